Background: an optimization exercise with open tools, aiming at small area. Do not read the settings as production practice. RTL that was checked went through simulation tests only; none was proved equivalent to the original. The runs stand in the order in which they began. Some may have run side by side, so a run need not build on the results above it, and the first need not be the original design. Some runs may be left out. An edit can pass the tests and still lose a function that they never use. The RTL of runs 2 to 5, 20, 22 and 25 was laid out without a check of its function. The flow treats the clock pin as an ideal source, which a real chip does not have. No activity file was given, so power comes from the tool's default toggle rates.

[config.mk]
export PLATFORM = sky130hd
export DESIGN_NAME = VectorAccumulate
export DESIGN_NICKNAME = VectorAccumulate
export VERILOG_FILES = /design/flow/design.v
export SDC_FILE = /design/flow/constraint.sdc
export NUM_CORES = 4
export LEC_CHECK = 0
export CAP_MARGIN = 20
export CORE_MARGIN = 2
export CORE_UTILIZATION = 40
export SLEW_MARGIN = 20
[constraint.sdc]
create_clock -name core_clock -period 4.0 [get_ports {clk}]
set_input_delay 0.8000 -clock core_clock [delete_from_list [all_inputs] [get_ports {clk}]]
set_output_delay 0.8000 -clock core_clock [all_outputs]
set_load 0.01 [all_outputs]
[design.v]
module VectorAccumulate #(
    parameter vector_length = 7,
    parameter data_width = 16
) (
    input wire clk,
    input wire [vector_length*data_width-1: 0] vector_in,
    output wire [data_width+$clog2(vector_length)-1: 0] vector_sum
);
localparam expanded_vector_length = 2 ** ($clog2(vector_length));
localparam length_diff = expanded_vector_length - vector_length;
localparam left_pad_zeros = length_diff * data_width;
wire [expanded_vector_length*data_width-1:0] expanded_vector_in;
assign expanded_vector_in = {{length_diff{1'b0}}, vector_in}; 
localparam num_stages = $clog2(vector_length);
generate
    begin: adder_gen
        genvar stage; 
        for (stage=0; stage<4; stage=stage+1) begin: stage_gen
            genvar i;
                for (i=2**(stage+1)-1; i<expanded_vector_length; i=i+(2**(stage+1))) begin: stage_io
                    reg [data_width+stage: 0] sum;
                    wire [data_width+stage-1: 0] A, B;
                    if (stage == 0) begin
                        assign A = expanded_vector_in[i*data_width-1: (i-1)*data_width];
                        assign B = expanded_vector_in[(i+1)*data_width-1: i*data_width];
                    end else begin
                        assign A = stage_gen[stage-1].stage_io[i].sum;
                        assign B = stage_gen[stage-1].stage_io[i-2**stage].sum; 
                    end
                    always@(posedge clk) begin
                        sum <= A + B; 
                    end
                end
        end
    end
endgenerate
assign vector_sum = adder_gen.stage_gen[num_stages-1].stage_io[expanded_vector_length-1].sum;
endmodule
[run.sh]
#!/bin/bash
# synth_recipe.tcl (not shown) runs the flow's synth.tcl, then flattens the netlist and writes it again
# the make line also repeats each setting of config.mk as NAME=value (left out here)
make -C /OpenROAD-flow-scripts/flow DESIGN_CONFIG=/design/flow/config.mk WORK_HOME=/design/flow/orfs CLKGATE_MAP_FILE= SYNTH_SCRIPT=/design/flow/synth_recipe.tcl finish
==> results of run 1 <==
## how the worst min path moves through the flow
stage | from | end | slack [ps] | cells after the start
after floorplan | adder_gen.stage_gen[0].stage_io[3].sum[0] | adder_gen.stage_gen[1].stage_io[3].sum[0] | 420 | 1
after detailed placement | adder_gen.stage_gen[0].stage_io[3].sum[0] | adder_gen.stage_gen[1].stage_io[3].sum[0] | 440 | 1
after global routing | adder_gen.stage_gen[1].stage_io[7].sum[0] | adder_gen.stage_gen[2].stage_io[7].sum[0] | 460 | 1
after global placement | adder_gen.stage_gen[0].stage_io[3].sum[0] | adder_gen.stage_gen[1].stage_io[3].sum[0] | 440 | 1
final | adder_gen.stage_gen[1].stage_io[7].sum[0] | adder_gen.stage_gen[2].stage_io[7].sum[0] | 460 | 1
after CTS | adder_gen.stage_gen[1].stage_io[7].sum[0] | adder_gen.stage_gen[2].stage_io[7].sum[0] | 460 | 1
## cell type report
type / instances / area [sq um]
Clock buffer: 21 / 460
Inverter: 21 / 78.8
Sequential cell: 122 / 2440
Tap cell: 225 / 282
Clock inverter: 11 / 96.3
Multi-Input combinational cell: 614 / 4530
Fill cell: 1587 / 8100
Timing Repair Buffer: 131 / 1310
## cell usage in the layout (no fill, tap or decap), drive strengths merged, types with 6 or more instances in the layout
cell type      instances
xnor2                 52
a21oi                 80
a21o                  36
ha                    99
inv                   22
clkbuf                21
o21bai                 7
nor2b                 11
clkdlybuf4s50        131
fa                     6
dfxtp                122
a211oi                15
o21ai                 49
nand2b                 8
nor2                  55
nand3                 19
nor3                   7
nand2                 44
a21boi                 6
a211o                  6
nand4                 12
o21a                  17
xor2                  24
a31oi                  7
## worst max-delay path: stages
cell and delay, ps:
clkdlybuf4s50_1 400, ha_1 260, fa_1 440, a211o_1 330
a21oi_1 270, a21oi_1 140, a31oi_1 260, o21ai_1 160
a311o_1 340
## stage by stage
step | setup slack, ps | instances | hold WS (ps) | utilization, % | total power, mW
floorplan | 1180 | 764 | 420 | - | 3.84
global placement | 530 | 1113 | 438 | 49.9 | 4.64
detailed placement | 485 | 1113 | 443 | 49.9 | 4.68
CTS | 921 | 1145 | 459 | 53.2 | 6.13
global route | 759 | 1145 | 462 | 53.2 | 6.56
finish | 906 | 1145 | 456 | 53.2 | 6.07
## routing by layer
layer	wire length (um)	GRT usage [%]
met1	7830	23.7
met2	7350	29.2
met3	651	3.85
met4	239	6.30
met5	0	0
## power by group through the flow
stage	Sequential, mW	Combinational, mW	Clock [mW]
after floorplan	1.81	2.03	0
after global placement	1.82	2.82	0
after detailed placement	1.83	2.85	0
after CTS	1.81	2.87	1.45
after global routing	1.83	3.23	1.51
final	1.79	2.86	1.42
## logic make-up (layout without fill, tap and decap cells)
| logic type | count (synthesis) | count (layout) | share of synthesized area, % |
|---|---|---|---|
| xor gates and xnor gates | 76 | 76 | 9.41 |
| DFF | 122 | 122 | 34.5 |
| AOI/OAI and AO/OA | 258 | 258 | 23.7 |
| muxes | 1 | 1 | 0.142 |
| adders and majority gates | 105 | 105 | 19.2 |
| and+or+nand+nor | 174 | 174 | 11.6 |
| buffers and inverters | 28 | 184 | 1.49 |
==> notes.md, run 1 <==
slew at the pin closest to its max-slew limit=564 ps; worst r2r dst=adder_gen.stage_gen[2].stage_io[7].sum[16]; Setup Skew=10.8 ps; initial detailed-routing violation count=244; core area=17300 sq um; H-tree Lvls=4; Cell Area, Placed=8640 sq um; global-route wire length before repair=26700 um; clock share of power=23.3%; switching share of power=35.9%; post-synthesis async set-or-reset flop share=0%; DP HPWL=13000 um; antenna-violating nets left=0; cell internal pwr=3.89 mW; vias per cell=5.17; Design Area, Final=9200 sq um; post-synth cell types=54; Post-Syn Area=7070 sq um; switching power=2.18 mW; Tmin final=3090 ps; max-cap viol count=0; vias=5915; total gr overflow=0; CP startpoint kind=primary input; crit path to=adder_gen.stage_gen[0].stage_io[3].sum[16]; initial antenna violation count=0; clock sinks=122; Largest regs=adder_gen.stage_gen.stage_io.sum (122); Synth area leader=dfxtp_1; Final Hold Fails=0; Setup crit end kind=register; share of the synthesized area in the top cell type=34.5%; Wirelength per Cell=14.0 um; Critical Path AT=3400 ps; cts hold-fix bufs=0; largest net degree at the start of global routing=17; DRC=0; Tcrit/Tclk final=77.3%; area grow syn2layout=30.0%; final WL=16100 um; worst reg2reg path startpoint=adder_gen.stage_gen[1].stage_io[3].sum[0]; Nets=1125; reg2reg path depth=9; die area=18800 sq um; largest register by flop count=adder_gen.stage_gen.stage_io.sum; VDD IR max=0.370 mV; Root Driver=clkbuf_16; Highest Clock Rate=323 MHz; status=no timing/DRC/antenna violations; Synth Register Bits=122; Leak=3.95 nW; final setup fails=0; Setup Buffers After CTS=0; die height=137 um; count of input and output buffers=131; CP Class=primary input to register; layout cells sized above 1=4.35%; most frequent cell after synthesis=dfxtp_1; Fin Setup TNS=0 ps; Worst Hold Class=register to register; CTS tree=done; number of flops mapped to enable cells by yosys=0; max FFs per register=122; die width=137 um; post-synthesis cell count=764; Synth area leaders=dfxtp_1, ha_1, xnor2_1; Final Max Slew Viols=0; peak fanout along the critical path=3; CTS Buf Count=17; most frequent cells after synthesis=dfxtp_1, ha_1, a21oi_1, nor2_1, xnor2_1; IO Pins=132; sequential power share=29.5%; Synth Flop Type=dfxtp_1; power share of the combinational group=47.2%; Initial Util=40.9%; gr usage total=18.0%; sequential area share after synthesis=34.5%; n_diodes=0; post-cts resize count=0; Initial DRT Pass Iterations=6; Avg Inst Size Synth=9.26 sq um; normalized max-slew margin=62.3%; pwr/cell area=660 nW/um^2; RSZ-0062 raised after global routing=no; Worst R2R Setup Slack=1680 ps; gpl congestion=0.877; Critical Path Start=vector_in[32]; FP Rows=48; vias in the first global route=5789; worst skew pair latency=420 ps; Post-Syn Nets=982; CP required=4310 ps; Reg clk slew, reported paths=50 ps; CTS Buffer Depth=2; synth warn=1
==> run 2, diff against run 1 <==
==> design.v (replaced) <==
module VectorAccumulate #(
    parameter vector_length = 7,
    parameter data_width = 16
) (
    input wire clk,
    input wire [vector_length*data_width-1: 0] vector_in,
    output wire [data_width+$clog2(vector_length)-1: 0] vector_sum
);
reg [18:0] s1, s2, s3;
always @(posedge clk) begin
    s1 <= vector_in[15:0] + vector_in[31:16] + vector_in[47:32] + vector_in[63:48]
        + vector_in[79:64] + vector_in[95:80] + vector_in[111:96];
    s2 <= s1;
    s3 <= s2;
end
assign vector_sum = s3;
endmodule
==> notes.md, run 2 <==
final WL=8400 um; Final Max Slew Viols=0; most frequent cells in the layout=inv_1, fa_1, dfxtp_1; Reg clk slew, reported paths=60 ps; max-cap viol count=0; RSZ-0062 raised after global routing=yes; post-synthesis async set-or-reset flop share=0%; worst skew pair latency=310 ps; post-synthesis cell count=429; Synth area leader=fa_1; synth warn=1; status=failed layout checks; Synth Register Bits=57; Synth area leaders=fa_1, dfxtp_1, inv_1; crit path max-delay cell type=fa_1; Design Power=7.34 mW; die width=107 um; Highest Clock Rate=247 MHz; Root Driver=clkbuf_8; final setup margin=-53.9 ps; post-synth cell types=37; hold slack=324 ps; vias per cell=4.24; CTS tree=done; CP Class=primary input to register; global-route wire length before repair=14900 um; multi-input combinational cell area=3020 sq um; Leak=3.34 nW; clock sinks=57; Tmin final=4050 ps; CP max stage delay=530 ps; CP startpoint kind=primary input; final setup fails=5; layout cells sized above 1=38.9%; Setup Skew=5.58 ps; VDD IR max=0.501 mV; gpl congestion=0.794; most common cell after layout, fill and taps aside=inv_1; CP dominant cell by count=fa_1; vias in the first global route=3597; Critical Path AT=4250 ps; CTS Buf Count=9; Fin Setup TNS=-163 ps; most frequent cells after synthesis=inv_1, fa_1, dfxtp_1, ha_1, nand2_1; Design Area, Final=6790 sq um; IO Pins=132; Nets=837; share of the synthesized area in the top cell type=36.6%; n_diodes=0; Largest regs=s1 (19), s2 (19), s3 (19); die height=107 um; pre-CTS setup slack=-919 ps; antenna-violating nets left=0; initial antenna violation count=0; number of flops mapped to enable cells by yosys=0; count of input and output buffers=131; DRC=0; Wirelength per Cell=11.0 um; largest net degree at the start of global routing=11; fillers=850; initial detailed-routing violation count=39; Final Hold Fails=0; CP required=4190 ps; Initial Util=41.3%; DP HPWL=7180 um; normalized max-slew margin=80.1%; peak fanout along the critical path=4; Setup crit end kind=register; slew at the pin closest to its max-slew limit=298 ps; sequential area share after synthesis=26.8%; area grow syn2layout=59.2%; FP Rows=37; register area=1140 sq um; Crit path max-delay family=adder cells; Synth Flop Type=dfxtp_1; die area=11500 sq um; vias=3248; Avg Inst Size Synth=9.93 sq um; total gr overflow=0; sequence of cells on the critical path=dlygate4sd2_1 > inv_1 > fa_1 > inv_1 > fa_1 > fa_1 > inv_2 > fa_1 > inv_2 > ha_4 > nand4_1 > buf_4 > a211oi_4 > nor3b_2 > xnor2_1; most frequent cell after synthesis=inv_1; Tcrit/Tclk final=101%; CTS Buffer Depth=2; Post-Syn Nets=641; Cell Area, Placed=6100 sq um; Failed Checks=negative setup slack; gr usage total=15.9%; pwr/cell area=1080 nW/um^2; Post-Syn Area=4260 sq um; H-tree Lvls=3; core area=10300 sq um; Initial DRT Pass Iterations=4; Worst Hold Class=register to register; worst path bufs/invs=6
run 2: changes by cell type in the layout (fill, tap and decap cells not counted), moves of 32 or more:
cell             change
clkdlybuf4s50_1     -92
fa_1                +64
o21ai_0             -46
dfxtp_1             -65
inv_1               +86
ha_1                -93
a21oi_1             -74
xnor2_1             -46
inv_2               +56
nand2_1             -34
buf_4               +46
nor2_1              -48
dlygate4sd2_1       +32
run 2: logic make-up (layout without fill, tap and decap cells):
logic type                 Yosys count  after routing  share of synthesized area [%]
buffers and inverters              170            371                           15.1
adders and majority gates           99             99                           42.8
DFF                                 57             57                           26.8
AOI/OAI and AO/OA                   47             47                           8.02
and+or+nand+nor                     44             44                           4.84
xor gates and xnor gates            11             11                           2.26
muxes                                1              1                          0.235
run 2: what timing repair did:
item                       CTS  global route
resized for setup          278            72
hold buffers                 0             0
setup endpoints to repair   15            13
buffers inserted            22             4
pin swaps                  132            77
run 2: through the flow:
| step | std cells | utilization (%) |
|---|---|---|
| 2_1_floorplan | 429 | - |
| 3_3_place_gp | 724 | 59.0 |
| 3_5_place_dp | 724 | 59.0 |
| 4_1_cts | 762 | 65.0 |
| 5_1_grt | 766 | 65.7 |
| 6_report | 766 | 65.7 |
run 2: layer usage:
metal | vias up | track usage (%) | part of all wire [%] | wire length (um)
met3 | 8 | 2.49 | 4.3 | 361
met1 | 1538 | 20.0 | 43 | 3630
li1 | 1624 | - | - | -
met4 | 0 | 4.73 | 1.0 | 88
met5 | - | 0 | 0 | 0
met2 | 78 | 28.1 | 51 | 4320
run 2: layout make-up:
| class | count | area share (%) |
|---|---|---|
| clock buffers | 11 | 2.23 |
| flip-flops and latches | 57 | 16.8 |
| clock inverters | 5 | 1.14 |
| inverters | 166 | 9.48 |
| repair buffers | 189 | 23.3 |
| well taps | 136 | 2.51 |
| multi-input cells | 202 | 44.5 |
run 2: path summary, 6_finish.rpt:
| check | start | to | slack [ps] | cells past startpoint |
|---|---|---|---|---|
| max | vector_in[5] | s1[14] | -50 | 15 |
| min | s1[15] | s2[15] | 320 | 0 |
| max reg2reg | s1[12] | s2[12] | 3570 | 0 |
| min reg2reg | s1[15] | s2[15] | 320 | 0 |
run 2: power breakdown:
group	switching [mW]	internal, mW
registers	0.0657	0.912
logic	2.70	3.08
clock network	0.197	0.382
total	2.96	4.37
==> run 3, diff against run 2 <==
==> design.v (replaced) <==
module VectorAccumulate #(
    parameter vector_length = 7,
    parameter data_width = 16
) (
    input wire clk,
    input wire [vector_length*data_width-1: 0] vector_in,
    output wire [data_width+$clog2(vector_length)-1: 0] vector_sum
);
wire s1 = vector_in[0] ^ vector_in[16] ^ vector_in[32];
wire c2 = (vector_in[0] & vector_in[16]) | (vector_in[0] & vector_in[32]) | (vector_in[16] & vector_in[32]);
wire s3 = vector_in[48] ^ vector_in[64] ^ vector_in[80];
wire c4 = (vector_in[48] & vector_in[64]) | (vector_in[48] & vector_in[80]) | (vector_in[64] & vector_in[80]);
wire s5 = vector_in[96] ^ s1 ^ s3;
wire c6 = (vector_in[96] & s1) | (vector_in[96] & s3) | (s1 & s3);
wire s7 = vector_in[1] ^ vector_in[17] ^ vector_in[33];
wire c8 = (vector_in[1] & vector_in[17]) | (vector_in[1] & vector_in[33]) | (vector_in[17] & vector_in[33]);
wire s9 = vector_in[49] ^ vector_in[65] ^ vector_in[81];
wire c10 = (vector_in[49] & vector_in[65]) | (vector_in[49] & vector_in[81]) | (vector_in[65] & vector_in[81]);
wire s11 = vector_in[97] ^ c2 ^ c4;
wire c12 = (vector_in[97] & c2) | (vector_in[97] & c4) | (c2 & c4);
wire s13 = s7 ^ s9 ^ s11;
wire c14 = (s7 & s9) | (s7 & s11) | (s9 & s11);
wire s15 = c6 ^ s13;
wire c16 = c6 & s13;
wire s17 = vector_in[2] ^ vector_in[18] ^ vector_in[34];
wire c18 = (vector_in[2] & vector_in[18]) | (vector_in[2] & vector_in[34]) | (vector_in[18] & vector_in[34]);
wire s19 = vector_in[50] ^ vector_in[66] ^ vector_in[82];
wire c20 = (vector_in[50] & vector_in[66]) | (vector_in[50] & vector_in[82]) | (vector_in[66] & vector_in[82]);
wire s21 = vector_in[98] ^ c8 ^ c10;
wire c22 = (vector_in[98] & c8) | (vector_in[98] & c10) | (c8 & c10);
wire s23 = s17 ^ s19 ^ c12;
wire c24 = (s17 & s19) | (s17 & c12) | (s19 & c12);
wire s25 = s21 ^ c14 ^ s23;
wire c26 = (s21 & c14) | (s21 & s23) | (c14 & s23);
wire s27 = c16 ^ s25;
wire c28 = c16 & s25;
wire s29 = vector_in[3] ^ vector_in[19] ^ vector_in[35];
wire c30 = (vector_in[3] & vector_in[19]) | (vector_in[3] & vector_in[35]) | (vector_in[19] & vector_in[35]);
wire s31 = vector_in[51] ^ vector_in[67] ^ vector_in[83];
wire c32 = (vector_in[51] & vector_in[67]) | (vector_in[51] & vector_in[83]) | (vector_in[67] & vector_in[83]);
wire s33 = vector_in[99] ^ c18 ^ c20;
wire c34 = (vector_in[99] & c18) | (vector_in[99] & c20) | (c18 & c20);
wire s35 = s29 ^ s31 ^ c22;
wire c36 = (s29 & s31) | (s29 & c22) | (s31 & c22);
wire s37 = s33 ^ c24 ^ s35;
wire c38 = (s33 & c24) | (s33 & s35) | (c24 & s35);
wire s39 = c26 ^ s37 ^ c28;
wire c40 = (c26 & s37) | (c26 & c28) | (s37 & c28);
wire s41 = vector_in[4] ^ vector_in[20] ^ vector_in[36];
wire c42 = (vector_in[4] & vector_in[20]) | (vector_in[4] & vector_in[36]) | (vector_in[20] & vector_in[36]);
wire s43 = vector_in[52] ^ vector_in[68] ^ vector_in[84];
wire c44 = (vector_in[52] & vector_in[68]) | (vector_in[52] & vector_in[84]) | (vector_in[68] & vector_in[84]);
wire s45 = vector_in[100] ^ c30 ^ c32;
wire c46 = (vector_in[100] & c30) | (vector_in[100] & c32) | (c30 & c32);
wire s47 = s41 ^ s43 ^ c34;
wire c48 = (s41 & s43) | (s41 & c34) | (s43 & c34);
wire s49 = s45 ^ c36 ^ s47;
wire c50 = (s45 & c36) | (s45 & s47) | (c36 & s47);
wire s53 = vector_in[5] ^ vector_in[21] ^ vector_in[37];
wire c54 = (vector_in[5] & vector_in[21]) | (vector_in[5] & vector_in[37]) | (vector_in[21] & vector_in[37]);
wire s55 = vector_in[53] ^ vector_in[69] ^ vector_in[85];
wire c56 = (vector_in[53] & vector_in[69]) | (vector_in[53] & vector_in[85]) | (vector_in[69] & vector_in[85]);
wire s57 = vector_in[101] ^ c42 ^ c44;
wire c58 = (vector_in[101] & c42) | (vector_in[101] & c44) | (c42 & c44);
wire s59 = s53 ^ s55 ^ c46;
wire c60 = (s53 & s55) | (s53 & c46) | (s55 & c46);
wire s61 = s57 ^ c48 ^ s59;
wire c62 = (s57 & c48) | (s57 & s59) | (c48 & s59);
wire s63 = c50 ^ s61;
wire c64 = c50 & s61;
wire s65 = vector_in[6] ^ vector_in[22] ^ vector_in[38];
wire c66 = (vector_in[6] & vector_in[22]) | (vector_in[6] & vector_in[38]) | (vector_in[22] & vector_in[38]);
wire s67 = vector_in[54] ^ vector_in[70] ^ vector_in[86];
wire c68 = (vector_in[54] & vector_in[70]) | (vector_in[54] & vector_in[86]) | (vector_in[70] & vector_in[86]);
wire s69 = vector_in[102] ^ c54 ^ c56;
wire c70 = (vector_in[102] & c54) | (vector_in[102] & c56) | (c54 & c56);
wire s71 = s65 ^ s67 ^ c58;
wire c72 = (s65 & s67) | (s65 & c58) | (s67 & c58);
wire s73 = s69 ^ c60 ^ s71;
wire c74 = (s69 & c60) | (s69 & s71) | (c60 & s71);
wire s75 = c62 ^ s73 ^ c64;
wire c76 = (c62 & s73) | (c62 & c64) | (s73 & c64);
wire s77 = vector_in[7] ^ vector_in[23] ^ vector_in[39];
wire c78 = (vector_in[7] & vector_in[23]) | (vector_in[7] & vector_in[39]) | (vector_in[23] & vector_in[39]);
wire s79 = vector_in[55] ^ vector_in[71] ^ vector_in[87];
wire c80 = (vector_in[55] & vector_in[71]) | (vector_in[55] & vector_in[87]) | (vector_in[71] & vector_in[87]);
wire s81 = vector_in[103] ^ c66 ^ c68;
wire c82 = (vector_in[103] & c66) | (vector_in[103] & c68) | (c66 & c68);
wire s83 = s77 ^ s79 ^ c70;
wire c84 = (s77 & s79) | (s77 & c70) | (s79 & c70);
wire s85 = s81 ^ c72 ^ s83;
wire c86 = (s81 & c72) | (s81 & s83) | (c72 & s83);
wire s89 = vector_in[8] ^ vector_in[24] ^ vector_in[40];
wire c90 = (vector_in[8] & vector_in[24]) | (vector_in[8] & vector_in[40]) | (vector_in[24] & vector_in[40]);
wire s91 = vector_in[56] ^ vector_in[72] ^ vector_in[88];
wire c92 = (vector_in[56] & vector_in[72]) | (vector_in[56] & vector_in[88]) | (vector_in[72] & vector_in[88]);
wire s93 = vector_in[104] ^ c78 ^ c80;
wire c94 = (vector_in[104] & c78) | (vector_in[104] & c80) | (c78 & c80);
wire s95 = s89 ^ s91 ^ c82;
wire c96 = (s89 & s91) | (s89 & c82) | (s91 & c82);
wire s97 = s93 ^ c84 ^ s95;
wire c98 = (s93 & c84) | (s93 & s95) | (c84 & s95);
wire s99 = c86 ^ s97;
wire c100 = c86 & s97;
wire s101 = vector_in[9] ^ vector_in[25] ^ vector_in[41];
wire c102 = (vector_in[9] & vector_in[25]) | (vector_in[9] & vector_in[41]) | (vector_in[25] & vector_in[41]);
wire s103 = vector_in[57] ^ vector_in[73] ^ vector_in[89];
wire c104 = (vector_in[57] & vector_in[73]) | (vector_in[57] & vector_in[89]) | (vector_in[73] & vector_in[89]);
wire s105 = vector_in[105] ^ c90 ^ c92;
wire c106 = (vector_in[105] & c90) | (vector_in[105] & c92) | (c90 & c92);
wire s107 = s101 ^ s103 ^ c94;
wire c108 = (s101 & s103) | (s101 & c94) | (s103 & c94);
wire s109 = s105 ^ c96 ^ s107;
wire c110 = (s105 & c96) | (s105 & s107) | (c96 & s107);
wire s111 = c98 ^ s109 ^ c100;
wire c112 = (c98 & s109) | (c98 & c100) | (s109 & c100);
wire s113 = vector_in[10] ^ vector_in[26] ^ vector_in[42];
wire c114 = (vector_in[10] & vector_in[26]) | (vector_in[10] & vector_in[42]) | (vector_in[26] & vector_in[42]);
wire s115 = vector_in[58] ^ vector_in[74] ^ vector_in[90];
wire c116 = (vector_in[58] & vector_in[74]) | (vector_in[58] & vector_in[90]) | (vector_in[74] & vector_in[90]);
wire s117 = vector_in[106] ^ c102 ^ c104;
wire c118 = (vector_in[106] & c102) | (vector_in[106] & c104) | (c102 & c104);
wire s119 = s113 ^ s115 ^ c106;
wire c120 = (s113 & s115) | (s113 & c106) | (s115 & c106);
wire s121 = s117 ^ c108 ^ s119;
wire c122 = (s117 & c108) | (s117 & s119) | (c108 & s119);
wire s125 = vector_in[11] ^ vector_in[27] ^ vector_in[43];
wire c126 = (vector_in[11] & vector_in[27]) | (vector_in[11] & vector_in[43]) | (vector_in[27] & vector_in[43]);
wire s127 = vector_in[59] ^ vector_in[75] ^ vector_in[91];
wire c128 = (vector_in[59] & vector_in[75]) | (vector_in[59] & vector_in[91]) | (vector_in[75] & vector_in[91]);
wire s129 = vector_in[107] ^ c114 ^ c116;
wire c130 = (vector_in[107] & c114) | (vector_in[107] & c116) | (c114 & c116);
wire s131 = s125 ^ s127 ^ c118;
wire c132 = (s125 & s127) | (s125 & c118) | (s127 & c118);
wire s133 = s129 ^ c120 ^ s131;
wire c134 = (s129 & c120) | (s129 & s131) | (c120 & s131);
wire s135 = c122 ^ s133;
wire c136 = c122 & s133;
wire s137 = vector_in[12] ^ vector_in[28] ^ vector_in[44];
wire c138 = (vector_in[12] & vector_in[28]) | (vector_in[12] & vector_in[44]) | (vector_in[28] & vector_in[44]);
wire s139 = vector_in[60] ^ vector_in[76] ^ vector_in[92];
wire c140 = (vector_in[60] & vector_in[76]) | (vector_in[60] & vector_in[92]) | (vector_in[76] & vector_in[92]);
wire s141 = vector_in[108] ^ c126 ^ c128;
wire c142 = (vector_in[108] & c126) | (vector_in[108] & c128) | (c126 & c128);
wire s143 = s137 ^ s139 ^ c130;
wire c144 = (s137 & s139) | (s137 & c130) | (s139 & c130);
wire s145 = s141 ^ c132 ^ s143;
wire c146 = (s141 & c132) | (s141 & s143) | (c132 & s143);
wire s147 = c134 ^ s145 ^ c136;
wire c148 = (c134 & s145) | (c134 & c136) | (s145 & c136);
wire s149 = vector_in[13] ^ vector_in[29] ^ vector_in[45];
wire c150 = (vector_in[13] & vector_in[29]) | (vector_in[13] & vector_in[45]) | (vector_in[29] & vector_in[45]);
wire s151 = vector_in[61] ^ vector_in[77] ^ vector_in[93];
wire c152 = (vector_in[61] & vector_in[77]) | (vector_in[61] & vector_in[93]) | (vector_in[77] & vector_in[93]);
wire s153 = vector_in[109] ^ c138 ^ c140;
wire c154 = (vector_in[109] & c138) | (vector_in[109] & c140) | (c138 & c140);
wire s155 = s149 ^ s151 ^ c142;
wire c156 = (s149 & s151) | (s149 & c142) | (s151 & c142);
wire s157 = s153 ^ c144 ^ s155;
wire c158 = (s153 & c144) | (s153 & s155) | (c144 & s155);
wire s161 = vector_in[14] ^ vector_in[30] ^ vector_in[46];
wire c162 = (vector_in[14] & vector_in[30]) | (vector_in[14] & vector_in[46]) | (vector_in[30] & vector_in[46]);
wire s163 = vector_in[62] ^ vector_in[78] ^ vector_in[94];
wire c164 = (vector_in[62] & vector_in[78]) | (vector_in[62] & vector_in[94]) | (vector_in[78] & vector_in[94]);
wire s165 = vector_in[110] ^ c150 ^ c152;
wire c166 = (vector_in[110] & c150) | (vector_in[110] & c152) | (c150 & c152);
wire s167 = s161 ^ s163 ^ c154;
wire c168 = (s161 & s163) | (s161 & c154) | (s163 & c154);
wire s169 = s165 ^ c156 ^ s167;
wire c170 = (s165 & c156) | (s165 & s167) | (c156 & s167);
wire s171 = c158 ^ s169;
wire c172 = c158 & s169;
wire s173 = vector_in[15] ^ vector_in[31] ^ vector_in[47];
wire c174 = (vector_in[15] & vector_in[31]) | (vector_in[15] & vector_in[47]) | (vector_in[31] & vector_in[47]);
wire s175 = vector_in[63] ^ vector_in[79] ^ vector_in[95];
wire c176 = (vector_in[63] & vector_in[79]) | (vector_in[63] & vector_in[95]) | (vector_in[79] & vector_in[95]);
wire s177 = vector_in[111] ^ c162 ^ c164;
wire c178 = (vector_in[111] & c162) | (vector_in[111] & c164) | (c162 & c164);
wire s179 = s173 ^ s175 ^ c166;
wire c180 = (s173 & s175) | (s173 & c166) | (s175 & c166);
wire s181 = s177 ^ c168 ^ s179;
wire c182 = (s177 & c168) | (s177 & s179) | (c168 & s179);
wire s183 = c170 ^ s181 ^ c172;
wire c184 = (c170 & s181) | (c170 & c172) | (s181 & c172);
wire s185 = c174 ^ c176 ^ c178;
wire c186 = (c174 & c176) | (c174 & c178) | (c176 & c178);
wire s187 = c180 ^ s185 ^ c182;
wire c188 = (c180 & s185) | (c180 & c182) | (s185 & c182);
reg [27:0] r1;
always @(posedge clk) begin
    r1[0] <= s5;
    r1[1] <= s15;
    r1[2] <= s27;
    r1[3] <= s39;
    r1[4] <= c38;
    r1[5] <= s49;
    r1[6] <= c40;
    r1[7] <= s63;
    r1[8] <= s75;
    r1[9] <= c74;
    r1[10] <= s85;
    r1[11] <= c76;
    r1[12] <= s99;
    r1[13] <= s111;
    r1[14] <= c110;
    r1[15] <= s121;
    r1[16] <= c112;
    r1[17] <= s135;
    r1[18] <= s147;
    r1[19] <= c146;
    r1[20] <= s157;
    r1[21] <= c148;
    r1[22] <= s171;
    r1[23] <= s183;
    r1[24] <= s187;
    r1[25] <= c184;
    r1[26] <= c186;
    r1[27] <= c188;
end
wire s191 = r1[4] ^ r1[5] ^ r1[6];
wire c192 = (r1[4] & r1[5]) | (r1[4] & r1[6]) | (r1[5] & r1[6]);
wire s193 = r1[7] ^ c192;
wire c194 = r1[7] & c192;
wire s195 = r1[8] ^ c194;
wire c196 = r1[8] & c194;
wire s197 = r1[9] ^ r1[10] ^ r1[11];
wire c198 = (r1[9] & r1[10]) | (r1[9] & r1[11]) | (r1[10] & r1[11]);
wire s199 = s197 ^ c196;
wire c200 = s197 & c196;
wire s201 = r1[12] ^ c198 ^ c200;
wire c202 = (r1[12] & c198) | (r1[12] & c200) | (c198 & c200);
wire s203 = r1[13] ^ c202;
wire c204 = r1[13] & c202;
wire s205 = r1[14] ^ r1[15] ^ r1[16];
wire c206 = (r1[14] & r1[15]) | (r1[14] & r1[16]) | (r1[15] & r1[16]);
wire s207 = s205 ^ c204;
wire c208 = s205 & c204;
wire s209 = r1[17] ^ c206 ^ c208;
wire c210 = (r1[17] & c206) | (r1[17] & c208) | (c206 & c208);
wire s211 = r1[18] ^ c210;
wire c212 = r1[18] & c210;
wire s213 = r1[19] ^ r1[20] ^ r1[21];
wire c214 = (r1[19] & r1[20]) | (r1[19] & r1[21]) | (r1[20] & r1[21]);
reg [21:0] r2;
always @(posedge clk) begin
    r2[0] <= r1[0];
    r2[1] <= r1[1];
    r2[2] <= r1[2];
    r2[3] <= r1[3];
    r2[4] <= s191;
    r2[5] <= s193;
    r2[6] <= s195;
    r2[7] <= s199;
    r2[8] <= s201;
    r2[9] <= s203;
    r2[10] <= s207;
    r2[11] <= s209;
    r2[12] <= s211;
    r2[13] <= s213;
    r2[14] <= c212;
    r2[15] <= r1[22];
    r2[16] <= c214;
    r2[17] <= r1[23];
    r2[18] <= r1[24];
    r2[19] <= r1[25];
    r2[20] <= r1[26];
    r2[21] <= r1[27];
end
wire s217 = r2[13] ^ r2[14];
wire c218 = r2[13] & r2[14];
wire s219 = r2[15] ^ r2[16] ^ c218;
wire c220 = (r2[15] & r2[16]) | (r2[15] & c218) | (r2[16] & c218);
wire s221 = r2[17] ^ c220;
wire c222 = r2[17] & c220;
wire s223 = r2[18] ^ r2[19] ^ c222;
wire c224 = (r2[18] & r2[19]) | (r2[18] & c222) | (r2[19] & c222);
wire s225 = r2[20] ^ r2[21] ^ c224;
wire c226 = (r2[20] & r2[21]) | (r2[20] & c224) | (r2[21] & c224);
reg [18:0] r3;
always @(posedge clk) begin
    r3[0] <= r2[0];
    r3[1] <= r2[1];
    r3[2] <= r2[2];
    r3[3] <= r2[3];
    r3[4] <= r2[4];
    r3[5] <= r2[5];
    r3[6] <= r2[6];
    r3[7] <= r2[7];
    r3[8] <= r2[8];
    r3[9] <= r2[9];
    r3[10] <= r2[10];
    r3[11] <= r2[11];
    r3[12] <= r2[12];
    r3[13] <= s217;
    r3[14] <= s219;
    r3[15] <= s221;
    r3[16] <= s223;
    r3[17] <= s225;
    r3[18] <= c226;
end
assign vector_sum = {r3[18], r3[17], r3[16], r3[15], r3[14], r3[13], r3[12], r3[11], r3[10], r3[9], r3[8], r3[7], r3[6], r3[5], r3[4], r3[3], r3[2], r3[1], r3[0]};
endmodule
==> flow/run.sh (new file) <==
#!/bin/bash
# The standard layout (standard.sh), with two changes to how it is made:
#  - Yosys's synth runs without its early "abc -fast" pass (-noabc), so that extract_fa
#    finds the design's full and half adders in their plain form and maps them to
#    fa/ha cells without inverters on their pins;
#  - every input and output port still gets a buffer, but a buf_1 rather than the
#    delay-buffer cell buffer_ports picks by default.
set -euo pipefail
export SYNTH_ARGS="-noabc"
export BUFFER_PORTS_ARGS="-buffer_cell sky130_fd_sc_hd__buf_1"
bash standard.sh > standard.log 2>&1
==> standard.sh (new file) <==
#!/bin/bash
# synth_recipe.tcl (not shown) runs the flow's synth.tcl, then flattens the netlist and writes it again
# the make line also repeats each setting of config.mk as NAME=value (left out here)
make -C /OpenROAD-flow-scripts/flow DESIGN_CONFIG=/design/flow/config.mk WORK_HOME=/design/flow/orfs CLKGATE_MAP_FILE= SYNTH_SCRIPT=/design/flow/synth_recipe.tcl "${@:-finish}"
removed: run.sh
==> notes.md, run 3 <==
max FFs per register=28; Hold EP=r3[1]; share of the synthesized area in the top cell type=54.5%; vias in the first global route=2016; VDD IR max=0.208 mV; worst skew pair latency=330 ps; die width=96.4 um; Highest Clock Rate=311 MHz; final non-filler cell total=427; sequence of cells on the critical path=buf_1 > fa_1 > fa_1 > fa_1 > fa_1 > ha_1 > fa_1; RSZ-0062 raised after global routing=no; Synth Register Bits=69; most frequent cells in the layout=buf_1, fa_1, dfxtp_1; DP HPWL=4590 um; initial antenna violation count=0; IO Pins=132; Setup Skew=8.69 ps; DRC=0; gr usage total=12.5%; synth warn=1; Layout Utilization=52.1%; Synth area leader=fa_1; Critical Path AT=3420 ps; Root Driver=clkbuf_8; Wirelength per Cell=11.8 um; Placed Cells=412; gpl congestion=0.776; largest register by flop count=r1; Setup crit end kind=register; status=no timing/DRC/antenna violations; FP Rows=33; sequential area share after synthesis=40.4%; Post-Syn Nets=396; CP Class=primary input to register; initial detailed-routing violation count=12; max-cap viol count=0; final setup margin=784 ps; die height=96.4 um; most frequent cells after synthesis=fa_1, dfxtp_1, ha_1; Reg clk slew, reported paths=70 ps; vias per cell=4.25; final WL=5020 um; Worst R2R Setup Slack=1120 ps; Leak=1.67 nW; Largest regs=r1 (28), r2 (22), r3 (19); most common cell after layout, fill and taps aside=buf_1; CTS tree=done; Initial Util=41.4%; area grow syn2layout=25.8%; n_diodes=0; global-route wire length before repair=8490 um; Post-Syn Area=3420 sq um; CP max stage delay=490 ps; post-cts resize count=0; Final Hold Fails=0; Avg Inst Size Synth=19.4 sq um; Tcrit/Tclk final=80.4%; normalized max-slew margin=86.4%; CTS Buffer Depth=2; Synth area leaders=fa_1, dfxtp_1, ha_1; post-synthesis async set-or-reset flop share=0%; peak fanout along the critical path=1; H-tree Lvls=3; Hold Path Cell Cnt=0; largest net degree at the start of global routing=13; antenna-violating nets left=0; total gr overflow=0; HP Start=r2[1]; Fin Setup TNS=0 ps; Nets=538; Synth Flop Type=dfxtp_1; vias=1815; cts hold-fix bufs=0; count of input and output buffers=131; reg2reg path depth=9; Tmin final=3220 ps; hold slack=326 ps; post-synth cell types=3; core area=8260 sq um; CTS Buf Count=9; pre-CTS setup slack=406 ps; Design Area, Final=4300 sq um; worst r2r dst=r2[12]; Final Max Slew Viols=0; Design Power=2.76 mW; CP dominant cell by count=fa_1; clock sinks=69; CP startpoint kind=primary input; Setup Buffers After CTS=0; layout cells sized above 1=4.66%; CP required=4210 ps; worst path bufs/invs=1; Worst Hold Class=register to register; worst reg2reg path startpoint=r1[4]; final setup fails=0; pwr/cell area=643 nW/um^2; die area=9300 sq um; post-synthesis cell count=176; crit path max-delay cell type=fa_1; Crit path max-delay family=adder cells; number of flops mapped to enable cells by yosys=0; slew at the pin closest to its max-slew limit=205 ps; Cell Area, Placed=4040 sq um; Initial DRT Pass Iterations=3; most frequent cell after synthesis=fa_1
## run 3: where the power goes
part | internal [mW] | switching [mW] | total, mW
sequential | 1.07 | 0.109 | 1.18
combinational | 0.413 | 0.459 | 0.872
clock | 0.475 | 0.243 | 0.718
## run 3: cells by family after synthesis
logic type	share of synthesized area, %
adders and majority gates	59.6
DFF	40.4
## run 3: worst max-delay path by stage
stage	startpoint	to	slack, ps	cells after the start
2_1_floorplan	vector_in[0]	r1[3]	620	6
3_3_place_gp	vector_in[0]	r1[3]	460	7
3_5_place_dp	vector_in[11]	r1[23]	410	7
4_1_cts	vector_in[11]	r1[23]	790	7
5_1_grt	vector_in[3]	r1[8]	690	7
6_report	vector_in[11]	r1[23]	780	7
## run 3: per-layer routing
layer  routed length, um  global-route usage (%)
met5                   0                       0
met4                  93                    6.34
met3                 508                    3.03
met2                2580                    22.5
met1                1840                    13.8
## run 3: final cells by class
| cell class | instances | area (sq um) |
|---|---|---|
| fillers | 722 | 3960 |
| multi-input cells | 107 | 2040 |
| flip-flops and latches | 69 | 1380 |
| repair buffers | 131 | 492 |
| clock inverters | 6 | 136 |
| well taps | 105 | 131 |
| clock buffers | 9 | 124 |
==> run 4, diff against run 3 <==
--- a/flow/run.sh
+++ b/flow/run.sh
@@ -9,3 +9,4 @@
 export SYNTH_ARGS="-noabc"
 export BUFFER_PORTS_ARGS="-buffer_cell sky130_fd_sc_hd__buf_1"
+export CTS_ARGS="-sink_clustering_enable -repair_clock_nets -dont_use_dummy_load -buf_list sky130_fd_sc_hd__clkbuf_4 -root_buf sky130_fd_sc_hd__clkbuf_4"
 bash standard.sh > standard.log 2>&1
==> notes.md, run 4 <==
global-route wire length before repair=8320 um; most frequent cells in the layout=buf_1, fa_1, dfxtp_1; CP required=4240 ps; cts hold-fix bufs=0; CP max stage delay=560 ps; max-cap viol count=0; clock sinks=69; DRC=0; Initial Util=41.4%; sequence of cells on the critical path=buf_1 > fa_1 > fa_1 > fa_1 > fa_1 > ha_1 > fa_1; VDD IR max=0.179 mV; Cell Area, Placed=4040 sq um; die width=96.4 um; Reg clk slew, reported paths=90 ps; Leak=1.58 nW; post-synthesis async set-or-reset flop share=0%; Synth area leaders=fa_1, dfxtp_1, ha_1; Final Hold Fails=0; antenna-violating nets left=0; Critical Path AT=3410 ps; layout cells sized above 1=2.85%; CP startpoint kind=primary input; slew at the pin closest to its max-slew limit=205 ps; max FFs per register=28; post-cts resize count=0; Setup crit end kind=register; final setup fails=0; status=no timing/DRC/antenna violations; largest net degree at the start of global routing=13; cell internal pwr=1.58 mW; CTS Buffer Depth=2; switching power=0.759 mW; die height=96.4 um; number of flops mapped to enable cells by yosys=0; Final Max Slew Viols=0; Avg Inst Size Synth=19.4 sq um; gr usage total=12.2%; Setup Skew=31.5 ps; gpl congestion=0.776; Tmin final=3170 ps; Design Power=2.34 mW; Setup Buffers After CTS=0; largest register by flop count=r1; switching share of power=32.4%; vias=1801; Post-Syn Nets=396; Worst Hold Class=register to register; initial detailed-routing violation count=9; IO Pins=132; Tcrit/Tclk final=79.3%; pwr/cell area=570 nW/um^2; post-synth cell types=3; share of the synthesized area in the top cell type=54.5%; vias in the first global route=1998; sequential power share=50.0%; n_diodes=0; Hold Path Cell Cnt=0; count of input and output buffers=131; power share of the combinational group=37.2%; Root Driver=clkbuf_4; area grow syn2layout=20.2%; most frequent cell after synthesis=fa_1; pre-CTS setup slack=406 ps; RSZ-0062 raised after global routing=no; Design Area, Final=4110 sq um; worst reg2reg path startpoint=r1[4]; HP Start=r2[3]; Synth Flop Type=dfxtp_1; Critical Path Start=vector_in[0]; CP dominant cell by count=fa_1; reg2reg path depth=9; CTS Buf Count=9; Wirelength per Cell=11.8 um; sequential area share after synthesis=40.4%; post-synthesis cell count=176; Crit path max-delay family=adder cells; most frequent cells after synthesis=fa_1, dfxtp_1, ha_1; Post-Syn Area=3420 sq um; DP HPWL=4590 um; Highest Clock Rate=315 MHz; Synth area leader=fa_1; normalized max-slew margin=86.4%; vias per cell=4.28; worst path bufs/invs=1; final WL=4960 um; H-tree Lvls=3; core area=8260 sq um; Initial DRT Pass Iterations=2; synth warn=1; CP Class=primary input to register; Largest regs=r1 (28), r2 (22), r3 (19); total gr overflow=0; Synth Register Bits=69; FP Rows=33; peak fanout along the critical path=1; Worst path depth=7; initial antenna violation count=0; worst skew pair latency=390 ps; most common cell after layout, fill and taps aside=buf_1; Fin Setup TNS=0 ps; clock share of power=12.8%; die area=9300 sq um; crit path max-delay cell type=fa_1; Worst R2R Setup Slack=1110 ps; final setup margin=828 ps; CTS tree=done; Nets=538
[run 4: per-stage QoR]
stage,utilization [%],instances,hold slack (ps)
global route,49.8,421,337
floorplan,-,176,310
CTS,49.8,421,333
global placement,48.9,412,311
finish,49.8,421,325
detailed placement,48.9,412,312
[run 4: path summary, 6_finish.rpt]
| path | to |
|---|---|
| worst max-delay path | r1[3] |
| worst min-delay path | r3[3] |
| worst max register to register | r2[12] |
| worst min register to register | r3[3] |
[run 4: power by group through the flow]
stage,sequential (mW),combinational (mW),clock [mW]
after floorplan,1.23,0.523,0
after global placement,1.19,0.881,0
after detailed placement,1.20,0.907,0
after CTS,1.18,0.921,0.319
after global routing,1.21,1.10,0.344
final,1.17,0.870,0.300
[run 4: worst reg2reg max path, delay by kind of cell, from the launching register on]
family,cells,cell delay (ps)
adders and majority gates,9,2470
DFF,1,330
[run 4: layout make-up]
type | instances | area, sq um
multi-input cells | 107 | 2040
clock buffers | 9 | 67.6
flip-flops and latches | 69 | 1380
repair buffers | 131 | 492
well taps | 105 | 131
fillers | 743 | 4150
[run 4: logic make-up after synthesis]
family | synth area share [%]
adders and majority gates | 59.6
DFF | 40.4
[run 4: metal layers]
layer | global-route usage (%) | vias to the layer above | part of all wire [%]
met5 | 0 | - | 0
met4 | 6.34 | 0 | 2.0
met3 | 2.79 | 9 | 10
met2 | 21.8 | 100 | 51
met1 | 13.6 | 868 | 37
li1 | - | 824 | -
==> run 5, diff against run 4 <==
--- a/flow/run.sh
+++ b/flow/run.sh
@@ -9,4 +9,4 @@
 export SYNTH_ARGS="-noabc"
 export BUFFER_PORTS_ARGS="-buffer_cell sky130_fd_sc_hd__buf_1"
-export CTS_ARGS="-sink_clustering_enable -repair_clock_nets -dont_use_dummy_load -buf_list sky130_fd_sc_hd__clkbuf_4 -root_buf sky130_fd_sc_hd__clkbuf_4"
+export CTS_ARGS="-sink_clustering_enable -repair_clock_nets -dont_use_dummy_load -buf_list sky130_fd_sc_hd__clkbuf_2 -root_buf sky130_fd_sc_hd__clkbuf_4 -sink_clustering_size 20"
 bash standard.sh > standard.log 2>&1
==> notes.md, run 5 <==
Critical Path AT=3410 ps; peak fanout along the critical path=1; max FFs per register=28; largest register by flop count=r1; count of input and output buffers=131; die width=96.4 um; pwr/cell area=570 nW/um^2; Worst Hold Class=register to register; H-tree Lvls=3; Wirelength per Cell=11.8 um; largest net degree at the start of global routing=13; Synth area leaders=fa_1, dfxtp_1, ha_1; CP required=4240 ps; RSZ-0062 raised after global routing=no; antenna-violating nets left=0; CTS Buffer Depth=2; slew at the pin closest to its max-slew limit=205 ps; Leak=1.58 nW; Nets=538; initial detailed-routing violation count=9; Final Hold Fails=0; clock sinks=69; multi-input combinational cell area=2040 sq um; most frequent cell after synthesis=fa_1; simple logic cell fraction of the synthesized area=0%; Setup Skew=31.5 ps; post-synthesis cell count=176; register area=1380 sq um; number of flops mapped to enable cells by yosys=0; Synth Area in Adders=59.6%; most frequent cells after synthesis=fa_1, dfxtp_1, ha_1; initial antenna violation count=0; Design Power=2.34 mW; Largest regs=r1 (28), r2 (22), r3 (19); Tcrit/Tclk final=79.3%; layout cells sized above 1=2.85%; max-cap viol count=0; Root Driver=clkbuf_4; vias=1801; mux cell area share after synthesis=0%; post-synthesis async set-or-reset flop share=0%; post-cts resize count=0; Cell Area, Placed=4040 sq um; Fin Setup TNS=0 ps; Synth area leader=fa_1; final setup margin=828 ps; Initial Util=41.4%; share of the synthesized area in the top cell type=54.5%; Reg clk slew, reported paths=90 ps; Critical Path Start=vector_in[0]; worst skew pair latency=390 ps; n_diodes=0; pre-CTS setup slack=406 ps; DRC=0; Post-Syn Nets=396; DP HPWL=4590 um; Setup Buffers After CTS=0; Highest Clock Rate=315 MHz; sequential area share after synthesis=40.4%; Synth Flop Type=dfxtp_1; Design Area, Final=4110 sq um; post-synthesis compound-gate area fraction=0%; Synth Register Bits=69; CTS Buf Count=9; Tmin final=3170 ps; Setup crit end kind=register; vias in the first global route=1998; IO Pins=132; vias per cell=4.28; die height=96.4 um; final setup fails=0; post-synth cell types=3; core area=8260 sq um; Avg Inst Size Synth=19.4 sq um; status=no timing/DRC/antenna violations; worst reg2reg path startpoint=r1[4]; normalized max-slew margin=86.4%; Post-Syn Area=3420 sq um; cts hold-fix bufs=0; fillers=743; CP Class=primary input to register; FP Rows=33; VDD IR max=0.179 mV; gr usage total=12.2%; global-route wire length before repair=8320 um; CP startpoint kind=primary input; total gr overflow=0; Initial DRT Pass Iterations=2; synth warn=1; most common cell after layout, fill and taps aside=buf_1; gpl congestion=0.776; CTS tree=done; area grow syn2layout=20.2%; XOR/XNOR Fraction of Synth Area=0%; HP Start=r2[3]; die area=9300 sq um; most frequent cells in the layout=buf_1, fa_1, dfxtp_1; largest family of logic cells by synthesized area=adder cells; Final Max Slew Viols=0; final WL=4960 um
-- run 5: worst max-delay path, stage by stage --
cell and delay (ps):
buf_1 90, fa_1 440, fa_1 430, fa_1 560
fa_1 420, ha_1 210, fa_1 450
-- run 5: cells by family (layout without fill, tap and decap cells) --
logic type / after synthesis / in the layout
buffers and inverters: 0 / 140
flip-flops: 69 / 69
adder cells (fa/ha/maj): 107 / 107
-- run 5: power breakdown --
part | internal [mW] | switching, mW
sequential | 1.06 | 0.106
combinational | 0.412 | 0.458
clock | 0.105 | 0.195
-- run 5: metrics by stage --
stage	std cells	utilization (%)	hold WS [ps]
2_1_floorplan	176	-	310
3_3_place_gp	412	48.9	311
3_5_place_dp	412	48.9	312
4_1_cts	421	49.8	333
5_1_grt	421	49.8	337
6_report	421	49.8	325
-- run 5: worst paths after layout --
| kind | slack (ps) | end | cells after the start |
|---|---|---|---|
| setup / recovery | 830 | r1[3] | 7 |
| hold / removal | 320 | r3[3] | 0 |
| setup reg to reg | 1110 | r2[12] | 9 |
| hold reg to reg | 320 | r3[3] | 0 |
-- run 5: final cells by class --
cell class                      count  share of cell area (%)
Multi-Input combinational cell    107                    49.6
Sequential cell                    69                    33.6
Timing Repair Buffer              131                    12.0
Tap cell                          105                    3.20
Clock buffer                        9                    1.64
-- run 5: routing by layer --
metal / wire, um / global-route usage [%]
met3: 510 / 2.79
met4: 98 / 6.34
met1: 1850 / 13.6
met5: 0 / 0
met2: 2510 / 21.8
==> run 6, diff against run 5 <==
==> design.v (replaced) <==
module VectorAccumulate #(
    parameter vector_length = 7,
    parameter data_width = 16
) (
    input wire clk,
    input wire [vector_length*data_width-1: 0] vector_in,
    output wire [data_width+$clog2(vector_length)-1: 0] vector_sum
);
reg [28:0] r1;
reg [20:0] r2;
reg [18:0] r3;
wire n1 = vector_in[0] ^ vector_in[16] ^ vector_in[32];
wire n2 = (vector_in[0] & vector_in[16]) | (vector_in[0] & vector_in[32]) | (vector_in[16] & vector_in[32]);
wire n3 = vector_in[48] ^ vector_in[64] ^ vector_in[80];
wire n4 = (vector_in[48] & vector_in[64]) | (vector_in[48] & vector_in[80]) | (vector_in[64] & vector_in[80]);
wire n5 = vector_in[96] ^ n1 ^ n3;
wire n6 = (vector_in[96] & n1) | (vector_in[96] & n3) | (n1 & n3);
wire n7 = vector_in[1] ^ vector_in[17] ^ vector_in[33];
wire n8 = (vector_in[1] & vector_in[17]) | (vector_in[1] & vector_in[33]) | (vector_in[17] & vector_in[33]);
wire n9 = vector_in[49] ^ vector_in[65] ^ vector_in[81];
wire n10 = (vector_in[49] & vector_in[65]) | (vector_in[49] & vector_in[81]) | (vector_in[65] & vector_in[81]);
wire n11 = vector_in[97] ^ n2 ^ n4;
wire n12 = (vector_in[97] & n2) | (vector_in[97] & n4) | (n2 & n4);
wire n13 = n7 ^ n9 ^ n6;
wire n14 = (n7 & n9) | (n7 & n6) | (n9 & n6);
wire n15 = n11 ^ n13;
wire n16 = n11 & n13;
wire n17 = vector_in[2] ^ vector_in[18] ^ vector_in[34];
wire n18 = (vector_in[2] & vector_in[18]) | (vector_in[2] & vector_in[34]) | (vector_in[18] & vector_in[34]);
wire n19 = vector_in[50] ^ vector_in[66] ^ vector_in[82];
wire n20 = (vector_in[50] & vector_in[66]) | (vector_in[50] & vector_in[82]) | (vector_in[66] & vector_in[82]);
wire n21 = vector_in[98] ^ n8 ^ n10;
wire n22 = (vector_in[98] & n8) | (vector_in[98] & n10) | (n8 & n10);
wire n23 = n17 ^ n19 ^ n12;
wire n24 = (n17 & n19) | (n17 & n12) | (n19 & n12);
wire n25 = n21 ^ n23 ^ n14;
wire n26 = (n21 & n23) | (n21 & n14) | (n23 & n14);
wire n27 = n16 ^ n25;
wire n28 = n16 & n25;
wire n29 = vector_in[3] ^ vector_in[19] ^ vector_in[35];
wire n30 = (vector_in[3] & vector_in[19]) | (vector_in[3] & vector_in[35]) | (vector_in[19] & vector_in[35]);
wire n31 = vector_in[51] ^ vector_in[67] ^ vector_in[83];
wire n32 = (vector_in[51] & vector_in[67]) | (vector_in[51] & vector_in[83]) | (vector_in[67] & vector_in[83]);
wire n33 = vector_in[99] ^ n18 ^ n20;
wire n34 = (vector_in[99] & n18) | (vector_in[99] & n20) | (n18 & n20);
wire n35 = n29 ^ n31 ^ n22;
wire n36 = (n29 & n31) | (n29 & n22) | (n31 & n22);
wire n37 = n33 ^ n24 ^ n35;
wire n38 = (n33 & n24) | (n33 & n35) | (n24 & n35);
wire n39 = n26 ^ n37 ^ n28;
wire n40 = (n26 & n37) | (n26 & n28) | (n37 & n28);
wire n41 = vector_in[4] ^ vector_in[20] ^ vector_in[36];
wire n42 = (vector_in[4] & vector_in[20]) | (vector_in[4] & vector_in[36]) | (vector_in[20] & vector_in[36]);
wire n43 = vector_in[52] ^ vector_in[68] ^ vector_in[84];
wire n44 = (vector_in[52] & vector_in[68]) | (vector_in[52] & vector_in[84]) | (vector_in[68] & vector_in[84]);
wire n45 = vector_in[100] ^ n30 ^ n32;
wire n46 = (vector_in[100] & n30) | (vector_in[100] & n32) | (n30 & n32);
wire n47 = n41 ^ n43 ^ n34;
wire n48 = (n41 & n43) | (n41 & n34) | (n43 & n34);
wire n49 = n45 ^ n36 ^ n47;
wire n50 = (n45 & n36) | (n45 & n47) | (n36 & n47);
wire n51 = n38 ^ n49 ^ n40;
wire n52 = (n38 & n49) | (n38 & n40) | (n49 & n40);
wire n53 = vector_in[5] ^ vector_in[21] ^ vector_in[37];
wire n54 = (vector_in[5] & vector_in[21]) | (vector_in[5] & vector_in[37]) | (vector_in[21] & vector_in[37]);
wire n55 = vector_in[53] ^ vector_in[69] ^ vector_in[85];
wire n56 = (vector_in[53] & vector_in[69]) | (vector_in[53] & vector_in[85]) | (vector_in[69] & vector_in[85]);
wire n57 = vector_in[101] ^ n42 ^ n44;
wire n58 = (vector_in[101] & n42) | (vector_in[101] & n44) | (n42 & n44);
wire n59 = n53 ^ n55 ^ n46;
wire n60 = (n53 & n55) | (n53 & n46) | (n55 & n46);
wire n61 = n57 ^ n48 ^ n59;
wire n62 = (n57 & n48) | (n57 & n59) | (n48 & n59);
wire n63 = vector_in[6] ^ vector_in[22] ^ vector_in[38];
wire n64 = (vector_in[6] & vector_in[22]) | (vector_in[6] & vector_in[38]) | (vector_in[22] & vector_in[38]);
wire n65 = vector_in[54] ^ vector_in[70] ^ vector_in[86];
wire n66 = (vector_in[54] & vector_in[70]) | (vector_in[54] & vector_in[86]) | (vector_in[70] & vector_in[86]);
wire n67 = vector_in[102] ^ n54 ^ n56;
wire n68 = (vector_in[102] & n54) | (vector_in[102] & n56) | (n54 & n56);
wire n69 = n63 ^ n65 ^ n58;
wire n70 = (n63 & n65) | (n63 & n58) | (n65 & n58);
wire n71 = n67 ^ n60 ^ n69;
wire n72 = (n67 & n60) | (n67 & n69) | (n60 & n69);
wire n73 = vector_in[7] ^ vector_in[23] ^ vector_in[39];
wire n74 = (vector_in[7] & vector_in[23]) | (vector_in[7] & vector_in[39]) | (vector_in[23] & vector_in[39]);
wire n75 = vector_in[55] ^ vector_in[71] ^ vector_in[87];
wire n76 = (vector_in[55] & vector_in[71]) | (vector_in[55] & vector_in[87]) | (vector_in[71] & vector_in[87]);
wire n77 = vector_in[103] ^ n64 ^ n66;
wire n78 = (vector_in[103] & n64) | (vector_in[103] & n66) | (n64 & n66);
wire n79 = n73 ^ n75 ^ n68;
wire n80 = (n73 & n75) | (n73 & n68) | (n75 & n68);
wire n81 = n77 ^ n70 ^ n79;
wire n82 = (n77 & n70) | (n77 & n79) | (n70 & n79);
wire n83 = vector_in[8] ^ vector_in[24] ^ vector_in[40];
wire n84 = (vector_in[8] & vector_in[24]) | (vector_in[8] & vector_in[40]) | (vector_in[24] & vector_in[40]);
wire n85 = vector_in[56] ^ vector_in[72] ^ vector_in[88];
wire n86 = (vector_in[56] & vector_in[72]) | (vector_in[56] & vector_in[88]) | (vector_in[72] & vector_in[88]);
wire n87 = vector_in[104] ^ n74 ^ n76;
wire n88 = (vector_in[104] & n74) | (vector_in[104] & n76) | (n74 & n76);
wire n89 = n83 ^ n85 ^ n78;
wire n90 = (n83 & n85) | (n83 & n78) | (n85 & n78);
wire n91 = n87 ^ n80 ^ n89;
wire n92 = (n87 & n80) | (n87 & n89) | (n80 & n89);
wire n93 = vector_in[9] ^ vector_in[25] ^ vector_in[41];
wire n94 = (vector_in[9] & vector_in[25]) | (vector_in[9] & vector_in[41]) | (vector_in[25] & vector_in[41]);
wire n95 = vector_in[57] ^ vector_in[73] ^ vector_in[89];
wire n96 = (vector_in[57] & vector_in[73]) | (vector_in[57] & vector_in[89]) | (vector_in[73] & vector_in[89]);
wire n97 = vector_in[105] ^ n84 ^ n86;
wire n98 = (vector_in[105] & n84) | (vector_in[105] & n86) | (n84 & n86);
wire n99 = n93 ^ n95 ^ n88;
wire n100 = (n93 & n95) | (n93 & n88) | (n95 & n88);
wire n101 = n97 ^ n90 ^ n99;
wire n102 = (n97 & n90) | (n97 & n99) | (n90 & n99);
wire n103 = vector_in[10] ^ vector_in[26] ^ vector_in[42];
wire n104 = (vector_in[10] & vector_in[26]) | (vector_in[10] & vector_in[42]) | (vector_in[26] & vector_in[42]);
wire n105 = vector_in[58] ^ vector_in[74] ^ vector_in[90];
wire n106 = (vector_in[58] & vector_in[74]) | (vector_in[58] & vector_in[90]) | (vector_in[74] & vector_in[90]);
wire n107 = vector_in[106] ^ n94 ^ n96;
wire n108 = (vector_in[106] & n94) | (vector_in[106] & n96) | (n94 & n96);
wire n109 = n103 ^ n105 ^ n98;
wire n110 = (n103 & n105) | (n103 & n98) | (n105 & n98);
wire n111 = n107 ^ n100 ^ n109;
wire n112 = (n107 & n100) | (n107 & n109) | (n100 & n109);
wire n113 = vector_in[11] ^ vector_in[27] ^ vector_in[43];
wire n114 = (vector_in[11] & vector_in[27]) | (vector_in[11] & vector_in[43]) | (vector_in[27] & vector_in[43]);
wire n115 = vector_in[59] ^ vector_in[75] ^ vector_in[91];
wire n116 = (vector_in[59] & vector_in[75]) | (vector_in[59] & vector_in[91]) | (vector_in[75] & vector_in[91]);
wire n117 = vector_in[107] ^ n104 ^ n106;
wire n118 = (vector_in[107] & n104) | (vector_in[107] & n106) | (n104 & n106);
wire n119 = n113 ^ n115 ^ n108;
wire n120 = (n113 & n115) | (n113 & n108) | (n115 & n108);
wire n121 = n117 ^ n110 ^ n119;
wire n122 = (n117 & n110) | (n117 & n119) | (n110 & n119);
wire n123 = vector_in[12] ^ vector_in[28] ^ vector_in[44];
wire n124 = (vector_in[12] & vector_in[28]) | (vector_in[12] & vector_in[44]) | (vector_in[28] & vector_in[44]);
wire n125 = vector_in[60] ^ vector_in[76] ^ vector_in[92];
wire n126 = (vector_in[60] & vector_in[76]) | (vector_in[60] & vector_in[92]) | (vector_in[76] & vector_in[92]);
wire n127 = vector_in[108] ^ n114 ^ n116;
wire n128 = (vector_in[108] & n114) | (vector_in[108] & n116) | (n114 & n116);
wire n129 = n123 ^ n125 ^ n118;
wire n130 = (n123 & n125) | (n123 & n118) | (n125 & n118);
wire n131 = n127 ^ n120 ^ n129;
wire n132 = (n127 & n120) | (n127 & n129) | (n120 & n129);
wire n133 = n122 ^ n131;
wire n134 = n122 & n131;
wire n135 = vector_in[13] ^ vector_in[29] ^ vector_in[45];
wire n136 = (vector_in[13] & vector_in[29]) | (vector_in[13] & vector_in[45]) | (vector_in[29] & vector_in[45]);
wire n137 = vector_in[61] ^ vector_in[77] ^ vector_in[93];
wire n138 = (vector_in[61] & vector_in[77]) | (vector_in[61] & vector_in[93]) | (vector_in[77] & vector_in[93]);
wire n139 = vector_in[109] ^ n124 ^ n126;
wire n140 = (vector_in[109] & n124) | (vector_in[109] & n126) | (n124 & n126);
wire n141 = n135 ^ n137 ^ n128;
wire n142 = (n135 & n137) | (n135 & n128) | (n137 & n128);
wire n143 = n139 ^ n130 ^ n141;
wire n144 = (n139 & n130) | (n139 & n141) | (n130 & n141);
wire n145 = n132 ^ n143 ^ n134;
wire n146 = (n132 & n143) | (n132 & n134) | (n143 & n134);
wire n147 = vector_in[14] ^ vector_in[30] ^ vector_in[46];
wire n148 = (vector_in[14] & vector_in[30]) | (vector_in[14] & vector_in[46]) | (vector_in[30] & vector_in[46]);
wire n149 = vector_in[62] ^ vector_in[78] ^ vector_in[94];
wire n150 = (vector_in[62] & vector_in[78]) | (vector_in[62] & vector_in[94]) | (vector_in[78] & vector_in[94]);
wire n151 = vector_in[110] ^ n136 ^ n138;
wire n152 = (vector_in[110] & n136) | (vector_in[110] & n138) | (n136 & n138);
wire n153 = n147 ^ n149 ^ n140;
wire n154 = (n147 & n149) | (n147 & n140) | (n149 & n140);
wire n155 = n151 ^ n142 ^ n153;
wire n156 = (n151 & n142) | (n151 & n153) | (n142 & n153);
wire n157 = n144 ^ n155 ^ n146;
wire n158 = (n144 & n155) | (n144 & n146) | (n155 & n146);
wire n159 = vector_in[15] ^ vector_in[31] ^ vector_in[47];
wire n160 = (vector_in[15] & vector_in[31]) | (vector_in[15] & vector_in[47]) | (vector_in[31] & vector_in[47]);
wire n161 = vector_in[63] ^ vector_in[79] ^ vector_in[95];
wire n162 = (vector_in[63] & vector_in[79]) | (vector_in[63] & vector_in[95]) | (vector_in[79] & vector_in[95]);
wire n163 = vector_in[111] ^ n148 ^ n150;
wire n164 = (vector_in[111] & n148) | (vector_in[111] & n150) | (n148 & n150);
wire n165 = n159 ^ n161 ^ n152;
wire n166 = (n159 & n161) | (n159 & n152) | (n161 & n152);
wire n167 = n163 ^ n154 ^ n165;
wire n168 = (n163 & n154) | (n163 & n165) | (n154 & n165);
wire n169 = n160 ^ n162 ^ n164;
wire n170 = (n160 & n162) | (n160 & n164) | (n162 & n164);
wire n171 = n166 ^ n169 ^ n168;
wire n172 = (n166 & n169) | (n166 & n168) | (n169 & n168);
always @(posedge clk) begin
    r1[0] <= n5;
    r1[1] <= n15;
    r1[2] <= n27;
    r1[3] <= n39;
    r1[4] <= n51;
    r1[5] <= n50;
    r1[6] <= n61;
    r1[7] <= n52;
    r1[8] <= n62;
    r1[9] <= n71;
    r1[10] <= n72;
    r1[11] <= n81;
    r1[12] <= n82;
    r1[13] <= n91;
    r1[14] <= n92;
    r1[15] <= n101;
    r1[16] <= n102;
    r1[17] <= n111;
    r1[18] <= n112;
    r1[19] <= n121;
    r1[20] <= n133;
    r1[21] <= n145;
    r1[22] <= n157;
    r1[23] <= n156;
    r1[24] <= n167;
    r1[25] <= n158;
    r1[26] <= n171;
    r1[27] <= n170;
    r1[28] <= n172;
end
wire n173 = r1[5] ^ r1[6] ^ r1[7];
wire n174 = (r1[5] & r1[6]) | (r1[5] & r1[7]) | (r1[6] & r1[7]);
wire n175 = r1[8] ^ r1[9] ^ n174;
wire n176 = (r1[8] & r1[9]) | (r1[8] & n174) | (r1[9] & n174);
wire n177 = r1[10] ^ r1[11] ^ n176;
wire n178 = (r1[10] & r1[11]) | (r1[10] & n176) | (r1[11] & n176);
wire n179 = r1[12] ^ r1[13] ^ n178;
wire n180 = (r1[12] & r1[13]) | (r1[12] & n178) | (r1[13] & n178);
wire n181 = r1[14] ^ r1[15] ^ n180;
wire n182 = (r1[14] & r1[15]) | (r1[14] & n180) | (r1[15] & n180);
wire n183 = r1[16] ^ r1[17] ^ n182;
wire n184 = (r1[16] & r1[17]) | (r1[16] & n182) | (r1[17] & n182);
wire n185 = r1[18] ^ r1[19] ^ n184;
wire n186 = (r1[18] & r1[19]) | (r1[18] & n184) | (r1[19] & n184);
wire n187 = r1[23] ^ r1[24] ^ r1[25];
wire n188 = (r1[23] & r1[24]) | (r1[23] & r1[25]) | (r1[24] & r1[25]);
always @(posedge clk) begin
    r2[0] <= r1[0];
    r2[1] <= r1[1];
    r2[2] <= r1[2];
    r2[3] <= r1[3];
    r2[4] <= r1[4];
    r2[5] <= n173;
    r2[6] <= n175;
    r2[7] <= n177;
    r2[8] <= n179;
    r2[9] <= n181;
    r2[10] <= n183;
    r2[11] <= n185;
    r2[12] <= r1[20];
    r2[13] <= n186;
    r2[14] <= r1[21];
    r2[15] <= r1[22];
    r2[16] <= n187;
    r2[17] <= r1[26];
    r2[18] <= n188;
    r2[19] <= r1[27];
    r2[20] <= r1[28];
end
wire n189 = r2[12] ^ r2[13];
wire n190 = r2[12] & r2[13];
wire n191 = r2[14] ^ n190;
wire n192 = r2[14] & n190;
wire n193 = r2[15] ^ n192;
wire n194 = r2[15] & n192;
wire n195 = r2[16] ^ n194;
wire n196 = r2[16] & n194;
wire n197 = r2[17] ^ r2[18] ^ n196;
wire n198 = (r2[17] & r2[18]) | (r2[17] & n196) | (r2[18] & n196);
wire n199 = r2[19] ^ r2[20] ^ n198;
wire n200 = (r2[19] & r2[20]) | (r2[19] & n198) | (r2[20] & n198);
always @(posedge clk) begin
    r3[0] <= r2[0];
    r3[1] <= r2[1];
    r3[2] <= r2[2];
    r3[3] <= r2[3];
    r3[4] <= r2[4];
    r3[5] <= r2[5];
    r3[6] <= r2[6];
    r3[7] <= r2[7];
    r3[8] <= r2[8];
    r3[9] <= r2[9];
    r3[10] <= r2[10];
    r3[11] <= r2[11];
    r3[12] <= n189;
    r3[13] <= n191;
    r3[14] <= n193;
    r3[15] <= n195;
    r3[16] <= n197;
    r3[17] <= n199;
    r3[18] <= n200;
end
assign vector_sum = {r3[18], r3[17], r3[16], r3[15], r3[14], r3[13], r3[12], r3[11], r3[10], r3[9], r3[8], r3[7], r3[6], r3[5], r3[4], r3[3], r3[2], r3[1], r3[0]};
endmodule
==> flow/run.sh (replaced) <==
#!/bin/bash
# The standard layout (standard.sh) with these changes to how it is made:
#  - Yosys's synth runs without its early "abc -fast" pass (-noabc), so that extract_fa
#    finds the design's full and half adders in their plain form and maps them to
#    fa/ha cells without inverters on their pins;
#  - every input and output port still gets a buffer, but a buf_1 rather than the
#    delay-buffer cell buffer_ports picks by default;
#  - clock tree synthesis uses clkbuf_4 buffers and no dummy loads.
# standard.sh's make output goes to standard.log; ORFS writes each step's log under orfs/logs.
set -euo pipefail
export SYNTH_ARGS="-noabc"
export BUFFER_PORTS_ARGS="-buffer_cell sky130_fd_sc_hd__buf_1"
export CTS_ARGS="-sink_clustering_enable -repair_clock_nets -dont_use_dummy_load -buf_list sky130_fd_sc_hd__clkbuf_4 -root_buf sky130_fd_sc_hd__clkbuf_4"
bash standard.sh > standard.log 2>&1
==> notes.md, run 6 <==
status=no timing/DRC/antenna violations; Initial DRT Pass Iterations=2; vias in the first global route=2027; number of flops mapped to enable cells by yosys=0; total gr overflow=0; Synth Flop Type=dfxtp_1; most frequent cells in the layout=buf_1, fa_1, dfxtp_1; post-synthesis cell count=169; post-synth cell types=3; Synth area leader=fa_1; DP HPWL=4400 um; Initial Util=40.9%; n_diodes=0; largest net degree at the start of global routing=13; CTS Buf Count=9; H-tree Lvls=3; die width=95.3 um; largest register by flop count=r1; pre-CTS setup slack=-43.2 ps; Synth area leaders=fa_1, dfxtp_1, ha_1; post-synthesis compound-gate area fraction=0%; Hold EP=r2[2]; Post-Syn Nets=382; VDD IR max=0.180 mV; Synth Register Bits=69; vias per cell=4.15; Setup Skew=31.4 ps; worst reg2reg path startpoint=r1[5]; die height=95.3 um; Final Max Slew Viols=0; peak fanout along the critical path=1; post-cts resize count=0; CTS Buffer Depth=2; Nets=524; Synth Area in Adders=58.5%; Wirelength per Cell=11.2 um; Setup Buffers After CTS=0; slew at the pin closest to its max-slew limit=166 ps; Setup crit end kind=register; final non-filler cell total=414; sequential area share after synthesis=41.5%; Critical Path AT=3860 ps; most frequent cell after synthesis=fa_1; worst skew pair latency=380 ps; initial antenna violation count=0; Reg clk slew, reported paths=100 ps; normalized max-slew margin=89.0%; post-synthesis async set-or-reset flop share=0%; cts hold-fix bufs=0; layout cells sized above 1=2.91%; final setup fails=0; DRC=0; Leak=1.52 nW; Design Power=2.28 mW; most frequent cells after synthesis=fa_1, dfxtp_1, ha_1; gpl congestion=0.701; global-route wire length before repair=8310 um; initial detailed-routing violation count=15; antenna-violating nets left=0; CTS tree=done; reg2reg path depth=7; most common cell after layout, fill and taps aside=buf_1; gr usage total=12.2%; Avg Inst Size Synth=19.7 sq um; pwr/cell area=568 nW/um^2; count of input and output buffers=131; IO Pins=132; die area=9070 sq um; FP Rows=33; worst r2r dst=r2[11]; Largest regs=r1 (29), r2 (21), r3 (19); CP startpoint kind=primary input; Post-Syn Area=3330 sq um; core area=8130 sq um; Hold Path Cell Cnt=0; Fin Setup TNS=0 ps; Final Hold Fails=0; Worst Hold Class=register to register; max-cap viol count=0; CP required=4260 ps; Tmin final=3600 ps; fillers=732; Tcrit/Tclk final=89.9%; share of the synthesized area in the top cell type=55.9%; largest family of logic cells by synthesized area=adder cells; clock sinks=69; mux cell area share after synthesis=0%; max FFs per register=29; Highest Clock Rate=278 MHz; XOR/XNOR Fraction of Synth Area=0%; HP Start=r1[2]; area grow syn2layout=20.7%; RSZ-0062 raised after global routing=no; final WL=4650 um; CP Class=primary input to register; simple logic cell fraction of the synthesized area=0%; Placed Cells=405; final setup margin=402 ps; synth warn=1; vias=1719; Root Driver=clkbuf_4; Worst R2R Setup Slack=700 ps
==> run 6: routing by layer <==
metal	GRT usage [%]	share of wire (%)	up-vias
met5	0	0	-
met4	4.35	1.0	0
met3	3.95	7.4	4
met2	20.5	52	75
met1	14.8	40	842
li1	-	-	798
==> run 6: cell families after synthesis <==
logic type | count (synthesis)
adder cells (fa/ha/maj) | 100
flip-flops | 69
==> run 6: critical path, cell delays in order <==
cell   delay, ps
buf_1         90
fa_1         500
fa_1         440
fa_1         460
fa_1         490
ha_1         220
fa_1         420
fa_1         450
==> run 6: power by group <==
part	leakage, nW	internal (mW)	switching [mW]
registers	0.582	1.06	0.118
clock network	0.0414	0.105	0.181
logic	0.897	0.390	0.427
==> run 6: area by class of cell <==
| class | count | area (sq um) | share of cell area, % |
|---|---|---|---|
| multi-input combinational | 100 | 1950 | 48.5 |
| clock buffer | 9 | 67.6 | 1.68 |
| timing repair buffer | 131 | 492 | 12.2 |
| tap | 105 | 131 | 3.27 |
| sequential | 69 | 1380 | 34.3 |
==> run 6: worst max-delay path by stage <==
stage / from / end / slack (ps) / cells after the start
floorplan: vector_in[0] / r1[4] / 170 / 7
global placement: vector_in[0] / r1[4] / 20 / 8
detailed placement: vector_in[0] / r1[4] / -40 / 8
CTS: vector_in[9] / r1[22] / 410 / 8
global route: vector_in[0] / r1[4] / 290 / 8
finish: vector_in[0] / r1[4] / 400 / 8
==> run 6: per-stage QoR <==
stage	utilization, %	hold WS (ps)	instance area (sq um)
2_1_floorplan	-	310	3330
3_3_place_gp	48.6	310	3950
3_5_place_dp	48.6	312	3950
4_1_cts	49.4	315	4020
5_1_grt	49.4	324	4020
6_report	49.4	314	4020
==> run 7, diff against run 6 <==
--- a/config.mk
+++ b/config.mk
@@ -8,4 +8,4 @@
 export CAP_MARGIN = 20
 export CORE_MARGIN = 2
-export CORE_UTILIZATION = 40
+export CORE_UTILIZATION = 60
 export SLEW_MARGIN = 20
==> notes.md, run 7 <==
count of input and output buffers=131; initial detailed-routing violation count=49; Synth area leader=fa_1; Highest Clock Rate=275 MHz; clock sinks=69; IO Pins=132; post-synth cell types=3; vias in the first global route=1930; die area=6160 sq um; Nets=524; Root Driver=clkbuf_4; final WL=4670 um; most frequent cells after synthesis=fa_1, dfxtp_1, ha_1; worst skew pair latency=380 ps; Initial Util=61.2%; most common cell after layout, fill and taps aside=buf_1; Synth Register Bits=69; Setup Skew=24.0 ps; Layout Utilization=73.2%; mux cell area share after synthesis=0%; Hold Path Cell Cnt=0; final setup fails=0; Post-Syn Area=3330 sq um; number of flops mapped to enable cells by yosys=0; post-synthesis cell count=169; synth warn=1; CP required=4240 ps; Post-Syn Nets=382; peak fanout along the critical path=1; antenna-violating nets left=0; CTS Buf Count=9; die height=78.5 um; most frequent cells in the layout=buf_1, fa_1, dfxtp_1; RSZ-0062 raised after global routing=no; global-route wire length before repair=8160 um; largest register by flop count=r1; post-cts resize count=0; Initial DRT Pass Iterations=4; cts hold-fix bufs=0; area grow syn2layout=19.5%; Avg Inst Size Synth=19.7 sq um; post-synthesis async set-or-reset flop share=0%; largest family of logic cells by synthesized area=adder cells; share of the synthesized area in the top cell type=55.9%; core area=5440 sq um; slew at the pin closest to its max-slew limit=186 ps; vias per cell=4.59; die width=78.5 um; CP Class=primary input to register; normalized max-slew margin=87.7%; Wirelength per Cell=12.3 um; Worst Hold Class=register to register; total gr overflow=0; Synth Flop Type=dfxtp_1; XOR/XNOR Fraction of Synth Area=0%; gr usage total=18.3%; Reg clk slew, reported paths=90 ps; Tmin final=3640 ps; gpl congestion=0.691; largest net degree at the start of global routing=13; max-cap viol count=0; Setup Buffers After CTS=0; CTS tree=done; fillers=366; simple logic cell fraction of the synthesized area=0%; Setup crit end kind=register; VDD IR max=0.294 mV; Leak=1.52 nW; Fin Setup TNS=0 ps; Final Hold Fails=0; Largest regs=r1 (29), r2 (21), r3 (19); n_diodes=0; layout cells sized above 1=2.91%; worst reg2reg path startpoint=r1[5]; DP HPWL=4300 um; vias=1747; CTS Buffer Depth=2; status=no timing/DRC/antenna violations; Synth area leaders=fa_1, dfxtp_1, ha_1; Worst R2R Setup Slack=720 ps; post-synthesis compound-gate area fraction=0%; max FFs per register=29; Tcrit/Tclk final=90.9%; H-tree Lvls=3; HP Start=r1[28]; CP startpoint kind=primary input; Cell Area, Placed=3910 sq um; most frequent cell after synthesis=fa_1; pwr/cell area=573 nW/um^2; Hold EP=r2[20]; sequential area share after synthesis=41.5%; initial antenna violation count=0; Final Max Slew Viols=0; Critical Path AT=3880 ps; worst r2r dst=r2[11]; Design Area, Final=3980 sq um; DRC=0; FP Rows=27; Design Power=2.28 mW; Synth Area in Adders=58.5%; reg2reg path depth=7
run 7: critical path, cell delays in order:
cell,delay (ps)
buf_1,90
fa_1,500
fa_1,430
fa_1,460
fa_1,500
ha_1,220
fa_1,420
fa_1,460
run 7: kinds of logic after synthesis:
logic type,after synthesis
adders and majority gates,100
DFF,69
run 7: worst max path at each step:
stage / slack [ps] / to / depth (start not counted) / startpoint
finish: 360 / r1[4] / 8 / vector_in[0]
global route: 330 / r1[22] / 8 / vector_in[9]
detailed placement: -50 / r1[4] / 8 / vector_in[0]
CTS: 370 / r1[4] / 8 / vector_in[0]
floorplan: 170 / r1[4] / 7 / vector_in[0]
global placement: 20 / r1[4] / 8 / vector_in[0]
run 7: stage by stage:
stage	hold WS [ps]	worst slack, ps	cells
CTS	312	372	381
finish	311	363	381
floorplan	310	171	169
detailed placement	312	-53.8	372
global placement	310	17.9	372
global route	310	330	381
run 7: routing by layer:
metal / GRT usage, % / share of wire [%] / vias up
met5: 0 / 0 / -
met4: 6.84 / 0.51 / 0
met3: 5.98 / 6.7 / 2
met2: 30.2 / 55 / 69
met1: 22.7 / 37 / 879
li1: - / - / 797
run 7: where the power goes:
part | internal (mW) | switching [mW]
Clock | 0.105 | 0.178
Combinational | 0.389 | 0.433
Sequential | 1.06 | 0.113
Total | 1.56 | 0.724
run 7: layout make-up:
cell class                 count  area [sq um]  area share, %
clock buffer                   9          67.6           1.70
multi-input combinational    100          1950           49.0
sequential                    69          1380           34.7
tap                           72          90.1           2.26
timing repair buffer         131           492           12.4
==> run 8, diff against run 7 <==
--- a/flow/run.sh
+++ b/flow/run.sh
@@ -11,4 +11,4 @@
 export SYNTH_ARGS="-noabc"
 export BUFFER_PORTS_ARGS="-buffer_cell sky130_fd_sc_hd__buf_1"
-export CTS_ARGS="-sink_clustering_enable -repair_clock_nets -dont_use_dummy_load -buf_list sky130_fd_sc_hd__clkbuf_4 -root_buf sky130_fd_sc_hd__clkbuf_4"
+export CTS_ARGS="-sink_clustering_enable -repair_clock_nets -dont_use_dummy_load -buf_list sky130_fd_sc_hd__clkbuf_8 -root_buf sky130_fd_sc_hd__clkbuf_8 -sink_clustering_size 35 -sink_clustering_max_diameter 200"
 bash standard.sh > standard.log 2>&1
--- a/config.mk
+++ b/config.mk
@@ -8,4 +8,4 @@
 export CAP_MARGIN = 20
 export CORE_MARGIN = 2
-export CORE_UTILIZATION = 60
+export CORE_UTILIZATION = 40
 export SLEW_MARGIN = 20
==> notes.md, run 8 <==
status=no timing/DRC/antenna violations; VDD IR max=0.212 mV; FP Rows=33; most frequent cells in the layout=buf_1, fa_1, dfxtp_1; Root Driver=clkbuf_8; Post-Syn Nets=382; normalized max-slew margin=88.5%; most common cell after layout, fill and taps aside=buf_1; number of flops mapped to enable cells by yosys=0; post-synth cell types=3; DP HPWL=4400 um; clock share of power=16.4%; Wirelength per Cell=11.3 um; Tmin final=3660 ps; Final Max Slew Viols=0; DRC=0; switching power=0.740 mW; Synth Register Bits=69; CP dominant cell by count=fa_1; clock sinks=69; H-tree Lvls=3; Highest Clock Rate=273 MHz; layout cells sized above 1=2.91%; post-cts resize count=0; IO Pins=132; final setup fails=0; Largest regs=r1 (29), r2 (21), r3 (19); crit path max-delay cell type=fa_1; vias in the first global route=2030; die height=95.3 um; register area=1380 sq um; Final Hold Fails=0; post-synthesis cell count=169; Synth area leader=fa_1; Worst Hold Class=register to register; Nets=524; core area=8130 sq um; largest register by flop count=r1; fillers=730; RSZ-0062 raised after global routing=no; sequence of cells on the critical path=buf_1 > fa_1 > fa_1 > fa_1 > fa_1 > ha_1 > fa_1 > fa_1; Leak=1.54 nW; post-synthesis async set-or-reset flop share=0%; Placed Cells=405; Avg Inst Size Synth=19.7 sq um; final WL=4660 um; Tcrit/Tclk final=91.6%; final setup margin=336 ps; cts hold-fix bufs=0; switching share of power=30.9%; Setup Skew=21.4 ps; sequential area share after synthesis=41.5%; vias=1716; Setup Buffers After CTS=0; most frequent cells after synthesis=fa_1, dfxtp_1, ha_1; gpl congestion=0.701; most frequent cell after synthesis=fa_1; n_diodes=0; CTS Buffer Depth=2; antenna-violating nets left=0; CTS tree=done; initial antenna violation count=0; synth warn=1; Initial DRT Pass Iterations=3; pwr/cell area=587 nW/um^2; Worst R2R Setup Slack=710 ps; Setup crit end kind=register; share of the synthesized area in the top cell type=55.9%; CP Class=primary input to register; CP max stage delay=500 ps; power share of the combinational group=34.1%; global-route wire length before repair=8280 um; sequential power share=49.5%; Reg clk slew, reported paths=70 ps; peak fanout along the critical path=1; Synth area leaders=fa_1, dfxtp_1, ha_1; Critical Path AT=3860 ps; count of input and output buffers=131; worst skew pair latency=330 ps; CP required=4200 ps; CP startpoint kind=primary input; die area=9070 sq um; area grow syn2layout=22.4%; Post-Syn Area=3330 sq um; multi-input combinational cell area=1950 sq um; max FFs per register=29; initial detailed-routing violation count=14; slew at the pin closest to its max-slew limit=173 ps; gr usage total=12.2%; largest net degree at the start of global routing=13; final non-filler cell total=414; CTS Buf Count=9; cell internal pwr=1.65 mW; Initial Util=40.9%; die width=95.3 um; max-cap viol count=0; Synth Flop Type=dfxtp_1; total gr overflow=0; vias per cell=4.14; pre-CTS setup slack=-43.2 ps
-- run 8: cell type report --
| cell class | count | area share, % |
|---|---|---|
| clock buffers | 9 | 3.04 |
| multi-input cells | 100 | 47.8 |
| flip-flops and latches | 69 | 33.9 |
| well taps | 105 | 3.22 |
| repair buffers | 131 | 12.1 |
-- run 8: kinds of logic after synthesis --
family | synth area share [%]
DFF | 41.5
adders and majority gates | 58.5
-- run 8: per-stage QoR --
step	utilization (%)	instance area, sq um	power, mW	hold slack (ps)	setup TNS (ps)
2_1_floorplan	-	3330	1.70	310	0
3_3_place_gp	48.6	3950	2.03	310	0
3_5_place_dp	48.6	3950	2.07	312	-61.3
4_1_cts	50.1	4080	2.47	316	0
5_1_grt	50.1	4080	2.68	321	0
6_report	50.1	4080	2.39	314	0
-- run 8: power groups by stage --
| stage | Combinational (mW) | Sequential (mW) | Clock [mW] |
|---|---|---|---|
| floorplan | 0.474 | 1.23 | 0 |
| global placement | 0.831 | 1.20 | 0 |
| detailed placement | 0.860 | 1.21 | 0 |
| CTS | 0.863 | 1.19 | 0.415 |
| global route | 1.01 | 1.22 | 0.442 |
| finish | 0.817 | 1.18 | 0.393 |
-- run 8: metal layers --
| layer | track usage, % | share of wire, % | up-vias |
|---|---|---|---|
| met5 | 0 | 0 | - |
| met4 | 4.71 | 1.6 | 0 |
| met3 | 3.72 | 7.4 | 6 |
| met2 | 20.8 | 52 | 75 |
| met1 | 14.6 | 39 | 839 |
| li1 | - | - | 796 |
-- run 8: worst max-delay path: cells and delay by family --
family / cells / cell delay (ps)
adders and majority gates: 7 / 2980
buffers and inverters: 1 / 90
-- run 8: worst paths after layout --
kind | start | end | depth (start not counted)
setup / recovery | vector_in[0] | r1[4] | 8
setup reg to reg | r1[5] | r2[11] | 7
hold / removal | r1[2] | r2[2] | 0
hold reg to reg | r1[2] | r2[2] | 0
==> run 9, diff against run 8 <==
--- a/flow/run.sh
+++ b/flow/run.sh
@@ -11,4 +11,4 @@
 export SYNTH_ARGS="-noabc"
 export BUFFER_PORTS_ARGS="-buffer_cell sky130_fd_sc_hd__buf_1"
-export CTS_ARGS="-sink_clustering_enable -repair_clock_nets -dont_use_dummy_load -buf_list sky130_fd_sc_hd__clkbuf_8 -root_buf sky130_fd_sc_hd__clkbuf_8 -sink_clustering_size 35 -sink_clustering_max_diameter 200"
+export CTS_ARGS="-sink_clustering_enable -repair_clock_nets -dont_use_dummy_load -buf_list sky130_fd_sc_hd__clkbuf_16 -root_buf sky130_fd_sc_hd__clkbuf_16 -sink_clustering_size 70 -sink_clustering_max_diameter 500"
 bash standard.sh > standard.log 2>&1
==> notes.md, run 9 <==
clock sinks=69; Highest Clock Rate=273 MHz; final setup fails=0; Wirelength per Cell=11.2 um; Tcrit/Tclk final=91.7%; clock share of power=23.3%; post-synth cell types=3; gpl congestion=0.701; die area=9070 sq um; Worst R2R Setup Slack=710 ps; Tmin final=3670 ps; Setup Buffers After CTS=0; CP required=4190 ps; Synth area leader=fa_1; most common cell after layout, fill and taps aside=buf_1; cts hold-fix bufs=0; most frequent cells in the layout=buf_1, fa_1, dfxtp_1; Final Max Slew Viols=0; Final Hold Fails=0; Root Driver=clkbuf_16; most frequent cell after synthesis=fa_1; CP Class=primary input to register; Fin Setup TNS=0 ps; Critical Path AT=3850 ps; sequential power share=45.4%; count of input and output buffers=131; IO Pins=132; total gr overflow=0; Synth Register Bits=69; area grow syn2layout=25.5%; Initial Util=40.9%; vias in the first global route=2052; Hold Path Cell Cnt=0; peak fanout along the critical path=1; Avg Inst Size Synth=19.7 sq um; Synth area leaders=fa_1, dfxtp_1, ha_1; Post-Syn Nets=382; Design Power=2.61 mW; Critical Path Start=vector_in[0]; cell internal pwr=1.85 mW; status=no timing/DRC/antenna violations; reg2reg path depth=7; post-cts resize count=0; normalized max-slew margin=88.5%; max FFs per register=29; die height=95.3 um; n_diodes=0; initial antenna violation count=0; post-synthesis cell count=169; antenna-violating nets left=0; CTS tree=done; power share of the combinational group=31.3%; max-cap viol count=0; slew at the pin closest to its max-slew limit=174 ps; initial detailed-routing violation count=10; Post-Syn Area=3330 sq um; switching power=0.762 mW; CP startpoint kind=primary input; pwr/cell area=624 nW/um^2; largest register by flop count=r1; gr usage total=12.3%; Synth Flop Type=dfxtp_1; Largest regs=r1 (29), r2 (21), r3 (19); core area=8130 sq um; Leak=1.59 nW; RSZ-0062 raised after global routing=no; FP Rows=33; number of flops mapped to enable cells by yosys=0; worst r2r dst=r2[11]; post-synthesis async set-or-reset flop share=0%; largest net degree at the start of global routing=13; final WL=4630 um; Initial DRT Pass Iterations=3; Setup crit end kind=register; die width=95.3 um; DP HPWL=4400 um; VDD IR max=0.212 mV; Worst Hold Class=register to register; worst skew pair latency=310 ps; vias=1727; hold slack=314 ps; Reg clk slew, reported paths=50 ps; switching share of power=29.2%; Setup Skew=16.4 ps; global-route wire length before repair=8330 um; synth warn=1; vias per cell=4.17; layout cells sized above 1=2.91%; sequential area share after synthesis=41.5%; CTS Buffer Depth=2; fillers=720; crit path to=r1[4]; most frequent cells after synthesis=fa_1, dfxtp_1, ha_1; CTS Buf Count=9; H-tree Lvls=3; DRC=0; Nets=524; share of the synthesized area in the top cell type=55.9%; worst reg2reg path startpoint=r1[5]
## run 9: cell counts after synthesis
Identical to the previous run, type by type.
## run 9: power groups by stage
| stage | combinational [mW] | clock (mW) | sequential (mW) |
|---|---|---|---|
| after floorplan | 0.474 | 0 | 1.23 |
| after global placement | 0.831 | 0 | 1.20 |
| after detailed placement | 0.860 | 0 | 1.21 |
| after CTS | 0.860 | 0.632 | 1.20 |
| after global routing | 1.01 | 0.660 | 1.23 |
| final | 0.815 | 0.608 | 1.19 |
## run 9: critical path, stage by stage
cell,delay [ps]
buf_1,90
fa_1,500
fa_1,440
fa_1,460
fa_1,490
ha_1,220
fa_1,420
fa_1,450
## run 9: cells by family (layout without fill, tap and decap cells)
logic type | after synthesis | count (layout) | share of synthesized area [%]
DFF | 69 | 69 | 41.5
buffers and inverters | 0 | 140 | 0
adders and majority gates | 100 | 100 | 58.5
## run 9: per-layer routing
metal / global-route usage [%] / part of all wire (%) / vias to the layer above / wire (um)
li1: - / - / 798 / -
met3: 3.72 / 6.9 / 6 / 319
met2: 21.0 / 52 / 73 / 2390
met5: 0 / 0 / - / 0
met1: 14.6 / 40 / 850 / 1850
met4: 4.71 / 1.6 / 0 / 74
## run 9: layout make-up
type / count / area, sq um / area share, %
Clock buffer: 9 / 225 / 5.39
Timing Repair Buffer: 131 / 492 / 11.8
Tap cell: 105 / 131 / 3.14
Sequential cell: 69 / 1380 / 33.1
Multi-Input combinational cell: 100 / 1950 / 46.6
## run 9: worst min-delay path by stage
stage            from     end
6_report        r1[2]   r2[2]
2_1_floorplan   r1[0]   r2[0]
5_1_grt        r1[27]  r2[19]
4_1_cts         r1[2]   r2[2]
3_3_place_gp   r1[27]  r2[19]
3_5_place_dp   r1[20]  r2[12]
## run 9: metrics by stage
step	instances	setup WS [ps]	utilization [%]	cell area [sq um]
after floorplan	169	171	-	3330
after global placement	405	16.0	48.6	3950
after detailed placement	405	-43.2	48.6	3950
after CTS	414	315	51.4	4180
after global routing	414	188	51.4	4180
final	414	333	51.4	4180
==> run 10, diff against run 9 <==
--- a/flow/run.sh
+++ b/flow/run.sh
@@ -11,4 +11,4 @@
 export SYNTH_ARGS="-noabc"
 export BUFFER_PORTS_ARGS="-buffer_cell sky130_fd_sc_hd__buf_1"
-export CTS_ARGS="-sink_clustering_enable -repair_clock_nets -dont_use_dummy_load -buf_list sky130_fd_sc_hd__clkbuf_16 -root_buf sky130_fd_sc_hd__clkbuf_16 -sink_clustering_size 70 -sink_clustering_max_diameter 500"
+export CTS_ARGS="-repair_clock_nets -dont_use_dummy_load -buf_list sky130_fd_sc_hd__clkbuf_8 -root_buf sky130_fd_sc_hd__clkbuf_8"
 bash standard.sh > standard.log 2>&1
==> notes.md, run 10 <==
status=no timing/DRC/antenna violations; clock sinks=69; Fin Setup TNS=0 ps; area grow syn2layout=22.4%; crit path to=r1[4]; DP HPWL=4400 um; largest net degree at the start of global routing=13; most frequent cells after synthesis=fa_1, dfxtp_1, ha_1; sequential area share after synthesis=41.5%; most frequent cell after synthesis=fa_1; Synth area leader=fa_1; IO Pins=132; Nets=524; Post-Syn Area=3330 sq um; vias=1716; largest register by flop count=r1; Critical Path Start=vector_in[0]; most common cell after layout, fill and taps aside=buf_1; switching share of power=30.9%; core area=8130 sq um; CTS Buf Count=9; Initial DRT Pass Iterations=3; Synth area leaders=fa_1, dfxtp_1, ha_1; DRC=0; Worst Hold Class=register to register; n_diodes=0; die width=95.3 um; antenna-violating nets left=0; Avg Inst Size Synth=19.7 sq um; Highest Clock Rate=273 MHz; Final Hold Fails=0; gpl congestion=0.701; Design Power=2.39 mW; Largest regs=r1 (29), r2 (21), r3 (19); pwr/cell area=587 nW/um^2; die area=9070 sq um; CTS Buffer Depth=2; Tcrit/Tclk final=91.6%; Synth Register Bits=69; synth warn=1; Initial Util=40.9%; sequential power share=49.5%; Post-Syn Nets=382; worst reg2reg path startpoint=r1[5]; H-tree Lvls=3; global-route wire length before repair=8280 um; max-cap viol count=0; number of flops mapped to enable cells by yosys=0; vias per cell=4.14; Setup crit end kind=register; slew at the pin closest to its max-slew limit=173 ps; Setup Skew=21.4 ps; final non-filler cell total=414; total gr overflow=0; CP Class=primary input to register; Placed Cells=405; initial detailed-routing violation count=14; clock share of power=16.4%; VDD IR max=0.212 mV; most frequent cells in the layout=buf_1, fa_1, dfxtp_1; power share of the combinational group=34.1%; Final Max Slew Viols=0; post-synthesis async set-or-reset flop share=0%; vias in the first global route=2030; Worst R2R Setup Slack=710 ps; switching power=0.740 mW; Setup Buffers After CTS=0; CTS tree=done; CP required=4200 ps; post-synth cell types=3; worst r2r dst=r2[11]; worst skew pair latency=330 ps; post-cts resize count=0; final WL=4660 um; normalized max-slew margin=88.5%; count of input and output buffers=131; Root Driver=clkbuf_8; Synth Flop Type=dfxtp_1; cell internal pwr=1.65 mW; RSZ-0062 raised after global routing=no; final setup fails=0; post-synthesis cell count=169; Wirelength per Cell=11.3 um; CP startpoint kind=primary input; gr usage total=12.2%; share of the synthesized area in the top cell type=55.9%; Tmin final=3660 ps; reg2reg path depth=7; peak fanout along the critical path=1; layout cells sized above 1=2.91%; FP Rows=33; die height=95.3 um; initial antenna violation count=0; max FFs per register=29; Reg clk slew, reported paths=70 ps; Critical Path AT=3860 ps; Leak=1.54 nW; cts hold-fix bufs=0
[run 10: cell counts after synthesis]
No cell type changed its count.
[run 10: how the worst min path moves through the flow]
stage | depth (start not counted) | slack, ps | startpoint | endpoint
after detailed placement | 0 | 310 | r1[20] | r2[12]
after global placement | 0 | 310 | r1[27] | r2[19]
after global routing | 0 | 320 | r1[27] | r2[19]
after floorplan | 0 | 310 | r1[0] | r2[0]
after CTS | 0 | 320 | r1[2] | r2[2]
final | 0 | 310 | r1[2] | r2[2]
[run 10: worst max-delay path, cell delays in order]
cell,delay (ps)
buf_1,90
fa_1,500
fa_1,440
fa_1,460
fa_1,490
ha_1,220
fa_1,420
fa_1,450
[run 10: per-layer routing]
metal | track usage (%) | up-vias | routed length [um]
li1 | - | 796 | -
met4 | 4.71 | 0 | 74
met3 | 3.72 | 6 | 344
met2 | 20.8 | 75 | 2410
met1 | 14.6 | 839 | 1830
met5 | 0 | - | 0
[run 10: layout make-up]
class | instances | area, sq um
Clock buffer | 9 | 124
Fill cell | 730 | 4060
Multi-Input combinational cell | 100 | 1950
Sequential cell | 69 | 1380
Tap cell | 105 | 131
Timing Repair Buffer | 131 | 492
[run 10: kinds of logic (layout without fill, tap and decap cells)]
family / Yosys count / after routing / share of synthesized area (%)
adders and majority gates: 100 / 100 / 58.5
buffers and inverters: 0 / 140 / 0
DFF: 69 / 69 / 41.5
[run 10: metrics by stage]
step	cell area [sq um]	utilization, %	hold slack, ps	setup WS, ps
2_1_floorplan	3330	-	310	171
3_3_place_gp	3950	48.6	310	16.0
3_5_place_dp	3950	48.6	312	-43.2
4_1_cts	4080	50.1	316	319
5_1_grt	4080	50.1	321	191
6_report	4080	50.1	314	336
[run 10: power groups by stage]
stage	Sequential [mW]	Combinational, mW	Clock [mW]
finish	1.18	0.817	0.393
global route	1.22	1.01	0.442
CTS	1.19	0.863	0.415
detailed placement	1.21	0.860	0
global placement	1.20	0.831	0
floorplan	1.23	0.474	0
==> run 11, diff against run 10 <==
--- a/flow/run.sh
+++ b/flow/run.sh
@@ -11,4 +11,4 @@
 export SYNTH_ARGS="-noabc"
 export BUFFER_PORTS_ARGS="-buffer_cell sky130_fd_sc_hd__buf_1"
-export CTS_ARGS="-repair_clock_nets -dont_use_dummy_load -buf_list sky130_fd_sc_hd__clkbuf_8 -root_buf sky130_fd_sc_hd__clkbuf_8"
+export CTS_ARGS="-sink_clustering_enable -repair_clock_nets -dont_use_dummy_load -buf_list sky130_fd_sc_hd__clkbuf_2 -root_buf sky130_fd_sc_hd__clkbuf_4"
 bash standard.sh > standard.log 2>&1
==> notes.md, run 11 <==
layout cells sized above 1=2.91%; gr usage total=12.2%; Synth Flop Type=dfxtp_1; Root Driver=clkbuf_4; max FFs per register=29; clock sinks=69; post-synthesis cell count=169; IO Pins=132; Post-Syn Area=3330 sq um; most common cell after layout, fill and taps aside=buf_1; Placed Cells=405; normalized max-slew margin=89.0%; final WL=4650 um; most frequent cells after synthesis=fa_1, dfxtp_1, ha_1; slew at the pin closest to its max-slew limit=166 ps; H-tree Lvls=3; Post-Syn Nets=382; initial antenna violation count=0; number of flops mapped to enable cells by yosys=0; Synth Register Bits=69; final setup fails=0; worst skew pair latency=380 ps; Reg clk slew, reported paths=100 ps; synth warn=1; vias=1719; final setup margin=402 ps; final non-filler cell total=414; Initial Util=40.9%; Leak=1.52 nW; Final Hold Fails=0; Highest Clock Rate=278 MHz; die area=9070 sq um; FP Rows=33; Initial DRT Pass Iterations=2; core area=8130 sq um; Fin Setup TNS=0 ps; CTS tree=done; vias per cell=4.15; fillers=732; cts hold-fix bufs=0; CP startpoint kind=primary input; pwr/cell area=568 nW/um^2; sequential area share after synthesis=41.5%; peak fanout along the critical path=1; Synth area leader=fa_1; Tmin final=3600 ps; status=no timing/DRC/antenna violations; antenna-violating nets left=0; area grow syn2layout=20.7%; Tcrit/Tclk final=89.9%; max-cap viol count=0; share of the synthesized area in the top cell type=55.9%; count of input and output buffers=131; die width=95.3 um; Avg Inst Size Synth=19.7 sq um; largest net degree at the start of global routing=13; Setup Skew=31.4 ps; RSZ-0062 raised after global routing=no; DP HPWL=4400 um; CP required=4260 ps; die height=95.3 um; CTS Buf Count=9; Setup crit end kind=register; Setup Buffers After CTS=0; Design Power=2.28 mW; Synth area leaders=fa_1, dfxtp_1, ha_1; post-cts resize count=0; largest register by flop count=r1; post-synthesis async set-or-reset flop share=0%; Nets=524; post-synth cell types=3; DRC=0; Wirelength per Cell=11.2 um; most frequent cells in the layout=buf_1, fa_1, dfxtp_1; global-route wire length before repair=8310 um; CTS Buffer Depth=2; initial detailed-routing violation count=15; gpl congestion=0.701; multi-input combinational cell area=1950 sq um; VDD IR max=0.180 mV; pre-CTS setup slack=-43.2 ps; vias in the first global route=2027; register area=1380 sq um; Worst Hold Class=register to register; most frequent cell after synthesis=fa_1; n_diodes=0; CP Class=primary input to register; Critical Path AT=3860 ps; Final Max Slew Viols=0; total gr overflow=0; Largest regs=r1 (29), r2 (21), r3 (19)
## run 11: cell types whose count changed in the layout (fill, tap and decap cells not counted)
cell	previous run	this run
clkbuf_4	0	9
clkbuf_8	9	0
## run 11: per-layer routing
metal	vias up	GRT usage [%]	wire, um
met2	75	20.5	2410
met1	842	14.8	1840
met3	4	3.95	346
met4	0	4.35	47
li1	798	-	-
met5	-	0	0
## run 11: final timing paths
kind                                   start  slack (ps)     end  cells past startpoint
worst max-delay path            vector_in[0]         400   r1[4]                      8
worst min-delay path                   r1[2]         310   r2[2]                      0
worst max register to register         r1[5]         700  r2[11]                      7
worst min register to register         r1[2]         310   r2[2]                      0
## run 11: logic make-up after synthesis
family     Yosys count  synth area share, %
flops               69                 41.5
fa+ha+maj          100                 58.5
## run 11: power by group
part           internal [mW]  switching, mW  total (mW)
combinational          0.390          0.427       0.818
sequential              1.06          0.118        1.18
clock                  0.105          0.181       0.286
total                   1.56          0.726        2.28
## run 11: area by class of cell
cell class,instances,share of cell area [%]
clock buffers,9,1.68
multi-input cells,100,48.5
flip-flops and latches,69,34.3
well taps,105,3.27
repair buffers,131,12.2
## run 11: worst max-delay path: stages
cell	delay [ps]
buf_1	90
fa_1	500
fa_1	440
fa_1	460
fa_1	490
ha_1	220
fa_1	420
fa_1	450
## run 11: through the flow
step	utilization (%)	hold WS, ps	area [sq um]
3_5_place_dp	48.6	312	3950
2_1_floorplan	-	310	3330
3_3_place_gp	48.6	310	3950
5_1_grt	49.4	324	4020
6_report	49.4	314	4020
4_1_cts	49.4	315	4020
==> run 12, diff against run 11 <==
--- a/flow/run.sh
+++ b/flow/run.sh
@@ -11,4 +11,4 @@
 export SYNTH_ARGS="-noabc"
 export BUFFER_PORTS_ARGS="-buffer_cell sky130_fd_sc_hd__buf_1"
-export CTS_ARGS="-sink_clustering_enable -repair_clock_nets -dont_use_dummy_load -buf_list sky130_fd_sc_hd__clkbuf_2 -root_buf sky130_fd_sc_hd__clkbuf_4"
+export CTS_ARGS="-sink_clustering_enable -repair_clock_nets -dont_use_dummy_load -buf_list sky130_fd_sc_hd__clkbuf_4 -root_buf sky130_fd_sc_hd__clkbuf_4 -sink_clustering_size 25 -sink_clustering_max_diameter 100"
 bash standard.sh > standard.log 2>&1
==> notes.md, run 12 <==
Synth area leaders=fa_1, dfxtp_1, ha_1; initial detailed-routing violation count=15; H-tree Lvls=3; CP startpoint kind=primary input; Synth Flop Type=dfxtp_1; total gr overflow=0; largest family of logic cells by synthesized area=adder cells; Tmin final=3600 ps; IO Pins=132; vias per cell=4.15; most frequent cells in the layout=buf_1, fa_1, dfxtp_1; Largest regs=r1 (29), r2 (21), r3 (19); mux cell area share after synthesis=0%; cts hold-fix bufs=0; count of input and output buffers=131; Root Driver=clkbuf_4; Post-Syn Area=3330 sq um; Post-Syn Nets=382; fillers=732; Final Max Slew Viols=0; share of the synthesized area in the top cell type=55.9%; vias=1719; final non-filler cell total=414; Initial Util=40.9%; final setup fails=0; Leak=1.52 nW; pwr/cell area=568 nW/um^2; post-synth cell types=3; Worst Hold Class=register to register; most frequent cells after synthesis=fa_1, dfxtp_1, ha_1; clock sinks=69; Layout Utilization=49.4%; Design Power=2.28 mW; CP Class=primary input to register; most common cell after layout, fill and taps aside=buf_1; Setup Buffers After CTS=0; final WL=4650 um; Highest Clock Rate=278 MHz; die area=9070 sq um; max FFs per register=29; slew at the pin closest to its max-slew limit=166 ps; peak fanout along the critical path=1; VDD IR max=0.180 mV; die height=95.3 um; Reg clk slew, reported paths=100 ps; Fin Setup TNS=0 ps; CTS Buf Count=9; die width=95.3 um; normalized max-slew margin=89.0%; vias in the first global route=2027; FP Rows=33; post-synthesis compound-gate area fraction=0%; Setup crit end kind=register; RSZ-0062 raised after global routing=no; Setup Skew=31.4 ps; gr usage total=12.2%; n_diodes=0; post-cts resize count=0; Nets=524; sequential area share after synthesis=41.5%; Wirelength per Cell=11.2 um; CTS Buffer Depth=2; post-synthesis cell count=169; most frequent cell after synthesis=fa_1; XOR/XNOR Fraction of Synth Area=0%; gpl congestion=0.701; layout cells sized above 1=2.91%; Tcrit/Tclk final=89.9%; final setup margin=402 ps; largest net degree at the start of global routing=13; largest register by flop count=r1; DRC=0; Avg Inst Size Synth=19.7 sq um; global-route wire length before repair=8310 um; number of flops mapped to enable cells by yosys=0; area grow syn2layout=20.7%; core area=8130 sq um; DP HPWL=4400 um; initial antenna violation count=0; simple logic cell fraction of the synthesized area=0%; post-synthesis async set-or-reset flop share=0%; Initial DRT Pass Iterations=2; worst skew pair latency=380 ps; CTS tree=done; synth warn=1; antenna-violating nets left=0; Synth Register Bits=69; Placed Cells=405; Critical Path AT=3860 ps; status=no timing/DRC/antenna violations; Final Hold Fails=0; max-cap viol count=0; pre-CTS setup slack=-43.2 ps; CP required=4260 ps; Synth area leader=fa_1; Synth Area in Adders=58.5%
[run 12: cell counts after synthesis]
No cell type changed its count.
[run 12: worst paths after layout]
path / from / endpoint / slack [ps] / cells after the start
max: vector_in[0] / r1[4] / 400 / 8
min: r1[2] / r2[2] / 310 / 0
max reg2reg: r1[5] / r2[11] / 700 / 7
min reg2reg: r1[2] / r2[2] / 310 / 0
[run 12: final cells by class]
class | count | area (sq um) | area share, %
Sequential cell | 69 | 1380 | 34.3
Tap cell | 105 | 131 | 3.27
Multi-Input combinational cell | 100 | 1950 | 48.5
Timing Repair Buffer | 131 | 492 | 12.2
Clock buffer | 9 | 67.6 | 1.68
[run 12: routing by layer]
layer  global-route usage, %  wire [um]  share of wire, %
met1                    14.8       1840                40
met2                    20.5       2410                52
met3                    3.95        346               7.4
met4                    4.35         47               1.0
met5                       0          0                 0
[run 12: worst max-delay path, stage by stage]
cell and delay [ps]:
buf_1 90, fa_1 500, fa_1 440, fa_1 460, fa_1 490, ha_1 220
fa_1 420, fa_1 450
[run 12: logic make-up after synthesis]
| family | after synthesis |
|---|---|
| adders and majority gates | 100 |
| DFF | 69 |
[run 12: through the flow]
step	area (sq um)	hold WS, ps
CTS	4020	315
floorplan	3330	310
global route	4020	324
finish	4020	314
global placement	3950	310
detailed placement	3950	312
[run 12: report_power, final]
part / switching, mW / total, mW / internal (mW)
combinational: 0.427 / 0.818 / 0.390
clock: 0.181 / 0.286 / 0.105
sequential: 0.118 / 1.18 / 1.06
==> run 13, diff against run 12 <==
--- a/flow/run.sh
+++ b/flow/run.sh
@@ -11,4 +11,4 @@
 export SYNTH_ARGS="-noabc"
 export BUFFER_PORTS_ARGS="-buffer_cell sky130_fd_sc_hd__buf_1"
-export CTS_ARGS="-sink_clustering_enable -repair_clock_nets -dont_use_dummy_load -buf_list sky130_fd_sc_hd__clkbuf_4 -root_buf sky130_fd_sc_hd__clkbuf_4 -sink_clustering_size 25 -sink_clustering_max_diameter 100"
+export CTS_ARGS="-sink_clustering_enable -repair_clock_nets -dont_use_dummy_load -buf_list sky130_fd_sc_hd__clkbuf_4 -root_buf sky130_fd_sc_hd__clkbuf_4 -sink_clustering_size 40 -sink_clustering_max_diameter 300"
 bash standard.sh > standard.log 2>&1
==> notes.md, run 13 <==
synth warn=1; Synth area leader=fa_1; Setup Buffers After CTS=0; pwr/cell area=568 nW/um^2; Avg Inst Size Synth=19.7 sq um; Reg clk slew, reported paths=100 ps; max-cap viol count=0; Tmin final=3600 ps; largest register by flop count=r1; CTS Buf Count=9; clock sinks=69; initial detailed-routing violation count=15; H-tree Lvls=3; Setup crit end kind=register; status=no timing/DRC/antenna violations; Post-Syn Nets=382; Fin Setup TNS=0 ps; final WL=4650 um; Wirelength per Cell=11.2 um; antenna-violating nets left=0; layout cells sized above 1=2.91%; Design Power=2.28 mW; DP HPWL=4400 um; post-cts resize count=0; Synth area leaders=fa_1, dfxtp_1, ha_1; most frequent cells in the layout=buf_1, fa_1, dfxtp_1; CP required=4260 ps; VDD IR max=0.180 mV; post-synthesis async set-or-reset flop share=0%; normalized max-slew margin=89.0%; hold slack=314 ps; die width=95.3 um; final setup fails=0; post-synth cell types=3; final setup margin=402 ps; CP Class=primary input to register; Layout Utilization=49.4%; Design Area, Final=4020 sq um; initial antenna violation count=0; Critical Path AT=3860 ps; number of flops mapped to enable cells by yosys=0; count of input and output buffers=131; pre-CTS setup slack=-43.2 ps; Synth Register Bits=69; RSZ-0062 raised after global routing=no; largest net degree at the start of global routing=13; die area=9070 sq um; Leak=1.52 nW; Final Max Slew Viols=0; Initial DRT Pass Iterations=2; vias=1719; IO Pins=132; FP Rows=33; area grow syn2layout=20.7%; Tcrit/Tclk final=89.9%; Highest Clock Rate=278 MHz; CTS Buffer Depth=2; Largest regs=r1 (29), r2 (21), r3 (19); Root Driver=clkbuf_4; gr usage total=12.2%; global-route wire length before repair=8310 um; core area=8130 sq um; sequential area share after synthesis=41.5%; Post-Syn Area=3330 sq um; vias in the first global route=2027; total gr overflow=0; die height=95.3 um; Worst Hold Class=register to register; fillers=732; most frequent cells after synthesis=fa_1, dfxtp_1, ha_1; max FFs per register=29; slew at the pin closest to its max-slew limit=166 ps; Final Hold Fails=0; vias per cell=4.15; most frequent cell after synthesis=fa_1; post-synthesis cell count=169; most common cell after layout, fill and taps aside=buf_1; DRC=0; n_diodes=0; cts hold-fix bufs=0; Placed Cells=405; CTS tree=done; Synth Flop Type=dfxtp_1; worst skew pair latency=380 ps; final non-filler cell total=414; CP startpoint kind=primary input; peak fanout along the critical path=1; share of the synthesized area in the top cell type=55.9%; Initial Util=40.9%; Cell Area, Placed=3950 sq um; Setup Skew=31.4 ps; Nets=524; gpl congestion=0.701
## run 13: cell counts after synthesis
No cell type changed its count.
## run 13: cells by family (layout without fill, tap and decap cells)
| group | after synthesis | count (layout) | synth area share [%] |
|---|---|---|---|
| buf+inv | 0 | 140 | 0 |
| flops | 69 | 69 | 41.5 |
| fa+ha+maj | 100 | 100 | 58.5 |
## run 13: worst max-delay path, cell delays in order
cell	delay, ps
buf_1	90
fa_1	500
fa_1	440
fa_1	460
fa_1	490
ha_1	220
fa_1	420
fa_1	450
## run 13: power breakdown
| part | internal, mW | total, mW | switching (mW) |
|---|---|---|---|
| clock | 0.105 | 0.286 | 0.181 |
| combinational | 0.390 | 0.818 | 0.427 |
| sequential | 1.06 | 1.18 | 0.118 |
## run 13: path summary, 6_finish.rpt
| kind | from | endpoint | slack [ps] | cells after the start |
|---|---|---|---|---|
| max reg2reg | r1[5] | r2[11] | 700 | 7 |
| min | r1[2] | r2[2] | 310 | 0 |
| max | vector_in[0] | r1[4] | 400 | 8 |
| min reg2reg | r1[2] | r2[2] | 310 | 0 |
## run 13: area by class of cell
| cell class | count | area, sq um | area share (%) |
|---|---|---|---|
| sequential | 69 | 1380 | 34.3 |
| timing repair buffer | 131 | 492 | 12.2 |
| multi-input combinational | 100 | 1950 | 48.5 |
| clock buffer | 9 | 67.6 | 1.68 |
| tap | 105 | 131 | 3.27 |
## run 13: layer usage
layer | track usage [%] | wire [um] | vias up
met1 | 14.8 | 1840 | 842
met5 | 0 | 0 | -
met2 | 20.5 | 2410 | 75
met3 | 3.95 | 346 | 4
li1 | - | - | 798
met4 | 4.35 | 47 | 0
==> run 14, diff against run 13 <==
--- a/flow/run.sh
+++ b/flow/run.sh
@@ -11,4 +11,4 @@
 export SYNTH_ARGS="-noabc"
 export BUFFER_PORTS_ARGS="-buffer_cell sky130_fd_sc_hd__buf_1"
-export CTS_ARGS="-sink_clustering_enable -repair_clock_nets -dont_use_dummy_load -buf_list sky130_fd_sc_hd__clkbuf_4 -root_buf sky130_fd_sc_hd__clkbuf_4 -sink_clustering_size 40 -sink_clustering_max_diameter 300"
+export CTS_ARGS="-sink_clustering_enable -repair_clock_nets -dont_use_dummy_load -buf_list sky130_fd_sc_hd__clkbuf_4 -root_buf sky130_fd_sc_hd__clkbuf_4 -sink_clustering_levels 1 -sink_clustering_size 35 -sink_clustering_max_diameter 150"
 bash standard.sh > standard.log 2>&1
==> notes.md, run 14 <==
status=no timing/DRC/antenna violations; gr usage total=12.2%; share of the synthesized area in the top cell type=55.9%; worst path bufs/invs=1; crit path max-delay cell type=fa_1; Nets=524; Worst Hold Class=register to register; DP HPWL=4400 um; pwr/cell area=568 nW/um^2; most frequent cells after synthesis=fa_1, dfxtp_1, ha_1; fillers=732; max-cap viol count=0; busiest metal layer after global routing=met2; layout cells sized above 1=2.91%; post-synthesis async set-or-reset flop share=0%; normalized max-slew margin=89.0%; met2 usage=20.5%; post-synth cell types=3; vias per cell=4.15; initial detailed-routing violation count=15; post-cts resize count=0; CTS Buf Count=9; gpl congestion=0.701; cts hold-fix bufs=0; Hold Path Cell Cnt=0; die height=95.3 um; vias in the first global route=2027; largest register by flop count=r1; Tmin final=3600 ps; Worst R2R Setup Slack=700 ps; most frequent cells in the layout=buf_1, fa_1, dfxtp_1; CTS Buffer Depth=2; Reg clk slew, reported paths=100 ps; multi-input combinational cell area=1950 sq um; sequence of cells on the critical path=buf_1 > fa_1 > fa_1 > fa_1 > fa_1 > ha_1 > fa_1 > fa_1; post-synthesis cell count=169; Synth area leader=fa_1; vias=1719; Crit path max-delay family=adder cells; Synth Register Bits=69; initial antenna violation count=0; RSZ-0062 raised after global routing=no; global-route wire length before repair=8310 um; Tcrit/Tclk final=89.9%; count of input and output buffers=131; Worst path depth=8; peak fanout along the critical path=1; worst skew pair latency=380 ps; clock sinks=69; IO Pins=132; Synth area leaders=fa_1, dfxtp_1, ha_1; final WL=4650 um; Final Hold Fails=0; number of flops mapped to enable cells by yosys=0; slew at the pin closest to its max-slew limit=166 ps; Final Max Slew Viols=0; most common cell after layout, fill and taps aside=buf_1; CP max stage delay=500 ps; core area=8130 sq um; Layout Utilization=49.4%; DRC=0; H-tree Lvls=3; register area=1380 sq um; Leak=1.52 nW; synth warn=1; Largest regs=r1 (29), r2 (21), r3 (19); final setup fails=0; CP dominant cell by count=fa_1; Initial Util=40.9%; die area=9070 sq um; largest net degree at the start of global routing=13; die width=95.3 um; Setup Buffers After CTS=0; Setup crit end kind=register; pre-CTS setup slack=-43.2 ps; Post-Syn Nets=382; met1 Track Usage GR=14.8%; VDD IR max=0.180 mV; max FFs per register=29; antenna-violating nets left=0; Setup Skew=31.4 ps; area grow syn2layout=20.7%; CTS tree=done; CP startpoint kind=primary input; n_diodes=0; Highest Clock Rate=278 MHz; FP Rows=33; Critical Path AT=3860 ps; reg2reg path depth=7; CP Class=primary input to register; Avg Inst Size Synth=19.7 sq um; sequential area share after synthesis=41.5%; CP required=4260 ps; Synth Flop Type=dfxtp_1; Post-Syn Area=3330 sq um; Root Driver=clkbuf_4; hold slack=314 ps; total gr overflow=0; Wirelength per Cell=11.2 um; final setup margin=402 ps; most frequent cell after synthesis=fa_1; Initial DRT Pass Iterations=2; grt met3 use=3.95%
-- run 14: cell counts after synthesis --
No cell type changed its count.
-- run 14: final timing paths --
path,endpoint,from
worst max register to register,r2[11],r1[5]
worst min-delay path,r2[2],r1[2]
worst min register to register,r2[2],r1[2]
worst max-delay path,r1[4],vector_in[0]
-- run 14: final cells by class --
class	instances	area share, %
well taps	105	3.27
flip-flops and latches	69	34.3
clock buffers	9	1.68
multi-input cells	100	48.5
repair buffers	131	12.2
-- run 14: worst register-to-register path, cell delays in order, from the launching register on --
cell     delay (ps)
dfxtp_1         320
fa_1            430
fa_1            380
fa_1            380
fa_1            390
fa_1            390
fa_1            400
fa_1            480
-- run 14: metrics by stage --
step                      instance area [sq um]  power [mW]  TNS (ps)  cells
final                                      4020        2.28         0    414
after global placement                     3950        2.03         0    405
after global routing                       4020        2.57         0    414
after floorplan                            3330        1.70         0    169
after detailed placement                   3950        2.07     -61.3    405
after CTS                                  4020        2.36         0    414
-- run 14: report_power, final --
group / internal [mW] / switching [mW]
clock network: 0.105 / 0.181
logic: 0.390 / 0.427
registers: 1.06 / 0.118
-- run 14: kinds of logic (layout without fill, tap and decap cells) --
kind of cell	count (synthesis)	in the layout	share of synthesized area (%)
flops	69	69	41.5
fa+ha+maj	100	100	58.5
buf+inv	0	140	0
-- run 14: per-layer routing --
layer,vias up,routed length [um]
met5,-,0
met1,842,1840
met2,75,2410
li1,798,-
met3,4,346
met4,0,47
==> run 15, diff against run 14 <==
--- a/flow/run.sh
+++ b/flow/run.sh
@@ -11,4 +11,4 @@
 export SYNTH_ARGS="-noabc"
 export BUFFER_PORTS_ARGS="-buffer_cell sky130_fd_sc_hd__buf_1"
-export CTS_ARGS="-sink_clustering_enable -repair_clock_nets -dont_use_dummy_load -buf_list sky130_fd_sc_hd__clkbuf_4 -root_buf sky130_fd_sc_hd__clkbuf_4 -sink_clustering_levels 1 -sink_clustering_size 35 -sink_clustering_max_diameter 150"
+export CTS_ARGS="-repair_clock_nets -dont_use_dummy_load -buf_list sky130_fd_sc_hd__clkbuf_4 -root_buf sky130_fd_sc_hd__clkbuf_4 -sink_clustering_size 35 -sink_clustering_max_diameter 150"
 bash standard.sh > standard.log 2>&1
==> notes.md, run 15 <==
CP startpoint kind=primary input; CTS Buffer Depth=2; Hold Path Cell Cnt=0; Largest regs=r1 (29), r2 (21), r3 (19); worst skew pair latency=380 ps; H-tree Lvls=3; met2 WL=2410 um; Critical Path AT=3860 ps; Setup Skew=31.4 ps; clock sinks=69; normalized max-slew margin=89.0%; max FFs per register=29; met3 wire length=346 um; Highest Clock Rate=278 MHz; n_diodes=0; gpl congestion=0.701; top sig layer=met4; Nets=524; DP HPWL=4400 um; Post-Syn Area=3330 sq um; Initial Util=40.9%; initial antenna violation count=0; largest net degree at the start of global routing=13; Synth Register Bits=69; Synth Flop Type=dfxtp_1; die width=95.3 um; vias in the first global route=2027; CP Class=primary input to register; post-cts resize count=0; core area=8130 sq um; CTS tree=done; final WL=4650 um; Design Area, Final=4020 sq um; share of the synthesized area in the top cell type=55.9%; Setup crit end kind=register; worst reg2reg path startpoint=r1[5]; area grow syn2layout=20.7%; number of flops mapped to enable cells by yosys=0; most frequent cell after synthesis=fa_1; VDD IR max=0.180 mV; largest register by flop count=r1; vias=1719; power share of the combinational group=35.8%; status=no timing/DRC/antenna violations; count of input and output buffers=131; reg2reg path depth=7; most common cell after layout, fill and taps aside=buf_1; Root Driver=clkbuf_4; Leak=1.52 nW; Worst Hold Class=register to register; Wirelength per Cell=11.2 um; peak fanout along the critical path=1; final setup fails=0; post-synth cell types=3; CP required=4260 ps; Critical Path Start=vector_in[0]; pwr/cell area=568 nW/um^2; initial detailed-routing violation count=15; Tmin final=3600 ps; Layout Utilization=49.4%; gr usage total=12.2%; sequential power share=51.7%; global-route wire length before repair=8310 um; Design Power=2.28 mW; cell internal pwr=1.56 mW; slew at the pin closest to its max-slew limit=166 ps; max-cap viol count=0; post-synthesis async set-or-reset flop share=0%; total gr overflow=0; layout cells sized above 1=2.91%; HP Start=r1[2]; CTS Buf Count=9; Post-Syn Nets=382; die area=9070 sq um; Reg clk slew, reported paths=100 ps; Final Hold Fails=0; Avg Inst Size Synth=19.7 sq um; DRC=0; die height=95.3 um; synth warn=1; vias per cell=4.15; M1 wire length=1840 um; Synth area leaders=fa_1, dfxtp_1, ha_1; antenna-violating nets left=0; IO Pins=132; Final Max Slew Viols=0; most frequent cells in the layout=buf_1, fa_1, dfxtp_1; Synth area leader=fa_1; most frequent cells after synthesis=fa_1, dfxtp_1, ha_1; sequential area share after synthesis=41.5%; switching share of power=31.8%; FP Rows=33; Initial DRT Pass Iterations=2; Cell Area, Placed=3950 sq um; RSZ-0062 raised after global routing=no; clock share of power=12.5%; post-synthesis cell count=169; Setup Buffers After CTS=0; cts hold-fix bufs=0; Tcrit/Tclk final=89.9%; switching power=0.726 mW
[run 15: cell counts after synthesis]
Identical to the previous run, type by type.
[run 15: metrics by stage]
| step | hold WS, ps | cells | worst slack (ps) | setup TNS (ps) |
|---|---|---|---|---|
| after floorplan | 310 | 169 | 171 | 0 |
| after global placement | 310 | 405 | 16.0 | 0 |
| after detailed placement | 312 | 405 | -43.2 | -61.3 |
| after CTS | 315 | 414 | 410 | 0 |
| after global routing | 324 | 414 | 293 | 0 |
| final | 314 | 414 | 402 | 0 |
[run 15: area by class of cell]
class | count | area [sq um]
Fill cell | 732 | 4110
Tap cell | 105 | 131
Sequential cell | 69 | 1380
Multi-Input combinational cell | 100 | 1950
Clock buffer | 9 | 67.6
Timing Repair Buffer | 131 | 492
[run 15: metal layers]
layer	vias up	track usage [%]
met5	-	0
met4	0	4.35
met3	4	3.95
met2	75	20.5
met1	842	14.8
li1	798	-
[run 15: power by group through the flow]
stage               clock network, mW  logic, mW  registers, mW
global placement                    0      0.831           1.20
global route                    0.336       1.01           1.22
finish                          0.286      0.818           1.18
CTS                             0.308      0.862           1.19
detailed placement                  0      0.860           1.21
floorplan                           0      0.474           1.23
[run 15: final timing paths]
kind	end	slack (ps)
setup / recovery	r1[4]	400
hold / removal	r2[2]	310
setup reg to reg	r2[11]	700
hold reg to reg	r2[2]	310
[run 15: kinds of logic after synthesis]
logic type	after synthesis	synth area share, %
fa+ha+maj	100	58.5
flops	69	41.5
[run 15: critical path, stage by stage]
cell   delay, ps
buf_1         90
fa_1         500
fa_1         440
fa_1         460
fa_1         490
ha_1         220
fa_1         420
fa_1         450
==> run 16, diff against run 15 <==
--- a/flow/run.sh
+++ b/flow/run.sh
@@ -11,4 +11,4 @@
 export SYNTH_ARGS="-noabc"
 export BUFFER_PORTS_ARGS="-buffer_cell sky130_fd_sc_hd__buf_1"
-export CTS_ARGS="-repair_clock_nets -dont_use_dummy_load -buf_list sky130_fd_sc_hd__clkbuf_4 -root_buf sky130_fd_sc_hd__clkbuf_4 -sink_clustering_size 35 -sink_clustering_max_diameter 150"
+export CTS_ARGS="-sink_clustering_enable -repair_clock_nets -dont_use_dummy_load -buf_list sky130_fd_sc_hd__clkbuf_4 -root_buf sky130_fd_sc_hd__clkbuf_4 -sink_buffer_max_cap_derate 1.0"
 bash standard.sh > standard.log 2>&1
==> notes.md, run 16 <==
HP Start=r1[2]; sequential area share after synthesis=41.5%; VDD IR max=0.180 mV; hold slack=314 ps; CP max stage delay=500 ps; CTS tree=done; normalized max-slew margin=89.0%; die height=95.3 um; Final Max Slew Viols=0; global-route wire length before repair=8310 um; Highest Clock Rate=278 MHz; final non-filler cell total=414; worst r2r dst=r2[11]; initial antenna violation count=0; Setup Buffers After CTS=0; post-cts resize count=0; peak fanout along the critical path=1; status=no timing/DRC/antenna violations; total gr overflow=0; final setup fails=0; worst reg2reg path startpoint=r1[5]; number of flops mapped to enable cells by yosys=0; DRC=0; CP Class=primary input to register; Initial DRT Pass Iterations=2; H-tree Lvls=3; slew at the pin closest to its max-slew limit=166 ps; most common cell after layout, fill and taps aside=buf_1; CTS Buffer Depth=2; RSZ-0062 raised after global routing=no; post-synthesis cell count=169; Post-Syn Area=3330 sq um; met3 wire length=346 um; core area=8130 sq um; M1 wire length=1840 um; antenna-violating nets left=0; final setup margin=402 ps; Tcrit/Tclk final=89.9%; most frequent cells in the layout=buf_1, fa_1, dfxtp_1; pre-CTS setup slack=-43.2 ps; die area=9070 sq um; area grow syn2layout=20.7%; Synth Register Bits=69; worst skew pair latency=380 ps; Leak=1.52 nW; crit path max-delay cell type=fa_1; Post-Syn Nets=382; max FFs per register=29; largest register by flop count=r1; Crit path max-delay family=adder cells; DP HPWL=4400 um; gpl congestion=0.701; vias in the first global route=2027; Largest regs=r1 (29), r2 (21), r3 (19); Synth Flop Type=dfxtp_1; clock sinks=69; most frequent cells after synthesis=fa_1, dfxtp_1, ha_1; IO Pins=132; Synth area leader=fa_1; Worst Hold Class=register to register; CP required=4260 ps; CTS Buf Count=9; synth warn=1; reg2reg path depth=7; Initial Util=40.9%; Wirelength per Cell=11.2 um; CP dominant cell by count=fa_1; Avg Inst Size Synth=19.7 sq um; max-cap viol count=0; Placed Cells=405; Setup Skew=31.4 ps; CP startpoint kind=primary input; count of input and output buffers=131; Reg clk slew, reported paths=100 ps; cts hold-fix bufs=0; Critical Path Start=vector_in[0]; largest net degree at the start of global routing=13; Final Hold Fails=0; post-synth cell types=3; FP Rows=33; top sig layer=met4; Worst R2R Setup Slack=700 ps; met2 WL=2410 um; Setup crit end kind=register; layout cells sized above 1=2.91%; post-synthesis async set-or-reset flop share=0%; vias=1719; Tmin final=3600 ps; worst path bufs/invs=1; Worst path depth=8; die width=95.3 um; gr usage total=12.2%; Synth area leaders=fa_1, dfxtp_1, ha_1; initial detailed-routing violation count=15; Fin Setup TNS=0 ps; pwr/cell area=568 nW/um^2; most frequent cell after synthesis=fa_1; sequence of cells on the critical path=buf_1 > fa_1 > fa_1 > fa_1 > fa_1 > ha_1 > fa_1 > fa_1; share of the synthesized area in the top cell type=55.9%; Critical Path AT=3860 ps; vias per cell=4.15; final WL=4650 um; n_diodes=0; crit path to=r1[4]; Root Driver=clkbuf_4; Nets=524
==> run 16: cell type report <==
cell class	count	area, sq um
Fill cell	732	4110
Timing Repair Buffer	131	492
Sequential cell	69	1380
Tap cell	105	131
Multi-Input combinational cell	100	1950
Clock buffer	9	67.6
==> run 16: how the worst min path moves through the flow <==
stage          cells past startpoint  slack [ps]     end
6_report                           0         310   r2[2]
5_1_grt                            0         320   r2[4]
4_1_cts                            0         320   r2[2]
3_5_place_dp                       0         310  r2[12]
3_3_place_gp                       0         310  r2[19]
2_1_floorplan                      0         310   r2[0]
==> run 16: stage by stage <==
step | total power, mW | util, % | cell area [sq um]
after floorplan | 1.70 | - | 3330
after global placement | 2.03 | 48.6 | 3950
after detailed placement | 2.07 | 48.6 | 3950
after CTS | 2.36 | 49.4 | 4020
after global routing | 2.57 | 49.4 | 4020
final | 2.28 | 49.4 | 4020
==> run 16: worst register-to-register path: stages (launching register included) <==
cell     delay, ps
dfxtp_1        320
fa_1           430
fa_1           380
fa_1           380
fa_1           390
fa_1           390
fa_1           400
fa_1           480
==> run 16: routing by layer <==
metal,vias up,global-route usage (%)
li1,798,-
met1,842,14.8
met2,75,20.5
met3,4,3.95
met4,0,4.35
met5,-,0
==> run 16: cell families (layout without fill, tap and decap cells) <==
family | after synthesis | count (layout) | synth area share (%)
DFF | 69 | 69 | 41.5
adders and majority gates | 100 | 100 | 58.5
buffers and inverters | 0 | 140 | 0
==> run 16: where the power goes <==
part           total [mW]  internal, mW  switching (mW)  leakage [nW]
Clock               0.286         0.105           0.181        0.0414
Combinational       0.818         0.390           0.427         0.897
Sequential           1.18          1.06           0.118         0.582
==> run 17, diff against run 16 <==
--- a/flow/run.sh
+++ b/flow/run.sh
@@ -11,4 +11,4 @@
 export SYNTH_ARGS="-noabc"
 export BUFFER_PORTS_ARGS="-buffer_cell sky130_fd_sc_hd__buf_1"
-export CTS_ARGS="-sink_clustering_enable -repair_clock_nets -dont_use_dummy_load -buf_list sky130_fd_sc_hd__clkbuf_4 -root_buf sky130_fd_sc_hd__clkbuf_4 -sink_buffer_max_cap_derate 1.0"
+export CTS_ARGS="-sink_clustering_enable -repair_clock_nets -dont_use_dummy_load -buf_list sky130_fd_sc_hd__clkbuf_8 -root_buf sky130_fd_sc_hd__clkbuf_8 -sink_buffer_max_cap_derate 1.0 -sink_clustering_size 69 -sink_clustering_max_diameter 500"
 bash standard.sh > standard.log 2>&1
==> notes.md, run 17 <==
post-synthesis async set-or-reset flop share=0%; Setup crit end kind=register; Final Max Slew Viols=0; antenna-violating nets left=0; Cell Area, Placed=3950 sq um; peak fanout along the critical path=1; pre-CTS setup slack=-43.2 ps; total gr overflow=0; global-route wire length before repair=8280 um; Final Hold Fails=0; Worst Hold Class=register to register; status=no timing/DRC/antenna violations; Tmin final=3660 ps; worst skew pair latency=330 ps; CP startpoint kind=primary input; synth warn=1; DP HPWL=4400 um; n_diodes=0; Synth Register Bits=69; Hold EP=r2[2]; DRC=0; Hold Path Cell Cnt=0; gpl congestion=0.701; cts hold-fix bufs=0; CP required=4200 ps; final setup fails=0; area grow syn2layout=22.4%; crit path max-delay cell type=fa_1; Synth area leader=fa_1; H-tree Lvls=3; max-cap viol count=0; gr usage total=12.2%; pwr/cell area=587 nW/um^2; post-synthesis cell count=169; worst path bufs/invs=1; CP dominant cell by count=fa_1; most common cell after layout, fill and taps aside=buf_1; Tcrit/Tclk final=91.6%; HP Start=r1[2]; Root Driver=clkbuf_8; Critical Path AT=3860 ps; slew at the pin closest to its max-slew limit=173 ps; Avg Inst Size Synth=19.7 sq um; final WL=4660 um; RSZ-0062 raised after global routing=no; core area=8130 sq um; Initial Util=40.9%; final setup margin=336 ps; vias per cell=4.14; FP Rows=33; Initial DRT Pass Iterations=3; die area=9070 sq um; sequence of cells on the critical path=buf_1 > fa_1 > fa_1 > fa_1 > fa_1 > ha_1 > fa_1 > fa_1; most frequent cells in the layout=buf_1, fa_1, dfxtp_1; CTS Buf Count=9; IO Pins=132; VDD IR max=0.212 mV; Post-Syn Nets=382; post-cts resize count=0; largest net degree at the start of global routing=13; sequential area share after synthesis=41.5%; clock sinks=69; Synth Flop Type=dfxtp_1; normalized max-slew margin=88.5%; CTS Buffer Depth=2; Setup Skew=21.4 ps; CP max stage delay=500 ps; initial detailed-routing violation count=14; Reg clk slew, reported paths=70 ps; initial antenna violation count=0; CTS tree=done; worst r2r dst=r2[11]; worst reg2reg path startpoint=r1[5]; Highest Clock Rate=273 MHz; die height=95.3 um; Worst R2R Setup Slack=710 ps; Post-Syn Area=3330 sq um; layout cells sized above 1=2.91%; reg2reg path depth=7; Synth area leaders=fa_1, dfxtp_1, ha_1; die width=95.3 um; number of flops mapped to enable cells by yosys=0; count of input and output buffers=131; CP Class=primary input to register; Crit path max-delay family=adder cells; Setup Buffers After CTS=0; vias=1716; largest register by flop count=r1; most frequent cells after synthesis=fa_1, dfxtp_1, ha_1; share of the synthesized area in the top cell type=55.9%; Design Area, Final=4080 sq um; Wirelength per Cell=11.3 um; Nets=524; max FFs per register=29; post-synth cell types=3; Layout Utilization=50.1%; most frequent cell after synthesis=fa_1; Leak=1.54 nW; Largest regs=r1 (29), r2 (21), r3 (19); vias in the first global route=2030
-- run 17: cell counts after synthesis --
No cell type changed its count.
-- run 17: how the worst max path moves through the flow --
stage	start	end	slack, ps	depth (start not counted)
floorplan	vector_in[0]	r1[4]	170	7
global placement	vector_in[0]	r1[4]	20	8
detailed placement	vector_in[0]	r1[4]	-40	8
CTS	vector_in[0]	r1[4]	320	8
global route	vector_in[0]	r1[4]	190	8
finish	vector_in[0]	r1[4]	340	8
-- run 17: cells by family after synthesis --
kind of cell	share of synthesized area (%)
adders and majority gates	58.5
DFF	41.5
-- run 17: power breakdown --
| group | total [mW] | switching, mW | internal (mW) | leakage (nW) |
|---|---|---|---|---|
| Sequential | 1.18 | 0.119 | 1.07 | 0.582 |
| Clock | 0.393 | 0.194 | 0.199 | 0.0647 |
| Combinational | 0.817 | 0.427 | 0.389 | 0.897 |
| Total | 2.39 | 0.740 | 1.65 | 1.54 |
-- run 17: layer usage --
metal | up-vias | part of all wire [%] | global-route usage, %
met5 | - | 0 | 0
met4 | 0 | 1.6 | 4.71
met3 | 6 | 7.4 | 3.72
met2 | 75 | 52 | 20.8
met1 | 839 | 39 | 14.6
li1 | 796 | - | -
-- run 17: worst reg2reg max path, stage by stage, from the launching register on --
cell,delay (ps)
dfxtp_1,310
fa_1,430
fa_1,380
fa_1,380
fa_1,390
fa_1,390
fa_1,400
fa_1,470
-- run 17: layout make-up --
class	instances	area (sq um)
clock buffers	9	124
multi-input cells	100	1950
well taps	105	131
flip-flops and latches	69	1380
fillers	730	4060
repair buffers	131	492
-- run 17: through the flow --
| stage | hold WS [ps] | setup TNS (ps) | power (mW) | std cells |
|---|---|---|---|---|
| floorplan | 310 | 0 | 1.70 | 169 |
| global placement | 310 | 0 | 2.03 | 405 |
| detailed placement | 312 | -61.3 | 2.07 | 405 |
| CTS | 316 | 0 | 2.47 | 414 |
| global route | 321 | 0 | 2.68 | 414 |
| finish | 314 | 0 | 2.39 | 414 |
==> run 18, diff against run 17 <==
--- a/design.v
+++ b/design.v
@@ -142,44 +142,44 @@
 wire n131 = n127 ^ n120 ^ n129;
 wire n132 = (n127 & n120) | (n127 & n129) | (n120 & n129);
-wire n133 = n122 ^ n131;
-wire n134 = n122 & n131;
-wire n135 = vector_in[13] ^ vector_in[29] ^ vector_in[45];
-wire n136 = (vector_in[13] & vector_in[29]) | (vector_in[13] & vector_in[45]) | (vector_in[29] & vector_in[45]);
-wire n137 = vector_in[61] ^ vector_in[77] ^ vector_in[93];
-wire n138 = (vector_in[61] & vector_in[77]) | (vector_in[61] & vector_in[93]) | (vector_in[77] & vector_in[93]);
-wire n139 = vector_in[109] ^ n124 ^ n126;
-wire n140 = (vector_in[109] & n124) | (vector_in[109] & n126) | (n124 & n126);
-wire n141 = n135 ^ n137 ^ n128;
-wire n142 = (n135 & n137) | (n135 & n128) | (n137 & n128);
-wire n143 = n139 ^ n130 ^ n141;
-wire n144 = (n139 & n130) | (n139 & n141) | (n130 & n141);
-wire n145 = n132 ^ n143 ^ n134;
-wire n146 = (n132 & n143) | (n132 & n134) | (n143 & n134);
-wire n147 = vector_in[14] ^ vector_in[30] ^ vector_in[46];
-wire n148 = (vector_in[14] & vector_in[30]) | (vector_in[14] & vector_in[46]) | (vector_in[30] & vector_in[46]);
-wire n149 = vector_in[62] ^ vector_in[78] ^ vector_in[94];
-wire n150 = (vector_in[62] & vector_in[78]) | (vector_in[62] & vector_in[94]) | (vector_in[78] & vector_in[94]);
-wire n151 = vector_in[110] ^ n136 ^ n138;
-wire n152 = (vector_in[110] & n136) | (vector_in[110] & n138) | (n136 & n138);
-wire n153 = n147 ^ n149 ^ n140;
-wire n154 = (n147 & n149) | (n147 & n140) | (n149 & n140);
-wire n155 = n151 ^ n142 ^ n153;
-wire n156 = (n151 & n142) | (n151 & n153) | (n142 & n153);
-wire n157 = n144 ^ n155 ^ n146;
-wire n158 = (n144 & n155) | (n144 & n146) | (n155 & n146);
-wire n159 = vector_in[15] ^ vector_in[31] ^ vector_in[47];
-wire n160 = (vector_in[15] & vector_in[31]) | (vector_in[15] & vector_in[47]) | (vector_in[31] & vector_in[47]);
-wire n161 = vector_in[63] ^ vector_in[79] ^ vector_in[95];
-wire n162 = (vector_in[63] & vector_in[79]) | (vector_in[63] & vector_in[95]) | (vector_in[79] & vector_in[95]);
-wire n163 = vector_in[111] ^ n148 ^ n150;
-wire n164 = (vector_in[111] & n148) | (vector_in[111] & n150) | (n148 & n150);
-wire n165 = n159 ^ n161 ^ n152;
-wire n166 = (n159 & n161) | (n159 & n152) | (n161 & n152);
-wire n167 = n163 ^ n154 ^ n165;
-wire n168 = (n163 & n154) | (n163 & n165) | (n154 & n165);
-wire n169 = n160 ^ n162 ^ n164;
-wire n170 = (n160 & n162) | (n160 & n164) | (n162 & n164);
-wire n171 = n166 ^ n169 ^ n168;
-wire n172 = (n166 & n169) | (n166 & n168) | (n169 & n168);
+wire n133 = vector_in[13] ^ vector_in[29] ^ vector_in[45];
+wire n134 = (vector_in[13] & vector_in[29]) | (vector_in[13] & vector_in[45]) | (vector_in[29] & vector_in[45]);
+wire n135 = vector_in[61] ^ vector_in[77] ^ vector_in[93];
+wire n136 = (vector_in[61] & vector_in[77]) | (vector_in[61] & vector_in[93]) | (vector_in[77] & vector_in[93]);
+wire n137 = vector_in[109] ^ n124 ^ n126;
+wire n138 = (vector_in[109] & n124) | (vector_in[109] & n126) | (n124 & n126);
+wire n139 = n133 ^ n135 ^ n128;
+wire n140 = (n133 & n135) | (n133 & n128) | (n135 & n128);
+wire n141 = n137 ^ n130 ^ n139;
+wire n142 = (n137 & n130) | (n137 & n139) | (n130 & n139);
+wire n143 = n132 ^ n141;
+wire n144 = n132 & n141;
+wire n145 = vector_in[14] ^ vector_in[30] ^ vector_in[46];
+wire n146 = (vector_in[14] & vector_in[30]) | (vector_in[14] & vector_in[46]) | (vector_in[30] & vector_in[46]);
+wire n147 = vector_in[62] ^ vector_in[78] ^ vector_in[94];
+wire n148 = (vector_in[62] & vector_in[78]) | (vector_in[62] & vector_in[94]) | (vector_in[78] & vector_in[94]);
+wire n149 = vector_in[110] ^ n134 ^ n136;
+wire n150 = (vector_in[110] & n134) | (vector_in[110] & n136) | (n134 & n136);
+wire n151 = n145 ^ n147 ^ n138;
+wire n152 = (n145 & n147) | (n145 & n138) | (n147 & n138);
+wire n153 = n149 ^ n140 ^ n151;
+wire n154 = (n149 & n140) | (n149 & n151) | (n140 & n151);
+wire n155 = n142 ^ n153 ^ n144;
+wire n156 = (n142 & n153) | (n142 & n144) | (n153 & n144);
+wire n157 = vector_in[15] ^ vector_in[31] ^ vector_in[47];
+wire n158 = (vector_in[15] & vector_in[31]) | (vector_in[15] & vector_in[47]) | (vector_in[31] & vector_in[47]);
+wire n159 = vector_in[63] ^ vector_in[79] ^ vector_in[95];
+wire n160 = (vector_in[63] & vector_in[79]) | (vector_in[63] & vector_in[95]) | (vector_in[79] & vector_in[95]);
+wire n161 = vector_in[111] ^ n146 ^ n148;
+wire n162 = (vector_in[111] & n146) | (vector_in[111] & n148) | (n146 & n148);
+wire n163 = n157 ^ n159 ^ n150;
+wire n164 = (n157 & n159) | (n157 & n150) | (n159 & n150);
+wire n165 = n161 ^ n152 ^ n163;
+wire n166 = (n161 & n152) | (n161 & n163) | (n152 & n163);
+wire n167 = n154 ^ n165 ^ n156;
+wire n168 = (n154 & n165) | (n154 & n156) | (n165 & n156);
+wire n169 = n158 ^ n160 ^ n162;
+wire n170 = (n158 & n160) | (n158 & n162) | (n160 & n162);
+wire n171 = n164 ^ n169 ^ n166;
+wire n172 = (n164 & n169) | (n164 & n166) | (n169 & n166);
 always @(posedge clk) begin
     r1[0] <= n5;
@@ -203,11 +203,11 @@
     r1[18] <= n112;
     r1[19] <= n121;
-    r1[20] <= n133;
-    r1[21] <= n145;
-    r1[22] <= n157;
-    r1[23] <= n156;
+    r1[20] <= n122;
+    r1[21] <= n131;
+    r1[22] <= n143;
+    r1[23] <= n155;
     r1[24] <= n167;
-    r1[25] <= n158;
-    r1[26] <= n171;
+    r1[25] <= n171;
+    r1[26] <= n168;
     r1[27] <= n170;
     r1[28] <= n172;
@@ -227,6 +227,6 @@
 wire n185 = r1[18] ^ r1[19] ^ n184;
 wire n186 = (r1[18] & r1[19]) | (r1[18] & n184) | (r1[19] & n184);
-wire n187 = r1[23] ^ r1[24] ^ r1[25];
-wire n188 = (r1[23] & r1[24]) | (r1[23] & r1[25]) | (r1[24] & r1[25]);
+wire n187 = r1[20] ^ r1[21] ^ n186;
+wire n188 = (r1[20] & r1[21]) | (r1[20] & n186) | (r1[21] & n186);
 always @(posedge clk) begin
     r2[0] <= r1[0];
@@ -242,26 +242,24 @@
     r2[10] <= n183;
     r2[11] <= n185;
-    r2[12] <= r1[20];
-    r2[13] <= n186;
-    r2[14] <= r1[21];
-    r2[15] <= r1[22];
-    r2[16] <= n187;
-    r2[17] <= r1[26];
-    r2[18] <= n188;
+    r2[12] <= n187;
+    r2[13] <= r1[22];
+    r2[14] <= n188;
+    r2[15] <= r1[23];
+    r2[16] <= r1[24];
+    r2[17] <= r1[25];
+    r2[18] <= r1[26];
     r2[19] <= r1[27];
     r2[20] <= r1[28];
 end
-wire n189 = r2[12] ^ r2[13];
-wire n190 = r2[12] & r2[13];
-wire n191 = r2[14] ^ n190;
-wire n192 = r2[14] & n190;
-wire n193 = r2[15] ^ n192;
-wire n194 = r2[15] & n192;
-wire n195 = r2[16] ^ n194;
-wire n196 = r2[16] & n194;
-wire n197 = r2[17] ^ r2[18] ^ n196;
-wire n198 = (r2[17] & r2[18]) | (r2[17] & n196) | (r2[18] & n196);
-wire n199 = r2[19] ^ r2[20] ^ n198;
-wire n200 = (r2[19] & r2[20]) | (r2[19] & n198) | (r2[20] & n198);
+wire n189 = r2[13] ^ r2[14];
+wire n190 = r2[13] & r2[14];
+wire n191 = r2[15] ^ n190;
+wire n192 = r2[15] & n190;
+wire n193 = r2[16] ^ n192;
+wire n194 = r2[16] & n192;
+wire n195 = r2[17] ^ r2[18] ^ n194;
+wire n196 = (r2[17] & r2[18]) | (r2[17] & n194) | (r2[18] & n194);
+wire n197 = r2[19] ^ r2[20] ^ n196;
+wire n198 = (r2[19] & r2[20]) | (r2[19] & n196) | (r2[20] & n196);
 always @(posedge clk) begin
     r3[0] <= r2[0];
@@ -277,11 +275,11 @@
     r3[10] <= r2[10];
     r3[11] <= r2[11];
-    r3[12] <= n189;
-    r3[13] <= n191;
-    r3[14] <= n193;
-    r3[15] <= n195;
-    r3[16] <= n197;
-    r3[17] <= n199;
-    r3[18] <= n200;
+    r3[12] <= r2[12];
+    r3[13] <= n189;
+    r3[14] <= n191;
+    r3[15] <= n193;
+    r3[16] <= n195;
+    r3[17] <= n197;
+    r3[18] <= n198;
 end
 assign vector_sum = {r3[18], r3[17], r3[16], r3[15], r3[14], r3[13], r3[12], r3[11], r3[10], r3[9], r3[8], r3[7], r3[6], r3[5], r3[4], r3[3], r3[2], r3[1], r3[0]};
--- a/flow/run.sh
+++ b/flow/run.sh
@@ -11,4 +11,4 @@
 export SYNTH_ARGS="-noabc"
 export BUFFER_PORTS_ARGS="-buffer_cell sky130_fd_sc_hd__buf_1"
-export CTS_ARGS="-sink_clustering_enable -repair_clock_nets -dont_use_dummy_load -buf_list sky130_fd_sc_hd__clkbuf_8 -root_buf sky130_fd_sc_hd__clkbuf_8 -sink_buffer_max_cap_derate 1.0 -sink_clustering_size 69 -sink_clustering_max_diameter 500"
+export CTS_ARGS="-sink_clustering_enable -repair_clock_nets -dont_use_dummy_load -buf_list sky130_fd_sc_hd__clkbuf_4 -root_buf sky130_fd_sc_hd__clkbuf_4"
 bash standard.sh > standard.log 2>&1
==> notes.md, run 18 <==
status=no timing/DRC/antenna violations; total gr overflow=0; Tmin final=3620 ps; die area=9040 sq um; Critical Path AT=3910 ps; most common cell after layout, fill and taps aside=buf_1; share of the synthesized area in the top cell type=56.1%; largest register by flop count=r1; Worst R2R Setup Slack=380 ps; H-tree Lvls=3; Worst Hold Class=register to register; synth warn=1; Root Driver=clkbuf_4; Setup Buffers After CTS=0; Post-Syn Nets=380; vias per cell=4.16; Post-Syn Area=3320 sq um; global-route wire length before repair=8220 um; top sig layer=met4; Tcrit/Tclk final=90.6%; final setup fails=0; normalized max-slew margin=87.1%; HP Start=r1[23]; antenna-violating nets left=0; Highest Clock Rate=276 MHz; n_diodes=0; vias=1718; cts hold-fix bufs=0; sequential area share after synthesis=41.6%; Synth area leaders=fa_1, dfxtp_1, ha_1; die width=95.1 um; core area=8130 sq um; max FFs per register=29; Initial Util=40.8%; clock sinks=69; CP startpoint kind=register; pwr/cell area=568 nW/um^2; gr usage total=12.1%; met2 WL=2410 um; max-cap viol count=0; count of input and output buffers=131; largest net degree at the start of global routing=13; Initial DRT Pass Iterations=4; Largest regs=r1 (29), r2 (21), r3 (19); sequence of cells on the critical path=fa_1 > fa_1 > fa_1 > fa_1 > fa_1 > fa_1 > fa_1 > fa_1; CP dominant cell by count=fa_1; area grow syn2layout=20.8%; post-synth cell types=3; reg2reg path depth=8; Synth area leader=fa_1; CP required=4280 ps; Hold EP=r2[15]; M1 wire length=1770 um; die height=95.1 um; most frequent cells after synthesis=fa_1, dfxtp_1, ha_1; initial antenna violation count=0; CP Class=register to register; Wirelength per Cell=11.2 um; Hold Path Cell Cnt=0; slew at the pin closest to its max-slew limit=194 ps; met3 wire length=383 um; Reg clk slew, reported paths=110 ps; FP Rows=33; Synth Register Bits=69; CTS Buffer Depth=2; RSZ-0062 raised after global routing=no; Crit path max-delay family=adder cells; Design Area, Final=4010 sq um; worst reg2reg path startpoint=r1[5]; Leak=1.51 nW; post-synthesis cell count=168; final WL=4630 um; gpl congestion=0.677; most frequent cells in the layout=buf_1, fa_1, dfxtp_1; vias in the first global route=1961; Cell Area, Placed=3940 sq um; DP HPWL=4330 um; Setup crit end kind=register; Nets=522; initial detailed-routing violation count=27; CTS tree=done; worst skew pair latency=390 ps; peak fanout along the critical path=1; crit path max-delay cell type=fa_1; CP max stage delay=440 ps; worst r2r dst=r2[12]; CTS Buf Count=9; Final Hold Fails=0; most frequent cell after synthesis=fa_1; Avg Inst Size Synth=19.8 sq um; Final Max Slew Viols=0; VDD IR max=0.209 mV; DRC=0; Fin Setup TNS=0 ps; post-cts resize count=0; layout cells sized above 1=2.92%; post-synthesis async set-or-reset flop share=0%; Setup Skew=37.8 ps; worst path bufs/invs=0; IO Pins=132; number of flops mapped to enable cells by yosys=0; Synth Flop Type=dfxtp_1
==> run 18: how the worst max path moves through the flow <==
stage | start | endpoint | slack, ps | cells after the start
global route | r1[5] | r2[12] | 250 | 8
global placement | vector_in[0] | r1[4] | 20 | 8
floorplan | vector_in[0] | r1[4] | 170 | 7
CTS | r1[5] | r2[12] | 360 | 8
detailed placement | vector_in[11] | r1[24] | -30 | 8
finish | r1[5] | r2[12] | 380 | 8
==> run 18: power by group <==
| part | leakage, nW | switching (mW) | total, mW | internal, mW |
|---|---|---|---|---|
| clock | 0.0414 | 0.185 | 0.289 | 0.105 |
| sequential | 0.582 | 0.112 | 1.18 | 1.06 |
| combinational | 0.888 | 0.427 | 0.813 | 0.385 |
| total | 1.51 | 0.724 | 2.28 | 1.55 |
==> run 18: cells by family after synthesis <==
logic type / count (synthesis) / synth area share (%)
flops: 69 / 41.6
fa+ha+maj: 99 / 58.4
==> run 18: metrics by stage <==
| stage | util (%) | cells | total power, mW | setup slack [ps] | hold slack, ps |
|---|---|---|---|---|---|
| CTS | 49.3 | 413 | 2.35 | 357 | 310 |
| detailed placement | 48.5 | 404 | 2.05 | -33.1 | 312 |
| floorplan | - | 168 | 1.70 | 171 | 310 |
| global route | 49.3 | 413 | 2.57 | 246 | 321 |
| finish | 49.3 | 413 | 2.28 | 377 | 309 |
| global placement | 48.5 | 404 | 2.02 | 16.8 | 311 |
==> run 18: layout make-up <==
type                    count  area [sq um]
fillers                   727          4130
multi-input cells          99          1940
flip-flops and latches     69          1380
repair buffers            131           492
well taps                 105           131
clock buffers               9          67.6
==> run 18: per-layer routing <==
metal  up-vias  GRT usage (%)
met3         6           4.27
li1        793              -
met5         -              0
met1       841           14.0
met4         0           3.62
met2        78           21.2
==> run 18: worst reg2reg max path: cells and delay by family, from the launching register on <==
family                     cells  cell delay [ps]
DFF                            1              320
adders and majority gates      8             3200
==> run 19, diff against run 18 <==
==> design.v (replaced) <==
module VectorAccumulate #(
    parameter vector_length = 7,
    parameter data_width = 16
) (
    input wire clk,
    input wire [vector_length*data_width-1: 0] vector_in,
    output wire [data_width+$clog2(vector_length)-1: 0] vector_sum
);
reg [23:0] r1;
reg [18:0] r2;
reg [18:0] r3;
wire n1 = vector_in[0] ^ vector_in[16] ^ vector_in[32];
wire n2 = (vector_in[0] & vector_in[16]) | (vector_in[0] & vector_in[32]) | (vector_in[16] & vector_in[32]);
wire n3 = vector_in[48] ^ vector_in[64] ^ vector_in[80];
wire n4 = (vector_in[48] & vector_in[64]) | (vector_in[48] & vector_in[80]) | (vector_in[64] & vector_in[80]);
wire n5 = vector_in[96] ^ n1 ^ n3;
wire n6 = (vector_in[96] & n1) | (vector_in[96] & n3) | (n1 & n3);
wire n7 = vector_in[1] ^ vector_in[17] ^ vector_in[33];
wire n8 = (vector_in[1] & vector_in[17]) | (vector_in[1] & vector_in[33]) | (vector_in[17] & vector_in[33]);
wire n9 = vector_in[49] ^ vector_in[65] ^ vector_in[81];
wire n10 = (vector_in[49] & vector_in[65]) | (vector_in[49] & vector_in[81]) | (vector_in[65] & vector_in[81]);
wire n11 = vector_in[97] ^ n2 ^ n4;
wire n12 = (vector_in[97] & n2) | (vector_in[97] & n4) | (n2 & n4);
wire n13 = n7 ^ n9 ^ n6;
wire n14 = (n7 & n9) | (n7 & n6) | (n9 & n6);
wire n15 = n11 ^ n13;
wire n16 = n11 & n13;
wire n17 = vector_in[2] ^ vector_in[18] ^ vector_in[34];
wire n18 = (vector_in[2] & vector_in[18]) | (vector_in[2] & vector_in[34]) | (vector_in[18] & vector_in[34]);
wire n19 = vector_in[50] ^ vector_in[66] ^ vector_in[82];
wire n20 = (vector_in[50] & vector_in[66]) | (vector_in[50] & vector_in[82]) | (vector_in[66] & vector_in[82]);
wire n21 = vector_in[98] ^ n8 ^ n10;
wire n22 = (vector_in[98] & n8) | (vector_in[98] & n10) | (n8 & n10);
wire n23 = n17 ^ n19 ^ n12;
wire n24 = (n17 & n19) | (n17 & n12) | (n19 & n12);
wire n25 = n21 ^ n23 ^ n14;
wire n26 = (n21 & n23) | (n21 & n14) | (n23 & n14);
wire n27 = n16 ^ n25;
wire n28 = n16 & n25;
wire n29 = vector_in[3] ^ vector_in[19] ^ vector_in[35];
wire n30 = (vector_in[3] & vector_in[19]) | (vector_in[3] & vector_in[35]) | (vector_in[19] & vector_in[35]);
wire n31 = vector_in[51] ^ vector_in[67] ^ vector_in[83];
wire n32 = (vector_in[51] & vector_in[67]) | (vector_in[51] & vector_in[83]) | (vector_in[67] & vector_in[83]);
wire n33 = vector_in[99] ^ n18 ^ n20;
wire n34 = (vector_in[99] & n18) | (vector_in[99] & n20) | (n18 & n20);
wire n35 = n29 ^ n31 ^ n22;
wire n36 = (n29 & n31) | (n29 & n22) | (n31 & n22);
wire n37 = n33 ^ n24 ^ n35;
wire n38 = (n33 & n24) | (n33 & n35) | (n24 & n35);
wire n39 = n26 ^ n37 ^ n28;
wire n40 = (n26 & n37) | (n26 & n28) | (n37 & n28);
wire n41 = vector_in[4] ^ vector_in[20] ^ vector_in[36];
wire n42 = (vector_in[4] & vector_in[20]) | (vector_in[4] & vector_in[36]) | (vector_in[20] & vector_in[36]);
wire n43 = vector_in[52] ^ vector_in[68] ^ vector_in[84];
wire n44 = (vector_in[52] & vector_in[68]) | (vector_in[52] & vector_in[84]) | (vector_in[68] & vector_in[84]);
wire n45 = vector_in[100] ^ n30 ^ n32;
wire n46 = (vector_in[100] & n30) | (vector_in[100] & n32) | (n30 & n32);
wire n47 = n41 ^ n43 ^ n34;
wire n48 = (n41 & n43) | (n41 & n34) | (n43 & n34);
wire n49 = n45 ^ n36 ^ n47;
wire n50 = (n45 & n36) | (n45 & n47) | (n36 & n47);
wire n51 = n38 ^ n49 ^ n40;
wire n52 = (n38 & n49) | (n38 & n40) | (n49 & n40);
wire n53 = vector_in[5] ^ vector_in[21] ^ vector_in[37];
wire n54 = (vector_in[5] & vector_in[21]) | (vector_in[5] & vector_in[37]) | (vector_in[21] & vector_in[37]);
wire n55 = vector_in[53] ^ vector_in[69] ^ vector_in[85];
wire n56 = (vector_in[53] & vector_in[69]) | (vector_in[53] & vector_in[85]) | (vector_in[69] & vector_in[85]);
wire n57 = vector_in[101] ^ n42 ^ n44;
wire n58 = (vector_in[101] & n42) | (vector_in[101] & n44) | (n42 & n44);
wire n59 = n53 ^ n55 ^ n46;
wire n60 = (n53 & n55) | (n53 & n46) | (n55 & n46);
wire n61 = n57 ^ n48 ^ n59;
wire n62 = (n57 & n48) | (n57 & n59) | (n48 & n59);
wire n63 = n50 ^ n61 ^ n52;
wire n64 = (n50 & n61) | (n50 & n52) | (n61 & n52);
wire n65 = vector_in[6] ^ vector_in[22] ^ vector_in[38];
wire n66 = (vector_in[6] & vector_in[22]) | (vector_in[6] & vector_in[38]) | (vector_in[22] & vector_in[38]);
wire n67 = vector_in[54] ^ vector_in[70] ^ vector_in[86];
wire n68 = (vector_in[54] & vector_in[70]) | (vector_in[54] & vector_in[86]) | (vector_in[70] & vector_in[86]);
wire n69 = vector_in[102] ^ n54 ^ n56;
wire n70 = (vector_in[102] & n54) | (vector_in[102] & n56) | (n54 & n56);
wire n71 = n65 ^ n67 ^ n58;
wire n72 = (n65 & n67) | (n65 & n58) | (n67 & n58);
wire n73 = n69 ^ n60 ^ n71;
wire n74 = (n69 & n60) | (n69 & n71) | (n60 & n71);
wire n75 = vector_in[7] ^ vector_in[23] ^ vector_in[39];
wire n76 = (vector_in[7] & vector_in[23]) | (vector_in[7] & vector_in[39]) | (vector_in[23] & vector_in[39]);
wire n77 = vector_in[55] ^ vector_in[71] ^ vector_in[87];
wire n78 = (vector_in[55] & vector_in[71]) | (vector_in[55] & vector_in[87]) | (vector_in[71] & vector_in[87]);
wire n79 = vector_in[103] ^ n66 ^ n68;
wire n80 = (vector_in[103] & n66) | (vector_in[103] & n68) | (n66 & n68);
wire n81 = n75 ^ n77 ^ n70;
wire n82 = (n75 & n77) | (n75 & n70) | (n77 & n70);
wire n83 = n79 ^ n72 ^ n81;
wire n84 = (n79 & n72) | (n79 & n81) | (n72 & n81);
wire n85 = n74 ^ n83;
wire n86 = n74 & n83;
wire n87 = vector_in[8] ^ vector_in[24] ^ vector_in[40];
wire n88 = (vector_in[8] & vector_in[24]) | (vector_in[8] & vector_in[40]) | (vector_in[24] & vector_in[40]);
wire n89 = vector_in[56] ^ vector_in[72] ^ vector_in[88];
wire n90 = (vector_in[56] & vector_in[72]) | (vector_in[56] & vector_in[88]) | (vector_in[72] & vector_in[88]);
wire n91 = vector_in[104] ^ n76 ^ n78;
wire n92 = (vector_in[104] & n76) | (vector_in[104] & n78) | (n76 & n78);
wire n93 = n87 ^ n89 ^ n80;
wire n94 = (n87 & n89) | (n87 & n80) | (n89 & n80);
wire n95 = n91 ^ n82 ^ n93;
wire n96 = (n91 & n82) | (n91 & n93) | (n82 & n93);
wire n97 = n84 ^ n95 ^ n86;
wire n98 = (n84 & n95) | (n84 & n86) | (n95 & n86);
wire n99 = vector_in[9] ^ vector_in[25] ^ vector_in[41];
wire n100 = (vector_in[9] & vector_in[25]) | (vector_in[9] & vector_in[41]) | (vector_in[25] & vector_in[41]);
wire n101 = vector_in[57] ^ vector_in[73] ^ vector_in[89];
wire n102 = (vector_in[57] & vector_in[73]) | (vector_in[57] & vector_in[89]) | (vector_in[73] & vector_in[89]);
wire n103 = vector_in[105] ^ n88 ^ n90;
wire n104 = (vector_in[105] & n88) | (vector_in[105] & n90) | (n88 & n90);
wire n105 = n99 ^ n101 ^ n92;
wire n106 = (n99 & n101) | (n99 & n92) | (n101 & n92);
wire n107 = n103 ^ n94 ^ n105;
wire n108 = (n103 & n94) | (n103 & n105) | (n94 & n105);
wire n109 = n96 ^ n107 ^ n98;
wire n110 = (n96 & n107) | (n96 & n98) | (n107 & n98);
wire n111 = vector_in[10] ^ vector_in[26] ^ vector_in[42];
wire n112 = (vector_in[10] & vector_in[26]) | (vector_in[10] & vector_in[42]) | (vector_in[26] & vector_in[42]);
wire n113 = vector_in[58] ^ vector_in[74] ^ vector_in[90];
wire n114 = (vector_in[58] & vector_in[74]) | (vector_in[58] & vector_in[90]) | (vector_in[74] & vector_in[90]);
wire n115 = vector_in[106] ^ n100 ^ n102;
wire n116 = (vector_in[106] & n100) | (vector_in[106] & n102) | (n100 & n102);
wire n117 = n111 ^ n113 ^ n104;
wire n118 = (n111 & n113) | (n111 & n104) | (n113 & n104);
wire n119 = n115 ^ n106 ^ n117;
wire n120 = (n115 & n106) | (n115 & n117) | (n106 & n117);
wire n121 = n108 ^ n119 ^ n110;
wire n122 = (n108 & n119) | (n108 & n110) | (n119 & n110);
wire n123 = vector_in[11] ^ vector_in[27] ^ vector_in[43];
wire n124 = (vector_in[11] & vector_in[27]) | (vector_in[11] & vector_in[43]) | (vector_in[27] & vector_in[43]);
wire n125 = vector_in[59] ^ vector_in[75] ^ vector_in[91];
wire n126 = (vector_in[59] & vector_in[75]) | (vector_in[59] & vector_in[91]) | (vector_in[75] & vector_in[91]);
wire n127 = vector_in[107] ^ n112 ^ n114;
wire n128 = (vector_in[107] & n112) | (vector_in[107] & n114) | (n112 & n114);
wire n129 = n123 ^ n125 ^ n116;
wire n130 = (n123 & n125) | (n123 & n116) | (n125 & n116);
wire n131 = n127 ^ n118 ^ n129;
wire n132 = (n127 & n118) | (n127 & n129) | (n118 & n129);
wire n133 = vector_in[12] ^ vector_in[28] ^ vector_in[44];
wire n134 = (vector_in[12] & vector_in[28]) | (vector_in[12] & vector_in[44]) | (vector_in[28] & vector_in[44]);
wire n135 = vector_in[60] ^ vector_in[76] ^ vector_in[92];
wire n136 = (vector_in[60] & vector_in[76]) | (vector_in[60] & vector_in[92]) | (vector_in[76] & vector_in[92]);
wire n137 = vector_in[108] ^ n124 ^ n126;
wire n138 = (vector_in[108] & n124) | (vector_in[108] & n126) | (n124 & n126);
wire n139 = n133 ^ n135 ^ n128;
wire n140 = (n133 & n135) | (n133 & n128) | (n135 & n128);
wire n141 = n137 ^ n130 ^ n139;
wire n142 = (n137 & n130) | (n137 & n139) | (n130 & n139);
wire n143 = n132 ^ n141;
wire n144 = n132 & n141;
wire n145 = vector_in[13] ^ vector_in[29] ^ vector_in[45];
wire n146 = (vector_in[13] & vector_in[29]) | (vector_in[13] & vector_in[45]) | (vector_in[29] & vector_in[45]);
wire n147 = vector_in[61] ^ vector_in[77] ^ vector_in[93];
wire n148 = (vector_in[61] & vector_in[77]) | (vector_in[61] & vector_in[93]) | (vector_in[77] & vector_in[93]);
wire n149 = vector_in[109] ^ n134 ^ n136;
wire n150 = (vector_in[109] & n134) | (vector_in[109] & n136) | (n134 & n136);
wire n151 = n145 ^ n147 ^ n138;
wire n152 = (n145 & n147) | (n145 & n138) | (n147 & n138);
wire n153 = n149 ^ n140 ^ n151;
wire n154 = (n149 & n140) | (n149 & n151) | (n140 & n151);
wire n155 = n142 ^ n153 ^ n144;
wire n156 = (n142 & n153) | (n142 & n144) | (n153 & n144);
wire n157 = vector_in[14] ^ vector_in[30] ^ vector_in[46];
wire n158 = (vector_in[14] & vector_in[30]) | (vector_in[14] & vector_in[46]) | (vector_in[30] & vector_in[46]);
wire n159 = vector_in[62] ^ vector_in[78] ^ vector_in[94];
wire n160 = (vector_in[62] & vector_in[78]) | (vector_in[62] & vector_in[94]) | (vector_in[78] & vector_in[94]);
wire n161 = vector_in[110] ^ n146 ^ n148;
wire n162 = (vector_in[110] & n146) | (vector_in[110] & n148) | (n146 & n148);
wire n163 = n157 ^ n159 ^ n150;
wire n164 = (n157 & n159) | (n157 & n150) | (n159 & n150);
wire n165 = n161 ^ n152 ^ n163;
wire n166 = (n161 & n152) | (n161 & n163) | (n152 & n163);
wire n167 = n154 ^ n165 ^ n156;
wire n168 = (n154 & n165) | (n154 & n156) | (n165 & n156);
wire n169 = vector_in[15] ^ vector_in[31] ^ vector_in[47];
wire n170 = (vector_in[15] & vector_in[31]) | (vector_in[15] & vector_in[47]) | (vector_in[31] & vector_in[47]);
wire n171 = vector_in[63] ^ vector_in[79] ^ vector_in[95];
wire n172 = (vector_in[63] & vector_in[79]) | (vector_in[63] & vector_in[95]) | (vector_in[79] & vector_in[95]);
wire n173 = vector_in[111] ^ n158 ^ n160;
wire n174 = (vector_in[111] & n158) | (vector_in[111] & n160) | (n158 & n160);
wire n175 = n169 ^ n171 ^ n162;
wire n176 = (n169 & n171) | (n169 & n162) | (n171 & n162);
wire n177 = n173 ^ n164 ^ n175;
wire n178 = (n173 & n164) | (n173 & n175) | (n164 & n175);
wire n179 = n166 ^ n177 ^ n168;
wire n180 = (n166 & n177) | (n166 & n168) | (n177 & n168);
wire n181 = n170 ^ n172 ^ n174;
wire n182 = (n170 & n172) | (n170 & n174) | (n172 & n174);
wire n183 = n176 ^ n181 ^ n178;
wire n184 = (n176 & n181) | (n176 & n178) | (n181 & n178);
always @(posedge clk) begin
    r1[0] <= n5;
    r1[1] <= n15;
    r1[2] <= n27;
    r1[3] <= n39;
    r1[4] <= n51;
    r1[5] <= n63;
    r1[6] <= n62;
    r1[7] <= n73;
    r1[8] <= n64;
    r1[9] <= n85;
    r1[10] <= n97;
    r1[11] <= n109;
    r1[12] <= n121;
    r1[13] <= n120;
    r1[14] <= n131;
    r1[15] <= n122;
    r1[16] <= n143;
    r1[17] <= n155;
    r1[18] <= n167;
    r1[19] <= n179;
    r1[20] <= n183;
    r1[21] <= n180;
    r1[22] <= n182;
    r1[23] <= n184;
end
wire n185 = r1[6] ^ r1[7] ^ r1[8];
wire n186 = (r1[6] & r1[7]) | (r1[6] & r1[8]) | (r1[7] & r1[8]);
wire n187 = r1[9] ^ n186;
wire n188 = r1[9] & n186;
wire n189 = r1[10] ^ n188;
wire n190 = r1[10] & n188;
wire n191 = r1[11] ^ n190;
wire n192 = r1[11] & n190;
wire n193 = r1[12] ^ n192;
wire n194 = r1[12] & n192;
wire n195 = r1[13] ^ r1[14] ^ r1[15];
wire n196 = (r1[13] & r1[14]) | (r1[13] & r1[15]) | (r1[14] & r1[15]);
wire n197 = n195 ^ n194;
wire n198 = n195 & n194;
wire n199 = r1[16] ^ n196 ^ n198;
wire n200 = (r1[16] & n196) | (r1[16] & n198) | (n196 & n198);
wire n201 = r1[17] ^ n200;
wire n202 = r1[17] & n200;
wire n203 = r1[18] ^ n202;
wire n204 = r1[18] & n202;
wire n205 = r1[19] ^ n204;
wire n206 = r1[19] & n204;
wire n207 = r1[20] ^ r1[21] ^ n206;
wire n208 = (r1[20] & r1[21]) | (r1[20] & n206) | (r1[21] & n206);
wire n209 = r1[22] ^ r1[23] ^ n208;
wire n210 = (r1[22] & r1[23]) | (r1[22] & n208) | (r1[23] & n208);
always @(posedge clk) begin
    r2[0] <= r1[0];
    r2[1] <= r1[1];
    r2[2] <= r1[2];
    r2[3] <= r1[3];
    r2[4] <= r1[4];
    r2[5] <= r1[5];
    r2[6] <= n185;
    r2[7] <= n187;
    r2[8] <= n189;
    r2[9] <= n191;
    r2[10] <= n193;
    r2[11] <= n197;
    r2[12] <= n199;
    r2[13] <= n201;
    r2[14] <= n203;
    r2[15] <= n205;
    r2[16] <= n207;
    r2[17] <= n209;
    r2[18] <= n210;
end
always @(posedge clk) begin
    r3[0] <= r2[0];
    r3[1] <= r2[1];
    r3[2] <= r2[2];
    r3[3] <= r2[3];
    r3[4] <= r2[4];
    r3[5] <= r2[5];
    r3[6] <= r2[6];
    r3[7] <= r2[7];
    r3[8] <= r2[8];
    r3[9] <= r2[9];
    r3[10] <= r2[10];
    r3[11] <= r2[11];
    r3[12] <= r2[12];
    r3[13] <= r2[13];
    r3[14] <= r2[14];
    r3[15] <= r2[15];
    r3[16] <= r2[16];
    r3[17] <= r2[17];
    r3[18] <= r2[18];
end
assign vector_sum = {r3[18], r3[17], r3[16], r3[15], r3[14], r3[13], r3[12], r3[11], r3[10], r3[9], r3[8], r3[7], r3[6], r3[5], r3[4], r3[3], r3[2], r3[1], r3[0]};
endmodule
==> notes.md, run 19 <==
area grow syn2layout=22.9%; VDD IR max=0.185 mV; count of input and output buffers=131; Nets=527; synth warn=1; Tcrit/Tclk final=94.3%; Highest Clock Rate=265 MHz; Crit path max-delay family=adder cells; Tmin final=3770 ps; Synth area leaders=fa_1, dfxtp_1, ha_1; clock sinks=62; core area=7810 sq um; CP required=4270 ps; H-tree Lvls=3; Setup Buffers After CTS=0; largest net degree at the start of global routing=11; Critical Path Start=vector_in[16]; gpl congestion=0.698; worst path bufs/invs=1; max FFs per register=24; largest register by flop count=r1; vias in the first global route=2042; Synth area leader=fa_1; hold slack=294 ps; DP HPWL=4330 um; Initial Util=41.7%; Largest regs=r1 (24), r2 (19), r3 (19); crit path max-delay cell type=fa_1; Setup crit end kind=register; Final Hold Fails=0; Leak=1.48 nW; Worst path depth=9; most frequent cell after synthesis=fa_1; share of the synthesized area in the top cell type=57.2%; Worst R2R Setup Slack=460 ps; die area=8870 sq um; worst reg2reg path startpoint=r1[6]; vias per cell=4.28; register area=1240 sq um; total gr overflow=0; Post-Syn Nets=385; multi-input combinational cell area=2070 sq um; CTS tree=done; initial antenna violation count=0; vias=1750; pwr/cell area=564 nW/um^2; status=no timing/DRC/antenna violations; max-cap viol count=0; initial detailed-routing violation count=16; post-synthesis async set-or-reset flop share=0%; CP max stage delay=480 ps; CTS Buf Count=9; Final Max Slew Viols=0; Wirelength per Cell=11.4 um; FP Rows=32; Synth Flop Type=dfxtp_1; die width=94.2 um; n_diodes=0; die height=94.2 um; Setup Skew=30.3 ps; most frequent cells in the layout=buf_1, fa_1, dfxtp_1; post-cts resize count=0; Reg clk slew, reported paths=90 ps; sequential area share after synthesis=38.2%; fillers=674; worst skew pair latency=380 ps; antenna-violating nets left=0; IO Pins=132; final setup fails=0; Worst Hold Class=register to register; sequence of cells on the critical path=buf_1 > fa_2 > fa_2 > fa_2 > fa_1 > ha_2 > fa_2 > fa_2 > fa_1; normalized max-slew margin=87.4%; CP dominant cell by count=fa_2; gr usage total=12.4%; layout cells sized above 1=10.4%; Root Driver=clkbuf_4; worst r2r dst=r2[17]; number of flops mapped to enable cells by yosys=0; crit path to=r1[5]; Initial DRT Pass Iterations=4; final WL=4650 um; slew at the pin closest to its max-slew limit=190 ps; most common cell after layout, fill and taps aside=buf_1; Synth Register Bits=62; reg2reg path depth=12; Post-Syn Area=3250 sq um; post-synthesis cell count=167; Critical Path AT=4040 ps; Hold Path Cell Cnt=0; RSZ-0062 raised after global routing=no; DRC=0; Design Power=2.25 mW; CP startpoint kind=primary input; CTS Buffer Depth=2; global-route wire length before repair=8230 um; post-synth cell types=3; cts hold-fix bufs=0; most frequent cells after synthesis=fa_1, dfxtp_1, ha_1; Avg Inst Size Synth=19.5 sq um; CP Class=primary input to register; peak fanout along the critical path=1
==> run 19: cell count changes in the layout (fill, tap and decap cells not counted) <==
cell / before / now
ha_2: 0 / 3
fa_2: 0 / 20
ha_1: 6 / 9
fa_1: 93 / 73
dfxtp_1: 69 / 62
==> run 19: final cells by class <==
class / instances / area share [%]
Multi-Input combinational cell: 105 / 51.8
Tap cell: 102 / 3.19
Sequential cell: 62 / 31.0
Timing Repair Buffer: 131 / 12.3
Clock buffer: 9 / 1.69
==> run 19: how the worst min path moves through the flow <==
stage,startpoint,to,slack [ps]
3_3_place_gp,r2[9],r3[9],310
3_5_place_dp,r2[10],r3[10],310
4_1_cts,r2[10],r3[10],300
2_1_floorplan,r1[0],r2[0],310
6_report,r2[10],r3[10],290
5_1_grt,r2[10],r3[10],290
==> run 19: worst register-to-register path: cells and delay by family, from the launching register on <==
family / cells / cell delay (ps)
fa+ha+maj: 12 / 3110
flops: 1 / 330
==> run 19: through the flow <==
stage	setup WS, ps	area [sq um]	instances	utilization [%]	TNS, ps
after global routing	154	4000	409	51.2	0
after global placement	-163	3930	400	50.3	-774
after CTS	249	4000	409	51.2	0
final	228	4000	409	51.2	0
after floorplan	-12.9	3310	167	-	-12.9
after detailed placement	-199	3930	400	50.3	-879
==> run 19: power breakdown <==
part | leakage, nW | internal (mW) | total [mW] | switching (mW)
Sequential | 0.523 | 0.969 | 1.06 | 0.0869
Combinational | 0.920 | 0.444 | 0.919 | 0.475
Clock | 0.0414 | 0.104 | 0.278 | 0.173
Total | 1.48 | 1.52 | 2.25 | 0.736
==> run 19: cells by family after synthesis <==
| kind of cell | count (synthesis) | share of synthesized area (%) |
|---|---|---|
| adders and majority gates | 105 | 61.8 |
| DFF | 62 | 38.2 |
==> run 19: per-layer routing <==
metal  wire length, um  global-route usage (%)  vias to the layer above
li1                  -                       -                      797
met1              1780                    14.2                      851
met2              2300                    21.0                       95
met3               479                    3.93                        7
met4                85                    6.16                        0
met5                 0                       0                        -
==> run 20, diff against run 19 <==
==> design.v (replaced) <==
module VectorAccumulate #(
    parameter vector_length = 7,
    parameter data_width = 16
) (
    input wire clk,
    input wire [vector_length*data_width-1: 0] vector_in,
    output wire [data_width+$clog2(vector_length)-1: 0] vector_sum
);
reg [24:0] r1;
reg [18:0] r2;
reg [18:0] r3;
wire n1 = vector_in[0] ^ vector_in[16] ^ vector_in[32];
wire n2 = (vector_in[0] & vector_in[16]) | (vector_in[0] & vector_in[32]) | (vector_in[16] & vector_in[32]);
wire n3 = vector_in[48] ^ vector_in[64] ^ vector_in[80];
wire n4 = (vector_in[48] & vector_in[64]) | (vector_in[48] & vector_in[80]) | (vector_in[64] & vector_in[80]);
wire n5 = vector_in[96] ^ n1 ^ n3;
wire n6 = (vector_in[96] & n1) | (vector_in[96] & n3) | (n1 & n3);
wire n7 = vector_in[1] ^ vector_in[17] ^ vector_in[33];
wire n8 = (vector_in[1] & vector_in[17]) | (vector_in[1] & vector_in[33]) | (vector_in[17] & vector_in[33]);
wire n9 = vector_in[49] ^ vector_in[65] ^ vector_in[81];
wire n10 = (vector_in[49] & vector_in[65]) | (vector_in[49] & vector_in[81]) | (vector_in[65] & vector_in[81]);
wire n11 = vector_in[97] ^ n2 ^ n4;
wire n12 = (vector_in[97] & n2) | (vector_in[97] & n4) | (n2 & n4);
wire n13 = n7 ^ n9 ^ n6;
wire n14 = (n7 & n9) | (n7 & n6) | (n9 & n6);
wire n15 = n11 ^ n13;
wire n16 = n11 & n13;
wire n17 = vector_in[2] ^ vector_in[18] ^ vector_in[34];
wire n18 = (vector_in[2] & vector_in[18]) | (vector_in[2] & vector_in[34]) | (vector_in[18] & vector_in[34]);
wire n19 = vector_in[50] ^ vector_in[66] ^ vector_in[82];
wire n20 = (vector_in[50] & vector_in[66]) | (vector_in[50] & vector_in[82]) | (vector_in[66] & vector_in[82]);
wire n21 = vector_in[98] ^ n8 ^ n10;
wire n22 = (vector_in[98] & n8) | (vector_in[98] & n10) | (n8 & n10);
wire n23 = n17 ^ n19 ^ n12;
wire n24 = (n17 & n19) | (n17 & n12) | (n19 & n12);
wire n25 = n21 ^ n23 ^ n14;
wire n26 = (n21 & n23) | (n21 & n14) | (n23 & n14);
wire n27 = n16 ^ n25;
wire n28 = n16 & n25;
wire n29 = vector_in[3] ^ vector_in[19] ^ vector_in[35];
wire n30 = (vector_in[3] & vector_in[19]) | (vector_in[3] & vector_in[35]) | (vector_in[19] & vector_in[35]);
wire n31 = vector_in[51] ^ vector_in[67] ^ vector_in[83];
wire n32 = (vector_in[51] & vector_in[67]) | (vector_in[51] & vector_in[83]) | (vector_in[67] & vector_in[83]);
wire n33 = vector_in[99] ^ n18 ^ n20;
wire n34 = (vector_in[99] & n18) | (vector_in[99] & n20) | (n18 & n20);
wire n35 = n29 ^ n31 ^ n22;
wire n36 = (n29 & n31) | (n29 & n22) | (n31 & n22);
wire n37 = n33 ^ n24 ^ n35;
wire n38 = (n33 & n24) | (n33 & n35) | (n24 & n35);
wire n39 = n26 ^ n37 ^ n28;
wire n40 = (n26 & n37) | (n26 & n28) | (n37 & n28);
wire n41 = vector_in[4] ^ vector_in[20] ^ vector_in[36];
wire n42 = (vector_in[4] & vector_in[20]) | (vector_in[4] & vector_in[36]) | (vector_in[20] & vector_in[36]);
wire n43 = vector_in[52] ^ vector_in[68] ^ vector_in[84];
wire n44 = (vector_in[52] & vector_in[68]) | (vector_in[52] & vector_in[84]) | (vector_in[68] & vector_in[84]);
wire n45 = vector_in[100] ^ n30 ^ n32;
wire n46 = (vector_in[100] & n30) | (vector_in[100] & n32) | (n30 & n32);
wire n47 = n41 ^ n43 ^ n34;
wire n48 = (n41 & n43) | (n41 & n34) | (n43 & n34);
wire n49 = n45 ^ n36 ^ n47;
wire n50 = (n45 & n36) | (n45 & n47) | (n36 & n47);
wire n51 = n38 ^ n49 ^ n40;
wire n52 = (n38 & n49) | (n38 & n40) | (n49 & n40);
wire n53 = vector_in[5] ^ vector_in[21] ^ vector_in[37];
wire n54 = (vector_in[5] & vector_in[21]) | (vector_in[5] & vector_in[37]) | (vector_in[21] & vector_in[37]);
wire n55 = vector_in[53] ^ vector_in[69] ^ vector_in[85];
wire n56 = (vector_in[53] & vector_in[69]) | (vector_in[53] & vector_in[85]) | (vector_in[69] & vector_in[85]);
wire n57 = vector_in[101] ^ n42 ^ n44;
wire n58 = (vector_in[101] & n42) | (vector_in[101] & n44) | (n42 & n44);
wire n59 = n53 ^ n55 ^ n46;
wire n60 = (n53 & n55) | (n53 & n46) | (n55 & n46);
wire n61 = n57 ^ n48 ^ n59;
wire n62 = (n57 & n48) | (n57 & n59) | (n48 & n59);
wire n63 = n50 ^ n61 ^ n52;
wire n64 = (n50 & n61) | (n50 & n52) | (n61 & n52);
wire n65 = vector_in[6] ^ vector_in[22] ^ vector_in[38];
wire n66 = (vector_in[6] & vector_in[22]) | (vector_in[6] & vector_in[38]) | (vector_in[22] & vector_in[38]);
wire n67 = vector_in[54] ^ vector_in[70] ^ vector_in[86];
wire n68 = (vector_in[54] & vector_in[70]) | (vector_in[54] & vector_in[86]) | (vector_in[70] & vector_in[86]);
wire n69 = vector_in[102] ^ n54 ^ n56;
wire n70 = (vector_in[102] & n54) | (vector_in[102] & n56) | (n54 & n56);
wire n71 = n65 ^ n67 ^ n58;
wire n72 = (n65 & n67) | (n65 & n58) | (n67 & n58);
wire n73 = n69 ^ n60 ^ n71;
wire n74 = (n69 & n60) | (n69 & n71) | (n60 & n71);
wire n75 = n62 ^ n73 ^ n64;
wire n76 = (n62 & n73) | (n62 & n64) | (n73 & n64);
wire n77 = vector_in[7] ^ vector_in[23] ^ vector_in[39];
wire n78 = (vector_in[7] & vector_in[23]) | (vector_in[7] & vector_in[39]) | (vector_in[23] & vector_in[39]);
wire n79 = vector_in[55] ^ vector_in[71] ^ vector_in[87];
wire n80 = (vector_in[55] & vector_in[71]) | (vector_in[55] & vector_in[87]) | (vector_in[71] & vector_in[87]);
wire n81 = vector_in[103] ^ n66 ^ n68;
wire n82 = (vector_in[103] & n66) | (vector_in[103] & n68) | (n66 & n68);
wire n83 = n77 ^ n79 ^ n70;
wire n84 = (n77 & n79) | (n77 & n70) | (n79 & n70);
wire n85 = n81 ^ n72 ^ n83;
wire n86 = (n81 & n72) | (n81 & n83) | (n72 & n83);
wire n87 = vector_in[8] ^ vector_in[24] ^ vector_in[40];
wire n88 = (vector_in[8] & vector_in[24]) | (vector_in[8] & vector_in[40]) | (vector_in[24] & vector_in[40]);
wire n89 = vector_in[56] ^ vector_in[72] ^ vector_in[88];
wire n90 = (vector_in[56] & vector_in[72]) | (vector_in[56] & vector_in[88]) | (vector_in[72] & vector_in[88]);
wire n91 = vector_in[104] ^ n78 ^ n80;
wire n92 = (vector_in[104] & n78) | (vector_in[104] & n80) | (n78 & n80);
wire n93 = n87 ^ n89 ^ n82;
wire n94 = (n87 & n89) | (n87 & n82) | (n89 & n82);
wire n95 = n91 ^ n84 ^ n93;
wire n96 = (n91 & n84) | (n91 & n93) | (n84 & n93);
wire n97 = vector_in[9] ^ vector_in[25] ^ vector_in[41];
wire n98 = (vector_in[9] & vector_in[25]) | (vector_in[9] & vector_in[41]) | (vector_in[25] & vector_in[41]);
wire n99 = vector_in[57] ^ vector_in[73] ^ vector_in[89];
wire n100 = (vector_in[57] & vector_in[73]) | (vector_in[57] & vector_in[89]) | (vector_in[73] & vector_in[89]);
wire n101 = vector_in[105] ^ n88 ^ n90;
wire n102 = (vector_in[105] & n88) | (vector_in[105] & n90) | (n88 & n90);
wire n103 = n97 ^ n99 ^ n92;
wire n104 = (n97 & n99) | (n97 & n92) | (n99 & n92);
wire n105 = n101 ^ n94 ^ n103;
wire n106 = (n101 & n94) | (n101 & n103) | (n94 & n103);
wire n107 = vector_in[10] ^ vector_in[26] ^ vector_in[42];
wire n108 = (vector_in[10] & vector_in[26]) | (vector_in[10] & vector_in[42]) | (vector_in[26] & vector_in[42]);
wire n109 = vector_in[58] ^ vector_in[74] ^ vector_in[90];
wire n110 = (vector_in[58] & vector_in[74]) | (vector_in[58] & vector_in[90]) | (vector_in[74] & vector_in[90]);
wire n111 = vector_in[106] ^ n98 ^ n100;
wire n112 = (vector_in[106] & n98) | (vector_in[106] & n100) | (n98 & n100);
wire n113 = n107 ^ n109 ^ n102;
wire n114 = (n107 & n109) | (n107 & n102) | (n109 & n102);
wire n115 = n111 ^ n104 ^ n113;
wire n116 = (n111 & n104) | (n111 & n113) | (n104 & n113);
wire n117 = vector_in[11] ^ vector_in[27] ^ vector_in[43];
wire n118 = (vector_in[11] & vector_in[27]) | (vector_in[11] & vector_in[43]) | (vector_in[27] & vector_in[43]);
wire n119 = vector_in[59] ^ vector_in[75] ^ vector_in[91];
wire n120 = (vector_in[59] & vector_in[75]) | (vector_in[59] & vector_in[91]) | (vector_in[75] & vector_in[91]);
wire n121 = vector_in[107] ^ n108 ^ n110;
wire n122 = (vector_in[107] & n108) | (vector_in[107] & n110) | (n108 & n110);
wire n123 = n117 ^ n119 ^ n112;
wire n124 = (n117 & n119) | (n117 & n112) | (n119 & n112);
wire n125 = n121 ^ n114 ^ n123;
wire n126 = (n121 & n114) | (n121 & n123) | (n114 & n123);
wire n127 = n116 ^ n125;
wire n128 = n116 & n125;
wire n129 = vector_in[12] ^ vector_in[28] ^ vector_in[44];
wire n130 = (vector_in[12] & vector_in[28]) | (vector_in[12] & vector_in[44]) | (vector_in[28] & vector_in[44]);
wire n131 = vector_in[60] ^ vector_in[76] ^ vector_in[92];
wire n132 = (vector_in[60] & vector_in[76]) | (vector_in[60] & vector_in[92]) | (vector_in[76] & vector_in[92]);
wire n133 = vector_in[108] ^ n118 ^ n120;
wire n134 = (vector_in[108] & n118) | (vector_in[108] & n120) | (n118 & n120);
wire n135 = n129 ^ n131 ^ n122;
wire n136 = (n129 & n131) | (n129 & n122) | (n131 & n122);
wire n137 = n133 ^ n124 ^ n135;
wire n138 = (n133 & n124) | (n133 & n135) | (n124 & n135);
wire n139 = n126 ^ n137 ^ n128;
wire n140 = (n126 & n137) | (n126 & n128) | (n137 & n128);
wire n141 = vector_in[13] ^ vector_in[29] ^ vector_in[45];
wire n142 = (vector_in[13] & vector_in[29]) | (vector_in[13] & vector_in[45]) | (vector_in[29] & vector_in[45]);
wire n143 = vector_in[61] ^ vector_in[77] ^ vector_in[93];
wire n144 = (vector_in[61] & vector_in[77]) | (vector_in[61] & vector_in[93]) | (vector_in[77] & vector_in[93]);
wire n145 = vector_in[109] ^ n130 ^ n132;
wire n146 = (vector_in[109] & n130) | (vector_in[109] & n132) | (n130 & n132);
wire n147 = n141 ^ n143 ^ n134;
wire n148 = (n141 & n143) | (n141 & n134) | (n143 & n134);
wire n149 = n145 ^ n136 ^ n147;
wire n150 = (n145 & n136) | (n145 & n147) | (n136 & n147);
wire n151 = n138 ^ n149 ^ n140;
wire n152 = (n138 & n149) | (n138 & n140) | (n149 & n140);
wire n153 = vector_in[14] ^ vector_in[30] ^ vector_in[46];
wire n154 = (vector_in[14] & vector_in[30]) | (vector_in[14] & vector_in[46]) | (vector_in[30] & vector_in[46]);
wire n155 = vector_in[62] ^ vector_in[78] ^ vector_in[94];
wire n156 = (vector_in[62] & vector_in[78]) | (vector_in[62] & vector_in[94]) | (vector_in[78] & vector_in[94]);
wire n157 = vector_in[110] ^ n142 ^ n144;
wire n158 = (vector_in[110] & n142) | (vector_in[110] & n144) | (n142 & n144);
wire n159 = n153 ^ n155 ^ n146;
wire n160 = (n153 & n155) | (n153 & n146) | (n155 & n146);
wire n161 = n157 ^ n148 ^ n159;
wire n162 = (n157 & n148) | (n157 & n159) | (n148 & n159);
wire n163 = n150 ^ n161 ^ n152;
wire n164 = (n150 & n161) | (n150 & n152) | (n161 & n152);
wire n165 = vector_in[15] ^ vector_in[31] ^ vector_in[47];
wire n166 = (vector_in[15] & vector_in[31]) | (vector_in[15] & vector_in[47]) | (vector_in[31] & vector_in[47]);
wire n167 = vector_in[63] ^ vector_in[79] ^ vector_in[95];
wire n168 = (vector_in[63] & vector_in[79]) | (vector_in[63] & vector_in[95]) | (vector_in[79] & vector_in[95]);
wire n169 = vector_in[111] ^ n154 ^ n156;
wire n170 = (vector_in[111] & n154) | (vector_in[111] & n156) | (n154 & n156);
wire n171 = n165 ^ n167 ^ n158;
wire n172 = (n165 & n167) | (n165 & n158) | (n167 & n158);
wire n173 = n169 ^ n160 ^ n171;
wire n174 = (n169 & n160) | (n169 & n171) | (n160 & n171);
wire n175 = n162 ^ n173 ^ n164;
wire n176 = (n162 & n173) | (n162 & n164) | (n173 & n164);
wire n177 = n166 ^ n168 ^ n170;
wire n178 = (n166 & n168) | (n166 & n170) | (n168 & n170);
wire n179 = n172 ^ n177 ^ n174;
wire n180 = (n172 & n177) | (n172 & n174) | (n177 & n174);
always @(posedge clk) begin
    r1[0] <= n5;
    r1[1] <= n15;
    r1[2] <= n27;
    r1[3] <= n39;
    r1[4] <= n51;
    r1[5] <= n63;
    r1[6] <= n75;
    r1[7] <= n74;
    r1[8] <= n85;
    r1[9] <= n76;
    r1[10] <= n86;
    r1[11] <= n95;
    r1[12] <= n96;
    r1[13] <= n105;
    r1[14] <= n106;
    r1[15] <= n115;
    r1[16] <= n127;
    r1[17] <= n139;
    r1[18] <= n151;
    r1[19] <= n163;
    r1[20] <= n175;
    r1[21] <= n179;
    r1[22] <= n176;
    r1[23] <= n178;
    r1[24] <= n180;
end
wire n181 = r1[7] ^ r1[8] ^ r1[9];
wire n182 = (r1[7] & r1[8]) | (r1[7] & r1[9]) | (r1[8] & r1[9]);
wire n183 = r1[10] ^ r1[11] ^ n182;
wire n184 = (r1[10] & r1[11]) | (r1[10] & n182) | (r1[11] & n182);
wire n185 = r1[12] ^ r1[13] ^ n184;
wire n186 = (r1[12] & r1[13]) | (r1[12] & n184) | (r1[13] & n184);
wire n187 = r1[14] ^ r1[15] ^ n186;
wire n188 = (r1[14] & r1[15]) | (r1[14] & n186) | (r1[15] & n186);
wire n189 = r1[16] ^ n188;
wire n190 = r1[16] & n188;
wire n191 = r1[17] ^ n190;
wire n192 = r1[17] & n190;
wire n193 = r1[18] ^ n192;
wire n194 = r1[18] & n192;
wire n195 = r1[19] ^ n194;
wire n196 = r1[19] & n194;
wire n197 = r1[20] ^ n196;
wire n198 = r1[20] & n196;
wire n199 = r1[21] ^ r1[22] ^ n198;
wire n200 = (r1[21] & r1[22]) | (r1[21] & n198) | (r1[22] & n198);
wire n201 = r1[23] ^ r1[24] ^ n200;
wire n202 = (r1[23] & r1[24]) | (r1[23] & n200) | (r1[24] & n200);
always @(posedge clk) begin
    r2[0] <= r1[0];
    r2[1] <= r1[1];
    r2[2] <= r1[2];
    r2[3] <= r1[3];
    r2[4] <= r1[4];
    r2[5] <= r1[5];
    r2[6] <= r1[6];
    r2[7] <= n181;
    r2[8] <= n183;
    r2[9] <= n185;
    r2[10] <= n187;
    r2[11] <= n189;
    r2[12] <= n191;
    r2[13] <= n193;
    r2[14] <= n195;
    r2[15] <= n197;
    r2[16] <= n199;
    r2[17] <= n201;
    r2[18] <= n202;
end
always @(posedge clk) begin
    r3[0] <= r2[0];
    r3[1] <= r2[1];
    r3[2] <= r2[2];
    r3[3] <= r2[3];
    r3[4] <= r2[4];
    r3[5] <= r2[5];
    r3[6] <= r2[6];
    r3[7] <= r2[7];
    r3[8] <= r2[8];
    r3[9] <= r2[9];
    r3[10] <= r2[10];
    r3[11] <= r2[11];
    r3[12] <= r2[12];
    r3[13] <= r2[13];
    r3[14] <= r2[14];
    r3[15] <= r2[15];
    r3[16] <= r2[16];
    r3[17] <= r2[17];
    r3[18] <= r2[18];
end
assign vector_sum = {r3[18], r3[17], r3[16], r3[15], r3[14], r3[13], r3[12], r3[11], r3[10], r3[9], r3[8], r3[7], r3[6], r3[5], r3[4], r3[3], r3[2], r3[1], r3[0]};
endmodule
==> notes.md, run 20 <==
pwr/cell area=572 nW/um^2; RSZ-0062 raised after global routing=yes; IO Pins=132; Design Power=2.28 mW; initial detailed-routing violation count=19; Root Driver=clkbuf_4; DP HPWL=4580 um; FP Rows=32; gr usage total=12.4%; most frequent cells after synthesis=fa_1, dfxtp_1, ha_1; worst reg2reg path startpoint=r1[7]; CTS Buffer Depth=2; cell internal pwr=1.53 mW; final non-filler cell total=406; CTS tree=done; post-synthesis async set-or-reset flop share=0%; max-cap viol count=0; Tmin final=4010 ps; Synth Register Bits=63; pre-CTS setup slack=-460 ps; CTS Buf Count=9; largest net degree at the start of global routing=12; vias=1732; Layout Utilization=51.3%; Setup crit end kind=register; fillers=685; final setup margin=-8.61 ps; final setup fails=1; Worst R2R Setup Slack=230 ps; Synth area leaders=fa_1, dfxtp_1, ha_1; Nets=520; initial antenna violation count=0; CP Class=primary input to register; DRC=0; synth warn=1; max FFs per register=25; Hold Path Cell Cnt=0; number of flops mapped to enable cells by yosys=0; Worst Hold Class=register to register; Setup Buffers After CTS=0; core area=7770 sq um; Largest regs=r1 (25), r2 (19), r3 (19); die height=93.8 um; VDD IR max=0.184 mV; peak fanout along the critical path=1; sequential area share after synthesis=39.1%; Critical Path AT=4260 ps; Hold EP=r3[3]; Post-Syn Area=3220 sq um; Initial DRT Pass Iterations=4; post-synthesis cell count=164; power share of the combinational group=40.6%; Placed Cells=397; most frequent cells in the layout=buf_1, fa_1, dfxtp_1; Final Hold Fails=0; vias per cell=4.27; share of the synthesized area in the top cell type=57.8%; normalized max-slew margin=87.6%; slew at the pin closest to its max-slew limit=186 ps; die width=93.8 um; largest register by flop count=r1; die area=8790 sq um; Cell Area, Placed=3890 sq um; post-synth cell types=3; multi-input combinational cell area=2020 sq um; Synth Flop Type=dfxtp_1; Leak=1.47 nW; vias in the first global route=1961; CP startpoint kind=primary input; Highest Clock Rate=249 MHz; Tcrit/Tclk final=100%; count of input and output buffers=131; total gr overflow=0; Post-Syn Nets=378; clock share of power=12.2%; Fin Setup TNS=-8.61 ps; worst r2r dst=r2[17]; area grow syn2layout=23.6%; layout cells sized above 1=11.5%; final WL=4960 um; sequential power share=47.1%; Initial Util=41.5%; worst skew pair latency=380 ps; Reg clk slew, reported paths=80 ps; Design Area, Final=3990 sq um; antenna-violating nets left=0; Setup Skew=25.9 ps; most frequent cell after synthesis=fa_1; reg2reg path depth=11; Avg Inst Size Synth=19.7 sq um; global-route wire length before repair=8040 um; clock sinks=63; Synth area leader=fa_1; hold slack=302 ps; CP required=4250 ps; Wirelength per Cell=12.2 um; register area=1260 sq um; Final Max Slew Viols=0; gpl congestion=0.706; H-tree Lvls=3; switching share of power=32.7%; most common cell after layout, fill and taps aside=buf_1; status=failed layout checks; switching power=0.745 mW; Failed Checks=negative setup slack; HP Start=r2[3]; n_diodes=0
-- run 20: cell count changes in the layout (fill, tap and decap cells not counted), sizes merged --
cell | before | now
dfxtp | 62 | 63
ha | 12 | 8
-- run 20: power by group through the flow --
stage,Clock (mW),Combinational [mW],Sequential [mW]
after floorplan,0,0.568,1.13
after detailed placement,0,0.966,1.10
after CTS,0.299,0.975,1.08
after global placement,0,0.924,1.09
final,0.279,0.926,1.07
after global routing,0.330,1.12,1.11
-- run 20: cell type report --
class | instances | share of cell area, %
multi-input combinational | 101 | 50.7
sequential | 63 | 31.6
tap | 102 | 3.20
timing repair buffer | 131 | 12.7
clock buffer | 9 | 1.70
-- run 20: cell families after synthesis --
kind of cell / Yosys count / share of synthesized area [%]
adders and majority gates: 101 / 60.9
DFF: 63 / 39.1
-- run 20: worst max-delay path by stage --
stage | startpoint | slack, ps | to | cells after the start
4_1_cts | vector_in[9] | -7 | r1[20] | 10
3_5_place_dp | vector_in[32] | -460 | r1[6] | 10
6_report | vector_in[0] | -9 | r1[6] | 10
3_3_place_gp | vector_in[41] | -430 | r1[20] | 10
2_1_floorplan | vector_in[41] | -260 | r1[20] | 9
5_1_grt | vector_in[1] | -50 | r1[6] | 9
-- run 20: repair_timing --
item / CTS / global route
pin swaps: 8 / 7
setup endpoints to repair: 2 / 3
gates resized for setup: 5 / 5
cloned: 0 / 0
hold buffers: 0 / 0
-- run 20: critical path: stages --
cell	delay, ps
buf_6	90
fa_2	390
fa_2	400
fa_1	510
fa_1	420
ha_2	190
fa_2	340
fa_2	350
fa_2	340
fa_1	430
-- run 20: per-layer routing --
layer / track usage [%] / up-vias / share of wire (%) / routed length, um
met5: 0 / - / 0 / 0
met4: 5.07 / 0 / 1.3 / 65
met3: 5.06 / 5 / 9.2 / 458
met2: 21.4 / 88 / 55 / 2730
met1: 13.6 / 852 / 34 / 1700
li1: - / 787 / - / -
==> run 21, diff against run 20 <==
==> design.v: back to that of run 19 <==
--- a/flow/run.sh
+++ b/flow/run.sh
@@ -10,4 +10,5 @@
 set -euo pipefail
 export SYNTH_ARGS="-noabc"
+export REMOVE_ABC_BUFFERS=1
 export BUFFER_PORTS_ARGS="-buffer_cell sky130_fd_sc_hd__buf_1"
 export CTS_ARGS="-sink_clustering_enable -repair_clock_nets -dont_use_dummy_load -buf_list sky130_fd_sc_hd__clkbuf_4 -root_buf sky130_fd_sc_hd__clkbuf_4"
==> notes.md, run 21 <==
status=no timing/DRC/antenna violations; post-synth cell types=3; core area=7810 sq um; Final Hold Fails=0; Design Area, Final=3970 sq um; vias in the first global route=1976; share of the synthesized area in the top cell type=57.2%; Post-Syn Area=3250 sq um; layout cells sized above 1=6.84%; Cell Area, Placed=3870 sq um; Synth Register Bits=62; DP HPWL=4410 um; reg2reg path depth=12; initial antenna violation count=0; most frequent cell after synthesis=fa_1; Initial DRT Pass Iterations=4; normalized max-slew margin=87.0%; pre-CTS setup slack=-471 ps; Wirelength per Cell=11.6 um; Tcrit/Tclk final=98.3%; Crit path max-delay family=adder cells; fillers=694; sequence of cells on the critical path=buf_1 > fa_1 > fa_2 > fa_1 > fa_1 > ha_1 > fa_1 > fa_2 > fa_1; met1 Track Usage GR=15.2%; Hold Path Cell Cnt=0; Setup crit end kind=register; most frequent cells after synthesis=fa_1, dfxtp_1, ha_1; busiest metal layer after global routing=met2; clock sinks=62; CP dominant cell by count=fa_1; worst reg2reg path startpoint=r1[6]; Largest regs=r1 (24), r2 (19), r3 (19); Avg Inst Size Synth=19.5 sq um; Reg clk slew, reported paths=100 ps; vias=1729; synth warn=1; final setup margin=68.6 ps; max-cap viol count=0; number of flops mapped to enable cells by yosys=0; IO Pins=132; sequential area share after synthesis=38.2%; CP max stage delay=560 ps; slew at the pin closest to its max-slew limit=196 ps; Setup Buffers After CTS=0; largest net degree at the start of global routing=13; pwr/cell area=570 nW/um^2; post-synthesis async set-or-reset flop share=0%; die height=94.2 um; CTS Buffer Depth=2; die area=8870 sq um; Initial Util=41.7%; initial detailed-routing violation count=20; gr usage total=12.3%; antenna-violating nets left=0; CP startpoint kind=primary input; cts hold-fix bufs=0; Synth area leader=fa_1; final non-filler cell total=409; Synth area leaders=fa_1, dfxtp_1, ha_1; final WL=4730 um; Leak=1.50 nW; Fin Setup TNS=0 ps; largest register by flop count=r1; crit path to=r1[5]; most frequent cells in the layout=buf_1, fa_1, dfxtp_1; gpl congestion=0.676; DRC=0; n_diodes=0; Worst Hold Class=register to register; count of input and output buffers=131; Setup Skew=26.1 ps; met2 usage=19.6%; RSZ-0062 raised after global routing=no; Worst path depth=9; area grow syn2layout=22.0%; Critical Path Start=vector_in[0]; Root Driver=clkbuf_4; post-synthesis cell count=167; Final Max Slew Viols=0; Synth Flop Type=dfxtp_1; Critical Path AT=4180 ps; worst path bufs/invs=1; Design Power=2.26 mW; peak fanout along the critical path=1; worst r2r dst=r2[17]; CP required=4250 ps; die width=94.2 um; most common cell after layout, fill and taps aside=buf_1; Tmin final=3930 ps; Worst R2R Setup Slack=470 ps; FP Rows=32; VDD IR max=0.163 mV; final setup fails=0; vias per cell=4.23; max FFs per register=24; worst skew pair latency=390 ps; CTS Buf Count=9; CTS tree=done; Highest Clock Rate=254 MHz; global-route wire length before repair=8130 um; total gr overflow=0; Placed Cells=400; H-tree Lvls=3; grt met3 use=3.93%; Nets=527; CP Class=primary input to register; crit path max-delay cell type=fa_1
[run 21: cell types whose count changed in the layout (fill, tap and decap cells not counted)]
cell / previous run / this run
dfxtp_1: 63 / 62
ha_2: 2 / 0
ha_1: 6 / 12
buf_1: 129 / 131
buf_6: 2 / 0
fa_2: 22 / 12
fa_1: 71 / 81
[run 21: layer usage]
metal  wire length (um)  vias up
met5                  0        -
met4                 78        0
met3                314        6
met2               2390       73
met1               1940      852
li1                   -      798
[run 21: timing repair]
| item | CTS | global route |
|---|---|---|
| cloned | 0 | 0 |
| gates resized for setup | 2 | 10 |
| setup endpoints to repair | 1 | 5 |
[run 21: final cells by class]
type / count / area (sq um) / area share (%)
clock buffer: 9 / 67.6 / 1.70
multi-input combinational: 105 / 2040 / 51.4
sequential: 62 / 1240 / 31.3
tap: 102 / 128 / 3.21
timing repair buffer: 131 / 492 / 12.4
[run 21: per-stage QoR]
stage	hold WS, ps	util [%]
3_5_place_dp	312	49.6
6_report	308	50.8
2_1_floorplan	310	-
3_3_place_gp	310	49.6
4_1_cts	311	50.5
5_1_grt	310	50.8
[run 21: worst min path at each step]
| stage | start | end |
|---|---|---|
| 2_1_floorplan | r1[0] | r2[0] |
| 3_5_place_dp | r2[10] | r3[10] |
| 3_3_place_gp | r2[3] | r3[3] |
| 4_1_cts | r1[2] | r2[2] |
| 6_report | r1[2] | r2[2] |
| 5_1_grt | r1[2] | r2[2] |
[run 21: report_power, final]
part	switching (mW)	internal (mW)	leakage [nW]	total, mW
clock network	0.169	0.104	0.0414	0.273
logic	0.492	0.443	0.932	0.935
registers	0.0845	0.969	0.523	1.05
total	0.745	1.52	1.50	2.26
[run 21: cells by family after synthesis]
family	count (synthesis)	synth area share, %
flip-flops	62	38.2
adder cells (fa/ha/maj)	105	61.8
==> run 22, diff against run 21 <==
==> design.v: back to that of run 20 <==
==> notes.md, run 22 <==
Root Driver=clkbuf_4; number of flops mapped to enable cells by yosys=0; Hold Path Cell Cnt=0; Tcrit/Tclk final=100%; cts hold-fix bufs=0; worst skew pair latency=380 ps; Design Power=2.25 mW; CTS Buffer Depth=2; HP Start=r2[10]; most frequent cells after synthesis=fa_1, dfxtp_1, ha_1; reg2reg path depth=11; pre-CTS setup slack=-886 ps; RSZ-0062 raised after global routing=yes; Worst Hold Class=register to register; worst reg2reg path startpoint=r1[8]; Synth area leader=fa_1; core area=7770 sq um; Wirelength per Cell=12.1 um; post-synthesis async set-or-reset flop share=0%; FP Rows=32; global-route wire length before repair=8340 um; most common cell after layout, fill and taps aside=buf_1; antenna-violating nets left=0; final setup margin=-13.6 ps; Hold EP=r3[10]; largest family of logic cells by synthesized area=adder cells; Tmin final=4010 ps; gpl congestion=0.752; layout cells sized above 1=11.2%; Highest Clock Rate=249 MHz; CTS tree=done; post-synthesis cell count=164; XOR/XNOR Fraction of Synth Area=0%; most frequent cell after synthesis=fa_1; Nets=520; gr usage total=12.9%; post-synthesis compound-gate area fraction=0%; area grow syn2layout=23.4%; mux cell area share after synthesis=0%; Avg Inst Size Synth=19.7 sq um; hold slack=300 ps; Final Hold Fails=0; n_diodes=0; post-synth cell types=3; initial detailed-routing violation count=16; final WL=4920 um; final non-filler cell total=406; Initial Util=41.5%; vias per cell=4.24; CTS Buf Count=9; Largest regs=r1 (25), r2 (19), r3 (19); initial antenna violation count=0; synth warn=1; pwr/cell area=567 nW/um^2; CP required=4250 ps; Setup Skew=34.1 ps; clock sinks=63; sequential area share after synthesis=39.1%; Leak=1.46 nW; Failed Checks=negative setup slack; status=failed layout checks; Synth Flop Type=dfxtp_1; die area=8790 sq um; peak fanout along the critical path=1; die height=93.8 um; CP max stage delay=510 ps; Placed Cells=397; CP dominant cell by count=fa_2; die width=93.8 um; sequence of cells on the critical path=buf_6 > fa_2 > fa_2 > fa_1 > fa_1 > ha_2 > fa_2 > fa_2 > fa_2 > fa_1; vias=1722; Synth Register Bits=63; share of the synthesized area in the top cell type=57.8%; max-cap viol count=0; worst r2r dst=r2[17]; CP startpoint kind=primary input; Setup Buffers After CTS=0; slew at the pin closest to its max-slew limit=161 ps; Worst R2R Setup Slack=240 ps; Setup crit end kind=register; VDD IR max=0.177 mV; crit path max-delay cell type=fa_1; DRC=0; Post-Syn Area=3220 sq um; normalized max-slew margin=89.2%; H-tree Lvls=3; Synth area leaders=fa_1, dfxtp_1, ha_1; simple logic cell fraction of the synthesized area=0%; count of input and output buffers=131; Synth Area in Adders=60.9%; final setup fails=1; largest register by flop count=r1; Final Max Slew Viols=0; CP Class=primary input to register; total gr overflow=0; IO Pins=132; largest net degree at the start of global routing=11; most frequent cells in the layout=buf_1, fa_1, dfxtp_1; Initial DRT Pass Iterations=4; Critical Path AT=4260 ps; Reg clk slew, reported paths=100 ps; DP HPWL=4530 um; max FFs per register=25; vias in the first global route=2028
-- run 22: cell count changes after synthesis --
cell     previous run  this run
dfxtp_1            62        63
ha_1               12         8
-- run 22: repair_timing --
| action | 4_1_cts | 5_1_grt |
|---|---|---|
| pin swaps | 16 | 0 |
| resized for setup | 24 | 2 |
| setup endpoints to repair | 6 | 3 |
-- run 22: report_power, final --
group | total [mW] | internal [mW] | switching [mW]
Sequential | 1.07 | 0.981 | 0.0896
Clock | 0.281 | 0.104 | 0.177
Combinational | 0.901 | 0.436 | 0.465
-- run 22: final cells by class --
cell class | instances | area (sq um)
fill | 677 | 3790
multi-input combinational | 101 | 2020
timing repair buffer | 131 | 499
sequential | 63 | 1260
tap | 102 | 128
clock buffer | 9 | 67.6
-- run 22: per-layer routing --
metal | routed length [um] | global-route usage [%] | vias up | share of wire (%)
li1 | - | - | 781 | -
met1 | 1690 | 13.4 | 861 | 34
met2 | 2800 | 23.4 | 71 | 57
met3 | 320 | 3.21 | 9 | 6.5
met4 | 110 | 7.49 | 0 | 2.2
met5 | 0 | 0 | - | 0
-- run 22: critical path, delay by kind of cell --
family,cells,cell delay [ps]
adder cells (fa/ha/maj),9,3360
buffers and inverters,1,90
-- run 22: worst max path at each step --
stage | startpoint | to | slack (ps) | depth (start not counted)
after floorplan | vector_in[0] | r1[6] | -670 | 9
after global placement | vector_in[0] | r1[6] | -850 | 10
after detailed placement | vector_in[9] | r1[20] | -890 | 10
after CTS | vector_in[80] | r1[6] | 9 | 10
after global routing | vector_in[0] | r1[6] | -50 | 10
final | vector_in[0] | r1[6] | -10 | 10
-- run 22: kinds of logic after synthesis --
kind of cell,count (synthesis)
fa+ha+maj,101
flops,63
-- run 22: metrics by stage --
| step | util (%) | instance area (sq um) | TNS [ps] |
|---|---|---|---|
| global route | 51.2 | 3980 | -90.3 |
| floorplan | - | 3220 | -2940 |
| finish | 51.2 | 3980 | -13.6 |
| CTS | 51.1 | 3970 | 0 |
| global placement | 49.5 | 3840 | -4100 |
| detailed placement | 49.5 | 3840 | -4230 |
==> run 23, diff against run 22 <==
==> design.v: back to that of run 19 <==
--- a/flow/run.sh
+++ b/flow/run.sh
@@ -4,4 +4,8 @@
 #    finds the design's full and half adders in their plain form and maps them to
 #    fa/ha cells without inverters on their pins;
+#  - the floorplan step skips its pre-placement timing repair (REMOVE_ABC_BUFFERS=1; the
+#    netlist has no abc buffers to remove). That repair sees ideal clocks and no wires and
+#    upsizes adders that the later, propagated-clock repairs after CTS and global routing
+#    find they do not need;
 #  - every input and output port still gets a buffer, but a buf_1 rather than the
 #    delay-buffer cell buffer_ports picks by default;
==> notes.md, run 23 <==
H-tree Lvls=3; reg2reg path depth=12; clock sinks=62; Cell Area, Placed=3870 sq um; Highest Clock Rate=254 MHz; worst path bufs/invs=1; vias per cell=4.23; cell internal pwr=1.52 mW; Worst Hold Class=register to register; post-synthesis cell count=167; Synth Flop Type=dfxtp_1; most common cell after layout, fill and taps aside=buf_1; fillers=694; CP dominant cell by count=fa_1; CTS Buf Count=9; switching share of power=33.0%; most frequent cells after synthesis=fa_1, dfxtp_1, ha_1; CP required=4250 ps; die height=94.2 um; CTS tree=done; count of input and output buffers=131; max FFs per register=24; Final Max Slew Viols=0; largest register by flop count=r1; Leak=1.50 nW; Synth area leader=fa_1; n_diodes=0; Final Hold Fails=0; gpl congestion=0.676; initial antenna violation count=0; vias in the first global route=1976; sequential area share after synthesis=38.2%; vias=1729; Synth area leaders=fa_1, dfxtp_1, ha_1; CP max stage delay=560 ps; status=no timing/DRC/antenna violations; multi-input combinational cell area=2040 sq um; Synth Register Bits=62; Setup crit end kind=register; register area=1240 sq um; initial detailed-routing violation count=20; die width=94.2 um; post-synth cell types=3; Tmin final=3930 ps; VDD IR max=0.163 mV; clock share of power=12.1%; Tcrit/Tclk final=98.3%; CTS Buffer Depth=2; sequential power share=46.6%; gr usage total=12.3%; synth warn=1; Design Area, Final=3970 sq um; Wirelength per Cell=11.6 um; DP HPWL=4410 um; final setup margin=68.6 ps; Nets=527; final setup fails=0; CP startpoint kind=primary input; largest net degree at the start of global routing=13; HP Start=r1[2]; pwr/cell area=570 nW/um^2; Layout Utilization=50.8%; RSZ-0062 raised after global routing=no; Worst R2R Setup Slack=470 ps; CP Class=primary input to register; Hold Path Cell Cnt=0; max-cap viol count=0; share of the synthesized area in the top cell type=57.2%; pre-CTS setup slack=-471 ps; normalized max-slew margin=87.0%; hold slack=308 ps; power share of the combinational group=41.3%; antenna-violating nets left=0; Avg Inst Size Synth=19.5 sq um; Fin Setup TNS=0 ps; IO Pins=132; Initial Util=41.7%; post-synthesis async set-or-reset flop share=0%; DRC=0; FP Rows=32; Critical Path AT=4180 ps; total gr overflow=0; final WL=4730 um; Reg clk slew, reported paths=100 ps; area grow syn2layout=22.0%; most frequent cell after synthesis=fa_1; layout cells sized above 1=6.84%; switching power=0.745 mW; sequence of cells on the critical path=buf_1 > fa_1 > fa_2 > fa_1 > fa_1 > ha_1 > fa_1 > fa_2 > fa_1; core area=7810 sq um; Hold EP=r2[2]; global-route wire length before repair=8130 um; worst r2r dst=r2[17]; slew at the pin closest to its max-slew limit=196 ps; number of flops mapped to enable cells by yosys=0; Crit path max-delay family=adder cells; crit path max-delay cell type=fa_1; Initial DRT Pass Iterations=4; Root Driver=clkbuf_4; Setup Skew=26.1 ps; most frequent cells in the layout=buf_1, fa_1, dfxtp_1; peak fanout along the critical path=1; worst skew pair latency=390 ps; die area=8870 sq um; Largest regs=r1 (24), r2 (19), r3 (19); Post-Syn Area=3250 sq um; cts hold-fix bufs=0; worst reg2reg path startpoint=r1[6]
==> run 23: cell types whose count changed after synthesis <==
cell | previous run | this run
dfxtp_1 | 63 | 62
ha_1 | 8 | 12
==> run 23: worst register-to-register path: stages (launching register included) <==
cell	delay, ps
dfxtp_1	320
fa_1	420
ha_1	190
ha_1	180
ha_1	180
ha_1	180
ha_1	200
fa_1	360
ha_1	190
ha_1	180
ha_1	190
fa_1	370
fa_1	440
==> run 23: cell type report <==
type,instances,share of cell area (%)
multi-input combinational,105,51.4
sequential,62,31.3
timing repair buffer,131,12.4
tap,102,3.21
clock buffer,9,1.70
==> run 23: how the worst max path moves through the flow <==
stage	start	end	slack, ps	cells past startpoint
6_report	vector_in[0]	r1[5]	70	9
5_1_grt	vector_in[52]	r1[12]	1	9
4_1_cts	vector_in[10]	r1[19]	0.1	9
3_5_place_dp	vector_in[0]	r1[5]	-470	9
3_3_place_gp	vector_in[0]	r1[5]	-390	9
2_1_floorplan	vector_in[0]	r1[5]	-250	8
==> run 23: kinds of logic after synthesis <==
group / after synthesis / share of synthesized area [%]
fa+ha+maj: 105 / 61.8
flops: 62 / 38.2
==> run 23: per-layer routing <==
metal | part of all wire [%] | GRT usage (%)
met1 | 41 | 15.2
met2 | 51 | 19.6
met3 | 6.6 | 3.93
met4 | 1.6 | 5.68
met5 | 0 | 0
==> run 23: timing repair <==
item / in CTS / in global routing
endpoints found under the setup margin: 1 / 5
setup buffers: 0 / 0
gates resized for setup: 2 / 10
==> run 23: metrics by stage <==
stage	power, mW	instances
4_1_cts	2.32	409
3_5_place_dp	2.04	400
3_3_place_gp	2.02	400
2_1_floorplan	1.67	167
6_report	2.26	409
5_1_grt	2.54	409
==> run 23: power by group through the flow <==
stage	registers [mW]	clock network [mW]	logic (mW)
3_5_place_dp	1.07	0	0.963
4_1_cts	1.06	0.292	0.968
2_1_floorplan	1.11	0	0.561
6_report	1.05	0.273	0.935
3_3_place_gp	1.07	0	0.948
5_1_grt	1.09	0.315	1.13
==> run 24, diff against run 23 <==
--- a/config.mk
+++ b/config.mk
@@ -8,4 +8,5 @@
 export CAP_MARGIN = 20
 export CORE_MARGIN = 2
-export CORE_UTILIZATION = 40
+export CORE_UTILIZATION = 60
+export PLACE_DENSITY = 0.75
 export SLEW_MARGIN = 20
==> notes.md, run 24 <==
Worst Hold Class=register to register; CP dominant cell by count=fa_1; fillers=342; die width=77.6 um; peak fanout along the critical path=1; most frequent cells in the layout=buf_1, fa_1, dfxtp_1; Root Driver=clkbuf_4; Setup Skew=25.0 ps; CTS Buffer Depth=2; CP required=4240 ps; IO Pins=132; Synth area leaders=fa_1, dfxtp_1, ha_1; Tmin final=3900 ps; Setup crit end kind=register; number of flops mapped to enable cells by yosys=0; Highest Clock Rate=256 MHz; FP Rows=26; Tcrit/Tclk final=97.5%; largest net degree at the start of global routing=10; Initial DRT Pass Iterations=4; post-synthesis cell count=167; most frequent cells after synthesis=fa_1, dfxtp_1, ha_1; gr usage total=19.0%; Design Power=2.27 mW; vias in the first global route=2098; worst path bufs/invs=1; count of input and output buffers=131; die height=77.6 um; core area=5170 sq um; layout cells sized above 1=8.14%; worst skew pair latency=360 ps; register area=1240 sq um; final setup fails=0; Final Hold Fails=0; most frequent cell after synthesis=fa_1; Largest regs=r1 (24), r2 (19), r3 (19); Placed Cells=368; area grow syn2layout=21.1%; Crit path max-delay family=adder cells; antenna-violating nets left=0; max FFs per register=24; clock sinks=62; Initial Util=62.9%; CTS Buf Count=9; VDD IR max=0.285 mV; post-synthesis async set-or-reset flop share=0%; share of the synthesized area in the top cell type=57.2%; slew at the pin closest to its max-slew limit=196 ps; crit path max-delay cell type=fa_1; post-cts resize count=7; largest register by flop count=r1; multi-input combinational cell area=2050 sq um; final non-filler cell total=377; Synth area leader=fa_1; CP max stage delay=560 ps; Leak=1.49 nW; initial antenna violation count=0; Nets=527; most common cell after layout, fill and taps aside=buf_1; Synth Register Bits=62; Wirelength per Cell=13.0 um; normalized max-slew margin=87.0%; synth warn=1; hold slack=321 ps; post-synth cell types=3; cts hold-fix bufs=0; Layout Utilization=76.2%; CTS tree=done; Avg Inst Size Synth=19.5 sq um; initial detailed-routing violation count=20; DRC=0; H-tree Lvls=3; pwr/cell area=577 nW/um^2; CP startpoint kind=primary input; Synth Flop Type=dfxtp_1; RSZ-0062 raised after global routing=no; n_diodes=0; vias=1782; sequential area share after synthesis=38.2%; Final Max Slew Viols=0; DP HPWL=4450 um; Setup Buffers After CTS=0; CP Class=primary input to register; Critical Path AT=4140 ps; Reg clk slew, reported paths=80 ps; vias per cell=4.73; sequence of cells on the critical path=buf_1 > fa_1 > fa_2 > fa_1 > fa_1 > ha_1 > fa_2 > fa_2 > fa_1; max-cap viol count=0; total gr overflow=0; global-route wire length before repair=8600 um; gpl congestion=0.764; Post-Syn Area=3250 sq um; die area=6030 sq um; status=no timing/DRC/antenna violations; final WL=4890 um
-- run 24: per-layer routing --
layer  vias to the layer above  GRT usage (%)  wire length, um
li1                        797              -                -
met1                       899           21.6             1640
met2                        73           33.4             2880
met3                        13           3.95              237
met4                         0           10.5              133
met5                         -              0                0
-- run 24: cell type report --
| type | instances | share of cell area, % |
|---|---|---|
| tap | 70 | 2.22 |
| sequential | 62 | 31.5 |
| clock buffer | 9 | 1.71 |
| timing repair buffer | 131 | 12.5 |
| multi-input combinational | 105 | 52.1 |
-- run 24: cell families after synthesis --
family / count (synthesis) / share of synthesized area, %
adders and majority gates: 105 / 61.8
DFF: 62 / 38.2
-- run 24: worst register-to-register path: cells and delay by family, from the launching register on --
family                   cells  cell delay (ps)
flip-flops                   1              320
adder cells (fa/ha/maj)     12             3130
-- run 24: where the power goes --
group	switching (mW)	internal, mW
Combinational	0.496	0.452
Sequential	0.0857	0.969
Clock	0.167	0.105
-- run 24: metrics by stage --
step	worst slack, ps	TNS, ps	area [sq um]
2_1_floorplan	-248	-1170	3250
3_3_place_gp	-409	-2200	3830
3_5_place_dp	-487	-2790	3830
4_1_cts	4.07	0	3920
5_1_grt	32.4	0	3940
6_report	100	0	3940
-- run 24: worst paths after layout --
kind	to	cells past startpoint	slack, ps	from
worst max-delay path	r1[19]	9	100	vector_in[10]
worst min-delay path	r3[10]	0	320	r2[10]
worst max register to register	r2[17]	12	430	r1[6]
worst min register to register	r3[10]	0	320	r2[10]
==> run 25, diff against run 24 <==
==> design.v: back to that of run 20 <==
==> notes.md, run 25 <==
peak fanout along the critical path=1; DRC=0; Post-Syn Area=3220 sq um; Critical Path Start=vector_in[80]; status=failed layout checks; most frequent cell after synthesis=fa_1; vias=1799; layout cells sized above 1=12.5%; largest register by flop count=r1; CTS Buffer Depth=2; Highest Clock Rate=244 MHz; Layout Utilization=76.9%; IO Pins=132; Final Max Slew Viols=0; clock sinks=63; reg2reg path depth=11; Failed Checks=negative setup slack; CTS Buf Count=9; Initial DRT Pass Iterations=4; CP max stage delay=540 ps; final WL=5000 um; final non-filler cell total=374; Placed Cells=365; register area=1260 sq um; switching share of power=32.4%; Initial Util=62.7%; crit path max-delay cell type=fa_1; Critical Path AT=4330 ps; Design Power=2.27 mW; Worst Hold Class=register to register; die area=5970 sq um; Setup Buffers After CTS=0; vias per cell=4.81; sequential power share=47.3%; DP HPWL=4670 um; Nets=520; Crit path max-delay family=adder cells; initial detailed-routing violation count=26; normalized max-slew margin=88.4%; largest net degree at the start of global routing=12; sequence of cells on the critical path=buf_6 > fa_2 > fa_2 > fa_1 > fa_1 > ha_2 > fa_2 > fa_2 > fa_2 > fa_1; CP dominant cell by count=fa_2; Root Driver=clkbuf_4; pwr/cell area=575 nW/um^2; initial antenna violation count=0; Wirelength per Cell=13.4 um; Final Hold Fails=0; gr usage total=20.2%; global-route wire length before repair=8920 um; count of input and output buffers=131; multi-input combinational cell area=2020 sq um; final setup margin=-97.4 ps; Worst path depth=10; die width=77.3 um; Setup crit end kind=register; CTS tree=done; CP Class=primary input to register; cell internal pwr=1.53 mW; post-synth cell types=3; Synth Flop Type=dfxtp_1; Setup Skew=30.1 ps; worst reg2reg path startpoint=r1[7]; number of flops mapped to enable cells by yosys=0; share of the synthesized area in the top cell type=57.8%; H-tree Lvls=3; Largest regs=r1 (25), r2 (19), r3 (19); vias in the first global route=2139; CP startpoint kind=primary input; worst path bufs/invs=1; most common cell after layout, fill and taps aside=buf_1; VDD IR max=0.260 mV; post-synthesis async set-or-reset flop share=0%; core area=5140 sq um; Avg Inst Size Synth=19.7 sq um; synth warn=1; most frequent cells in the layout=buf_1, fa_1, dfxtp_1; die height=77.3 um; sequential area share after synthesis=39.1%; Synth Register Bits=63; worst skew pair latency=380 ps; max FFs per register=25; FP Rows=26; Fin Setup TNS=-148 ps; post-synthesis cell count=164; CP required=4230 ps; Leak=1.47 nW; antenna-violating nets left=0; hold slack=314 ps; power share of the combinational group=40.7%; RSZ-0062 raised after global routing=yes; Tmin final=4100 ps; Hold Path Cell Cnt=0; cts hold-fix bufs=0; Reg clk slew, reported paths=70 ps; Synth area leaders=fa_1, dfxtp_1, ha_1; Synth area leader=fa_1; max-cap viol count=0; final setup fails=3; total gr overflow=0; area grow syn2layout=22.6%; Tcrit/Tclk final=102%; clock share of power=11.9%; switching power=0.736 mW; n_diodes=0; most frequent cells after synthesis=fa_1, dfxtp_1, ha_1; fillers=330; HP Start=r1[3]; slew at the pin closest to its max-slew limit=174 ps; gpl congestion=0.762
run 25: cell types whose count changed after synthesis:
cell     before  now
dfxtp_1      62   63
ha_1         12    8
run 25: path summary, 6_finish.rpt:
check | endpoint | slack, ps
max | r1[6] | -100
min | r2[3] | 310
max reg2reg | r2[17] | 210
min reg2reg | r2[3] | 310
run 25: final cells by class:
cell class | instances | area share, %
multi-input cells | 101 | 51.3
flip-flops and latches | 63 | 31.9
repair buffers | 131 | 12.9
well taps | 70 | 2.22
clock buffers | 9 | 1.71
run 25: per-layer routing:
metal	GRT usage, %	vias to the layer above	routed length (um)
met1	21.2	924	1600
met3	4.00	15	244
met2	36.9	77	2980
met4	12.5	0	173
li1	-	783	-
met5	0	-	0
run 25: repair_timing:
| action | 4_1_cts | 5_1_grt |
|---|---|---|
| setup endpoints to repair | 6 | 4 |
| pin swaps | 20 | 5 |
| cloned | 0 | 0 |
| gates resized for setup | 26 | 5 |
run 25: power groups by stage:
stage	Clock, mW	Combinational, mW	Sequential [mW]
2_1_floorplan	0	0.536	1.13
3_3_place_gp	0	0.864	1.08
3_5_place_dp	0	0.924	1.10
4_1_cts	0.284	0.964	1.08
5_1_grt	0.309	1.12	1.11
6_report	0.271	0.924	1.07
run 25: per-stage QoR:
step | cell area [sq um] | setup slack, ps
6_report | 3950 | -97.4
5_1_grt | 3950 | -144
4_1_cts | 3940 | -101
3_5_place_dp | 3800 | -904
3_3_place_gp | 3800 | -837
2_1_floorplan | 3220 | -667
run 25: cells by family (layout without fill, tap and decap cells):
family                     Yosys count  in the layout  share of synthesized area [%]
adders and majority gates          101            101                           60.9
buffers and inverters                0            140                              0
DFF                                 63             63                           39.1
run 25: worst register-to-register path, delay by kind of cell, from the launching register on:
family                     cells  cell delay (ps)
adders and majority gates     11             3340
DFF                            1              330

==> re-timing with driven ports <==
How much do the figures lean on ideal ports? The routed layouts below were timed once more, with nothing changed but the port constraints. Step 1 (the two cells are an assumption about what drives the block):
set clk [get_ports {clk}]
set_driving_cell -lib_cell sky130_fd_sc_hd__clkbuf_16 $clk
set_driving_cell -lib_cell sky130_fd_sc_hd__buf_2 [delete_from_list [all_inputs] $clk]
Step 2 moves the port delays by t, midway between the first and last clock arrival at a register: inputs arrive t later, outputs are due t later. That takes back most of the time a late clock gives input paths. Slacks: ideal / step 1 / step 2; pairs: ideal / step 1.
| run | shift t [ns] | slack for setup (ns) | worst setup path after step 2 | worst register clock-pin slew, ns |
|---|---|---|---|---|
| run 1 | 0.456 | 0.906 / 0.919 / 0.463 | input to register | 0.06 / 0.06 |
| run 2 | 0.332 | -0.054 / -0.059 / -0.391 | input to register | 0.06 / 0.06 |
| run 3 | 0.354 | 0.784 / 0.789 / 0.435 | input to register | 0.07 / 0.07 |
| run 4 | 0.402 | 0.828 / 0.834 / 0.432 | input to register | 0.12 / 0.12 |
| run 5 | 0.402 | 0.828 / 0.834 / 0.432 | input to register | 0.12 / 0.12 |
| run 6 | 0.392 | 0.402 / 0.402 / 0.010 | input to register | 0.10 / 0.10 |
| run 7 | 0.390 | 0.363 / 0.365 / -0.024 | input to register | 0.10 / 0.10 |
| run 8 | 0.343 | 0.336 / 0.337 / -0.005 | input to register | 0.07 / 0.07 |
| run 9 | 0.337 | 0.333 / 0.339 / 0.002 | input to register | 0.05 / 0.05 |
| run 10 | 0.343 | 0.336 / 0.337 / -0.005 | input to register | 0.07 / 0.07 |
| run 11 | 0.392 | 0.402 / 0.402 / 0.010 | input to register | 0.10 / 0.10 |
| run 12 | 0.392 | 0.402 / 0.402 / 0.010 | input to register | 0.10 / 0.10 |
| run 13 | 0.392 | 0.402 / 0.402 / 0.010 | input to register | 0.10 / 0.10 |
| run 14 | 0.392 | 0.402 / 0.402 / 0.010 | input to register | 0.10 / 0.10 |
| run 15 | 0.392 | 0.402 / 0.402 / 0.010 | input to register | 0.10 / 0.10 |
| run 16 | 0.392 | 0.402 / 0.402 / 0.010 | input to register | 0.10 / 0.10 |
| run 17 | 0.343 | 0.336 / 0.337 / -0.005 | input to register | 0.07 / 0.07 |
| run 18 | 0.397 | 0.377 / 0.377 / -0.011 | input to register | 0.11 / 0.11 |
| run 19 | 0.392 | 0.228 / 0.231 / -0.162 | input to register | 0.09 / 0.09 |
| run 20 | 0.393 | -0.009 / -0.015 / -0.409 | input to register | 0.10 / 0.10 |
| run 21 | 0.395 | 0.069 / 0.070 / -0.325 | input to register | 0.10 / 0.10 |
| run 22 | 0.393 | -0.014 / -0.022 / -0.415 | input to register | 0.10 / 0.10 |
| run 23 | 0.395 | 0.069 / 0.070 / -0.325 | input to register | 0.10 / 0.10 |
| run 24 | 0.373 | 0.100 / 0.103 / -0.271 | input to register | 0.09 / 0.09 |
| run 25 | 0.385 | -0.097 / -0.105 / -0.490 | input to register | 0.10 / 0.10 |
With both steps, setup timing fails in 9 of these runs, where it was met with ideal ports. For run 1, which loses most, drivers alone change the setup slack by +0.013 ns; drivers and shift together by -0.443 ns.
